This design comes from an exercise in tuning for small area on the open sky130 flow, not from production work. RTL that was checked went through simulation tests only; none was proved equivalent to the original. The runs stand in the order in which they began. Some may have run side by side, so a run need not build on the results above it, and the first need not be the original design. The series may have gaps, and a smaller design here may also do less where the tests do not look. No functional check of the RTL was part of runs 1 to 6 and 9. Power and IR drop assume default switching activity.

<file path="design/flow/run.sh">
#!/bin/bash
# synth_recipe.tcl (not shown) runs the flow's synth.tcl, then flattens the netlist and writes it again
# the make line also repeats each setting of config.mk as NAME=value (left out here)
make -C /OpenROAD-flow-scripts/flow DESIGN_CONFIG=/design/flow/config.mk WORK_HOME=/design/flow/orfs CLKGATE_MAP_FILE= SYNTH_SCRIPT=/design/flow/synth_recipe.tcl finish
</file>
<file path="design/flow/config.mk">
export PLATFORM = sky130hd
export DESIGN_NAME = Top
export DESIGN_NICKNAME = Top
export VERILOG_FILES = /design/flow/design.v
export SDC_FILE = /design/flow/constraint.sdc
export NUM_CORES = 4
export LEC_CHECK = 0
export CAP_MARGIN = 20
export CORE_MARGIN = 2
export CORE_UTILIZATION = 40
export SLEW_MARGIN = 20
</file>
<file path="design/flow/constraint.sdc">
create_clock -name core_clock -period 4.0 [get_ports {clk}]
set_input_delay 0.8000 -clock core_clock [delete_from_list [all_inputs] [get_ports {clk}]]
set_output_delay 0.8000 -clock core_clock [all_outputs]
set_load 0.01 [all_outputs]
</file>
<file path="design/flow/design.v">
module RREncode(
    input  io_valid_0,
    output io_chosen,
    input  io_ready);
  wire choose;
  assign io_chosen = choose;
  assign choose = io_valid_0 ? 1'h0  : 1'h1 ;
endmodule
module RREncode_1(
    input  io_valid_0,
    output io_chosen,
    input  io_ready);
  wire choose;
  assign io_chosen = choose;
  assign choose = io_valid_0 ? 1'h0  : 1'h1 ;
endmodule
module RREncode_2(
    input  io_valid_0,
    output io_chosen,
    input  io_ready);
  wire choose;
  assign io_chosen = choose;
  assign choose = io_valid_0 ? 1'h0  : 1'h1 ;
endmodule
module incThroughOffload(input clk, input reset,
    output io_in_ready,
    input  io_in_valid,
    input [31:0] io_in_bits,
    input [4:0] io_in_tag,
    input  io_out_ready,
    output io_out_valid,
    output[31:0] io_out_bits,
    output[4:0] io_out_tag,
    input  pcIn0_valid,
    input  pcIn0_bits_request,
    input [15:0] pcIn0_bits_moduleId,
    input [7:0] pcIn0_bits_portId,
    input [15:0] pcIn0_bits_pcValue,
    input [3:0] pcIn0_bits_pcType,
    output io_pcOut_valid,
    output io_pcOut_bits_request,
    output[15:0] io_pcOut_bits_moduleId,
    output[7:0] io_pcOut_bits_portId,
    output[15:0] io_pcOut_bits_pcValue,
    output[3:0] io_pcOut_bits_pcType,
    input  io_off_incrementFactor_req_ready,
    output io_off_incrementFactor_req_valid,
    output[31:0] io_off_incrementFactor_req_bits,
    output[4:0] io_off_incrementFactor_req_tag,
    output io_off_incrementFactor_rep_ready,
    input  io_off_incrementFactor_rep_valid,
    input [31:0] io_off_incrementFactor_rep_bits,
    input [4:0] io_off_incrementFactor_rep_tag);
  reg[0:0] R0;
  wire T1;
  wire T2;
  wire T3;
  wire T4;
  wire T5;
  wire T6;
  wire T7;
  reg[15:0] R8;
  wire T9;
  wire[15:0] T10;
  wire T11;
  reg[0:0] R12;
  wire T13;
  wire T14;
  wire T15;
  reg[3:0] R16;
  wire T17;
  wire[3:0] T18;
  wire T19;
  wire incrementFactorPort_rep_ready;
  wire incrementFactorPort_req_valid;
  wire T20;
  wire T21;
  wire T22;
  wire[7:0] T23;
  wire[7:0] T24;
  wire[7:0] T25;
  wire T26;
  wire T27;
  wire[1:0] T28;
  wire rThreadEncoder_io_chosen;
  wire T29;
  reg[0:0] subStateTh_0;
  wire T30;
  wire T31;
  wire T32;
  wire vThreadEncoder_io_chosen;
  wire T33;
  wire AllOffloadsValid_0;
  wire T34;
  wire T35;
  reg[0:0] incrementFactorPortHadValidRequest_0;
  wire T36;
  wire T37;
  wire T38;
  wire T39;
  wire[4:0] T40;
  wire T41;
  wire T42;
  wire[4:0] T43;
  wire T44;
  reg[0:0] incrementFactor_valid_received_0;
  wire T45;
  wire T46;
  wire T47;
  wire T48;
  wire[4:0] incrementFactorPort_rep_tag;
  wire incrementFactorPort_rep_valid;
  wire T49;
  wire T50;
  wire[4:0] T51;
  wire T52;
  wire T53;
  wire T54;
  wire T55;
  wire T56;
  reg[7:0] State_0;
  wire T57;
  wire T58;
  wire T59;
  wire T60;
  wire[1:0] T61;
  wire T62;
  wire T63;
  wire[7:0] T64;
  wire[7:0] T65;
  wire[7:0] T66;
  wire T67;
  wire T68;
  wire T69;
  wire T70;
  wire T71;
  wire[31:0] T72;
  wire[31:0] T73;
  reg[31:0] counter_0;
  wire T74;
  wire T75;
  wire T76;
  wire T77;
  wire[7:0] T78;
  wire T79;
  wire T80;
  wire T81;
  wire T82;
  wire[7:0] T83;
  wire T84;
  wire[31:0] T85;
  wire[31:0] T86;
  wire[31:0] T87;
  wire T88;
  wire T89;
  wire T90;
  wire T91;
  wire T92;
  wire T93;
  wire T94;
  wire T95;
  wire T96;
  wire T97;
  wire T98;
  wire T99;
  wire T100;
  wire[1:0] T101;
  wire sThreadEncoder_io_chosen;
  wire T102;
  wire T103;
  wire T104;
  wire T105;
  wire T106;
  wire T107;
  wire[7:0] T108;
  wire[7:0] T109;
  wire[7:0] T110;
  wire[7:0] T111;
  wire[7:0] T112;
  wire[7:0] T113;
  wire[7:0] T114;
  wire[7:0] T115;
  reg[7:0] EmitReturnState_0;
  wire[7:0] T116;
  wire[7:0] T117;
  wire[7:0] T118;
  wire T119;
  wire T120;
  wire T121;
  wire T122;
  wire T123;
  wire T124;
  wire T125;
  wire T126;
  wire[4:0] incrementFactorPort_req_tag;
  wire[4:0] T127;
  reg[7:0] R128;
  wire T129;
  wire[7:0] T130;
  wire T131;
  reg[15:0] R132;
  wire T133;
  wire[15:0] T134;
  wire[15:0] T135;
  wire[15:0] T136;
  reg[15:0] R137;
  wire T138;
  wire T139;
  wire T140;
  wire T141;
  wire T142;
  wire T143;
  wire T144;
  wire[3:0] T145;
  wire T146;
  wire[15:0] T147;
  wire[15:0] T148;
  wire[15:0] T149;
  reg[15:0] R150;
  wire T151;
  wire T152;
  wire T153;
  wire T154;
  wire T155;
  wire T156;
  wire T157;
  wire[3:0] T158;
  wire T159;
  wire[15:0] T160;
  wire[15:0] T161;
  wire[15:0] T162;
  wire T163;
  wire[15:0] T164;
  wire[4:0] T165;
  wire[4:0] T166;
  reg[4:0] inputTag_0;
  wire[4:0] T167;
  wire[31:0] T168;
  wire[31:0] T169;
  reg[31:0] outputReg_0;
  wire[31:0] T170;
  wire[31:0] T171;
  wire[31:0] incrementFactorPort_rep_bits;
  wire[31:0] T172;
  wire[31:0] T173;
  reg[31:0] inputReg_0;
  wire[31:0] T174;
  assign io_pcOut_bits_request = R0;
  assign T1 = T3 || T2;
  assign T2 = ! T3;
  assign T3 = T4 && pcIn0_bits_request;
  assign T4 = pcIn0_valid && T5;
  assign T5 = pcIn0_bits_moduleId == 16'h3 ;
  assign T6 = T2 ? pcIn0_bits_request : T7;
  assign T7 = T3 ? 1'h0  : R0;
  assign io_pcOut_bits_moduleId = R8;
  assign T9 = T3 || T2;
  assign T10 = T11 ? pcIn0_bits_moduleId : R8;
  assign T11 = T3 || T2;
  assign io_pcOut_valid = R12;
  assign T13 = T3 || T2;
  assign T14 = T2 ? pcIn0_valid : T15;
  assign T15 = T3 ? 1'h1  : R12;
  assign io_pcOut_bits_pcType = R16;
  assign T17 = T3 || T2;
  assign T18 = T19 ? pcIn0_bits_pcType : R16;
  assign T19 = T3 || T2;
  assign io_off_incrementFactor_rep_ready = incrementFactorPort_rep_ready;
  assign incrementFactorPort_rep_ready = 1'h1 ;
  assign io_off_incrementFactor_req_valid = incrementFactorPort_req_valid;
  assign incrementFactorPort_req_valid = T20;
  assign T20 = T123 && T21;
  assign T21 = T122 && T22;
  assign T22 = T24 == T23;
  assign T23 = {6'h0 , 2'h3 };
  assign T24 = State_0 & T25;
  assign T25 = {4'h8 {T26}};
  assign T26 = T27;
  assign T27 = T28[1'h0 :1'h0 ];
  assign T28 = 1'h1  << rThreadEncoder_io_chosen;
  assign T29 = subStateTh_0 == 1'h0 ;
  assign T30 = T55 ? 1'h1  : T31;
  assign T31 = T32 ? 1'h0  : subStateTh_0;
  assign T32 = 1'h0  == vThreadEncoder_io_chosen;
  assign T33 = T54 && AllOffloadsValid_0;
  assign AllOffloadsValid_0 = T34;
  assign T34 = T44 || T35;
  assign T35 = ! incrementFactorPortHadValidRequest_0;
  assign T36 = T41 && T37;
  assign T37 = incrementFactorPortHadValidRequest_0 || T38;
  assign T38 = T39 && incrementFactorPort_req_valid;
  assign T39 = 5'h0  == T40;
  assign T40 = {4'h0 , rThreadEncoder_io_chosen};
  assign T41 = ! T42;
  assign T42 = T43 == 5'h0 ;
  assign T43 = {4'h0 , vThreadEncoder_io_chosen};
  assign T44 = T52 || incrementFactor_valid_received_0;
  assign T45 = T49 && T46;
  assign T46 = incrementFactor_valid_received_0 || T47;
  assign T47 = incrementFactorPort_rep_valid && T48;
  assign T48 = incrementFactorPort_rep_tag == 5'h0 ;
  assign incrementFactorPort_rep_tag = io_off_incrementFactor_rep_tag;
  assign incrementFactorPort_rep_valid = io_off_incrementFactor_rep_valid;
  assign T49 = ! T50;
  assign T50 = T51 == 5'h0 ;
  assign T51 = {4'h0 , vThreadEncoder_io_chosen};
  assign T52 = incrementFactorPort_rep_valid && T53;
  assign T53 = incrementFactorPort_rep_tag == 5'h0 ;
  assign T54 = subStateTh_0 == 1'h1 ;
  assign T55 = T119 && T56;
  assign T56 = State_0 != 8'hff ;
  assign T57 = T68 || T58;
  assign T58 = T62 && T59;
  assign T59 = T60;
  assign T60 = T61[1'h0 :1'h0 ];
  assign T61 = 1'h1  << vThreadEncoder_io_chosen;
  assign T62 = T67 && T63;
  assign T63 = T65 == T64;
  assign T64 = {6'h0 , 2'h3 };
  assign T65 = State_0 & T66;
  assign T66 = {4'h8 {T59}};
  assign T67 = vThreadEncoder_io_chosen != 1'h1 ;
  assign T68 = T88 || T69;
  assign T69 = T70 && T59;
  assign T70 = T76 && T71;
  assign T71 = T72 == 32'h0 ;
  assign T72 = counter_0 & T73;
  assign T73 = {6'h20 {T59}};
  assign T74 = T80 || T75;
  assign T75 = T76 && T59;
  assign T76 = T79 && T77;
  assign T77 = T65 == T78;
  assign T78 = {6'h0 , 2'h2 };
  assign T79 = vThreadEncoder_io_chosen != 1'h1 ;
  assign T80 = T81 && T59;
  assign T81 = T84 && T82;
  assign T82 = T65 == T83;
  assign T83 = {7'h0 , 1'h1 };
  assign T84 = vThreadEncoder_io_chosen != 1'h1 ;
  assign T85 = T75 ? T87 : T86;
  assign T86 = T80 ? 32'ha  : counter_0;
  assign T87 = T72 - 32'h1 ;
  assign T88 = T89 || T80;
  assign T89 = T98 || T90;
  assign T90 = T91 && T26;
  assign T91 = T95 && io_out_ready;
  assign io_out_valid = T92;
  assign T92 = T94 && T93;
  assign T93 = T24 == 8'hff ;
  assign T94 = rThreadEncoder_io_chosen != 1'h1 ;
  assign T95 = T97 && T96;
  assign T96 = T24 == 8'hff ;
  assign T97 = rThreadEncoder_io_chosen != 1'h1 ;
  assign T98 = T105 && T99;
  assign T99 = T100;
  assign T100 = T101[1'h0 :1'h0 ];
  assign T101 = 1'h1  << sThreadEncoder_io_chosen;
  assign T102 = T104 && T103;
  assign T103 = State_0 == 8'h0 ;
  assign T104 = subStateTh_0 == 1'h0 ;
  assign T105 = T107 && io_in_valid;
  assign io_in_ready = T106;
  assign T106 = sThreadEncoder_io_chosen != 1'h1 ;
  assign T107 = sThreadEncoder_io_chosen != 1'h1 ;
  assign T108 = T58 ? 8'hff  : T109;
  assign T109 = T69 ? T118 : T110;
  assign T110 = T80 ? T117 : T111;
  assign T111 = T90 ? T114 : T112;
  assign T112 = T98 ? T113 : State_0;
  assign T113 = {7'h0 , 1'h1 };
  assign T114 = EmitReturnState_0 & T115;
  assign T115 = {4'h8 {T26}};
  assign T116 = T58 ? 8'h0  : EmitReturnState_0;
  assign T117 = {6'h0 , 2'h2 };
  assign T118 = {6'h0 , 2'h3 };
  assign T119 = T121 && T120;
  assign T120 = State_0 != 8'h0 ;
  assign T121 = 1'h0  == rThreadEncoder_io_chosen;
  assign T122 = rThreadEncoder_io_chosen != 1'h1 ;
  assign T123 = T126 && T124;
  assign T124 = ! T125;
  assign T125 = incrementFactor_valid_received_0 & T26;
  assign T126 = rThreadEncoder_io_chosen != 1'h1 ;
  assign io_off_incrementFactor_req_tag = incrementFactorPort_req_tag;
  assign incrementFactorPort_req_tag = T127;
  assign T127 = {4'h0 , rThreadEncoder_io_chosen};
  assign io_pcOut_bits_portId = R128;
  assign T129 = T3 || T2;
  assign T130 = T131 ? pcIn0_bits_portId : R128;
  assign T131 = T3 || T2;
  assign io_pcOut_bits_pcValue = R132;
  assign T133 = T3 || T2;
  assign T134 = T2 ? pcIn0_bits_pcValue : T135;
  assign T135 = T3 ? T136 : R132;
  assign T136 = T163 ? R150 : R137;
  assign T138 = T143 || T139;
  assign T139 = T142 && T140;
  assign T140 = io_out_valid && T141;
  assign T141 = ! io_out_ready;
  assign T142 = ! T143;
  assign T143 = T146 && T144;
  assign T144 = pcIn0_bits_pcType == T145;
  assign T145 = {2'h0 , 2'h2 };
  assign T146 = pcIn0_valid && pcIn0_bits_request;
  assign T147 = T139 ? T149 : T148;
  assign T148 = T143 ? 16'h0  : R137;
  assign T149 = R137 + 16'h1 ;
  assign T151 = T156 || T152;
  assign T152 = T155 && T153;
  assign T153 = io_in_valid && T154;
  assign T154 = ! io_in_ready;
  assign T155 = ! T156;
  assign T156 = T159 && T157;
  assign T157 = pcIn0_bits_pcType == T158;
  assign T158 = {2'h0 , 2'h2 };
  assign T159 = pcIn0_valid && pcIn0_bits_request;
  assign T160 = T152 ? T162 : T161;
  assign T161 = T156 ? 16'h0  : R150;
  assign T162 = R150 + 16'h1 ;
  assign T163 = T164 == 16'h1 ;
  assign T164 = {8'h0 , pcIn0_bits_portId};
  assign io_out_tag = T165;
  assign T165 = inputTag_0 & T166;
  assign T166 = {3'h5 {T26}};
  assign T167 = T98 ? io_in_tag : inputTag_0;
  assign io_out_bits = T168;
  assign T168 = outputReg_0 & T169;
  assign T169 = {6'h20 {T26}};
  assign T170 = T58 ? T171 : outputReg_0;
  assign T171 = T172 + incrementFactorPort_rep_bits;
  assign incrementFactorPort_rep_bits = io_off_incrementFactor_rep_bits;
  assign T172 = inputReg_0 & T173;
  assign T173 = {6'h20 {T59}};
  assign T174 = T98 ? io_in_bits : inputReg_0;
  RREncode rThreadEncoder(
       .io_valid_0( T29 ),
       .io_chosen( rThreadEncoder_io_chosen ),
       .io_ready(  ));
  RREncode_1 vThreadEncoder(
       .io_valid_0( T33 ),
       .io_chosen( vThreadEncoder_io_chosen ),
       .io_ready(  ));
  RREncode_2 sThreadEncoder(
       .io_valid_0( T102 ),
       .io_chosen( sThreadEncoder_io_chosen ),
       .io_ready(  ));
  always @(posedge clk) begin
    if(reset) begin
      R0 <= 1'h1 ;
    end else if(T1) begin
      R0 <= T6;
    end
    if(reset) begin
      R8 <= 16'h0 ;
    end else if(T9) begin
      R8 <= T10;
    end
    if(reset) begin
      R12 <= 1'h0 ;
    end else if(T13) begin
      R12 <= T14;
    end
    if(reset) begin
      R16 <= 4'h0 ;
    end else if(T17) begin
      R16 <= T18;
    end
    subStateTh_0 <= reset ? 1'h0  : T30;
    incrementFactorPortHadValidRequest_0 <= reset ? 1'h0  : T36;
    incrementFactor_valid_received_0 <= reset ? 1'h0  : T45;
    if(reset) begin
      State_0 <= 8'h0 ;
    end else if(T57) begin
      State_0 <= T108;
    end
    if(T74) begin
      counter_0 <= T85;
    end
    if(reset) begin
      EmitReturnState_0 <= 8'h0 ;
    end else if(T58) begin
      EmitReturnState_0 <= T116;
    end
    if(reset) begin
      R128 <= 8'h0 ;
    end else if(T129) begin
      R128 <= T130;
    end
    if(reset) begin
      R132 <= 16'h0 ;
    end else if(T133) begin
      R132 <= T134;
    end
    if(reset) begin
      R137 <= 16'h0 ;
    end else if(T138) begin
      R137 <= T147;
    end
    if(reset) begin
      R150 <= 16'h0 ;
    end else if(T151) begin
      R150 <= T160;
    end
    if(T98) begin
      inputTag_0 <= T167;
    end
    if(T58) begin
      outputReg_0 <= T170;
    end
    if(T98) begin
      inputReg_0 <= T174;
    end
  end
endmodule
module RREncode_3(
    input  io_valid_0,
    output io_chosen,
    input  io_ready);
  wire choose;
  assign io_chosen = choose;
  assign choose = io_valid_0 ? 1'h0  : 1'h1 ;
endmodule
module RREncode_4(
    input  io_valid_0,
    output io_chosen,
    input  io_ready);
  wire choose;
  assign io_chosen = choose;
  assign choose = io_valid_0 ? 1'h0  : 1'h1 ;
endmodule
module RREncode_5(
    input  io_valid_0,
    output io_chosen,
    input  io_ready);
  wire choose;
  assign io_chosen = choose;
  assign choose = io_valid_0 ? 1'h0  : 1'h1 ;
endmodule
module incThroughOffload_1(input clk, input reset,
    output io_in_ready,
    input  io_in_valid,
    input [31:0] io_in_bits,
    input [4:0] io_in_tag,
    input  io_out_ready,
    output io_out_valid,
    output[31:0] io_out_bits,
    output[4:0] io_out_tag,
    input  io_pcIn_valid,
    input  io_pcIn_bits_request,
    input [15:0] io_pcIn_bits_moduleId,
    input [7:0] io_pcIn_bits_portId,
    input [15:0] io_pcIn_bits_pcValue,
    input [3:0] io_pcIn_bits_pcType,
    output pcOutN_valid,
    output pcOutN_bits_request,
    output[15:0] pcOutN_bits_moduleId,
    output[7:0] pcOutN_bits_portId,
    output[15:0] pcOutN_bits_pcValue,
    output[3:0] pcOutN_bits_pcType,
    input  io_off_incrementFactor_req_ready,
    output io_off_incrementFactor_req_valid,
    output[31:0] io_off_incrementFactor_req_bits,
    output[4:0] io_off_incrementFactor_req_tag,
    output io_off_incrementFactor_rep_ready,
    input  io_off_incrementFactor_rep_valid,
    input [31:0] io_off_incrementFactor_rep_bits,
    input [4:0] io_off_incrementFactor_rep_tag);
  reg[0:0] R0;
  wire T1;
  wire T2;
  wire T3;
  wire T4;
  wire T5;
  wire T6;
  wire T7;
  reg[15:0] R8;
  wire T9;
  wire[15:0] T10;
  wire T11;
  reg[0:0] R12;
  wire T13;
  wire T14;
  wire T15;
  reg[3:0] R16;
  wire T17;
  wire[3:0] T18;
  wire T19;
  wire incrementFactorPort_rep_ready;
  wire incrementFactorPort_req_valid;
  wire T20;
  wire T21;
  wire T22;
  wire[7:0] T23;
  wire[7:0] T24;
  wire[7:0] T25;
  wire T26;
  wire T27;
  wire[1:0] T28;
  wire rThreadEncoder_io_chosen;
  wire T29;
  reg[0:0] subStateTh_0;
  wire T30;
  wire T31;
  wire T32;
  wire vThreadEncoder_io_chosen;
  wire T33;
  wire AllOffloadsValid_0;
  wire T34;
  wire T35;
  reg[0:0] incrementFactorPortHadValidRequest_0;
  wire T36;
  wire T37;
  wire T38;
  wire T39;
  wire[4:0] T40;
  wire T41;
  wire T42;
  wire[4:0] T43;
  wire T44;
  reg[0:0] incrementFactor_valid_received_0;
  wire T45;
  wire T46;
  wire T47;
  wire T48;
  wire[4:0] incrementFactorPort_rep_tag;
  wire T49;
  wire T50;
  wire T51;
  wire T52;
  wire sThreadEncoder_io_chosen;
  wire T53;
  wire T54;
  reg[7:0] State_0;
  wire T55;
  wire T56;
  wire T57;
  wire T58;
  wire[1:0] T59;
  wire T60;
  wire T61;
  wire[7:0] T62;
  wire[7:0] T63;
  wire[7:0] T64;
  wire T65;
  wire T66;
  wire T67;
  wire T68;
  wire T69;
  wire[31:0] T70;
  wire[31:0] T71;
  reg[31:0] counter_0;
  wire T72;
  wire T73;
  wire T74;
  wire T75;
  wire[7:0] T76;
  wire T77;
  wire T78;
  wire T79;
  wire T80;
  wire[7:0] T81;
  wire T82;
  wire[31:0] T83;
  wire[31:0] T84;
  wire[31:0] T85;
  wire T86;
  wire T87;
  wire T88;
  wire T89;
  wire T90;
  wire T91;
  wire T92;
  wire T93;
  wire T94;
  wire T95;
  wire[1:0] T96;
  wire T97;
  wire T98;
  wire[7:0] T99;
  wire[7:0] T100;
  wire[7:0] T101;
  wire[7:0] T102;
  wire[7:0] T103;
  wire[7:0] T104;
  wire[7:0] T105;
  wire[7:0] T106;
  reg[7:0] EmitReturnState_0;
  wire[7:0] T107;
  wire[7:0] T108;
  wire[7:0] T109;
  wire T110;
  wire[4:0] incrementFactorPort_req_tag;
  wire[4:0] T111;
  wire incrementFactorPort_rep_valid;
  wire T112;
  wire T113;
  wire[4:0] T114;
  wire T115;
  wire T116;
  wire T117;
  wire T118;
  wire T119;
  wire T120;
  wire T121;
  wire T122;
  wire T123;
  wire T124;
  wire T125;
  wire T126;
  wire T127;
  reg[7:0] R128;
  wire T129;
  wire[7:0] T130;
  wire T131;
  reg[15:0] R132;
  wire T133;
  wire[15:0] T134;
  wire[15:0] T135;
  wire[15:0] T136;
  reg[15:0] R137;
  wire T138;
  wire T139;
  wire T140;
  wire T141;
  wire T142;
  wire T143;
  wire T144;
  wire[3:0] T145;
  wire T146;
  wire[15:0] T147;
  wire[15:0] T148;
  wire[15:0] T149;
  reg[15:0] R150;
  wire T151;
  wire T152;
  wire T153;
  wire T154;
  wire T155;
  wire T156;
  wire T157;
  wire[3:0] T158;
  wire T159;
  wire[15:0] T160;
  wire[15:0] T161;
  wire[15:0] T162;
  wire T163;
  wire[15:0] T164;
  wire[4:0] T165;
  wire[4:0] T166;
  reg[4:0] inputTag_0;
  wire[4:0] T167;
  wire[31:0] T168;
  wire[31:0] T169;
  reg[31:0] outputReg_0;
  wire[31:0] T170;
  wire[31:0] T171;
  wire[31:0] incrementFactorPort_rep_bits;
  wire[31:0] T172;
  wire[31:0] T173;
  reg[31:0] inputReg_0;
  wire[31:0] T174;
  assign pcOutN_bits_request = R0;
  assign T1 = T3 || T2;
  assign T2 = ! T3;
  assign T3 = T4 && io_pcIn_bits_request;
  assign T4 = io_pcIn_valid && T5;
  assign T5 = io_pcIn_bits_moduleId == 16'h4 ;
  assign T6 = T2 ? io_pcIn_bits_request : T7;
  assign T7 = T3 ? 1'h0  : R0;
  assign pcOutN_bits_moduleId = R8;
  assign T9 = T3 || T2;
  assign T10 = T11 ? io_pcIn_bits_moduleId : R8;
  assign T11 = T3 || T2;
  assign pcOutN_valid = R12;
  assign T13 = T3 || T2;
  assign T14 = T2 ? io_pcIn_valid : T15;
  assign T15 = T3 ? 1'h1  : R12;
  assign pcOutN_bits_pcType = R16;
  assign T17 = T3 || T2;
  assign T18 = T19 ? io_pcIn_bits_pcType : R16;
  assign T19 = T3 || T2;
  assign io_off_incrementFactor_rep_ready = incrementFactorPort_rep_ready;
  assign incrementFactorPort_rep_ready = 1'h1 ;
  assign io_off_incrementFactor_req_valid = incrementFactorPort_req_valid;
  assign incrementFactorPort_req_valid = T20;
  assign T20 = T124 && T21;
  assign T21 = T123 && T22;
  assign T22 = T24 == T23;
  assign T23 = {6'h0 , 2'h3 };
  assign T24 = State_0 & T25;
  assign T25 = {4'h8 {T26}};
  assign T26 = T27;
  assign T27 = T28[1'h0 :1'h0 ];
  assign T28 = 1'h1  << rThreadEncoder_io_chosen;
  assign T29 = subStateTh_0 == 1'h0 ;
  assign T30 = T118 ? 1'h1  : T31;
  assign T31 = T32 ? 1'h0  : subStateTh_0;
  assign T32 = 1'h0  == vThreadEncoder_io_chosen;
  assign T33 = T117 && AllOffloadsValid_0;
  assign AllOffloadsValid_0 = T34;
  assign T34 = T44 || T35;
  assign T35 = ! incrementFactorPortHadValidRequest_0;
  assign T36 = T41 && T37;
  assign T37 = incrementFactorPortHadValidRequest_0 || T38;
  assign T38 = T39 && incrementFactorPort_req_valid;
  assign T39 = 5'h0  == T40;
  assign T40 = {4'h0 , rThreadEncoder_io_chosen};
  assign T41 = ! T42;
  assign T42 = T43 == 5'h0 ;
  assign T43 = {4'h0 , vThreadEncoder_io_chosen};
  assign T44 = T115 || incrementFactor_valid_received_0;
  assign T45 = T112 && T46;
  assign T46 = incrementFactor_valid_received_0 || T47;
  assign T47 = incrementFactorPort_rep_valid && T48;
  assign T48 = incrementFactorPort_rep_tag == 5'h0 ;
  assign incrementFactorPort_rep_tag = io_off_incrementFactor_rep_tag;
  assign io_out_valid = T49;
  assign T49 = T51 && T50;
  assign T50 = T24 == 8'hff ;
  assign T51 = rThreadEncoder_io_chosen != 1'h1 ;
  assign io_in_ready = T52;
  assign T52 = sThreadEncoder_io_chosen != 1'h1 ;
  assign T53 = T110 && T54;
  assign T54 = State_0 == 8'h0 ;
  assign T55 = T66 || T56;
  assign T56 = T60 && T57;
  assign T57 = T58;
  assign T58 = T59[1'h0 :1'h0 ];
  assign T59 = 1'h1  << vThreadEncoder_io_chosen;
  assign T60 = T65 && T61;
  assign T61 = T63 == T62;
  assign T62 = {6'h0 , 2'h3 };
  assign T63 = State_0 & T64;
  assign T64 = {4'h8 {T57}};
  assign T65 = vThreadEncoder_io_chosen != 1'h1 ;
  assign T66 = T86 || T67;
  assign T67 = T68 && T57;
  assign T68 = T74 && T69;
  assign T69 = T70 == 32'h0 ;
  assign T70 = counter_0 & T71;
  assign T71 = {6'h20 {T57}};
  assign T72 = T78 || T73;
  assign T73 = T74 && T57;
  assign T74 = T77 && T75;
  assign T75 = T63 == T76;
  assign T76 = {6'h0 , 2'h2 };
  assign T77 = vThreadEncoder_io_chosen != 1'h1 ;
  assign T78 = T79 && T57;
  assign T79 = T82 && T80;
  assign T80 = T63 == T81;
  assign T81 = {7'h0 , 1'h1 };
  assign T82 = vThreadEncoder_io_chosen != 1'h1 ;
  assign T83 = T73 ? T85 : T84;
  assign T84 = T78 ? 32'ha  : counter_0;
  assign T85 = T70 - 32'h1 ;
  assign T86 = T87 || T78;
  assign T87 = T93 || T88;
  assign T88 = T89 && T26;
  assign T89 = T90 && io_out_ready;
  assign T90 = T92 && T91;
  assign T91 = T24 == 8'hff ;
  assign T92 = rThreadEncoder_io_chosen != 1'h1 ;
  assign T93 = T97 && T94;
  assign T94 = T95;
  assign T95 = T96[1'h0 :1'h0 ];
  assign T96 = 1'h1  << sThreadEncoder_io_chosen;
  assign T97 = T98 && io_in_valid;
  assign T98 = sThreadEncoder_io_chosen != 1'h1 ;
  assign T99 = T56 ? 8'hff  : T100;
  assign T100 = T67 ? T109 : T101;
  assign T101 = T78 ? T108 : T102;
  assign T102 = T88 ? T105 : T103;
  assign T103 = T93 ? T104 : State_0;
  assign T104 = {7'h0 , 1'h1 };
  assign T105 = EmitReturnState_0 & T106;
  assign T106 = {4'h8 {T26}};
  assign T107 = T56 ? 8'h0  : EmitReturnState_0;
  assign T108 = {6'h0 , 2'h2 };
  assign T109 = {6'h0 , 2'h3 };
  assign T110 = subStateTh_0 == 1'h0 ;
  assign io_off_incrementFactor_req_tag = incrementFactorPort_req_tag;
  assign incrementFactorPort_req_tag = T111;
  assign T111 = {4'h0 , rThreadEncoder_io_chosen};
  assign incrementFactorPort_rep_valid = io_off_incrementFactor_rep_valid;
  assign T112 = ! T113;
  assign T113 = T114 == 5'h0 ;
  assign T114 = {4'h0 , vThreadEncoder_io_chosen};
  assign T115 = incrementFactorPort_rep_valid && T116;
  assign T116 = incrementFactorPort_rep_tag == 5'h0 ;
  assign T117 = subStateTh_0 == 1'h1 ;
  assign T118 = T120 && T119;
  assign T119 = State_0 != 8'hff ;
  assign T120 = T122 && T121;
  assign T121 = State_0 != 8'h0 ;
  assign T122 = 1'h0  == rThreadEncoder_io_chosen;
  assign T123 = rThreadEncoder_io_chosen != 1'h1 ;
  assign T124 = T127 && T125;
  assign T125 = ! T126;
  assign T126 = incrementFactor_valid_received_0 & T26;
  assign T127 = rThreadEncoder_io_chosen != 1'h1 ;
  assign pcOutN_bits_portId = R128;
  assign T129 = T3 || T2;
  assign T130 = T131 ? io_pcIn_bits_portId : R128;
  assign T131 = T3 || T2;
  assign pcOutN_bits_pcValue = R132;
  assign T133 = T3 || T2;
  assign T134 = T2 ? io_pcIn_bits_pcValue : T135;
  assign T135 = T3 ? T136 : R132;
  assign T136 = T163 ? R150 : R137;
  assign T138 = T143 || T139;
  assign T139 = T142 && T140;
  assign T140 = io_out_valid && T141;
  assign T141 = ! io_out_ready;
  assign T142 = ! T143;
  assign T143 = T146 && T144;
  assign T144 = io_pcIn_bits_pcType == T145;
  assign T145 = {2'h0 , 2'h2 };
  assign T146 = io_pcIn_valid && io_pcIn_bits_request;
  assign T147 = T139 ? T149 : T148;
  assign T148 = T143 ? 16'h0  : R137;
  assign T149 = R137 + 16'h1 ;
  assign T151 = T156 || T152;
  assign T152 = T155 && T153;
  assign T153 = io_in_valid && T154;
  assign T154 = ! io_in_ready;
  assign T155 = ! T156;
  assign T156 = T159 && T157;
  assign T157 = io_pcIn_bits_pcType == T158;
  assign T158 = {2'h0 , 2'h2 };
  assign T159 = io_pcIn_valid && io_pcIn_bits_request;
  assign T160 = T152 ? T162 : T161;
  assign T161 = T156 ? 16'h0  : R150;
  assign T162 = R150 + 16'h1 ;
  assign T163 = T164 == 16'h1 ;
  assign T164 = {8'h0 , io_pcIn_bits_portId};
  assign io_out_tag = T165;
  assign T165 = inputTag_0 & T166;
  assign T166 = {3'h5 {T26}};
  assign T167 = T93 ? io_in_tag : inputTag_0;
  assign io_out_bits = T168;
  assign T168 = outputReg_0 & T169;
  assign T169 = {6'h20 {T26}};
  assign T170 = T56 ? T171 : outputReg_0;
  assign T171 = T172 + incrementFactorPort_rep_bits;
  assign incrementFactorPort_rep_bits = io_off_incrementFactor_rep_bits;
  assign T172 = inputReg_0 & T173;
  assign T173 = {6'h20 {T57}};
  assign T174 = T93 ? io_in_bits : inputReg_0;
  RREncode_3 rThreadEncoder(
       .io_valid_0( T29 ),
       .io_chosen( rThreadEncoder_io_chosen ),
       .io_ready(  ));
  RREncode_4 vThreadEncoder(
       .io_valid_0( T33 ),
       .io_chosen( vThreadEncoder_io_chosen ),
       .io_ready(  ));
  RREncode_5 sThreadEncoder(
       .io_valid_0( T53 ),
       .io_chosen( sThreadEncoder_io_chosen ),
       .io_ready(  ));
  always @(posedge clk) begin
    if(reset) begin
      R0 <= 1'h1 ;
    end else if(T1) begin
      R0 <= T6;
    end
    if(reset) begin
      R8 <= 16'h0 ;
    end else if(T9) begin
      R8 <= T10;
    end
    if(reset) begin
      R12 <= 1'h0 ;
    end else if(T13) begin
      R12 <= T14;
    end
    if(reset) begin
      R16 <= 4'h0 ;
    end else if(T17) begin
      R16 <= T18;
    end
    subStateTh_0 <= reset ? 1'h0  : T30;
    incrementFactorPortHadValidRequest_0 <= reset ? 1'h0  : T36;
    incrementFactor_valid_received_0 <= reset ? 1'h0  : T45;
    if(reset) begin
      State_0 <= 8'h0 ;
    end else if(T55) begin
      State_0 <= T99;
    end
    if(T72) begin
      counter_0 <= T83;
    end
    if(reset) begin
      EmitReturnState_0 <= 8'h0 ;
    end else if(T56) begin
      EmitReturnState_0 <= T107;
    end
    if(reset) begin
      R128 <= 8'h0 ;
    end else if(T129) begin
      R128 <= T130;
    end
    if(reset) begin
      R132 <= 16'h0 ;
    end else if(T133) begin
      R132 <= T134;
    end
    if(reset) begin
      R137 <= 16'h0 ;
    end else if(T138) begin
      R137 <= T147;
    end
    if(reset) begin
      R150 <= 16'h0 ;
    end else if(T151) begin
      R150 <= T160;
    end
    if(T93) begin
      inputTag_0 <= T167;
    end
    if(T56) begin
      outputReg_0 <= T170;
    end
    if(T93) begin
      inputReg_0 <= T174;
    end
  end
endmodule
module gRRDistributor(input clk, input reset,
    input  io_out_0_ready,
    output io_out_0_valid,
    output[31:0] io_out_0_bits,
    output[4:0] io_out_0_tag,
    input  io_out_1_ready,
    output io_out_1_valid,
    output[31:0] io_out_1_bits,
    output[4:0] io_out_1_tag,
    output io_in_ready,
    input  io_in_valid,
    input [31:0] io_in_bits,
    input [4:0] io_in_tag,
    output io_chosen);
  wire T0;
  wire T1;
  wire T2;
  wire T3;
  wire T4;
  wire T5;
  reg[0:0] last_grant;
  wire T6;
  wire T7;
  wire T8;
  wire T9;
  wire T10;
  wire T11;
  wire T12;
  wire T13;
  wire T14;
  wire T15;
  wire T16;
  wire T17;
  wire T18;
  wire choose;
  wire T19;
  wire T20;
  wire T21;
  wire T22;
  assign io_out_0_valid = T0;
  assign T0 = T1 && io_in_valid;
  assign T1 = T22 || T2;
  assign T2 = ! T3;
  assign T3 = T13 || T4;
  assign T4 = io_out_1_ready && T5;
  assign T5 = 1'h1  > last_grant;
  assign T6 = io_in_valid && io_in_ready;
  assign io_in_ready = T7;
  assign T7 = io_out_0_ready || io_out_1_ready;
  assign io_out_1_valid = T8;
  assign T8 = T9 && io_in_valid;
  assign T9 = T15 || T10;
  assign T10 = ! T11;
  assign T11 = T12 || io_out_0_ready;
  assign T12 = T13 || T4;
  assign T13 = io_out_0_ready && T14;
  assign T14 = 1'h0  > last_grant;
  assign T15 = T17 && T16;
  assign T16 = 1'h1  > last_grant;
  assign T17 = ! T13;
  assign T18 = T6 ? choose : last_grant;
  assign choose = T20 ? 1'h1  : T19;
  assign T19 = io_out_0_ready ? 1'h0  : 1'h1 ;
  assign T20 = io_out_1_ready && T21;
  assign T21 = 1'h1  > last_grant;
  assign T22 = 1'h0  > last_grant;
  assign io_out_1_tag = io_in_tag;
  assign io_out_0_tag = io_in_tag;
  assign io_out_1_bits = io_in_bits;
  assign io_out_0_bits = io_in_bits;
  always @(posedge clk) begin
    if(reset) begin
      last_grant <= 1'h0 ;
    end else if(T6) begin
      last_grant <= T18;
    end
  end
endmodule
module RRDistributorComponent(input clk, input reset,
    input  io_out_0_ready,
    output io_out_0_valid,
    output[31:0] io_out_0_bits,
    output[4:0] io_out_0_tag,
    input  io_out_1_ready,
    output io_out_1_valid,
    output[31:0] io_out_1_bits,
    output[4:0] io_out_1_tag,
    output io_in_ready,
    input  io_in_valid,
    input [31:0] io_in_bits,
    input [4:0] io_in_tag,
    output io_chosen);
  wire rrDist_io_out_0_valid;
  wire rrDist_io_out_1_valid;
  wire[4:0] rrDist_io_out_1_tag;
  wire[4:0] rrDist_io_out_0_tag;
  wire[31:0] rrDist_io_out_1_bits;
  wire[31:0] rrDist_io_out_0_bits;
  wire rrDist_io_in_ready;
  assign io_out_0_valid = rrDist_io_out_0_valid;
  assign io_out_1_valid = rrDist_io_out_1_valid;
  assign io_out_1_tag = rrDist_io_out_1_tag;
  assign io_out_0_tag = rrDist_io_out_0_tag;
  assign io_out_1_bits = rrDist_io_out_1_bits;
  assign io_out_0_bits = rrDist_io_out_0_bits;
  assign io_in_ready = rrDist_io_in_ready;
  gRRDistributor rrDist(.clk(clk), .reset(reset),
       .io_out_0_ready( io_out_0_ready ),
       .io_out_0_valid( rrDist_io_out_0_valid ),
       .io_out_0_bits( rrDist_io_out_0_bits ),
       .io_out_0_tag( rrDist_io_out_0_tag ),
       .io_out_1_ready( io_out_1_ready ),
       .io_out_1_valid( rrDist_io_out_1_valid ),
       .io_out_1_bits( rrDist_io_out_1_bits ),
       .io_out_1_tag( rrDist_io_out_1_tag ),
       .io_in_ready( rrDist_io_in_ready ),
       .io_in_valid( io_in_valid ),
       .io_in_bits( io_in_bits ),
       .io_in_tag( io_in_tag ),
       .io_chosen(  ));
endmodule
module gRRArbiter(input clk, input reset,
    input  io_out_ready,
    output io_out_valid,
    output[31:0] io_out_bits,
    output[4:0] io_out_tag,
    output io_in_0_ready,
    input  io_in_0_valid,
    input [31:0] io_in_0_bits,
    input [4:0] io_in_0_tag,
    output io_in_1_ready,
    input  io_in_1_valid,
    input [31:0] io_in_1_bits,
    input [4:0] io_in_1_tag,
    output io_chosen);
  wire T0;
  wire T1;
  wire T2;
  wire T3;
  wire T4;
  wire T5;
  reg[0:0] last_grant;
  wire T6;
  wire T7;
  wire T8;
  wire choose;
  wire T9;
  wire T10;
  wire T11;
  wire T12;
  wire T13;
  wire T14;
  wire T15;
  wire T16;
  wire T17;
  wire T18;
  wire T19;
  wire T20;
  wire T21;
  wire T22;
  wire[4:0] T23;
  wire[6:0] T24;
  wire[6:0] T25;
  wire[6:0] T26;
  wire T27;
  wire[1:0] T28;
  wire[2:0] T29;
  wire[6:0] tvec_1;
  wire[6:0] T30;
  wire[6:0] T31;
  wire[6:0] T32;
  wire T33;
  wire[6:0] tvec_0;
  wire[6:0] T34;
  wire[31:0] T35;
  wire[31:0] T36;
  wire[31:0] T37;
  wire T38;
  wire[1:0] T39;
  wire[2:0] T40;
  wire[31:0] dvec_1;
  wire[31:0] T41;
  wire[31:0] T42;
  wire T43;
  wire[31:0] dvec_0;
  assign io_in_0_ready = T0;
  assign T0 = T1 && io_out_ready;
  assign T1 = T14 || T2;
  assign T2 = ! T3;
  assign T3 = T12 || T4;
  assign T4 = io_in_1_valid && T5;
  assign T5 = 1'h1  > last_grant;
  assign T6 = io_out_valid && io_out_ready;
  assign io_out_valid = T7;
  assign T7 = io_in_0_valid || io_in_1_valid;
  assign T8 = T6 ? choose : last_grant;
  assign choose = T10 ? 1'h1  : T9;
  assign T9 = io_in_0_valid ? 1'h0  : 1'h1 ;
  assign T10 = io_in_1_valid && T11;
  assign T11 = 1'h1  > last_grant;
  assign T12 = io_in_0_valid && T13;
  assign T13 = 1'h0  > last_grant;
  assign T14 = 1'h0  > last_grant;
  assign io_in_1_ready = T15;
  assign T15 = T16 && io_out_ready;
  assign T16 = T20 || T17;
  assign T17 = ! T18;
  assign T18 = T19 || io_in_0_valid;
  assign T19 = T12 || T4;
  assign T20 = T22 && T21;
  assign T21 = 1'h1  > last_grant;
  assign T22 = ! T12;
  assign io_out_tag = T23;
  assign T23 = T24[3'h4 :1'h0 ];
  assign T24 = T31 | T25;
  assign T25 = tvec_1 & T26;
  assign T26 = {3'h7 {T27}};
  assign T27 = T28[1'h1 ];
  assign T28 = T29[1'h1 :1'h0 ];
  assign T29 = 2'h1  << choose;
  assign tvec_1 = T30;
  assign T30 = {2'h0 , io_in_1_tag};
  assign T31 = tvec_0 & T32;
  assign T32 = {3'h7 {T33}};
  assign T33 = T28[1'h0 ];
  assign tvec_0 = T34;
  assign T34 = {2'h0 , io_in_0_tag};
  assign io_out_bits = T35;
  assign T35 = T41 | T36;
  assign T36 = dvec_1 & T37;
  assign T37 = {6'h20 {T38}};
  assign T38 = T39[1'h1 ];
  assign T39 = T40[1'h1 :1'h0 ];
  assign T40 = 2'h1  << choose;
  assign dvec_1 = io_in_1_bits;
  assign T41 = dvec_0 & T42;
  assign T42 = {6'h20 {T43}};
  assign T43 = T39[1'h0 ];
  assign dvec_0 = io_in_0_bits;
  always @(posedge clk) begin
    if(reset) begin
      last_grant <= 1'h0 ;
    end else if(T6) begin
      last_grant <= T8;
    end
  end
endmodule
module RRAggregatorComponent(input clk, input reset,
    input  io_out_ready,
    output io_out_valid,
    output[31:0] io_out_bits,
    output[4:0] io_out_tag,
    output io_in_0_ready,
    input  io_in_0_valid,
    input [31:0] io_in_0_bits,
    input [4:0] io_in_0_tag,
    output io_in_1_ready,
    input  io_in_1_valid,
    input [31:0] io_in_1_bits,
    input [4:0] io_in_1_tag,
    output io_chosen);
  wire rrArb_io_in_0_ready;
  wire rrArb_io_in_1_ready;
  wire[4:0] rrArb_io_out_tag;
  wire rrArb_io_out_valid;
  wire[31:0] rrArb_io_out_bits;
  assign io_in_0_ready = rrArb_io_in_0_ready;
  assign io_in_1_ready = rrArb_io_in_1_ready;
  assign io_out_tag = rrArb_io_out_tag;
  assign io_out_valid = rrArb_io_out_valid;
  assign io_out_bits = rrArb_io_out_bits;
  gRRArbiter rrArb(.clk(clk), .reset(reset),
       .io_out_ready( io_out_ready ),
       .io_out_valid( rrArb_io_out_valid ),
       .io_out_bits( rrArb_io_out_bits ),
       .io_out_tag( rrArb_io_out_tag ),
       .io_in_0_ready( rrArb_io_in_0_ready ),
       .io_in_0_valid( io_in_0_valid ),
       .io_in_0_bits( io_in_0_bits ),
       .io_in_0_tag( io_in_0_tag ),
       .io_in_1_ready( rrArb_io_in_1_ready ),
       .io_in_1_valid( io_in_1_valid ),
       .io_in_1_bits( io_in_1_bits ),
       .io_in_1_tag( io_in_1_tag ),
       .io_chosen(  ));
endmodule
module gRRArbiter_1(input clk, input reset,
    input  io_out_ready,
    output io_out_valid,
    output[31:0] io_out_bits,
    output[4:0] io_out_tag,
    output io_in_0_ready,
    input  io_in_0_valid,
    input [31:0] io_in_0_bits,
    input [4:0] io_in_0_tag,
    output io_in_1_ready,
    input  io_in_1_valid,
    input [31:0] io_in_1_bits,
    input [4:0] io_in_1_tag,
    output io_chosen);
  wire T0;
  wire[4:0] T1;
  wire[6:0] T2;
  wire[6:0] T3;
  wire[6:0] T4;
  wire T5;
  wire[1:0] T6;
  wire[2:0] T7;
  wire choose;
  wire T8;
  wire T9;
  wire T10;
  reg[0:0] last_grant;
  wire T11;
  wire T12;
  wire[6:0] tvec_1;
  wire[6:0] T13;
  wire[6:0] T14;
  wire[6:0] T15;
  wire T16;
  wire[6:0] tvec_0;
  wire[6:0] T17;
  assign io_out_valid = T0;
  assign T0 = io_in_0_valid || io_in_1_valid;
  assign io_out_tag = T1;
  assign T1 = T2[3'h4 :1'h0 ];
  assign T2 = T14 | T3;
  assign T3 = tvec_1 & T4;
  assign T4 = {3'h7 {T5}};
  assign T5 = T6[1'h1 ];
  assign T6 = T7[1'h1 :1'h0 ];
  assign T7 = 2'h1  << choose;
  assign choose = T9 ? 1'h1  : T8;
  assign T8 = io_in_0_valid ? 1'h0  : 1'h1 ;
  assign T9 = io_in_1_valid && T10;
  assign T10 = 1'h1  > last_grant;
  assign T11 = io_out_valid && io_out_ready;
  assign T12 = T11 ? choose : last_grant;
  assign tvec_1 = T13;
  assign T13 = {2'h0 , io_in_1_tag};
  assign T14 = tvec_0 & T15;
  assign T15 = {3'h7 {T16}};
  assign T16 = T6[1'h0 ];
  assign tvec_0 = T17;
  assign T17 = {2'h0 , io_in_0_tag};
  always @(posedge clk) begin
    if(reset) begin
      last_grant <= 1'h0 ;
    end else if(T11) begin
      last_grant <= T12;
    end
  end
endmodule
module gRRDistributor_1(input clk, input reset,
    input  io_out_0_ready,
    output io_out_0_valid,
    output[31:0] io_out_0_bits,
    output[4:0] io_out_0_tag,
    input  io_out_1_ready,
    output io_out_1_valid,
    output[31:0] io_out_1_bits,
    output[4:0] io_out_1_tag,
    output io_in_ready,
    input  io_in_valid,
    input [31:0] io_in_bits,
    input [4:0] io_in_tag,
    output io_chosen);
  wire T0;
  wire T1;
  wire T2;
  wire T3;
  wire T4;
  wire T5;
  wire T6;
  reg[0:0] last_grant;
  wire T7;
  wire T8;
  wire choose;
  wire T9;
  wire T10;
  wire T11;
  wire T12;
  wire T13;
  wire T14;
  wire T15;
  wire T16;
  wire T17;
  wire T18;
  wire T19;
  wire T20;
  wire T21;
  wire T22;
  assign io_in_ready = T0;
  assign T0 = io_out_0_ready || io_out_1_ready;
  assign io_out_1_tag = io_in_tag;
  assign io_out_0_tag = io_in_tag;
  assign io_out_0_valid = T1;
  assign T1 = T2 && io_in_valid;
  assign T2 = T14 || T3;
  assign T3 = ! T4;
  assign T4 = T12 || T5;
  assign T5 = io_out_1_ready && T6;
  assign T6 = 1'h1  > last_grant;
  assign T7 = io_in_valid && io_in_ready;
  assign T8 = T7 ? choose : last_grant;
  assign choose = T10 ? 1'h1  : T9;
  assign T9 = io_out_0_ready ? 1'h0  : 1'h1 ;
  assign T10 = io_out_1_ready && T11;
  assign T11 = 1'h1  > last_grant;
  assign T12 = io_out_0_ready && T13;
  assign T13 = 1'h0  > last_grant;
  assign T14 = 1'h0  > last_grant;
  assign io_out_1_valid = T15;
  assign T15 = T16 && io_in_valid;
  assign T16 = T20 || T17;
  assign T17 = ! T18;
  assign T18 = T19 || io_out_0_ready;
  assign T19 = T12 || T5;
  assign T20 = T22 && T21;
  assign T21 = 1'h1  > last_grant;
  assign T22 = ! T12;
  assign io_out_1_bits = io_in_bits;
  assign io_out_0_bits = io_in_bits;
  always @(posedge clk) begin
    if(reset) begin
      last_grant <= 1'h0 ;
    end else if(T7) begin
      last_grant <= T8;
    end
  end
endmodule
module gReplicatedComponent(input clk, input reset,
    output io_in_ready,
    input  io_in_valid,
    input [31:0] io_in_bits,
    input [4:0] io_in_tag,
    input  io_out_ready,
    output io_out_valid,
    output[31:0] io_out_bits,
    output[4:0] io_out_tag,
    input  io_pcIn_valid,
    input  io_pcIn_bits_request,
    input [15:0] io_pcIn_bits_moduleId,
    input [7:0] io_pcIn_bits_portId,
    input [15:0] io_pcIn_bits_pcValue,
    input [3:0] io_pcIn_bits_pcType,
    output io_pcOut_valid,
    output io_pcOut_bits_request,
    output[15:0] io_pcOut_bits_moduleId,
    output[7:0] io_pcOut_bits_portId,
    output[15:0] io_pcOut_bits_pcValue,
    output[3:0] io_pcOut_bits_pcType,
    input  mainOff_incrementFactor_req_ready,
    output mainOff_incrementFactor_req_valid,
    output[31:0] mainOff_incrementFactor_req_bits,
    output[4:0] mainOff_incrementFactor_req_tag,
    output mainOff_incrementFactor_rep_ready,
    input  mainOff_incrementFactor_rep_valid,
    input [31:0] mainOff_incrementFactor_rep_bits,
    input [4:0] mainOff_incrementFactor_rep_tag);
  wire incThroughOffload_1_pcOutN_bits_request;
  wire incThroughOffload_io_pcOut_bits_request;
  wire[15:0] incThroughOffload_io_pcOut_bits_moduleId;
  wire incThroughOffload_io_pcOut_valid;
  wire[15:0] incThroughOffload_1_pcOutN_bits_moduleId;
  wire incThroughOffload_1_pcOutN_valid;
  wire[3:0] incThroughOffload_1_pcOutN_bits_pcType;
  wire[3:0] incThroughOffload_io_pcOut_bits_pcType;
  wire gRRDistributor_io_in_ready;
  wire incThroughOffload_1_io_off_incrementFactor_rep_ready;
  wire incThroughOffload_io_off_incrementFactor_rep_ready;
  wire gRRArbiter_io_out_valid;
  wire incThroughOffload_1_io_off_incrementFactor_req_valid;
  wire[4:0] gRRDistributor_io_out_1_tag;
  wire[4:0] gRRArbiter_io_out_tag;
  wire incThroughOffload_io_off_incrementFactor_req_valid;
  wire[4:0] gRRDistributor_io_out_0_tag;
  wire gRRDistributor_io_out_0_valid;
  wire outputArb_io_in_0_ready;
  wire incThroughOffload_1_io_out_valid;
  wire incThroughOffload_io_out_valid;
  wire inputDist_io_out_0_valid;
  wire incThroughOffload_1_io_in_ready;
  wire outputArb_io_in_1_ready;
  wire inputDist_io_out_1_valid;
  wire incThroughOffload_io_in_ready;
  wire[4:0] incThroughOffload_1_io_off_incrementFactor_req_tag;
  wire[4:0] incThroughOffload_io_off_incrementFactor_req_tag;
  wire gRRDistributor_io_out_1_valid;
  wire[7:0] incThroughOffload_1_pcOutN_bits_portId;
  wire[7:0] incThroughOffload_io_pcOut_bits_portId;
  wire[15:0] incThroughOffload_1_pcOutN_bits_pcValue;
  wire[15:0] incThroughOffload_io_pcOut_bits_pcValue;
  wire[4:0] outputArb_io_out_tag;
  wire[4:0] incThroughOffload_1_io_out_tag;
  wire[4:0] inputDist_io_out_1_tag;
  wire[4:0] incThroughOffload_io_out_tag;
  wire[4:0] inputDist_io_out_0_tag;
  wire outputArb_io_out_valid;
  wire[31:0] outputArb_io_out_bits;
  wire[31:0] incThroughOffload_1_io_out_bits;
  wire[31:0] gRRDistributor_io_out_1_bits;
  wire[31:0] inputDist_io_out_1_bits;
  wire[31:0] incThroughOffload_io_out_bits;
  wire[31:0] gRRDistributor_io_out_0_bits;
  wire[31:0] inputDist_io_out_0_bits;
  wire inputDist_io_in_ready;
  assign io_pcOut_bits_request = incThroughOffload_1_pcOutN_bits_request;
  assign io_pcOut_bits_moduleId = incThroughOffload_1_pcOutN_bits_moduleId;
  assign io_pcOut_valid = incThroughOffload_1_pcOutN_valid;
  assign io_pcOut_bits_pcType = incThroughOffload_1_pcOutN_bits_pcType;
  assign mainOff_incrementFactor_rep_ready = gRRDistributor_io_in_ready;
  assign mainOff_incrementFactor_req_valid = gRRArbiter_io_out_valid;
  assign mainOff_incrementFactor_req_tag = gRRArbiter_io_out_tag;
  assign io_pcOut_bits_portId = incThroughOffload_1_pcOutN_bits_portId;
  assign io_pcOut_bits_pcValue = incThroughOffload_1_pcOutN_bits_pcValue;
  assign io_out_tag = outputArb_io_out_tag;
  assign io_out_valid = outputArb_io_out_valid;
  assign io_out_bits = outputArb_io_out_bits;
  assign io_in_ready = inputDist_io_in_ready;
  incThroughOffload incThroughOffload(.clk(clk), .reset(reset),
       .io_in_ready( incThroughOffload_io_in_ready ),
       .io_in_valid( inputDist_io_out_0_valid ),
       .io_in_bits( inputDist_io_out_0_bits ),
       .io_in_tag( inputDist_io_out_0_tag ),
       .io_out_ready( outputArb_io_in_0_ready ),
       .io_out_valid( incThroughOffload_io_out_valid ),
       .io_out_bits( incThroughOffload_io_out_bits ),
       .io_out_tag( incThroughOffload_io_out_tag ),
       .pcIn0_valid( io_pcIn_valid ),
       .pcIn0_bits_request( io_pcIn_bits_request ),
       .pcIn0_bits_moduleId( io_pcIn_bits_moduleId ),
       .pcIn0_bits_portId( io_pcIn_bits_portId ),
       .pcIn0_bits_pcValue( io_pcIn_bits_pcValue ),
       .pcIn0_bits_pcType( io_pcIn_bits_pcType ),
       .io_pcOut_valid( incThroughOffload_io_pcOut_valid ),
       .io_pcOut_bits_request( incThroughOffload_io_pcOut_bits_request ),
       .io_pcOut_bits_moduleId( incThroughOffload_io_pcOut_bits_moduleId ),
       .io_pcOut_bits_portId( incThroughOffload_io_pcOut_bits_portId ),
       .io_pcOut_bits_pcValue( incThroughOffload_io_pcOut_bits_pcValue ),
       .io_pcOut_bits_pcType( incThroughOffload_io_pcOut_bits_pcType ),
       .io_off_incrementFactor_req_ready(  ),
       .io_off_incrementFactor_req_valid( incThroughOffload_io_off_incrementFactor_req_valid ),
       .io_off_incrementFactor_req_bits(  ),
       .io_off_incrementFactor_req_tag( incThroughOffload_io_off_incrementFactor_req_tag ),
       .io_off_incrementFactor_rep_ready( incThroughOffload_io_off_incrementFactor_rep_ready ),
       .io_off_incrementFactor_rep_valid( gRRDistributor_io_out_0_valid ),
       .io_off_incrementFactor_rep_bits( gRRDistributor_io_out_0_bits ),
       .io_off_incrementFactor_rep_tag( gRRDistributor_io_out_0_tag ));
  incThroughOffload_1 incThroughOffload_1(.clk(clk), .reset(reset),
       .io_in_ready( incThroughOffload_1_io_in_ready ),
       .io_in_valid( inputDist_io_out_1_valid ),
       .io_in_bits( inputDist_io_out_1_bits ),
       .io_in_tag( inputDist_io_out_1_tag ),
       .io_out_ready( outputArb_io_in_1_ready ),
       .io_out_valid( incThroughOffload_1_io_out_valid ),
       .io_out_bits( incThroughOffload_1_io_out_bits ),
       .io_out_tag( incThroughOffload_1_io_out_tag ),
       .io_pcIn_valid( incThroughOffload_io_pcOut_valid ),
       .io_pcIn_bits_request( incThroughOffload_io_pcOut_bits_request ),
       .io_pcIn_bits_moduleId( incThroughOffload_io_pcOut_bits_moduleId ),
       .io_pcIn_bits_portId( incThroughOffload_io_pcOut_bits_portId ),
       .io_pcIn_bits_pcValue( incThroughOffload_io_pcOut_bits_pcValue ),
       .io_pcIn_bits_pcType( incThroughOffload_io_pcOut_bits_pcType ),
       .pcOutN_valid( incThroughOffload_1_pcOutN_valid ),
       .pcOutN_bits_request( incThroughOffload_1_pcOutN_bits_request ),
       .pcOutN_bits_moduleId( incThroughOffload_1_pcOutN_bits_moduleId ),
       .pcOutN_bits_portId( incThroughOffload_1_pcOutN_bits_portId ),
       .pcOutN_bits_pcValue( incThroughOffload_1_pcOutN_bits_pcValue ),
       .pcOutN_bits_pcType( incThroughOffload_1_pcOutN_bits_pcType ),
       .io_off_incrementFactor_req_ready(  ),
       .io_off_incrementFactor_req_valid( incThroughOffload_1_io_off_incrementFactor_req_valid ),
       .io_off_incrementFactor_req_bits(  ),
       .io_off_incrementFactor_req_tag( incThroughOffload_1_io_off_incrementFactor_req_tag ),
       .io_off_incrementFactor_rep_ready( incThroughOffload_1_io_off_incrementFactor_rep_ready ),
       .io_off_incrementFactor_rep_valid( gRRDistributor_io_out_1_valid ),
       .io_off_incrementFactor_rep_bits( gRRDistributor_io_out_1_bits ),
       .io_off_incrementFactor_rep_tag( gRRDistributor_io_out_1_tag ));
  RRDistributorComponent inputDist(.clk(clk), .reset(reset),
       .io_out_0_ready( incThroughOffload_io_in_ready ),
       .io_out_0_valid( inputDist_io_out_0_valid ),
       .io_out_0_bits( inputDist_io_out_0_bits ),
       .io_out_0_tag( inputDist_io_out_0_tag ),
       .io_out_1_ready( incThroughOffload_1_io_in_ready ),
       .io_out_1_valid( inputDist_io_out_1_valid ),
       .io_out_1_bits( inputDist_io_out_1_bits ),
       .io_out_1_tag( inputDist_io_out_1_tag ),
       .io_in_ready( inputDist_io_in_ready ),
       .io_in_valid( io_in_valid ),
       .io_in_bits( io_in_bits ),
       .io_in_tag( io_in_tag ),
       .io_chosen(  ));
  RRAggregatorComponent outputArb(.clk(clk), .reset(reset),
       .io_out_ready( io_out_ready ),
       .io_out_valid( outputArb_io_out_valid ),
       .io_out_bits( outputArb_io_out_bits ),
       .io_out_tag( outputArb_io_out_tag ),
       .io_in_0_ready( outputArb_io_in_0_ready ),
       .io_in_0_valid( incThroughOffload_io_out_valid ),
       .io_in_0_bits( incThroughOffload_io_out_bits ),
       .io_in_0_tag( incThroughOffload_io_out_tag ),
       .io_in_1_ready( outputArb_io_in_1_ready ),
       .io_in_1_valid( incThroughOffload_1_io_out_valid ),
       .io_in_1_bits( incThroughOffload_1_io_out_bits ),
       .io_in_1_tag( incThroughOffload_1_io_out_tag ),
       .io_chosen(  ));
  gRRArbiter_1 gRRArbiter(.clk(clk), .reset(reset),
       .io_out_ready( mainOff_incrementFactor_req_ready ),
       .io_out_valid( gRRArbiter_io_out_valid ),
       .io_out_bits(  ),
       .io_out_tag( gRRArbiter_io_out_tag ),
       .io_in_0_ready(  ),
       .io_in_0_valid( incThroughOffload_io_off_incrementFactor_req_valid ),
       .io_in_0_bits(  ),
       .io_in_0_tag( incThroughOffload_io_off_incrementFactor_req_tag ),
       .io_in_1_ready(  ),
       .io_in_1_valid( incThroughOffload_1_io_off_incrementFactor_req_valid ),
       .io_in_1_bits(  ),
       .io_in_1_tag( incThroughOffload_1_io_off_incrementFactor_req_tag ),
       .io_chosen(  ));
  gRRDistributor_1 gRRDistributor(.clk(clk), .reset(reset),
       .io_out_0_ready( incThroughOffload_io_off_incrementFactor_rep_ready ),
       .io_out_0_valid( gRRDistributor_io_out_0_valid ),
       .io_out_0_bits( gRRDistributor_io_out_0_bits ),
       .io_out_0_tag( gRRDistributor_io_out_0_tag ),
       .io_out_1_ready( incThroughOffload_1_io_off_incrementFactor_rep_ready ),
       .io_out_1_valid( gRRDistributor_io_out_1_valid ),
       .io_out_1_bits( gRRDistributor_io_out_1_bits ),
       .io_out_1_tag( gRRDistributor_io_out_1_tag ),
       .io_in_ready( gRRDistributor_io_in_ready ),
       .io_in_valid( mainOff_incrementFactor_rep_valid ),
       .io_in_bits( mainOff_incrementFactor_rep_bits ),
       .io_in_tag( mainOff_incrementFactor_rep_tag ),
       .io_chosen(  ));
endmodule
module RREncode_6(
    input  io_valid_0,
    output io_chosen,
    input  io_ready);
  wire choose;
  assign io_chosen = choose;
  assign choose = io_valid_0 ? 1'h0  : 1'h1 ;
endmodule
module RREncode_7(
    input  io_valid_0,
    output io_chosen,
    input  io_ready);
  wire choose;
  assign io_chosen = choose;
  assign choose = io_valid_0 ? 1'h0  : 1'h1 ;
endmodule
module RREncode_8(
    input  io_valid_0,
    output io_chosen,
    input  io_ready);
  wire choose;
  assign io_chosen = choose;
  assign choose = io_valid_0 ? 1'h0  : 1'h1 ;
endmodule
module sendConst(input clk, input reset,
    output io_in_ready,
    input  io_in_valid,
    input [31:0] io_in_bits,
    input [4:0] io_in_tag,
    input  io_out_ready,
    output io_out_valid,
    output[31:0] io_out_bits,
    output[4:0] io_out_tag,
    input  io_pcIn_valid,
    input  io_pcIn_bits_request,
    input [15:0] io_pcIn_bits_moduleId,
    input [7:0] io_pcIn_bits_portId,
    input [15:0] io_pcIn_bits_pcValue,
    input [3:0] io_pcIn_bits_pcType,
    output io_pcOut_valid,
    output io_pcOut_bits_request,
    output[15:0] io_pcOut_bits_moduleId,
    output[7:0] io_pcOut_bits_portId,
    output[15:0] io_pcOut_bits_pcValue,
    output[3:0] io_pcOut_bits_pcType);
  reg[0:0] R0;
  wire T1;
  wire T2;
  wire T3;
  wire T4;
  wire T5;
  wire T6;
  wire T7;
  reg[3:0] R8;
  wire T9;
  wire[3:0] T10;
  wire T11;
  reg[15:0] R12;
  wire T13;
  wire[15:0] T14;
  wire[15:0] T15;
  wire[15:0] T16;
  reg[15:0] R17;
  wire T18;
  wire T19;
  wire T20;
  wire T21;
  wire T22;
  wire T23;
  wire[7:0] T24;
  wire[7:0] T25;
  wire T26;
  wire T27;
  wire[1:0] T28;
  wire rThreadEncoder_io_chosen;
  wire T29;
  reg[0:0] subStateTh_0;
  wire T30;
  wire T31;
  wire T32;
  wire vThreadEncoder_io_chosen;
  wire T33;
  wire AllOffloadsValid_0;
  wire T34;
  wire T35;
  wire T36;
  reg[7:0] State_0;
  wire T37;
  wire T38;
  wire T39;
  wire T40;
  wire[1:0] T41;
  wire T42;
  wire T43;
  wire[7:0] T44;
  wire[7:0] T45;
  wire[7:0] T46;
  wire T47;
  wire T48;
  wire T49;
  wire T50;
  wire T51;
  wire[7:0] T52;
  wire T53;
  wire T54;
  wire T55;
  wire T56;
  wire T57;
  wire T58;
  wire T59;
  wire T60;
  wire T61;
  wire T62;
  wire[1:0] T63;
  wire sThreadEncoder_io_chosen;
  wire T64;
  wire T65;
  wire T66;
  wire T67;
  wire[4:0] T68;
  wire[4:0] T69;
  reg[4:0] inputTag_0;
  wire[4:0] T70;
  wire T71;
  wire T72;
  wire[7:0] T73;
  wire[7:0] T74;
  wire[7:0] T75;
  wire[7:0] T76;
  wire[7:0] T77;
  wire[7:0] T78;
  wire[7:0] T79;
  reg[7:0] EmitReturnState_0;
  wire[7:0] T80;
  wire[7:0] T81;
  wire T82;
  wire T83;
  wire T84;
  wire T85;
  wire T86;
  wire T87;
  wire T88;
  wire[3:0] T89;
  wire T90;
  wire[15:0] T91;
  wire[15:0] T92;
  wire[15:0] T93;
  reg[15:0] R94;
  wire T95;
  wire T96;
  wire T97;
  wire T98;
  wire T99;
  wire T100;
  wire T101;
  wire[3:0] T102;
  wire T103;
  wire[15:0] T104;
  wire[15:0] T105;
  wire[15:0] T106;
  wire T107;
  wire[15:0] T108;
  reg[7:0] R109;
  wire T110;
  wire[7:0] T111;
  wire T112;
  reg[15:0] R113;
  wire T114;
  wire[15:0] T115;
  wire T116;
  reg[0:0] R117;
  wire T118;
  wire T119;
  wire T120;
  wire[31:0] T121;
  wire[31:0] T122;
  reg[31:0] outputReg_0;
  wire[31:0] T123;
  assign io_pcOut_valid = R0;
  assign T1 = T3 || T2;
  assign T2 = ! T3;
  assign T3 = T4 && io_pcIn_bits_request;
  assign T4 = io_pcIn_valid && T5;
  assign T5 = io_pcIn_bits_moduleId == 16'h5 ;
  assign T6 = T2 ? io_pcIn_valid : T7;
  assign T7 = T3 ? 1'h1  : R0;
  assign io_pcOut_bits_pcType = R8;
  assign T9 = T3 || T2;
  assign T10 = T11 ? io_pcIn_bits_pcType : R8;
  assign T11 = T3 || T2;
  assign io_pcOut_bits_pcValue = R12;
  assign T13 = T3 || T2;
  assign T14 = T2 ? io_pcIn_bits_pcValue : T15;
  assign T15 = T3 ? T16 : R12;
  assign T16 = T107 ? R94 : R17;
  assign T18 = T87 || T19;
  assign T19 = T86 && T20;
  assign T20 = io_out_valid && T21;
  assign T21 = ! io_out_ready;
  assign io_out_valid = T22;
  assign T22 = T85 && T23;
  assign T23 = T24 == 8'hff ;
  assign T24 = State_0 & T25;
  assign T25 = {4'h8 {T26}};
  assign T26 = T27;
  assign T27 = T28[1'h0 :1'h0 ];
  assign T28 = 1'h1  << rThreadEncoder_io_chosen;
  assign T29 = subStateTh_0 == 1'h0 ;
  assign T30 = T35 ? 1'h1  : T31;
  assign T31 = T32 ? 1'h0  : subStateTh_0;
  assign T32 = 1'h0  == vThreadEncoder_io_chosen;
  assign T33 = T34 && AllOffloadsValid_0;
  assign AllOffloadsValid_0 = 1'h1 ;
  assign T34 = subStateTh_0 == 1'h1 ;
  assign T35 = T82 && T36;
  assign T36 = State_0 != 8'hff ;
  assign T37 = T48 || T38;
  assign T38 = T42 && T39;
  assign T39 = T40;
  assign T40 = T41[1'h0 :1'h0 ];
  assign T41 = 1'h1  << vThreadEncoder_io_chosen;
  assign T42 = T47 && T43;
  assign T43 = T45 == T44;
  assign T44 = {6'h0 , 2'h2 };
  assign T45 = State_0 & T46;
  assign T46 = {4'h8 {T39}};
  assign T47 = vThreadEncoder_io_chosen != 1'h1 ;
  assign T48 = T54 || T49;
  assign T49 = T50 && T39;
  assign T50 = T53 && T51;
  assign T51 = T45 == T52;
  assign T52 = {7'h0 , 1'h1 };
  assign T53 = vThreadEncoder_io_chosen != 1'h1 ;
  assign T54 = T60 || T55;
  assign T55 = T56 && T26;
  assign T56 = T57 && io_out_ready;
  assign T57 = T59 && T58;
  assign T58 = T24 == 8'hff ;
  assign T59 = rThreadEncoder_io_chosen != 1'h1 ;
  assign T60 = T67 && T61;
  assign T61 = T62;
  assign T62 = T63[1'h0 :1'h0 ];
  assign T63 = 1'h1  << sThreadEncoder_io_chosen;
  assign T64 = T66 && T65;
  assign T65 = State_0 == 8'h0 ;
  assign T66 = subStateTh_0 == 1'h0 ;
  assign T67 = T72 && io_in_valid;
  assign io_out_tag = T68;
  assign T68 = inputTag_0 & T69;
  assign T69 = {3'h5 {T26}};
  assign T70 = T60 ? io_in_tag : inputTag_0;
  assign io_in_ready = T71;
  assign T71 = sThreadEncoder_io_chosen != 1'h1 ;
  assign T72 = sThreadEncoder_io_chosen != 1'h1 ;
  assign T73 = T38 ? 8'hff  : T74;
  assign T74 = T49 ? T81 : T75;
  assign T75 = T55 ? T78 : T76;
  assign T76 = T60 ? T77 : State_0;
  assign T77 = {7'h0 , 1'h1 };
  assign T78 = EmitReturnState_0 & T79;
  assign T79 = {4'h8 {T26}};
  assign T80 = T38 ? 8'h0  : EmitReturnState_0;
  assign T81 = {6'h0 , 2'h2 };
  assign T82 = T84 && T83;
  assign T83 = State_0 != 8'h0 ;
  assign T84 = 1'h0  == rThreadEncoder_io_chosen;
  assign T85 = rThreadEncoder_io_chosen != 1'h1 ;
  assign T86 = ! T87;
  assign T87 = T90 && T88;
  assign T88 = io_pcIn_bits_pcType == T89;
  assign T89 = {2'h0 , 2'h2 };
  assign T90 = io_pcIn_valid && io_pcIn_bits_request;
  assign T91 = T19 ? T93 : T92;
  assign T92 = T87 ? 16'h0  : R17;
  assign T93 = R17 + 16'h1 ;
  assign T95 = T100 || T96;
  assign T96 = T99 && T97;
  assign T97 = io_in_valid && T98;
  assign T98 = ! io_in_ready;
  assign T99 = ! T100;
  assign T100 = T103 && T101;
  assign T101 = io_pcIn_bits_pcType == T102;
  assign T102 = {2'h0 , 2'h2 };
  assign T103 = io_pcIn_valid && io_pcIn_bits_request;
  assign T104 = T96 ? T106 : T105;
  assign T105 = T100 ? 16'h0  : R94;
  assign T106 = R94 + 16'h1 ;
  assign T107 = T108 == 16'h1 ;
  assign T108 = {8'h0 , io_pcIn_bits_portId};
  assign io_pcOut_bits_portId = R109;
  assign T110 = T3 || T2;
  assign T111 = T112 ? io_pcIn_bits_portId : R109;
  assign T112 = T3 || T2;
  assign io_pcOut_bits_moduleId = R113;
  assign T114 = T3 || T2;
  assign T115 = T116 ? io_pcIn_bits_moduleId : R113;
  assign T116 = T3 || T2;
  assign io_pcOut_bits_request = R117;
  assign T118 = T3 || T2;
  assign T119 = T2 ? io_pcIn_bits_request : T120;
  assign T120 = T3 ? 1'h0  : R117;
  assign io_out_bits = T121;
  assign T121 = outputReg_0 & T122;
  assign T122 = {6'h20 {T26}};
  assign T123 = T49 ? 32'h2  : outputReg_0;
  RREncode_6 rThreadEncoder(
       .io_valid_0( T29 ),
       .io_chosen( rThreadEncoder_io_chosen ),
       .io_ready(  ));
  RREncode_7 vThreadEncoder(
       .io_valid_0( T33 ),
       .io_chosen( vThreadEncoder_io_chosen ),
       .io_ready(  ));
  RREncode_8 sThreadEncoder(
       .io_valid_0( T64 ),
       .io_chosen( sThreadEncoder_io_chosen ),
       .io_ready(  ));
  always @(posedge clk) begin
    if(reset) begin
      R0 <= 1'h0 ;
    end else if(T1) begin
      R0 <= T6;
    end
    if(reset) begin
      R8 <= 4'h0 ;
    end else if(T9) begin
      R8 <= T10;
    end
    if(reset) begin
      R12 <= 16'h0 ;
    end else if(T13) begin
      R12 <= T14;
    end
    if(reset) begin
      R17 <= 16'h0 ;
    end else if(T18) begin
      R17 <= T91;
    end
    subStateTh_0 <= reset ? 1'h0  : T30;
    if(reset) begin
      State_0 <= 8'h0 ;
    end else if(T37) begin
      State_0 <= T73;
    end
    if(T60) begin
      inputTag_0 <= T70;
    end
    if(reset) begin
      EmitReturnState_0 <= 8'h0 ;
    end else if(T38) begin
      EmitReturnState_0 <= T80;
    end
    if(reset) begin
      R94 <= 16'h0 ;
    end else if(T95) begin
      R94 <= T104;
    end
    if(reset) begin
      R109 <= 8'h0 ;
    end else if(T110) begin
      R109 <= T111;
    end
    if(reset) begin
      R113 <= 16'h0 ;
    end else if(T114) begin
      R113 <= T115;
    end
    if(reset) begin
      R117 <= 1'h1 ;
    end else if(T118) begin
      R117 <= T119;
    end
    if(T49) begin
      outputReg_0 <= T123;
    end
  end
endmodule
module gOffloadedComponent(input clk, input reset,
    output io_in_ready,
    input  io_in_valid,
    input [31:0] io_in_bits,
    input [4:0] io_in_tag,
    input  io_out_ready,
    output io_out_valid,
    output[31:0] io_out_bits,
    output[4:0] io_out_tag,
    input  io_pcIn_valid,
    input  io_pcIn_bits_request,
    input [15:0] io_pcIn_bits_moduleId,
    input [7:0] io_pcIn_bits_portId,
    input [15:0] io_pcIn_bits_pcValue,
    input [3:0] io_pcIn_bits_pcType,
    output io_pcOut_valid,
    output io_pcOut_bits_request,
    output[15:0] io_pcOut_bits_moduleId,
    output[7:0] io_pcOut_bits_portId,
    output[15:0] io_pcOut_bits_pcValue,
    output[3:0] io_pcOut_bits_pcType);
  wire offComp_io_pcOut_valid;
  wire mainComp_io_pcOut_bits_request;
  wire[15:0] mainComp_io_pcOut_bits_moduleId;
  wire mainComp_io_pcOut_valid;
  wire[3:0] offComp_io_pcOut_bits_pcType;
  wire[3:0] mainComp_io_pcOut_bits_pcType;
  wire[15:0] offComp_io_pcOut_bits_pcValue;
  wire mainComp_mainOff_incrementFactor_rep_ready;
  wire mainComp_mainOff_incrementFactor_req_valid;
  wire[4:0] offComp_io_out_tag;
  wire[4:0] mainComp_mainOff_incrementFactor_req_tag;
  wire offComp_io_out_valid;
  wire offComp_io_in_ready;
  wire[7:0] mainComp_io_pcOut_bits_portId;
  wire[15:0] mainComp_io_pcOut_bits_pcValue;
  wire[7:0] offComp_io_pcOut_bits_portId;
  wire[15:0] offComp_io_pcOut_bits_moduleId;
  wire offComp_io_pcOut_bits_request;
  wire[4:0] mainComp_io_out_tag;
  wire mainComp_io_out_valid;
  wire[31:0] mainComp_io_out_bits;
  wire[31:0] offComp_io_out_bits;
  wire mainComp_io_in_ready;
  assign io_pcOut_valid = offComp_io_pcOut_valid;
  assign io_pcOut_bits_pcType = offComp_io_pcOut_bits_pcType;
  assign io_pcOut_bits_pcValue = offComp_io_pcOut_bits_pcValue;
  assign io_pcOut_bits_portId = offComp_io_pcOut_bits_portId;
  assign io_pcOut_bits_moduleId = offComp_io_pcOut_bits_moduleId;
  assign io_pcOut_bits_request = offComp_io_pcOut_bits_request;
  assign io_out_tag = mainComp_io_out_tag;
  assign io_out_valid = mainComp_io_out_valid;
  assign io_out_bits = mainComp_io_out_bits;
  assign io_in_ready = mainComp_io_in_ready;
  gReplicatedComponent mainComp(.clk(clk), .reset(reset),
       .io_in_ready( mainComp_io_in_ready ),
       .io_in_valid( io_in_valid ),
       .io_in_bits( io_in_bits ),
       .io_in_tag( io_in_tag ),
       .io_out_ready( io_out_ready ),
       .io_out_valid( mainComp_io_out_valid ),
       .io_out_bits( mainComp_io_out_bits ),
       .io_out_tag( mainComp_io_out_tag ),
       .io_pcIn_valid( io_pcIn_valid ),
       .io_pcIn_bits_request( io_pcIn_bits_request ),
       .io_pcIn_bits_moduleId( io_pcIn_bits_moduleId ),
       .io_pcIn_bits_portId( io_pcIn_bits_portId ),
       .io_pcIn_bits_pcValue( io_pcIn_bits_pcValue ),
       .io_pcIn_bits_pcType( io_pcIn_bits_pcType ),
       .io_pcOut_valid( mainComp_io_pcOut_valid ),
       .io_pcOut_bits_request( mainComp_io_pcOut_bits_request ),
       .io_pcOut_bits_moduleId( mainComp_io_pcOut_bits_moduleId ),
       .io_pcOut_bits_portId( mainComp_io_pcOut_bits_portId ),
       .io_pcOut_bits_pcValue( mainComp_io_pcOut_bits_pcValue ),
       .io_pcOut_bits_pcType( mainComp_io_pcOut_bits_pcType ),
       .mainOff_incrementFactor_req_ready( offComp_io_in_ready ),
       .mainOff_incrementFactor_req_valid( mainComp_mainOff_incrementFactor_req_valid ),
       .mainOff_incrementFactor_req_bits(  ),
       .mainOff_incrementFactor_req_tag( mainComp_mainOff_incrementFactor_req_tag ),
       .mainOff_incrementFactor_rep_ready( mainComp_mainOff_incrementFactor_rep_ready ),
       .mainOff_incrementFactor_rep_valid( offComp_io_out_valid ),
       .mainOff_incrementFactor_rep_bits( offComp_io_out_bits ),
       .mainOff_incrementFactor_rep_tag( offComp_io_out_tag ));
  sendConst offComp(.clk(clk), .reset(reset),
       .io_in_ready( offComp_io_in_ready ),
       .io_in_valid( mainComp_mainOff_incrementFactor_req_valid ),
       .io_in_bits(  ),
       .io_in_tag( mainComp_mainOff_incrementFactor_req_tag ),
       .io_out_ready( mainComp_mainOff_incrementFactor_rep_ready ),
       .io_out_valid( offComp_io_out_valid ),
       .io_out_bits( offComp_io_out_bits ),
       .io_out_tag( offComp_io_out_tag ),
       .io_pcIn_valid( mainComp_io_pcOut_valid ),
       .io_pcIn_bits_request( mainComp_io_pcOut_bits_request ),
       .io_pcIn_bits_moduleId( mainComp_io_pcOut_bits_moduleId ),
       .io_pcIn_bits_portId( mainComp_io_pcOut_bits_portId ),
       .io_pcIn_bits_pcValue( mainComp_io_pcOut_bits_pcValue ),
       .io_pcIn_bits_pcType( mainComp_io_pcOut_bits_pcType ),
       .io_pcOut_valid( offComp_io_pcOut_valid ),
       .io_pcOut_bits_request( offComp_io_pcOut_bits_request ),
       .io_pcOut_bits_moduleId( offComp_io_pcOut_bits_moduleId ),
       .io_pcOut_bits_portId( offComp_io_pcOut_bits_portId ),
       .io_pcOut_bits_pcValue( offComp_io_pcOut_bits_pcValue ),
       .io_pcOut_bits_pcType( offComp_io_pcOut_bits_pcType ));
endmodule
module Top(input clk, input reset,
    output io_in_ready,
    input  io_in_valid,
    input [31:0] io_in_bits,
    input [4:0] io_in_tag,
    input  io_out_ready,
    output io_out_valid,
    output[31:0] io_out_bits,
    output[4:0] io_out_tag,
    input  io_pcIn_valid,
    input  io_pcIn_bits_request,
    input [15:0] io_pcIn_bits_moduleId,
    input [7:0] io_pcIn_bits_portId,
    input [15:0] io_pcIn_bits_pcValue,
    input [3:0] io_pcIn_bits_pcType,
    output io_pcOut_valid,
    output io_pcOut_bits_request,
    output[15:0] io_pcOut_bits_moduleId,
    output[7:0] io_pcOut_bits_portId,
    output[15:0] io_pcOut_bits_pcValue,
    output[3:0] io_pcOut_bits_pcType);
  wire generatedTop_io_pcOut_valid;
  wire[3:0] generatedTop_io_pcOut_bits_pcType;
  wire[15:0] generatedTop_io_pcOut_bits_pcValue;
  wire[7:0] generatedTop_io_pcOut_bits_portId;
  wire[15:0] generatedTop_io_pcOut_bits_moduleId;
  wire generatedTop_io_pcOut_bits_request;
  wire[4:0] generatedTop_io_out_tag;
  wire generatedTop_io_out_valid;
  wire[31:0] generatedTop_io_out_bits;
  wire generatedTop_io_in_ready;
  assign io_pcOut_valid = generatedTop_io_pcOut_valid;
  assign io_pcOut_bits_pcType = generatedTop_io_pcOut_bits_pcType;
  assign io_pcOut_bits_pcValue = generatedTop_io_pcOut_bits_pcValue;
  assign io_pcOut_bits_portId = generatedTop_io_pcOut_bits_portId;
  assign io_pcOut_bits_moduleId = generatedTop_io_pcOut_bits_moduleId;
  assign io_pcOut_bits_request = generatedTop_io_pcOut_bits_request;
  assign io_out_tag = generatedTop_io_out_tag;
  assign io_out_valid = generatedTop_io_out_valid;
  assign io_out_bits = generatedTop_io_out_bits;
  assign io_in_ready = generatedTop_io_in_ready;
  gOffloadedComponent generatedTop(.clk(clk), .reset(reset),
       .io_in_ready( generatedTop_io_in_ready ),
       .io_in_valid( io_in_valid ),
       .io_in_bits( io_in_bits ),
       .io_in_tag( io_in_tag ),
       .io_out_ready( io_out_ready ),
       .io_out_valid( generatedTop_io_out_valid ),
       .io_out_bits( generatedTop_io_out_bits ),
       .io_out_tag( generatedTop_io_out_tag ),
       .io_pcIn_valid( io_pcIn_valid ),
       .io_pcIn_bits_request( io_pcIn_bits_request ),
       .io_pcIn_bits_moduleId( io_pcIn_bits_moduleId ),
       .io_pcIn_bits_portId( io_pcIn_bits_portId ),
       .io_pcIn_bits_pcValue( io_pcIn_bits_pcValue ),
       .io_pcIn_bits_pcType( io_pcIn_bits_pcType ),
       .io_pcOut_valid( generatedTop_io_pcOut_valid ),
       .io_pcOut_bits_request( generatedTop_io_pcOut_bits_request ),
       .io_pcOut_bits_moduleId( generatedTop_io_pcOut_bits_moduleId ),
       .io_pcOut_bits_portId( generatedTop_io_pcOut_bits_portId ),
       .io_pcOut_bits_pcValue( generatedTop_io_pcOut_bits_pcValue ),
       .io_pcOut_bits_pcType( generatedTop_io_pcOut_bits_pcType ));
endmodule
</file>
==> results of run 1 <==
[routing by layer]
layer | wire, µm | vias to the layer above | part of all wire | GRT usage
met4 | 1100 | 0 | 0.024 | 0.0591
met5 | 0 | - | 0 | 0
li1 | - | 6950 | - | -
met2 | 22300 | 320 | 0.48 | 0.308
met1 | 21100 | 6829 | 0.45 | 0.243
met3 | 2070 | 64 | 0.045 | 0.0269
[synth_stat cells (12+ instances only)]
cell,count
sky130_fd_sc_hd__xnor2_1,48
sky130_fd_sc_hd__nor2b_1,98
sky130_fd_sc_hd__and3_1,20
sky130_fd_sc_hd__nor2_1,218
sky130_fd_sc_hd__dfxtp_1,237
sky130_fd_sc_hd__nand4_1,53
sky130_fd_sc_hd__xor2_1,96
sky130_fd_sc_hd__mux2_2,31
sky130_fd_sc_hd__ha_1,13
sky130_fd_sc_hd__o211ai_1,12
sky130_fd_sc_hd__nor4_1,34
sky130_fd_sc_hd__nand3b_1,42
sky130_fd_sc_hd__inv_1,17
sky130_fd_sc_hd__edfxtp_1,203
sky130_fd_sc_hd__nand2_1,195
sky130_fd_sc_hd__a21oi_1,64
sky130_fd_sc_hd__clkbuf_1,77
sky130_fd_sc_hd__o21ai_0,33
sky130_fd_sc_hd__nor3_1,37
sky130_fd_sc_hd__or3_1,36
sky130_fd_sc_hd__and4_1,18
sky130_fd_sc_hd__or4_1,22
sky130_fd_sc_hd__mux2i_1,53
sky130_fd_sc_hd__nand3_1,65
[metrics by stage]
step | hold slack, ns | util | setup slack [ns] | cell area [µm²] | total power, mW
after global placement | 0.442 | 0.456 | 0.864 | 21800 | 7.89
after floorplan | 0.423 | - | 0.0428 | 19400 | 7.01
final | 0.450 | 0.489 | 0.247 | 23400 | 12.2
after detailed placement | 0.440 | 0.456 | 0.796 | 21800 | 7.95
after CTS | 0.453 | 0.489 | 0.249 | 23400 | 12.3
after global routing | 0.472 | 0.489 | 0.104 | 23400 | 12.8
[final timing paths]
kind	slack, ns	endpoint
setup / recovery	0.25	io_out_bits[8]
setup reg to reg	0.77	register
hold reg to reg	0.45	generatedTop.offComp.R12[14]
hold / removal	0.45	generatedTop.offComp.R12[14]
[report_power, final]
group / internal (mW) / leakage [nW] / total [mW] / switching, mW
sequential: 5.28 / 3.77 / 5.67 / 0.386
combinational: 0.893 / 3.50 / 2.20 / 1.31
clock: 2.54 / 0.774 / 4.35 / 1.81
total: 8.71 / 8.04 / 12.2 / 3.51
[logic make-up (layout without fill, tap and decap cells)]
group                    Yosys count  count (layout)  share of synthesized area
adder cells (fa/ha/maj)           13              13                    0.00840
flip-flops                       440             440                      0.560
other                              0               2                          0
multiplexers                      84              84                     0.0454
AND/OR/NAND/NOR                  903             903                      0.246
AO/OA/AOI/OAI                    161             161                     0.0515
XOR/XNOR                         144             144                     0.0652
buffers and inverters            114             306                     0.0234
[sequential cells by signal, summed over array words and instances (netlist names), 16 cells and up, named ones only]
| register | cells |
|---|---|
| generatedTop.offComp.R12 | 16 |
| generatedTop.mainComp.incThroughOffload.outputReg_0 | 32 |
| generatedTop.mainComp.incThroughOffload.inputReg_0 | 32 |
| generatedTop.mainComp.incThroughOffload.R150 | 16 |
| generatedTop.mainComp.incThroughOffload_1.outputReg_0 | 32 |
| generatedTop.mainComp.incThroughOffload_1.counter_0 | 32 |
| generatedTop.offComp.R113 | 16 |
| generatedTop.mainComp.incThroughOffload_1.R150 | 16 |
| generatedTop.mainComp.incThroughOffload_1.inputReg_0 | 32 |
| generatedTop.mainComp.incThroughOffload.R132 | 16 |
| generatedTop.mainComp.incThroughOffload_1.R132 | 16 |
| generatedTop.mainComp.incThroughOffload.R8 | 16 |
| generatedTop.offComp.R94 | 16 |
| generatedTop.mainComp.incThroughOffload_1.R8 | 16 |
| generatedTop.mainComp.incThroughOffload.R137 | 16 |
| generatedTop.mainComp.incThroughOffload.counter_0 | 32 |
| generatedTop.mainComp.incThroughOffload_1.R137 | 16 |
[cell type report]
| class | instances | area [µm²] |
|---|---|---|
| fill | 4364 | 24400 |
| sequential | 440 | 10800 |
| antenna | 2 | 5.00 |
| tap | 615 | 769 |
| clock buffer | 68 | 1420 |
| clock inverter | 20 | 153 |
| multi-input combinational | 1305 | 8190 |
| inverter | 18 | 67.6 |
| timing repair buffer | 200 | 1930 |
[worst register-to-register path: stages, from the launching register on]
cell	delay, ns
sky130_fd_sc_hd__dfxtp_1	0.55
sky130_fd_sc_hd__and4b_1	0.32
sky130_fd_sc_hd__a22oi_2	0.19
sky130_fd_sc_hd__nor2b_1	0.17
sky130_fd_sc_hd__ha_1	0.26
sky130_fd_sc_hd__ha_1	0.26
sky130_fd_sc_hd__and4_1	0.33
sky130_fd_sc_hd__nand3_1	0.29
sky130_fd_sc_hd__or4_1	0.59
sky130_fd_sc_hd__a21oi_1	0.16
==> flow_summary.rst, run 1 <==
.. list-table::
   :header-rows: 1

   * - Metric
     - Value
   * - Result of the run
     - timing/DRC/antenna clean
   * - Critical path class
     - reg -> out
   * - Library cell occupying the most area in the post-synthesis netlist
     - sky130_fd_sc_hd__edfxtp_1
   * - Final GP Congestion
     - 0.812
   * - Top library cells by usage in the layout, fill and taps aside
     - sky130_fd_sc_hd__dfxtp_1 (237), sky130_fd_sc_hd__nor2_1 (217), sky130_fd_sc_hd__edfxtp_1 (203), sky130_fd_sc_hd__nand2_1 (195), sky130_fd_sc_hd__clkdlybuf4s50_1 (170)
   * - Relative max-transition margin
     - 0.358
   * - Wire length of the first global-routing pass
     - 73300 µm
   * - Clock Tree Buf Depth
     - 3
   * - Aggregate routed wire length
     - 46500 µm
   * - Most common cell after layout, fill and taps aside
     - sky130_fd_sc_hd__dfxtp_1
   * - Number of detailed-route iterations in the first pass
     - 5
   * - CTS buffer count
     - 47
   * - Violation count after the first detailed-route iteration
     - 848
   * - Accumulated negative setup slack
     - 0 ns
   * - Buffers plus inverters on the worst setup path
     - 3
   * - Post-CTS setup-driven buffer insertion count
     - 0
   * - Post-CTS Hold Buffers
     - 0
   * - Clock period minus final worst setup slack
     - 3.75 ns
   * - Max-capacitance violation count
     - 0
   * - Buffers on Ports
     - 171
   * - Kind of launch point of the worst setup path
     - register
   * - Area overhead of the layout relative to synthesis
     - 20.7%
   * - Final routed DRC violation total
     - 0
   * - Share of post-route cells with drive strength above 1
     - 0.0834
   * - Synthesized netlist net count
     - 1959
   * - Sum of overflow across all layers after global routing
     - 0
   * - Class of the tightest hold or removal check
     - reg -> reg
   * - H-tree levels
     - 2
   * - Number of clock sinks
     - 440
   * - CTS Root Cell
     - sky130_fd_sc_hd__clkbuf_16
   * - Clock slew seen by the registers of the worst setup and hold paths
     - 0.06 ns
   * - Core Rows
     - 80
   * - Initial antenna violation count
     - 2
   * - Unrepaired setup endpoints after global routing
     - false
   * - Flop and latch count out of synthesis
     - 440
   * - Summed instance area of the synthesized netlist
     - 19400 µm²
   * - Cell type of the slowest stage on the worst timing path
     - sky130_fd_sc_hd__clkdlybuf4s50_1
   * - Cells along the critical path
     - buf_4 -> nand4b_2 -> o21ai_2 -> buf_4 -> nand3b_1 -> nand2_1 -> clkdlybuf4s50_1
   * - Worst Hold Path Cells
     - 2
   * - Count of flip-flops with a built-in enable after synthesis
     - 203
   * - Arrival time of the worst setup path
     - 2.95 ns
   * - Top area cells in the synthesized netlist
     - sky130_fd_sc_hd__edfxtp_1 (31%), sky130_fd_sc_hd__dfxtp_1 (25%), sky130_fd_sc_hd__xor2_1 (4.3%)
   * - Via Count
     - 14163
   * - Initial standard-cell utilization of the core
     - 0.405
   * - Primary FF master, synth
     - sky130_fd_sc_hd__dfxtp_1
   * - Count of pins on the block boundary
     - 172
   * - Hold Violations, Final
     - 0
   * - P per Cell Area
     - 523 nW/µm²
   * - Clk Latency, worst-skew pair
     - 0.58 ns
   * - Yosys top cell area share
     - 0.315
   * - Max Transition Viols Final
     - 0
   * - Count of distinct cell types in the synthesized netlist
     - 71
   * - Number of global-route vias before repair
     - 13510
   * - Crit Reg-Reg Startpoint
     - generatedTop.offComp.State_0[6]
   * - Number of placed instances, taps included
     - 2578
   * - Routed Antenna Nets
     - 0
   * - Average vias per placed instance
     - 5.31
   * - Crit-path leading delay family
     - buffers and inverters
   * - Horizontal die dimension
     - 224 µm
   * - Post-synthesis cell count
     - 1859
   * - Share of the cycle needed by the critical path after routing
     - 0.938
   * - Die height
     - 224 µm
   * - Stage delay of the slowest cell on the critical path
     - 0.53 ns
   * - Floorplan core area
     - 47700 µm²
   * - Dominant cell type by count on the critical path
     - sky130_fd_sc_hd__buf_4
   * - Dpl hpwl
     - 32100 µm
   * - Depth of the worst register-to-register path
     - 9
   * - Clock tree from TritonCTS
     - yes
   * - Maximum number of pins on one net before global-route repair
     - 81
   * - Number of nets in the finished design
     - 2112
   * - CP Depth
     - 7
   * - Die area
     - 50200 µm²
   * - Ys Warns
     - 7
   * - Number of gates resized after CTS
     - 0
   * - Post-synth ARST share
     - 0
   * - Wire length per cell
     - 17.4 µm
   * - Crit end category
     - primary output
   * - Standby leakage power
     - 8.04 nW
   * - Max frequency
     - 0.266 GHz
   * - Clk_skew
     - 0.0274 ns
   * - Worst vdd rail ir drop
     - 0.000304 V
   * - Critical path fanouts, max
     - 47
   * - Synthesized area per cell
     - 10.4 µm²
   * - Required time of the worst setup path
     - 3.20 ns
   * - All-layer global routing usage
     - 0.183
   * - Share of synthesized area occupied by flip-flops and latches
     - 0.560
   * - Final Non-Filler Cells
     - 2668
   * - Slew at the pin closest to its max-slew limit
     - 0.954 ns
   * - Final setup violating endpoints
     - 0
==> inputs of run 2 (changes only) <==
==> design/flow/design.v (replaced) <==
module Top(input clk, input reset,
    output io_in_ready,
    input  io_in_valid,
    input [31:0] io_in_bits,
    input [4:0] io_in_tag,
    input  io_out_ready,
    output io_out_valid,
    output[31:0] io_out_bits,
    output[4:0] io_out_tag,
    input  io_pcIn_valid,
    input  io_pcIn_bits_request,
    input [15:0] io_pcIn_bits_moduleId,
    input [7:0] io_pcIn_bits_portId,
    input [15:0] io_pcIn_bits_pcValue,
    input [3:0] io_pcIn_bits_pcType,
    output io_pcOut_valid,
    output io_pcOut_bits_request,
    output[15:0] io_pcOut_bits_moduleId,
    output[7:0] io_pcOut_bits_portId,
    output[15:0] io_pcOut_bits_pcValue,
    output[3:0] io_pcOut_bits_pcType);
  reg [4:0] st0, st1;
  reg [2:0] ss;
  reg lg_in, lg_out, lg_rep;
  reg recv0, recv1;
  reg [31:0] d0, d1;
  reg [4:0] t0, t1;
  wire r0 = st0 == 5'd0;
  wire r1 = st1 == 5'd0;
  wire f0 = st0 == 5'd29;
  wire f1 = st1 == 5'd29;
  wire g0 = st0 == 5'd30;
  wire g1 = st1 == 5'd30;
  wire v0 = st0 == 5'd31;
  wire v1 = st1 == 5'd31;
  wire iv0 = io_in_valid & ~(r1 & ~lg_in);
  wire iv1 = io_in_valid & (~lg_in | ~r0);
  wire fire0 = iv0 & r0;
  wire fire1 = iv1 & r1;
  assign io_in_ready = r0 | r1;
  wire ch = (v1 & ~lg_out) | ~v0;
  wire ord0 = io_out_ready & ~(v1 & ~lg_out);
  wire ord1 = io_out_ready & (~lg_out | ~v0);
  wire leave0 = v0 & ord0;
  wire leave1 = v1 & ord1;
  assign io_out_valid = v0 | v1;
  assign io_out_bits = ch ? d1 : d0;
  assign io_out_tag = ch ? t1 : t0;
  wire sv = ss == 3'd7;
  wire sr = ss == 3'd0;
  wire req = f0 | f1;
  wire rep0 = sv & lg_rep;
  wire rep1 = sv & ~lg_rep;
  wire [31:0] inc = {io_in_bits[31:1] + 31'd1, io_in_bits[0]};
  always @(posedge clk) begin
    if (reset) begin
      st0 <= 5'd0;
      st1 <= 5'd0;
      ss <= 3'd0;
      lg_in <= 1'b0;
      lg_out <= 1'b0;
      lg_rep <= 1'b0;
    end else begin
      if (r0) begin
        if (fire0) st0 <= 5'd5;
      end else if (!(g0 & ~(rep0 | recv0)) && !(v0 & ~ord0))
        st0 <= st0 + 5'd1;
      if (r1) begin
        if (fire1) st1 <= 5'd5;
      end else if (!(g1 & ~(rep1 | recv1)) && !(v1 & ~ord1))
        st1 <= st1 + 5'd1;
      if (sr) begin
        if (req) ss <= 3'd3;
      end else
        ss <= ss + 3'd1;
      if (io_in_valid & (r0 | r1)) lg_in <= (r1 & ~lg_in) | ~r0;
      if ((v0 | v1) & io_out_ready) lg_out <= ch;
      if (sv) lg_rep <= ~lg_rep;
    end
    recv0 <= f0 & rep0;
    recv1 <= f1 & rep1;
    if (fire0) begin d0 <= inc; t0 <= io_in_tag; end
    if (fire1) begin d1 <= inc; t1 <= io_in_tag; end
  end
  reg [15:0] is0, os0, is1, os1, iss;
  reg pv1, pq1, pv2, pq2, pv3, pq3;
  reg [15:0] pm1, pm2, pm3, pval1, pval2, pval3;
  reg [7:0] pp1, pp2, pp3;
  reg [3:0] pt1, pt2, pt3;
  wire hit1 = io_pcIn_valid & io_pcIn_bits_request & (io_pcIn_bits_moduleId == 16'd3);
  wire clr1 = io_pcIn_valid & io_pcIn_bits_request & (io_pcIn_bits_pcType == 4'd2);
  wire hit2 = pv1 & pq1 & (pm1 == 16'd4);
  wire clr2 = pv1 & pq1 & (pt1 == 4'd2);
  wire hit3 = pv2 & pq2 & (pm2 == 16'd5);
  wire clr3 = pv2 & pq2 & (pt2 == 4'd2);
  always @(posedge clk) begin
    if (reset) begin
      pv1 <= 1'b0;
      pv2 <= 1'b0;
      pv3 <= 1'b0;
    end else begin
      pv1 <= io_pcIn_valid;
      pv2 <= pv1;
      pv3 <= pv2;
    end
    pq1 <= io_pcIn_bits_request & ~hit1;
    pm1 <= io_pcIn_bits_moduleId;
    pp1 <= io_pcIn_bits_portId;
    pt1 <= io_pcIn_bits_pcType;
    pval1 <= hit1 ? ((io_pcIn_bits_portId == 8'd1) ? is0 : os0) : io_pcIn_bits_pcValue;
    pq2 <= pq1 & ~hit2;
    pm2 <= pm1;
    pp2 <= pp1;
    pt2 <= pt1;
    pval2 <= hit2 ? ((pp1 == 8'd1) ? is1 : os1) : pval1;
    pq3 <= pq2 & ~hit3;
    pm3 <= pm2;
    pp3 <= pp2;
    pt3 <= pt2;
    pval3 <= hit3 ? ((pp2 == 8'd1) ? iss : 16'd0) : pval2;
    if (reset | clr1) begin
      is0 <= 16'd0;
      os0 <= 16'd0;
    end else begin
      if (iv0 & ~r0) is0 <= is0 + 16'd1;
      if (v0 & ~ord0) os0 <= os0 + 16'd1;
    end
    if (reset | clr2) begin
      is1 <= 16'd0;
      os1 <= 16'd0;
    end else begin
      if (iv1 & ~r1) is1 <= is1 + 16'd1;
      if (v1 & ~ord1) os1 <= os1 + 16'd1;
    end
    if (reset | clr3)
      iss <= 16'd0;
    else if (req & ~sr)
      iss <= iss + 16'd1;
  end
  assign io_pcOut_valid = pv3;
  assign io_pcOut_bits_request = pq3;
  assign io_pcOut_bits_moduleId = pm3;
  assign io_pcOut_bits_portId = pp3;
  assign io_pcOut_bits_pcValue = pval3;
  assign io_pcOut_bits_pcType = pt3;
endmodule
==> run 2 against run 1 <==
Effect of this change: largest power group unchanged; first-iteration DRC count is 46% lower; sequential share of layout area is 1.4 points lower; still clean; fmax is 1.0% lower; critical endpoint is now io_out_bits[28].
==> flow_summary.rst, run 2 <==
.. list-table::
   :header-rows: 1

   * - Metric
     - Value
   * - Result of the run
     - timing/DRC/antenna clean
   * - Max-capacitance violation count
     - 0
   * - Class of the tightest hold or removal check
     - reg -> reg
   * - Clk_skew
     - 0.0181 ns
   * - Crit end category
     - primary output
   * - Initial antenna violation count
     - 2
   * - Depth of the worst register-to-register path
     - 6
   * - Post-route cell area
     - 15400 µm²
   * - Crit Reg-Reg Startpoint
     - st1[0]
   * - Pre-CTS setup slack
     - 0.568 ns
   * - Wire length of the first global-routing pass
     - 43500 µm
   * - Share of post-route cells with drive strength above 1
     - 0.144
   * - Buffers on Ports
     - 171
   * - Top area cells in the synthesized netlist
     - sky130_fd_sc_hd__dfxtp_1 (39%), sky130_fd_sc_hd__edfxtp_1 (18%), sky130_fd_sc_hd__mux2_2 (9.5%)
   * - Clock Tree Buf Depth
     - 3
   * - Worst setup path startpoint
     - st1[1]
   * - Stage delay of the slowest cell on the critical path
     - 0.48 ns
   * - Dominant cell type by count on the critical path
     - sky130_fd_sc_hd__ha_1
   * - Count of distinct cell types in the synthesized netlist
     - 60
   * - Dpl hpwl
     - 19900 µm
   * - Number of clock sinks
     - 310
   * - CP Depth
     - 8
   * - Ys Warns
     - 1
   * - Crit-path leading delay family
     - buffers and inverters
   * - Initial standard-cell utilization of the core
     - 0.408
   * - Fillers
     - 2618
   * - Final setup violating endpoints
     - 0
   * - Cells along the critical path
     - ha_1 -> and3_1 -> ha_1 -> nand2b_1 -> nand2_1 -> buf_12 -> mux2_2 -> clkdlybuf4s50_1
   * - Clk Latency, worst-skew pair
     - 0.51 ns
   * - Via Count
     - 8541
   * - Core Rows
     - 63
   * - Count of flip-flops with a built-in enable after synthesis
     - 74
   * - Number of nets in the finished design
     - 1344
   * - Average vias per placed instance
     - 5.17
   * - Horizontal die dimension
     - 178 µm
   * - Buffers plus inverters on the worst setup path
     - 2
   * - Die height
     - 178 µm
   * - Worst setup path endpoint
     - io_out_bits[28]
   * - Unrepaired setup endpoints after global routing
     - false
   * - Most congested layer reported by global routing
     - met2
   * - Top library cells by usage in the layout, fill and taps aside
     - sky130_fd_sc_hd__dfxtp_1 (236), sky130_fd_sc_hd__clkdlybuf4s50_1 (171), sky130_fd_sc_hd__mux2_2 (103), sky130_fd_sc_hd__edfxtp_1 (74), sky130_fd_sc_hd__nand2_1 (60)
   * - GRT met3 Usage
     - 0.0343
   * - Share of synthesized area occupied by flip-flops and latches
     - 0.571
   * - Slack of the worst reg-to-reg path
     - 1.37 ns
   * - Worst reg2reg path endpoint
     - is0[13]
   * - Worst vdd rail ir drop
     - 0.000319 V
   * - Max frequency
     - 0.264 GHz
   * - Most common cell after layout, fill and taps aside
     - sky130_fd_sc_hd__dfxtp_1
   * - Wire length per cell
     - 16.8 µm
   * - Standby leakage power
     - 5.47 nW
   * - Floorplan core area
     - 29800 µm²
   * - Sum of overflow across all layers after global routing
     - 0
   * - Synthesized area per cell
     - 11.5 µm²
   * - All-layer global routing usage
     - 0.174
   * - Violation count after the first detailed-route iteration
     - 461
   * - Post-synth ARST share
     - 0
   * - Number of global-route vias before repair
     - 8276
   * - Arrival time of the worst setup path
     - 2.99 ns
   * - Die area
     - 31800 µm²
   * - Post-route setup slack
     - 0.208 ns
   * - Slew at the pin closest to its max-slew limit
     - 1.06 ns
   * - Area overhead of the layout relative to synthesis
     - 27.0%
   * - Final Non-Filler Cells
     - 1652
   * - Final GP Congestion
     - 0.788
   * - Synthesized netlist net count
     - 1163
   * - Accumulated negative setup slack
     - 0 ns
   * - CTS buffer count
     - 36
   * - Post-CTS Hold Buffers
     - 0
   * - Count of pins on the block boundary
     - 172
   * - Summed instance area of the synthesized netlist
     - 12200 µm²
   * - Cell type of the slowest stage on the worst timing path
     - sky130_fd_sc_hd__clkdlybuf4s50_1
   * - Relative max-transition margin
     - 0.292
   * - Post-synthesis cell count
     - 1057
   * - Most repeated cell in the gate-level netlist after synthesis
     - sky130_fd_sc_hd__dfxtp_1
   * - Flop and latch count out of synthesis
     - 310
   * - Met1 track utilization from global routing
     - 0.226
   * - Post-synth top cells
     - sky130_fd_sc_hd__dfxtp_1 (236), sky130_fd_sc_hd__mux2_2 (103), sky130_fd_sc_hd__edfxtp_1 (74)
   * - Clock period minus final worst setup slack
     - 3.79 ns
   * - Share of the cycle needed by the critical path after routing
     - 0.948
   * - CTS Root Cell
     - sky130_fd_sc_hd__clkbuf_16
   * - Kind of launch point of the worst setup path
     - register
   * - Clock slew seen by the registers of the worst setup and hold paths
     - 0.06 ns
   * - Hold Violations, Final
     - 0
   * - Met2 usage in global routing
     - 0.293
   * - Primary FF master, synth
     - sky130_fd_sc_hd__dfxtp_1
   * - Placed standard-cell area
     - 14300 µm²
   * - Routed Antenna Nets
     - 0
   * - Final standard cell utilization of the core
     - 0.518
   * - Library cell occupying the most area in the post-synthesis netlist
     - sky130_fd_sc_hd__dfxtp_1
   * - P per Cell Area
     - 522 nW/µm²
   * - Number of placed instances, taps included
     - 1589
   * - Critical path fanouts, max
     - 37
   * - Critical path class
     - reg -> out
   * - Required time of the worst setup path
     - 3.20 ns
   * - Clock tree from TritonCTS
     - yes
   * - Biggest regs
     - d0 x32, d1 x32
   * - Aggregate routed wire length
     - 27800 µm
   * - H-tree levels
     - 2
   * - Number of detailed-route iterations in the first pass
     - 7
   * - Maximum number of pins on one net before global-route repair
     - 40
   * - Final routed DRC violation total
     - 0
   * - Yosys top cell area share
     - 0.389
   * - Max Transition Viols Final
     - 0
-- run 2: cell types whose count changed in the layout (fill, tap and decap cells not counted), sizes merged, moves of 26 or more --
cell / previous run / this run
nor2: 218 / 41
nand2: 195 / 60
edfxtp: 203 / 74
nor2b: 98 / 10
xor2: 96 / 14
mux2: 31 / 103
nand3b: 42 / 2
mux2i: 53 / 22
nand4: 53 / 24
nor3: 37 / 11
-- run 2: cell type report --
cell class,instances,area [µm²],area share
timing repair buffer,182,1810,0.117
clock inverter,13,131,0.00850
sequential,310,6950,0.450
tap,390,488,0.0316
inverter,41,154,0.00996
antenna,1,2.50,0.000162
clock buffer,48,986,0.0638
multi-input combinational,667,4930,0.319
-- run 2: cell families (layout without fill, tap and decap cells) --
group / Yosys count / in the layout / share of synthesized area
AND/OR/NAND/NOR: 312 / 312 / 0.145
flip-flops: 310 / 310 / 0.571
AO/OA/AOI/OAI: 155 / 155 / 0.0842
multiplexers: 125 / 125 / 0.114
buffers and inverters: 80 / 284 / 0.0263
XOR/XNOR: 56 / 56 / 0.0403
adder cells (fa/ha/maj): 19 / 19 / 0.0196
other: 0 / 1 / 0
-- run 2: worst min path at each step --
stage / from / end / slack, ns / depth (start not counted)
finish: pp2[1] / pp3[1] / 0.34 / 0
floorplan: pm1[9] / pm2[9] / 0.32 / 0
global route: pp2[1] / pp3[1] / 0.35 / 0
CTS: pp2[1] / pp3[1] / 0.34 / 0
detailed placement: pp2[1] / pp3[1] / 0.33 / 0
global placement: pp2[0] / pp3[0] / 0.33 / 0
-- run 2: through the flow --
step | hold slack, ns | total power, mW
finish | 0.341 | 8.06
global route | 0.347 | 8.42
CTS | 0.342 | 8.15
detailed placement | 0.329 | 5.03
global placement | 0.330 | 5.02
floorplan | 0.322 | 4.43
-- run 2: worst register-to-register path: stages (launching register included) --
cell and delay [ns]:
sky130_fd_sc_hd__dfxtp_1 0.35, sky130_fd_sc_hd__inv_1 0.12, sky130_fd_sc_hd__ha_1 0.17, sky130_fd_sc_hd__or4b_1 0.65
sky130_fd_sc_hd__o211ai_1 0.90, sky130_fd_sc_hd__or4_1 0.23, sky130_fd_sc_hd__a21oi_1 0.06
-- run 2: per-layer routing --
layer	wire length, µm	part of all wire	up-vias
met5	0	0	-
met3	1430	0.051	43
met4	593	0.021	0
met2	13200	0.48	192
li1	-	-	4254
met1	12600	0.45	4052
-- run 2: timing repair --
action                     CTS  global route
setup endpoints to repair    2            37
setup buffers                0             0
gates resized for setup      1             3
-- run 2: report_power, final --
group	leakage [nW]	switching, mW	internal [mW]
clock	0.550	1.24	1.86
combinational	2.28	0.651	0.553
sequential	2.64	0.164	3.59
total	5.47	2.05	6.00
==> inputs of run 3 (changes only) <==
--- a/design/flow/config.mk
+++ b/design/flow/config.mk
@@ -9,3 +9,4 @@
 export CORE_MARGIN = 2
 export CORE_UTILIZATION = 40
+export CTS_BUF_LIST = sky130_fd_sc_hd__clkbuf_4
 export SLEW_MARGIN = 20
==> run 3 against run 2 <==
Effect of this change: sequential share of layout area rose by 0.43 points; still clean; largest cell class unchanged; critical endpoint is now io_out_bits[1]; die area stayed put; worst hold slack got worse by 0.0088 ns.
==> flow_summary.rst, run 3 <==
.. list-table::
   :header-rows: 1

   * - Metric
     - Value
   * - Buffers plus inverters on the worst setup path
     - 2
   * - Yosys top cell area share
     - 0.389
   * - Relative max-transition margin
     - 0.301
   * - Power dissipated by switching net loads
     - 2.04 mW
   * - Area of combinational cells with multiple inputs
     - 4940 µm²
   * - H-tree levels
     - 3
   * - Wire length per cell
     - 16.6 µm
   * - Critical path class
     - reg -> out
   * - Post-CTS setup-driven buffer insertion count
     - 0
   * - Number of placed instances, taps included
     - 1589
   * - Synthesized area per cell
     - 11.5 µm²
   * - Floorplan core area
     - 29800 µm²
   * - Clk Latency, worst-skew pair
     - 0.70 ns
   * - Clock share of power
     - 0.342
   * - Final Non-Filler Cells
     - 1717
   * - Post-synth ARST share
     - 0
   * - Number of global-route vias before repair
     - 8654
   * - Stage delay of the slowest cell on the critical path
     - 0.48 ns
   * - Core Rows
     - 63
   * - Sequential cell area in the final layout
     - 6950 µm²
   * - Post-synth top cells
     - sky130_fd_sc_hd__dfxtp_1 (236), sky130_fd_sc_hd__mux2_2 (103), sky130_fd_sc_hd__edfxtp_1 (74)
   * - Crit end category
     - primary output
   * - Dpl hpwl
     - 19900 µm
   * - Result of the run
     - timing/DRC/antenna clean
   * - Clock slew seen by the registers of the worst setup and hold paths
     - 0.07 ns
   * - Cell type of the slowest stage on the worst timing path
     - sky130_fd_sc_hd__clkdlybuf4s50_1
   * - Final setup violating endpoints
     - 0
   * - Share of synthesized area occupied by flip-flops and latches
     - 0.571
   * - Routed met3 length
     - 1530 µm
   * - Dominant cell type by count on the critical path
     - sky130_fd_sc_hd__ha_1
   * - Sum of overflow across all layers after global routing
     - 0
   * - Share of the cycle needed by the critical path after routing
     - 0.946
   * - Max Transition Viols Final
     - 0
   * - Number of nets in the finished design
     - 1390
   * - Slew at the pin closest to its max-slew limit
     - 1.05 ns
   * - Top sig layer
     - met4
   * - Primary FF master, synth
     - sky130_fd_sc_hd__dfxtp_1
   * - Die area
     - 31800 µm²
   * - Area overhead of the layout relative to synthesis
     - 25.9%
   * - Max frequency
     - 0.264 GHz
   * - Wire length on met2
     - 13600 µm
   * - Buffers on Ports
     - 171
   * - Max-capacitance violation count
     - 0
   * - Combinational fraction of design power
     - 0.161
   * - Count of distinct cell types in the synthesized netlist
     - 60
   * - Required time of the worst setup path
     - 3.20 ns
   * - Clk_skew
     - 0.0564 ns
   * - Summed instance area of the synthesized netlist
     - 12200 µm²
   * - Via Count
     - 8836
   * - Cells along the critical path
     - ha_1 -> and3_1 -> ha_1 -> nand2b_2 -> nand2_4 -> clkbuf_16 -> mux2_2 -> clkdlybuf4s50_1
   * - Synthesized netlist net count
     - 1163
   * - Critical path fanouts, max
     - 18
   * - Horizontal die dimension
     - 178 µm
   * - Worst vdd rail ir drop
     - 0.000253 V
   * - Maximum number of pins on one net before global-route repair
     - 40
   * - Count of flip-flops with a built-in enable after synthesis
     - 74
   * - Post-synthesis cell count
     - 1057
   * - Library cell occupying the most area in the post-synthesis netlist
     - sky130_fd_sc_hd__dfxtp_1
   * - Clock Tree Buf Depth
     - 3
   * - Unrepaired setup endpoints after global routing
     - false
   * - Design internal power
     - 5.51 mW
   * - P per Cell Area
     - 493 nW/µm²
   * - Class of the tightest hold or removal check
     - reg -> reg
   * - Crit-path leading delay family
     - buffers and inverters
   * - Violation count after the first detailed-route iteration
     - 413
   * - Initial standard-cell utilization of the core
     - 0.408
   * - Most common cell after layout, fill and taps aside
     - sky130_fd_sc_hd__dfxtp_1
   * - Top library cells by usage in the layout, fill and taps aside
     - sky130_fd_sc_hd__dfxtp_1 (234), sky130_fd_sc_hd__clkdlybuf4s50_1 (171), sky130_fd_sc_hd__clkbuf_4 (108), sky130_fd_sc_hd__mux2_2 (103), sky130_fd_sc_hd__edfxtp_1 (74)
   * - Wire length of the first global-routing pass
     - 44200 µm
   * - Biggest regs
     - d0 x32, d1 x32
   * - Accumulated negative setup slack
     - 0 ns
   * - Fillers
     - 2697
   * - Final GP Congestion
     - 0.788
   * - Flop and latch count out of synthesis
     - 310
   * - Metal1 wirelength
     - 12600 µm
   * - Clock period minus final worst setup slack
     - 3.79 ns
   * - Sequential share of power
     - 0.498
   * - Switching fraction of total power
     - 0.270
   * - Ys Warns
     - 1
   * - Average vias per placed instance
     - 5.15
   * - Die height
     - 178 µm
   * - Arrival time of the worst setup path
     - 2.99 ns
   * - Initial antenna violation count
     - 3
   * - Top area cells in the synthesized netlist
     - sky130_fd_sc_hd__dfxtp_1 (39%), sky130_fd_sc_hd__edfxtp_1 (18%), sky130_fd_sc_hd__mux2_2 (9.5%)
   * - Routed Antenna Nets
     - 0
   * - CTS Root Cell
     - sky130_fd_sc_hd__clkbuf_4
   * - All-layer global routing usage
     - 0.178
   * - Standby leakage power
     - 5.49 nW
   * - Clock tree from TritonCTS
     - yes
   * - Count of pins on the block boundary
     - 172
   * - Kind of launch point of the worst setup path
     - register
   * - Final routed DRC violation total
     - 0
   * - Number of detailed-route iterations in the first pass
     - 4
   * - Number of clock sinks
     - 310
   * - Hold Violations, Final
     - 0
   * - Aggregate routed wire length
     - 28500 µm
   * - Share of post-route cells with drive strength above 1
     - 0.189
   * - Most repeated cell in the gate-level netlist after synthesis
     - sky130_fd_sc_hd__dfxtp_1
   * - CTS buffer count
     - 81
-- run 3: cell types whose count changed in the layout (fill, tap and decap cells not counted), moves of 2 or more --
cell | previous run | this run
sky130_fd_sc_hd__clkbuf_4 | 0 | 108
sky130_fd_sc_hd__clkbuf_1 | 8 | 0
sky130_fd_sc_hd__clkinvlp_4 | 0 | 2
sky130_fd_sc_hd__dfxtp_2 | 0 | 2
sky130_fd_sc_hd__clkinv_2 | 4 | 1
sky130_fd_sc_hd__clkinv_1 | 3 | 9
sky130_fd_sc_hd__dfxtp_1 | 236 | 234
sky130_fd_sc_hd__clkbuf_16 | 36 | 1
sky130_fd_sc_hd__clkbuf_8 | 5 | 1
-- run 3: cell type report --
class / count / area share
timing repair buffer: 183 / 0.120
sequential: 310 / 0.454
multi-input combinational: 667 / 0.322
clock inverter: 16 / 0.00826
antenna: 2 / 0.000327
inverter: 41 / 0.0101
tap: 390 / 0.0319
clock buffer: 108 / 0.0530
-- run 3: power by group through the flow --
| stage | Combinational, mW | Sequential, mW | Clock (mW) |
|---|---|---|---|
| 6_report | 1.21 | 3.76 | 2.58 |
| 5_1_grt | 1.33 | 3.79 | 2.84 |
| 4_1_cts | 1.21 | 3.76 | 2.69 |
| 3_5_place_dp | 1.20 | 3.82 | 0 |
| 3_3_place_gp | 1.19 | 3.83 | 0 |
| 2_1_floorplan | 0.677 | 3.76 | 0 |
-- run 3: path summary, 6_finish.rpt --
check                           startpoint              to  slack, ns  cells past startpoint
worst max-delay path                st1[1]  io_out_bits[1]       0.21                      8
worst min-delay path                pm1[9]          pm2[9]       0.33                      0
worst max register to register      st1[0]          is0[5]       1.39                      6
worst min register to register      pm1[9]          pm2[9]       0.33                      0
-- run 3: cells by family (layout without fill, tap and decap cells) --
logic type | Yosys count | count (layout) | synth area share
DFF | 310 | 310 | 0.571
AOI/OAI and AO/OA | 155 | 155 | 0.0842
buffers and inverters | 80 | 348 | 0.0263
xor gates and xnor gates | 56 | 56 | 0.0403
muxes | 125 | 125 | 0.114
and+or+nand+nor | 312 | 312 | 0.145
adders and majority gates | 19 | 19 | 0.0196
other | 0 | 2 | 0
-- run 3: per-stage QoR --
stage	util	total power, mW	hold slack (ns)	worst slack (ns)	cell area, µm²
after floorplan	-	4.43	0.322	0.715	12200
after global placement	0.480	5.02	0.330	0.663	14300
after detailed placement	0.480	5.03	0.329	0.568	14300
after CTS	0.512	7.66	0.320	0.0476	15200
after global routing	0.514	7.96	0.325	0.0524	15300
final	0.514	7.55	0.333	0.214	15300
-- run 3: timing repair --
item | CTS | global route
gates cloned | 0 | 1
gates resized for setup | 4 | 4
hold buffers | 0 | 0
endpoints found under the hold margin | 0 | 0
endpoints found under the setup margin | 37 | 37
-- run 3: routing by layer --
metal / up-vias / track usage
li1: 4381 / -
met1: 4179 / 0.222
met2: 222 / 0.295
met3: 54 / 0.0437
met4: 0 / 0.0718
met5: - / 0
==> inputs of run 4 (changes only) <==
--- a/design/flow/config.mk
+++ b/design/flow/config.mk
@@ -6,7 +6,7 @@
 export NUM_CORES = 4
 export LEC_CHECK = 0
+export ABC_AREA = 1
 export CAP_MARGIN = 20
 export CORE_MARGIN = 2
 export CORE_UTILIZATION = 40
-export CTS_BUF_LIST = sky130_fd_sc_hd__clkbuf_4
 export SLEW_MARGIN = 20
==> run 4 against run 3 <==
Effect of this change: critical endpoint is now io_out_bits[3]; still clean; sequential share of layout area shrank 2.3 points; global-route usage grew 1.5 points; setup slack gained 0.093 ns; highest routed layer is now met5; cell count grew 28%.
==> flow_summary.rst, run 4 <==
.. list-table::
   :header-rows: 1

   * - Metric
     - Value
   * - Required time of the worst setup path
     - 3.20 ns
   * - Horizontal die dimension
     - 183 µm
   * - Aggregate routed wire length
     - 32200 µm
   * - Via Count
     - 10680
   * - Arrival time of the worst setup path
     - 2.89 ns
   * - Depth of the worst register-to-register path
     - 13
   * - Average vias per placed instance
     - 4.85
   * - Most common cell after layout, fill and taps aside
     - sky130_fd_sc_hd__nand2_1
   * - Max Transition Viols Final
     - 0
   * - Number of global-route vias before repair
     - 10189
   * - Worst Hold Path Cells
     - 0
   * - Core Rows
     - 65
   * - Library cell occupying the most area in the post-synthesis netlist
     - sky130_fd_sc_hd__dfxtp_1
   * - Number of detailed-route iterations in the first pass
     - 5
   * - Final Non-Filler Cells
     - 2202
   * - Number of placed instances, taps included
     - 2139
   * - Share of the cycle needed by the critical path after routing
     - 0.923
   * - CTS Root Cell
     - sky130_fd_sc_hd__clkbuf_16
   * - Area overhead of the layout relative to synthesis
     - 25.4%
   * - Synthesized area per cell
     - 8.07 µm²
   * - Relative max-transition margin
     - 0.463
   * - Final GP Congestion
     - 0.878
   * - Class of the tightest hold or removal check
     - reg -> reg
   * - Critical path fanouts, max
     - 33
   * - Clk Latency, worst-skew pair
     - 0.51 ns
   * - Buffers on Ports
     - 171
   * - Max frequency
     - 0.271 GHz
   * - Top library cells by usage in the layout, fill and taps aside
     - sky130_fd_sc_hd__nand2_1 (536), sky130_fd_sc_hd__dfxtp_1 (236), sky130_fd_sc_hd__nor2_1 (188), sky130_fd_sc_hd__clkdlybuf4s50_1 (171), sky130_fd_sc_hd__inv_1 (125)
   * - Clock slew seen by the registers of the worst setup and hold paths
     - 0.06 ns
   * - Initial standard-cell utilization of the core
     - 0.407
   * - Standby leakage power
     - 6.35 nW
   * - Share of post-route cells with drive strength above 1
     - 0.0583
   * - Count of distinct cell types in the synthesized netlist
     - 41
   * - Post-synth top cells
     - sky130_fd_sc_hd__nand2_1 (536), sky130_fd_sc_hd__dfxtp_1 (236), sky130_fd_sc_hd__nor2_1 (188)
   * - Number of gates resized after CTS
     - 0
   * - Area of combinational cells with multiple inputs
     - 5230 µm²
   * - Final routed DRC violation total
     - 0
   * - Crit end category
     - primary output
   * - Max-capacitance violation count
     - 0
   * - Fillers
     - 3014
   * - Die area
     - 33600 µm²
   * - Antenna Diode Count
     - 0
   * - Clk_skew
     - 0.0163 ns
   * - Number of nets in the finished design
     - 1881
   * - Die height
     - 183 µm
   * - Count of flip-flops with a built-in enable after synthesis
     - 74
   * - Critical path class
     - reg -> out
   * - Accumulated negative setup slack
     - 0 ns
   * - Clock period minus final worst setup slack
     - 3.69 ns
   * - CTS buffer count
     - 35
   * - Post-synthesis cell count
     - 1591
   * - Unrepaired setup endpoints after global routing
     - false
   * - Post-CTS Hold Buffers
     - 0
   * - Most repeated cell in the gate-level netlist after synthesis
     - sky130_fd_sc_hd__nand2_1
   * - Flop and latch count out of synthesis
     - 310
   * - Clock Tree Buf Depth
     - 3
   * - Worst vdd rail ir drop
     - 0.000290 V
   * - P per Cell Area
     - 504 nW/µm²
   * - Primary FF master, synth
     - sky130_fd_sc_hd__dfxtp_1
   * - Maximum number of pins on one net before global-route repair
     - 38
   * - Yosys top cell area share
     - 0.368
   * - Routed Antenna Nets
     - 0
   * - Slew at the pin closest to its max-slew limit
     - 0.800 ns
   * - Violation count after the first detailed-route iteration
     - 680
   * - Wire length of the first global-routing pass
     - 52000 µm
   * - Number of clock sinks
     - 310
   * - Post-synth ARST share
     - 0
   * - Initial antenna violation count
     - 1
   * - H-tree levels
     - 2
   * - Share of synthesized area occupied by flip-flops and latches
     - 0.541
   * - All-layer global routing usage
     - 0.193
   * - Wire length per cell
     - 14.6 µm
   * - Sum of overflow across all layers after global routing
     - 0
   * - Ys Warns
     - 1
   * - Dpl hpwl
     - 24200 µm
   * - Hold Violations, Final
     - 0
   * - Top area cells in the synthesized netlist
     - sky130_fd_sc_hd__dfxtp_1 (37%), sky130_fd_sc_hd__edfxtp_1 (17%), sky130_fd_sc_hd__nand2_1 (16%)
   * - Summed instance area of the synthesized netlist
     - 12800 µm²
   * - Clock tree from TritonCTS
     - yes
   * - Biggest regs
     - d0 x32, d1 x32
   * - Sequential cell area in the final layout
     - 6950 µm²
   * - Post-CTS setup-driven buffer insertion count
     - 0
   * - Floorplan core area
     - 31600 µm²
   * - Count of pins on the block boundary
     - 172
   * - Final setup violating endpoints
     - 0
   * - Result of the run
     - timing/DRC/antenna clean
   * - Synthesized netlist net count
     - 1697
   * - Kind of launch point of the worst setup path
     - register
==> run 4: cell count changes after synthesis, sizes merged, moves of 22 or more <==
cell,delta
nand3,+48
mux2,-103
xnor2,-27
nand2,+478
inv,+90
mux2i,-22
o21ai,+46
nor2,+161
or4,-22
==> run 4: final timing paths <==
path                            slack (ns)        endpoint    start
worst max register to register        1.67          os0[9]   st1[0]
worst min register to register        0.35         pm3[10]  pm2[10]
worst min-delay path                  0.35         pm3[10]  pm2[10]
worst max-delay path                  0.31  io_out_bits[3]   st0[0]
==> run 4: cell type report <==
cell class	count	area share
Clock buffer	45	0.0586
Clock inverter	17	0.0112
Inverter	131	0.0307
Multi-Input combinational cell	1115	0.325
Sequential cell	310	0.431
Tap cell	402	0.0312
Timing Repair Buffer	182	0.112
==> run 4: through the flow <==
step                hold WS (ns)  worst slack [ns]  area (µm²)  total power, mW  utilization
finish                     0.349             0.307       16100             8.12        0.510
global route               0.349            0.0789       16100             8.51        0.510
CTS                        0.348             0.178       16100             8.21        0.510
detailed placement         0.336             0.746       15000             5.05        0.474
global placement           0.334             0.832       15000             5.06        0.474
floorplan                  0.322              1.50       12800             4.47            -
==> run 4: where the power goes <==
group | switching (mW) | internal, mW | total, mW | leakage (nW)
sequential | 0.180 | 3.60 | 3.79 | 2.64
combinational | 0.709 | 0.498 | 1.21 | 3.16
clock | 1.26 | 1.87 | 3.13 | 0.557
total | 2.15 | 5.98 | 8.12 | 6.35
==> run 4: kinds of logic (layout without fill, tap and decap cells) <==
group	after synthesis	after routing	synth area share
AND/OR/NAND/NOR	920	920	0.306
flip-flops	310	310	0.541
buffers and inverters	166	375	0.0528
AO/OA/AOI/OAI	140	140	0.0574
XOR/XNOR	36	36	0.0246
adder cells (fa/ha/maj)	19	19	0.0185
==> run 4: worst max-delay path: stages (launching register included) <==
cell                              delay, ns
sky130_fd_sc_hd__dfxtp_1               0.40
sky130_fd_sc_hd__ha_1                  0.20
sky130_fd_sc_hd__inv_1                 0.04
sky130_fd_sc_hd__nor2_1                0.10
sky130_fd_sc_hd__ha_1                  0.23
sky130_fd_sc_hd__inv_1                 0.11
sky130_fd_sc_hd__a21oi_4               0.26
sky130_fd_sc_hd__buf_6                 0.30
sky130_fd_sc_hd__nand2_1               0.10
sky130_fd_sc_hd__nand2_1               0.08
sky130_fd_sc_hd__clkdlybuf4s50_1       0.53
==> run 4: routing by layer <==
layer / part of all wire / up-vias / GRT usage
met5: 0.00053 / - / 0
met4: 0.027 / 2 / 0.0637
met2: 0.46 / 285 / 0.321
li1: - / 5507 / -
met1: 0.45 / 4830 / 0.250
met3: 0.066 / 56 / 0.0411
==> inputs of run 5 (changes only) <==
--- a/design/flow/config.mk
+++ b/design/flow/config.mk
@@ -6,7 +6,8 @@
 export NUM_CORES = 4
 export LEC_CHECK = 0
-export ABC_AREA = 1
 export CAP_MARGIN = 20
 export CORE_MARGIN = 2
-export CORE_UTILIZATION = 40
+export CORE_UTILIZATION = 60
+export CTS_CLUSTER_DIAMETER = 100
+export CTS_CLUSTER_SIZE = 30
 export SLEW_MARGIN = 20
==> run 5 against run 4 <==
Effect of this change: cell area decreased by 9.5%; clock power down 47%; sequential cell count unchanged; synthesized cell count down 34%; worst hold slack better by 0.0052 ns; sequential share of layout area rose by 4.5 points; largest cell class unchanged.
==> flow_summary.rst, run 5 <==
.. list-table::
   :header-rows: 1

   * - Metric
     - Value
   * - Result of the run
     - timing/DRC/antenna clean
   * - Routed Antenna Nets
     - 0
   * - P per Cell Area
     - 453 nW/µm²
   * - Ys Warns
     - 1
   * - Clock share of power
     - 0.252
   * - Core Rows
     - 52
   * - Floorplan core area
     - 20000 µm²
   * - Design internal power
     - 4.85 mW
   * - Arrival time of the worst setup path
     - 3.02 ns
   * - Average vias per placed instance
     - 5.73
   * - Class of the tightest hold or removal check
     - reg -> reg
   * - Unrepaired setup endpoints after global routing
     - false
   * - Switching fraction of total power
     - 0.265
   * - Worst vdd rail ir drop
     - 0.000357 V
   * - Slack of the worst reg-to-reg path
     - 1.36 ns
   * - Critical path fanouts, max
     - 37
   * - Post-synthesis cell count
     - 1057
   * - Post-CTS Hold Buffers
     - 0
   * - Clock Tree Buf Depth
     - 3
   * - Aggregate routed wire length
     - 25800 µm
   * - Depth of the worst register-to-register path
     - 6
   * - Slew at the pin closest to its max-slew limit
     - 1.06 ns
   * - Synthesized area per cell
     - 11.5 µm²
   * - Post-route cell area
     - 14600 µm²
   * - H-tree levels
     - 1
   * - Sum of overflow across all layers after global routing
     - 0
   * - Largest family of logic cells by synthesized area
     - simple AND/OR/NAND/NOR gates
   * - Maximum number of pins on one net before global-route repair
     - 40
   * - Share of synthesized area occupied by flip-flops and latches
     - 0.571
   * - Library cell occupying the most area in the post-synthesis netlist
     - sky130_fd_sc_hd__dfxtp_1
   * - Horizontal die dimension
     - 146 µm
   * - Post-Synth XOR/XNOR Area
     - 0.0403
   * - Via Count
     - 8539
   * - Number of clock sinks
     - 310
   * - Max Transition Viols Final
     - 0
   * - Count of pins on the block boundary
     - 172
   * - Post-Synth Adder-Cell Area
     - 0.0196
   * - Combinational fraction of design power
     - 0.180
   * - Number of nets in the finished design
     - 1321
   * - Dpl hpwl
     - 18600 µm
   * - Hold Violations, Final
     - 0
   * - Accumulated negative setup slack
     - 0 ns
   * - CTS Root Cell
     - sky130_fd_sc_hd__clkbuf_16
   * - Share of post-route cells with drive strength above 1
     - 0.119
   * - Buffers on Ports
     - 171
   * - Worst reg2reg path endpoint
     - is0[10]
   * - Final GP Congestion
     - 0.821
   * - Relative max-transition margin
     - 0.288
   * - Summed instance area of the synthesized netlist
     - 12200 µm²
   * - Power dissipated by switching net loads
     - 1.75 mW
   * - Clock slew seen by the registers of the worst setup and hold paths
     - 0.12 ns
   * - Worst Hold Path Cells
     - 0
   * - Initial standard-cell utilization of the core
     - 0.607
   * - Critical path class
     - reg -> out
   * - Flop and latch count out of synthesis
     - 310
   * - Hold slack
     - 0.354 ns
   * - Top library cells by usage in the layout, fill and taps aside
     - sky130_fd_sc_hd__dfxtp_1 (236), sky130_fd_sc_hd__clkdlybuf4s50_1 (171), sky130_fd_sc_hd__mux2_2 (103), sky130_fd_sc_hd__edfxtp_1 (74), sky130_fd_sc_hd__nand2_1 (60)
   * - Kind of launch point of the worst setup path
     - register
   * - Clock tree from TritonCTS
     - yes
   * - Final setup violating endpoints
     - 0
   * - Primary FF master, synth
     - sky130_fd_sc_hd__dfxtp_1
   * - Die area
     - 21400 µm²
   * - Placed standard-cell area
     - 14100 µm²
   * - Clk Latency, worst-skew pair
     - 0.50 ns
   * - Count of flip-flops with a built-in enable after synthesis
     - 74
   * - Yosys top cell area share
     - 0.389
   * - Most common cell after layout, fill and taps aside
     - sky130_fd_sc_hd__dfxtp_1
   * - Post-synth ARST share
     - 0
   * - Final routed DRC violation total
     - 0
   * - Biggest regs
     - d0 x32, d1 x32
   * - Sequential share of power
     - 0.568
   * - Number of global-route vias before repair
     - 8030
   * - All-layer global routing usage
     - 0.235
   * - Number of gates resized after CTS
     - 0
   * - Clk_skew
     - 0.0287 ns
   * - Antenna Diode Count
     - 0
   * - Fraction of the mapped netlist area in compound gates
     - 0.0842
   * - Wire length per cell
     - 17.3 µm
   * - Worst hold endpoint
     - pp2[0]
   * - Post-CTS setup-driven buffer insertion count
     - 0
   * - Critical hold path startpoint
     - pp1[0]
   * - Max frequency
     - 0.262 GHz
   * - Crit end category
     - primary output
   * - Required time of the worst setup path
     - 3.20 ns
   * - Most repeated cell in the gate-level netlist after synthesis
     - sky130_fd_sc_hd__dfxtp_1
   * - Share of the cycle needed by the critical path after routing
     - 0.954
   * - Top area cells in the synthesized netlist
     - sky130_fd_sc_hd__dfxtp_1 (39%), sky130_fd_sc_hd__edfxtp_1 (18%), sky130_fd_sc_hd__mux2_2 (9.5%)
   * - Clock period minus final worst setup slack
     - 3.82 ns
   * - Number of detailed-route iterations in the first pass
     - 5
   * - Initial antenna violation count
     - 0
   * - Synthesized netlist net count
     - 1163
   * - Proportion of synthesized area in mux cells
     - 0.114
   * - Violation count after the first detailed-route iteration
     - 444
   * - Post-synth top cells
     - sky130_fd_sc_hd__dfxtp_1 (236), sky130_fd_sc_hd__mux2_2 (103), sky130_fd_sc_hd__edfxtp_1 (74)
   * - Fillers
     - 1478
   * - Die height
     - 146 µm
   * - Area overhead of the layout relative to synthesis
     - 19.9%
   * - Simple-Gate Fraction of Synth Area
     - 0.145
   * - Wire length of the first global-routing pass
     - 41100 µm
   * - CTS buffer count
     - 14
   * - Crit Reg-Reg Startpoint
     - st1[0]
   * - Max-capacitance violation count
     - 0
   * - Standby leakage power
     - 5.12 nW
   * - Count of distinct cell types in the synthesized netlist
     - 60
[run 5: critical path: stages, from the launching register on]
cell and delay (ns):
sky130_fd_sc_hd__dfxtp_1 0.42, sky130_fd_sc_hd__ha_1 0.22, sky130_fd_sc_hd__and3_1 0.17, sky130_fd_sc_hd__ha_1 0.18
sky130_fd_sc_hd__nand2b_1 0.22, sky130_fd_sc_hd__nand2_1 0.19, sky130_fd_sc_hd__buf_12 0.22, sky130_fd_sc_hd__mux2_2 0.37
sky130_fd_sc_hd__clkdlybuf4s50_1 0.49
[run 5: kinds of logic (layout without fill, tap and decap cells)]
family,after synthesis,after routing
xor gates and xnor gates,56,56
adders and majority gates,19,19
muxes,125,125
and+or+nand+nor,312,312
buffers and inverters,80,243
DFF,310,310
AOI/OAI and AO/OA,155,155
[run 5: area by class of cell]
type                       instances  area (µm²)  area share
timing repair buffer             181        1810       0.124
multi-input combinational        667        4920       0.337
inverter                          41         154      0.0106
clock inverter                     1        20.0     0.00137
sequential                       310        6950       0.477
clock buffer                      20         394      0.0270
tap                              270         338      0.0232
[run 5: layer usage]
layer	wire (µm)	vias up	global-route usage	part of all wire
met5	0	-	0	0
met4	631	0	0.0675	0.024
met3	1370	37	0.0359	0.053
met2	12500	212	0.396	0.48
met1	11300	4090	0.319	0.44
li1	-	4200	-	-
[run 5: worst max-delay path by stage]
| stage | startpoint | endpoint | depth (start not counted) |
|---|---|---|---|
| 6_report | st1[1] | io_out_tag[4] | 8 |
| 5_1_grt | st1[1] | io_out_bits[3] | 8 |
| 4_1_cts | st1[1] | io_out_bits[31] | 8 |
| 3_5_place_dp | io_in_bits[3] | d1[26] | 5 |
| 3_3_place_gp | st1[0] | io_out_bits[28] | 8 |
| 2_1_floorplan | st1[0] | st1[1] | 7 |
[run 5: power groups by stage]
stage | clock (mW) | sequential (mW) | combinational [mW]
global route | 1.80 | 3.79 | 1.29
floorplan | 0 | 3.76 | 0.677
CTS | 1.69 | 3.75 | 1.20
detailed placement | 0 | 3.82 | 1.19
finish | 1.66 | 3.75 | 1.19
global placement | 0 | 3.82 | 1.17
[run 5: per-stage QoR]
step	total power, mW	util	setup slack, ns	instances
2_1_floorplan	4.43	-	0.715	1057
3_3_place_gp	4.98	0.706	0.826	1468
3_5_place_dp	5.01	0.706	0.744	1468
4_1_cts	6.64	0.727	0.183	1489
5_1_grt	6.88	0.727	0.0366	1490
6_report	6.60	0.727	0.183	1490
==> inputs of run 6 (changes only) <==
--- a/design/flow/design.v
+++ b/design/flow/design.v
@@ -94,4 +94,23 @@
   wire hit3 = pv2 & pq2 & (pm2 == 16'd5);
   wire clr3 = pv2 & pq2 & (pt2 == 4'd2);
+  wire [15:0] c_is0, c_os0, c_is1, c_os1, c_iss;
+  assign c_is0[0] = iv0 & ~r0;
+  assign c_os0[0] = v0 & ~ord0;
+  assign c_is1[0] = iv1 & ~r1;
+  assign c_os1[0] = v1 & ~ord1;
+  assign c_iss[0] = req & ~sr;
+  genvar k;
+  generate
+    for (k = 1; k < 16; k = k + 1) begin : carry
+      assign c_is0[k] = c_is0[k-1] & is0[k-1];
+      assign c_os0[k] = c_os0[k-1] & os0[k-1];
+      assign c_is1[k] = c_is1[k-1] & is1[k-1];
+      assign c_os1[k] = c_os1[k-1] & os1[k-1];
+      assign c_iss[k] = c_iss[k-1] & iss[k-1];
+    end
+  endgenerate
+  wire port1_0 = io_pcIn_bits_portId == 8'd1;
+  wire port1_1 = pp1 == 8'd1;
+  wire port1_2 = pp2 == 8'd1;
   always @(posedge clk) begin
     if (reset) begin
@@ -108,33 +127,20 @@
     pp1 <= io_pcIn_bits_portId;
     pt1 <= io_pcIn_bits_pcType;
-    pval1 <= hit1 ? ((io_pcIn_bits_portId == 8'd1) ? is0 : os0) : io_pcIn_bits_pcValue;
+    pval1 <= ({16{hit1 & port1_0}} & is0) | ({16{hit1 & ~port1_0}} & os0) | ({16{~hit1}} & io_pcIn_bits_pcValue);
     pq2 <= pq1 & ~hit2;
     pm2 <= pm1;
     pp2 <= pp1;
     pt2 <= pt1;
-    pval2 <= hit2 ? ((pp1 == 8'd1) ? is1 : os1) : pval1;
+    pval2 <= ({16{hit2 & port1_1}} & is1) | ({16{hit2 & ~port1_1}} & os1) | ({16{~hit2}} & pval1);
     pq3 <= pq2 & ~hit3;
     pm3 <= pm2;
     pp3 <= pp2;
     pt3 <= pt2;
-    pval3 <= hit3 ? ((pp2 == 8'd1) ? iss : 16'd0) : pval2;
-    if (reset | clr1) begin
-      is0 <= 16'd0;
-      os0 <= 16'd0;
-    end else begin
-      if (iv0 & ~r0) is0 <= is0 + 16'd1;
-      if (v0 & ~ord0) os0 <= os0 + 16'd1;
-    end
-    if (reset | clr2) begin
-      is1 <= 16'd0;
-      os1 <= 16'd0;
-    end else begin
-      if (iv1 & ~r1) is1 <= is1 + 16'd1;
-      if (v1 & ~ord1) os1 <= os1 + 16'd1;
-    end
-    if (reset | clr3)
-      iss <= 16'd0;
-    else if (req & ~sr)
-      iss <= iss + 16'd1;
+    pval3 <= ({16{hit3 & port1_2}} & iss) | ({16{~hit3}} & pval2);
+    is0 <= (is0 ^ c_is0) & {16{~(reset | clr1)}};
+    os0 <= (os0 ^ c_os0) & {16{~(reset | clr1)}};
+    is1 <= (is1 ^ c_is1) & {16{~(reset | clr2)}};
+    os1 <= (os1 ^ c_os1) & {16{~(reset | clr2)}};
+    iss <= (iss ^ c_iss) & {16{~(reset | clr3)}};
   end
   assign io_pcOut_valid = pv3;
--- a/design/flow/config.mk
+++ b/design/flow/config.mk
@@ -8,6 +8,4 @@
 export CAP_MARGIN = 20
 export CORE_MARGIN = 2
-export CORE_UTILIZATION = 60
-export CTS_CLUSTER_DIAMETER = 100
-export CTS_CLUSTER_SIZE = 30
+export CORE_UTILIZATION = 40
 export SLEW_MARGIN = 20
==> run 6 against run 5 <==
Effect of this change: worst hold slack got worse by 0.0087 ns; fmax decreased by 3.6%; first-iteration DRC count is 19% lower; wire length shrank 9.5%; sequential cell count unchanged; utilization fell by 17 points; critical endpoint is now is0[15]; largest power group unchanged; highest routed layer unchanged.
==> flow_summary.rst, run 6 <==
.. list-table::
   :header-rows: 1

   * - Metric
     - Value
   * - Yosys top cell area share
     - 0.414
   * - Library cell occupying the most area in the post-synthesis netlist
     - sky130_fd_sc_hd__dfxtp_1
   * - Result of the run
     - timing/DRC/antenna clean
   * - Post-synth top cells
     - sky130_fd_sc_hd__dfxtp_1 (236), sky130_fd_sc_hd__mux2_2 (103), sky130_fd_sc_hd__ha_1 (89)
   * - Biggest regs
     - d0 x32, d1 x32
   * - CTS Root Cell
     - sky130_fd_sc_hd__clkbuf_16
   * - Slew at the pin closest to its max-slew limit
     - 0.778 ns
   * - Aggregate routed wire length
     - 23400 µm
   * - Number of clock sinks
     - 310
   * - Crit end category
     - register
   * - Sequential share of power
     - 0.455
   * - Kind of launch point of the worst setup path
     - register
   * - Count of distinct cell types in the synthesized netlist
     - 51
   * - Post-route cell area
     - 15600 µm²
   * - Number of global-route vias before repair
     - 6838
   * - Share of synthesized area occupied by flip-flops and latches
     - 0.609
   * - Routed Antenna Nets
     - 0
   * - Placed standard-cell area
     - 13900 µm²
   * - Unrepaired setup endpoints after global routing
     - true
   * - Power dissipated by switching net loads
     - 1.97 mW
   * - Area overhead of the layout relative to synthesis
     - 37.0%
   * - Clock slew seen by the registers of the worst setup and hold paths
     - 0.07 ns
   * - All-layer global routing usage
     - 0.153
   * - Switching fraction of total power
     - 0.240
   * - Post-synth ARST share
     - 0
   * - Final setup violating endpoints
     - 0
   * - Clock period minus final worst setup slack
     - 3.96 ns
   * - Dpl hpwl
     - 16400 µm
   * - CTS buffer count
     - 31
   * - Ys Warns
     - 1
   * - Cell type of the slowest stage on the worst timing path
     - sky130_fd_sc_hd__or4b_4
   * - Average vias per placed instance
     - 4.70
   * - Final GP Congestion
     - 0.777
   * - Hold Violations, Final
     - 0
   * - Share of post-route cells with drive strength above 1
     - 0.288
   * - Cells along the critical path
     - inv_4 -> ha_4 -> or4b_4 -> o21ai_2 -> nor2_1 -> ha_2 -> ha_4 -> ha_4 -> ha_4 -> ha_4 -> ha_4 -> ha_4 -> ha_4 -> ha_4 -> ha_4 -> ha_4 -> ha_4 -> ha_4 -> ha_4 -> ha_4 -> xor2_1 -> and2_1
   * - Clock Tree Buf Depth
     - 3
   * - Wire length of the first global-routing pass
     - 36600 µm
   * - Accumulated negative setup slack
     - 0 ns
   * - Fillers
     - 2343
   * - Sum of overflow across all layers after global routing
     - 0
   * - Synthesized netlist net count
     - 1012
   * - Class of the tightest hold or removal check
     - reg -> reg
   * - Clk_skew
     - 0.00983 ns
   * - Clock share of power
     - 0.391
   * - Critical path class
     - reg -> reg
   * - Flop and latch count out of synthesis
     - 310
   * - Horizontal die dimension
     - 173 µm
   * - Floorplan core area
     - 27900 µm²
   * - Initial antenna violation count
     - 1
   * - P per Cell Area
     - 526 nW/µm²
   * - Max-capacitance violation count
     - 0
   * - Violation count after the first detailed-route iteration
     - 358
   * - Via Count
     - 6884
   * - Initial standard-cell utilization of the core
     - 0.408
   * - Max frequency
     - 0.253 GHz
   * - H-tree levels
     - 1
   * - Summed instance area of the synthesized netlist
     - 11400 µm²
   * - Final standard cell utilization of the core
     - 0.559
   * - Post-CTS Hold Buffers
     - 0
   * - Most common cell after layout, fill and taps aside
     - sky130_fd_sc_hd__dfxtp_1
   * - Count of flip-flops with a built-in enable after synthesis
     - 74
   * - Synthesized area per cell
     - 13.6 µm²
   * - Number of nets in the finished design
     - 1237
   * - Relative max-transition margin
     - 0.480
   * - Design internal power
     - 6.25 mW
   * - Wire length per cell
     - 15.9 µm
   * - Standby leakage power
     - 6.10 nW
   * - Stage delay of the slowest cell on the critical path
     - 0.47 ns
   * - Pre-CTS setup slack
     - -0.591 ns
   * - Max Transition Viols Final
     - 0
   * - Final routed DRC violation total
     - 0
   * - Core Rows
     - 61
   * - Clk Latency, worst-skew pair
     - 0.55 ns
   * - Post-route setup slack
     - 0.0405 ns
   * - Top area cells in the synthesized netlist
     - sky130_fd_sc_hd__dfxtp_1 (41%), sky130_fd_sc_hd__edfxtp_1 (19%), sky130_fd_sc_hd__mux2_2 (10%)
   * - Die area
     - 29900 µm²
   * - Crit-path leading delay family
     - adder cells
   * - Arrival time of the worst setup path
     - 4.41 ns
   * - Required time of the worst setup path
     - 4.45 ns
   * - Worst vdd rail ir drop
     - 0.000391 V
   * - Share of the cycle needed by the critical path after routing
     - 0.990
   * - Post-synthesis cell count
     - 836
   * - Clock tree from TritonCTS
     - yes
   * - Buffers plus inverters on the worst setup path
     - 1
   * - Die height
     - 173 µm
   * - Number of detailed-route iterations in the first pass
     - 4
   * - Dominant cell type by count on the critical path
     - sky130_fd_sc_hd__ha_4
   * - Critical path fanouts, max
     - 4
   * - Primary FF master, synth
     - sky130_fd_sc_hd__dfxtp_1
   * - Maximum number of pins on one net before global-route repair
     - 41
   * - Combinational fraction of design power
     - 0.154
   * - Most repeated cell in the gate-level netlist after synthesis
     - sky130_fd_sc_hd__dfxtp_1
   * - Count of pins on the block boundary
     - 172
   * - Buffers on Ports
     - 171
   * - Top library cells by usage in the layout, fill and taps aside
     - sky130_fd_sc_hd__dfxtp_1 (231), sky130_fd_sc_hd__clkdlybuf4s50_1 (171), sky130_fd_sc_hd__mux2_2 (103), sky130_fd_sc_hd__and2_1 (81), sky130_fd_sc_hd__edfxtp_1 (74)
==> run 6: cell types whose count changed in the layout (fill, tap and decap cells not counted), sizes merged, moves of 19 or more <==
cell / delta
and2: +76
ha: +70
a21oi: -47
nand2: -39
buf: +31
nand3: -30
nor2: -28
inv: -23
or4: -22
mux2i: -21
or3: -21
o31ai: -19
xnor2: -19
==> run 6: final cells by class <==
cell class | count | area, µm² | share of cell area
Antenna cell | 1 | 2.50 | 0.000160
Clock buffer | 39 | 931 | 0.0596
Clock inverter | 19 | 251 | 0.0161
Inverter | 14 | 65.1 | 0.00417
Multi-Input combinational cell | 493 | 4920 | 0.315
Sequential cell | 310 | 6960 | 0.446
Tap cell | 378 | 473 | 0.0303
Timing Repair Buffer | 211 | 2010 | 0.129
==> run 6: worst register-to-register path, cell delays in order (launching register included) <==
cell and delay (ns):
sky130_fd_sc_hd__dfxtp_4 0.37, sky130_fd_sc_hd__inv_4 0.06, sky130_fd_sc_hd__ha_4 0.12, sky130_fd_sc_hd__or4b_4 0.47, sky130_fd_sc_hd__o21ai_2 0.15, sky130_fd_sc_hd__nor2_1 0.05, sky130_fd_sc_hd__ha_2 0.19, sky130_fd_sc_hd__ha_4 0.16
sky130_fd_sc_hd__ha_4 0.15, sky130_fd_sc_hd__ha_4 0.15, sky130_fd_sc_hd__ha_4 0.15, sky130_fd_sc_hd__ha_4 0.15, sky130_fd_sc_hd__ha_4 0.15, sky130_fd_sc_hd__ha_4 0.15, sky130_fd_sc_hd__ha_4 0.15, sky130_fd_sc_hd__ha_4 0.15
sky130_fd_sc_hd__ha_4 0.15, sky130_fd_sc_hd__ha_4 0.16, sky130_fd_sc_hd__ha_4 0.15, sky130_fd_sc_hd__ha_4 0.16, sky130_fd_sc_hd__ha_4 0.15, sky130_fd_sc_hd__xor2_1 0.15, sky130_fd_sc_hd__and2_1 0.15
==> run 6: per-stage QoR <==
step / cells / power (mW) / hold WS, ns
final: 1465 / 8.22 / 0.345
after global routing: 1465 / 8.58 / 0.352
after CTS: 1461 / 8.28 / 0.344
after detailed placement: 1403 / 5.02 / 0.330
after global placement: 1403 / 5.01 / 0.329
after floorplan: 836 / 4.36 / 0.322
==> run 6: power by group through the flow <==
stage | logic [mW] | registers [mW] | clock network, mW
floorplan | 0.576 | 3.78 | 0
global placement | 1.23 | 3.78 | 0
detailed placement | 1.23 | 3.79 | 0
CTS | 1.25 | 3.73 | 3.30
global route | 1.38 | 3.78 | 3.42
finish | 1.26 | 3.74 | 3.22
==> run 6: path summary, 6_finish.rpt <==
check          from       to  slack (ns)  depth (start not counted)
max          st1[0]  is0[15]        0.04                         22
min          pm2[0]   pm3[0]        0.35                          0
max reg2reg  st1[0]  is0[15]        0.04                         22
min reg2reg  pm2[0]   pm3[0]        0.35                          0
==> run 6: timing repair <==
action | in CTS | in global routing
pin swaps | 8 | 11
setup buffers | 0 | 3
gates resized for setup | 47 | 46
endpoints found under the setup margin | 10 | 9
==> run 6: logic make-up after synthesis <==
| logic type | share of synthesized area |
|---|---|
| AOI/OAI and AO/OA | 0.0338 |
| xor gates and xnor gates | 0.0261 |
| adders and majority gates | 0.0977 |
| buffers and inverters | 0.0115 |
| and+or+nand+nor | 0.119 |
| DFF | 0.609 |
| muxes | 0.103 |
==> run 6: layer usage <==
metal | vias up | wire (µm) | GRT usage
li1 | 3464 | - | -
met1 | 3242 | 11500 | 0.214
met2 | 140 | 10500 | 0.241
met3 | 38 | 872 | 0.0255
met4 | 0 | 557 | 0.0516
met5 | - | 0 | 0
==> inputs of run 7 (changes only) <==
--- a/design/flow/design.v
+++ b/design/flow/design.v
@@ -94,20 +94,25 @@
   wire hit3 = pv2 & pq2 & (pm2 == 16'd5);
   wire clr3 = pv2 & pq2 & (pt2 == 4'd2);
-  wire [15:0] c_is0, c_os0, c_is1, c_os1, c_iss;
-  assign c_is0[0] = iv0 & ~r0;
-  assign c_os0[0] = v0 & ~ord0;
-  assign c_is1[0] = iv1 & ~r1;
-  assign c_os1[0] = v1 & ~ord1;
-  assign c_iss[0] = req & ~sr;
+  wire [15:0] p_is0, p_os0, p_is1, p_os1, p_iss;
+  assign p_is0[0] = 1'b1;
+  assign p_os0[0] = 1'b1;
+  assign p_is1[0] = 1'b1;
+  assign p_os1[0] = 1'b1;
+  assign p_iss[0] = 1'b1;
   genvar k;
   generate
     for (k = 1; k < 16; k = k + 1) begin : carry
-      assign c_is0[k] = c_is0[k-1] & is0[k-1];
-      assign c_os0[k] = c_os0[k-1] & os0[k-1];
-      assign c_is1[k] = c_is1[k-1] & is1[k-1];
-      assign c_os1[k] = c_os1[k-1] & os1[k-1];
-      assign c_iss[k] = c_iss[k-1] & iss[k-1];
+      assign p_is0[k] = p_is0[k-1] & is0[k-1];
+      assign p_os0[k] = p_os0[k-1] & os0[k-1];
+      assign p_is1[k] = p_is1[k-1] & is1[k-1];
+      assign p_os1[k] = p_os1[k-1] & os1[k-1];
+      assign p_iss[k] = p_iss[k-1] & iss[k-1];
     end
   endgenerate
+  wire [15:0] c_is0 = p_is0 & {16{iv0 & ~r0}};
+  wire [15:0] c_os0 = p_os0 & {16{v0 & ~ord0}};
+  wire [15:0] c_is1 = p_is1 & {16{iv1 & ~r1}};
+  wire [15:0] c_os1 = p_os1 & {16{v1 & ~ord1}};
+  wire [15:0] c_iss = p_iss & {16{req & ~sr}};
   wire port1_0 = io_pcIn_bits_portId == 8'd1;
   wire port1_1 = pp1 == 8'd1;
==> run 7 against run 6 <==
Effect of this change: die area grew 4.9%; combinational power shrank about 10%; cell area shrank 3.1%; area after synthesis grew 5.0%; still clean on timing, DRC and antenna; count of clock-buffer cells in the layout grew 8; utilization shrank 4.7 points; power shrank 6.7%; worst hold slack lost 0.00073 ns; global-route usage grew 2.4 points; largest cell class unchanged; clock skew grew 0.00074 ns; register-to-register slack gained 1.0 ns; cell count grew 11%; critical endpoint is now io_out_bits[23].
==> flow_summary.rst, run 7 <==
.. list-table::
   :header-rows: 1

   * - Metric
     - Value
   * - Result of the run
     - timing/DRC/antenna clean
   * - Clock Tree Buf Depth
     - 3
   * - Share of the cycle needed by the critical path after routing
     - 0.932
   * - Final GP Congestion
     - 0.823
   * - Biggest regs
     - d0 x32, d1 x32
   * - Clock share of power
     - 0.363
   * - Critical path fanouts, max
     - 37
   * - Top library cells by usage in the layout, fill and taps aside
     - sky130_fd_sc_hd__dfxtp_1 (236), sky130_fd_sc_hd__clkdlybuf4s50_1 (171), sky130_fd_sc_hd__mux2_2 (102), sky130_fd_sc_hd__edfxtp_1 (74), sky130_fd_sc_hd__a21oi_1 (61)
   * - Post-synth ARST share
     - 0
   * - Routed Antenna Nets
     - 0
   * - H-tree levels
     - 1
   * - Clk_skew
     - 0.0106 ns
   * - Accumulated negative setup slack
     - 0 ns
   * - Post-synthesis cell count
     - 1028
   * - Violation count after the first detailed-route iteration
     - 482
   * - Max frequency
     - 0.268 GHz
   * - Summed instance area of the synthesized netlist
     - 12000 µm²
   * - Synthesized netlist net count
     - 1134
   * - Final routed DRC violation total
     - 0
   * - P per Cell Area
     - 507 nW/µm²
   * - Worst setup path startpoint
     - st1[1]
   * - Clock slew seen by the registers of the worst setup and hold paths
     - 0.06 ns
   * - Flop and latch count out of synthesis
     - 310
   * - Sum of overflow across all layers after global routing
     - 0
   * - Primary FF master, synth
     - sky130_fd_sc_hd__dfxtp_1
   * - Maximum number of pins on one net before global-route repair
     - 38
   * - Initial standard-cell utilization of the core
     - 0.405
   * - Clk Latency, worst-skew pair
     - 0.55 ns
   * - Die area
     - 31300 µm²
   * - Horizontal die dimension
     - 177 µm
   * - Final setup violating endpoints
     - 0
   * - Count of flip-flops with a built-in enable after synthesis
     - 74
   * - Max-capacitance violation count
     - 0
   * - CTS Root Cell
     - sky130_fd_sc_hd__clkbuf_16
   * - Library cell occupying the most area in the post-synthesis netlist
     - sky130_fd_sc_hd__dfxtp_1
   * - Design internal power
     - 5.77 mW
   * - Wire length per cell
     - 17.4 µm
   * - Area of combinational cells with multiple inputs
     - 4760 µm²
   * - Most repeated cell in the gate-level netlist after synthesis
     - sky130_fd_sc_hd__dfxtp_1
   * - Clock period minus final worst setup slack
     - 3.73 ns
   * - Unrepaired setup endpoints after global routing
     - false
   * - Power dissipated by switching net loads
     - 1.91 mW
   * - Number of gates resized after CTS
     - 0
   * - Pre-CTS setup slack
     - 0.608 ns
   * - Number of clock sinks
     - 310
   * - Crit Reg-Reg Startpoint
     - st0[0]
   * - Average vias per placed instance
     - 5.17
   * - Combinational fraction of design power
     - 0.147
   * - Core Rows
     - 63
   * - Required time of the worst setup path
     - 3.20 ns
   * - Class of the tightest hold or removal check
     - reg -> reg
   * - Clock tree from TritonCTS
     - yes
   * - Number of global-route vias before repair
     - 7939
   * - Dpl hpwl
     - 20900 µm
   * - Count of pins on the block boundary
     - 172
   * - Number of nets in the finished design
     - 1313
   * - Arrival time of the worst setup path
     - 2.93 ns
   * - Fillers
     - 2644
   * - Sequential share of power
     - 0.490
   * - Count of distinct cell types in the synthesized netlist
     - 58
   * - Slew at the pin closest to its max-slew limit
     - 1.00 ns
   * - Share of synthesized area occupied by flip-flops and latches
     - 0.581
   * - Area overhead of the layout relative to synthesis
     - 26.4%
   * - All-layer global routing usage
     - 0.177
   * - Synthesized area per cell
     - 11.6 µm²
   * - Initial antenna violation count
     - 2
   * - Post-CTS setup-driven buffer insertion count
     - 0
   * - Kind of launch point of the worst setup path
     - register
   * - Critical hold path startpoint
     - pt1[2]
   * - Share of post-route cells with drive strength above 1
     - 0.141
   * - Worst vdd rail ir drop
     - 0.000316 V
   * - Max Transition Viols Final
     - 0
   * - Relative max-transition margin
     - 0.324
   * - Die height
     - 177 µm
   * - Ys Warns
     - 1
   * - Post-route setup slack
     - 0.272 ns
   * - Wire length of the first global-routing pass
     - 43800 µm
   * - Most common cell after layout, fill and taps aside
     - sky130_fd_sc_hd__dfxtp_1
   * - Crit end category
     - primary output
   * - Power, Total
     - 7.67 mW
   * - Floorplan core area
     - 29600 µm²
   * - Switching fraction of total power
     - 0.248
   * - Aggregate routed wire length
     - 28200 µm
   * - Critical path class
     - reg -> out
   * - Hold Violations, Final
     - 0
   * - Post-CTS Hold Buffers
     - 0
   * - Via Count
     - 8397
   * - Buffers on Ports
     - 171
   * - Top area cells in the synthesized netlist
     - sky130_fd_sc_hd__dfxtp_1 (39%), sky130_fd_sc_hd__edfxtp_1 (19%), sky130_fd_sc_hd__mux2_2 (9.6%)
   * - Yosys top cell area share
     - 0.395
   * - Standby leakage power
     - 5.41 nW
   * - Number of detailed-route iterations in the first pass
     - 5
   * - Post-synth top cells
     - sky130_fd_sc_hd__dfxtp_1 (236), sky130_fd_sc_hd__mux2_2 (102), sky130_fd_sc_hd__edfxtp_1 (74)
   * - Sequential cell area in the final layout
     - 6950 µm²
   * - CTS buffer count
     - 31
-- run 7: power by group through the flow --
stage | registers (mW) | clock network, mW | logic [mW]
final | 3.76 | 2.78 | 1.13
after CTS | 3.77 | 2.85 | 1.13
after detailed placement | 3.83 | 0 | 1.13
after global placement | 3.84 | 0 | 1.11
after floorplan | 3.79 | 0 | 0.588
after global routing | 3.79 | 2.99 | 1.23
-- run 7: cell families after synthesis --
family,Yosys count,share of synthesized area
and+or+nand+nor,306,0.148
DFF,310,0.581
AOI/OAI and AO/OA,167,0.0913
adders and majority gates,19,0.0199
muxes,111,0.104
buffers and inverters,71,0.0243
xor gates and xnor gates,44,0.0322
-- run 7: final timing paths --
check                     to  slack [ns]  cells past startpoint
max          io_out_bits[23]        0.27                      8
min                   pt2[2]        0.34                      0
max reg2reg          os1[15]        1.09                      7
min reg2reg           pt2[2]        0.34                      0
-- run 7: per-layer routing --
metal / up-vias / track usage / share of wire
li1: 4191 / - / -
met1: 3980 / 0.238 / 0.46
met2: 197 / 0.300 / 0.48
met3: 29 / 0.0292 / 0.053
met4: 0 / 0.0375 / 0.015
met5: - / 0 / 0
-- run 7: worst max-delay path: stages (launching register included) --
cell                              delay, ns
sky130_fd_sc_hd__dfxtp_1               0.39
sky130_fd_sc_hd__ha_1                  0.22
sky130_fd_sc_hd__and3_1                0.17
sky130_fd_sc_hd__ha_2                  0.24
sky130_fd_sc_hd__nand2b_1              0.13
sky130_fd_sc_hd__nand2_1               0.13
sky130_fd_sc_hd__buf_12                0.22
sky130_fd_sc_hd__mux2_2                0.37
sky130_fd_sc_hd__clkdlybuf4s50_1       0.48
-- run 7: area by class of cell --
class | count | area share
inverters | 38 | 0.00943
diodes | 2 | 0.000331
flip-flops and latches | 310 | 0.459
clock inverters | 10 | 0.00571
multi-input cells | 647 | 0.315
well taps | 390 | 0.0323
repair buffers | 179 | 0.119
clock buffers | 47 | 0.0595
-- run 7: through the flow --
step	hold WS (ns)	util	area, µm²	instances
2_1_floorplan	0.322	-	12000	1028
3_3_place_gp	0.329	0.477	14100	1563
3_5_place_dp	0.334	0.477	14100	1564
4_1_cts	0.346	0.511	15100	1621
5_1_grt	0.351	0.512	15100	1622
6_report	0.344	0.512	15100	1623
==> inputs of run 8 (changes only) <==
==> design/flow/flow/run.sh (new file) <==
#!/bin/bash
set -euo pipefail
export BUFFER_PORTS_ARGS="-buffer_cell sky130_fd_sc_hd__buf_1"
bash standard.sh > standard.log 2>&1
==> design/flow/standard.sh (new file) <==
#!/bin/bash
# synth_recipe.tcl (not shown) runs the flow's synth.tcl, then flattens the netlist and writes it again
# the make line also repeats each setting of config.mk as NAME=value (left out here)
make -C /OpenROAD-flow-scripts/flow DESIGN_CONFIG=/design/flow/config.mk WORK_HOME=/design/flow/orfs CLKGATE_MAP_FILE= SYNTH_SCRIPT=/design/flow/synth_recipe.tcl "${@:-finish}"
--- a/design/flow/config.mk
+++ b/design/flow/config.mk
@@ -8,4 +8,6 @@
 export CAP_MARGIN = 20
 export CORE_MARGIN = 2
-export CORE_UTILIZATION = 40
+export CORE_UTILIZATION = 60
+export CTS_CLUSTER_DIAMETER = 100
+export CTS_CLUSTER_SIZE = 30
 export SLEW_MARGIN = 20
removed: design/flow/run.sh
==> run 8 against run 7 <==
Effect of this change: die area decreased by 33%; utilization increased by 17 points; wire length decreased by 13%; still clean on timing, DRC and antenna; critical path type unchanged; cell count decreased by 10%; register-to-register slack improved by 0.02 ns; setup slack improved by 0.17 ns; critical path depth unchanged; first-iteration DRC count decreased by 7.3%; cell area decreased by 12%; fmax increased by 4.8%; area after synthesis unchanged.
==> flow_summary.rst, run 8 <==
.. list-table::
   :header-rows: 1

   * - Metric
     - Value
   * - Fillers
     - 1541
   * - Violation count after the first detailed-route iteration
     - 447
   * - Critical path class
     - reg -> out
   * - Clock Tree Buf Depth
     - 3
   * - Clk Latency, worst-skew pair
     - 0.50 ns
   * - Core Rows
     - 51
   * - Max Transition Viols Final
     - 0
   * - Number of nets in the finished design
     - 1298
   * - Wire length per cell
     - 16.8 µm
   * - Cell type of the slowest stage on the worst timing path
     - sky130_fd_sc_hd__dfxtp_1
   * - Dominant cell type by count on the critical path
     - sky130_fd_sc_hd__ha_1
   * - CTS Root Cell
     - sky130_fd_sc_hd__clkbuf_16
   * - Final routed DRC violation total
     - 0
   * - Unrepaired setup endpoints after global routing
     - false
   * - Share of post-route cells with drive strength above 1
     - 0.118
   * - Post-route setup slack
     - 0.442 ns
   * - Wire length of the first global-routing pass
     - 39500 µm
   * - Buffers on Ports
     - 171
   * - Kind of launch point of the worst setup path
     - register
   * - Post-synth ARST share
     - 0
   * - Number of detailed-route iterations in the first pass
     - 5
   * - Worst vdd rail ir drop
     - 0.000375 V
   * - Proportion of synthesized area in mux cells
     - 0.104
   * - Sequential cell area in the final layout
     - 6950 µm²
   * - CTS buffer count
     - 14
   * - Clock tree from TritonCTS
     - yes
   * - Design internal power
     - 4.64 mW
   * - Yosys top cell area share
     - 0.395
   * - Post-CTS setup-driven buffer insertion count
     - 0
   * - Fraction of the mapped netlist area in compound gates
     - 0.0913
   * - Post-Synth XOR/XNOR Area
     - 0.0322
   * - Hold Violations, Final
     - 0
   * - Slew at the pin closest to its max-slew limit
     - 0.928 ns
   * - Class of the tightest hold or removal check
     - reg -> reg
   * - Pre-CTS setup slack
     - 0.998 ns
   * - Dpl hpwl
     - 17800 µm
   * - Area overhead of the layout relative to synthesis
     - 11.1%
   * - Stage delay of the slowest cell on the critical path
     - 0.41 ns
   * - Synthesized netlist net count
     - 1134
   * - Power dissipated by switching net loads
     - 1.64 mW
   * - Clk_skew
     - 0.0291 ns
   * - Top library cells by usage in the layout, fill and taps aside
     - sky130_fd_sc_hd__dfxtp_1 (236), sky130_fd_sc_hd__buf_1 (171), sky130_fd_sc_hd__mux2_2 (102), sky130_fd_sc_hd__edfxtp_1 (74), sky130_fd_sc_hd__a21oi_1 (61)
   * - Post-Synth Adder-Cell Area
     - 0.0199
   * - Sum of overflow across all layers after global routing
     - 0
   * - Most repeated cell in the gate-level netlist after synthesis
     - sky130_fd_sc_hd__dfxtp_1
   * - Post-synth top cells
     - sky130_fd_sc_hd__dfxtp_1 (236), sky130_fd_sc_hd__mux2_2 (102), sky130_fd_sc_hd__edfxtp_1 (74)
   * - Top area cells in the synthesized netlist
     - sky130_fd_sc_hd__dfxtp_1 (39%), sky130_fd_sc_hd__edfxtp_1 (19%), sky130_fd_sc_hd__mux2_2 (9.6%)
   * - Buffers plus inverters on the worst setup path
     - 2
   * - Average vias per placed instance
     - 5.61
   * - Initial standard-cell utilization of the core
     - 0.613
   * - Share of synthesized area occupied by flip-flops and latches
     - 0.581
   * - Routed Antenna Nets
     - 0
   * - Largest family of logic cells by synthesized area
     - simple AND/OR/NAND/NOR gates
   * - Standby leakage power
     - 4.65 nW
   * - Relative max-transition margin
     - 0.380
   * - Switching fraction of total power
     - 0.261
   * - Count of distinct cell types in the synthesized netlist
     - 58
   * - Via Count
     - 8195
   * - Aggregate routed wire length
     - 24500 µm
   * - Flop and latch count out of synthesis
     - 310
   * - Clock share of power
     - 0.261
   * - Crit-path leading delay family
     - buffers and inverters
   * - Crit end category
     - primary output
   * - Synthesized area per cell
     - 11.6 µm²
   * - Antenna Diode Count
     - 0
   * - Count of pins on the block boundary
     - 172
   * - Power, Total
     - 6.28 mW
   * - Final Non-Filler Cells
     - 1461
   * - Max-capacitance violation count
     - 0
   * - Required time of the worst setup path
     - 3.20 ns
   * - Primary FF master, synth
     - sky130_fd_sc_hd__dfxtp_1
   * - Combinational fraction of design power
     - 0.142
   * - Ys Warns
     - 1
   * - Result of the run
     - timing/DRC/antenna clean
   * - Area of combinational cells with multiple inputs
     - 4750 µm²
   * - Sequential share of power
     - 0.597
   * - Post-CTS Hold Buffers
     - 0
   * - Arrival time of the worst setup path
     - 2.76 ns
   * - Number of placed instances, taps included
     - 1441
   * - Simple-Gate Fraction of Synth Area
     - 0.148
   * - Die height
     - 145 µm
   * - Critical path fanouts, max
     - 37
   * - Library cell occupying the most area in the post-synthesis netlist
     - sky130_fd_sc_hd__dfxtp_1
   * - Number of clock sinks
     - 310
   * - Cells along the critical path
     - ha_1 -> and3_1 -> ha_1 -> nand2b_1 -> nand2_1 -> buf_4 -> mux2_2 -> buf_1
   * - Share of the cycle needed by the critical path after routing
     - 0.889
   * - Clock slew seen by the registers of the worst setup and hold paths
     - 0.11 ns
   * - Summed instance area of the synthesized netlist
     - 12000 µm²
   * - All-layer global routing usage
     - 0.227
   * - Number of gates resized after CTS
     - 0
   * - Maximum number of pins on one net before global-route repair
     - 40
   * - Most common cell after layout, fill and taps aside
     - sky130_fd_sc_hd__dfxtp_1
   * - Accumulated negative setup slack
     - 0 ns
   * - Number of global-route vias before repair
     - 7864
   * - Floorplan core area
     - 19500 µm²
   * - Max frequency
     - 0.281 GHz
   * - Count of flip-flops with a built-in enable after synthesis
     - 74
   * - P per Cell Area
     - 472 nW/µm²
   * - Die area
     - 21100 µm²
   * - Post-synthesis cell count
     - 1028
   * - Final setup violating endpoints
     - 0
   * - Biggest regs
     - d0 x32, d1 x32
   * - Clock period minus final worst setup slack
     - 3.56 ns
   * - Final GP Congestion
     - 0.833
   * - Initial antenna violation count
     - 1
   * - Horizontal die dimension
     - 145 µm
   * - H-tree levels
     - 1
run 8: cell counts after synthesis:
No cell type changed its count.
run 8: layer usage:
layer  wire length [µm]  GRT usage  up-vias
met5                 11          0        -
met4                502     0.0515        2
met3               1050     0.0355       30
met2              11900      0.393      164
met1              11100      0.302     3860
li1                   -          -     4139
run 8: through the flow:
step / instance area (µm²) / util / hold slack (ns)
after global routing: 13300 / 0.681 / 0.351
after floorplan: 12000 / - / 0.322
after CTS: 13300 / 0.681 / 0.342
final: 13300 / 0.681 / 0.340
after detailed placement: 12900 / 0.660 / 0.331
after global placement: 12900 / 0.660 / 0.328
run 8: logic make-up after synthesis:
logic type	after synthesis
fa+ha+maj	19
mux	111
compound gates	167
buf+inv	71
flops	310
simple gates	306
xor+xnor	44
run 8: power groups by stage:
stage                     Combinational [mW]  Sequential, mW  Clock, mW
after global routing                   0.996            3.79       1.79
after floorplan                        0.588            3.79          0
after CTS                              0.903            3.75       1.69
final                                  0.892            3.75       1.64
after global placement                 0.881            3.82          0
after detailed placement               0.897            3.83          0
run 8: area by class of cell:
type | instances | area share
clock buffer | 19 | 0.0294
clock inverter | 1 | 0.00151
inverter | 38 | 0.0107
multi-input combinational | 647 | 0.357
sequential | 310 | 0.522
tap | 265 | 0.0249
timing repair buffer | 181 | 0.0539
run 8: worst paths after layout:
check | from | endpoint | slack, ns | cells after the start
max reg2reg | st0[1] | os1[14] | 1.11 | 7
min reg2reg | pt1[1] | pt2[1] | 0.34 | 0
min | pt1[1] | pt2[1] | 0.34 | 0
max | st1[1] | io_out_tag[1] | 0.44 | 8
==> inputs of run 9 (changes only) <==
--- a/design/flow/design.v
+++ b/design/flow/design.v
@@ -52,5 +52,13 @@
   wire rep0 = sv & lg_rep;
   wire rep1 = sv & ~lg_rep;
-  wire [31:0] inc = {io_in_bits[31:1] + 31'd1, io_in_bits[0]};
+  wire [31:0] icy;
+  assign icy[1:0] = 2'b11;
+  genvar j;
+  generate
+    for (j = 2; j < 32; j = j + 1) begin : incc
+      assign icy[j] = icy[j-1] & io_in_bits[j-1];
+    end
+  endgenerate
+  wire [31:0] inc = {io_in_bits[31:1] ^ icy[31:1], io_in_bits[0]};
   always @(posedge clk) begin
     if (reset) begin
==> run 9 against run 8 <==
Effect of this change: now fails the layout checks on negative setup slack; synthesized cell count fell by 7.2%; largest cell class unchanged; highest routed layer is now met4; via count decreased by 4.4%; sequential share of layout area shrank 0.47 points; power shrank 0.38%; worst hold slack better by 0.0044 ns; cell count decreased by 5.2%.
==> flow_summary.rst, run 9 <==
.. list-table::
   :header-rows: 1

   * - Metric
     - Value
   * - Worst Hold Path Cells
     - 0
   * - All-layer global routing usage
     - 0.224
   * - Max-capacitance violation count
     - 0
   * - Wire length per cell
     - 16.9 µm
   * - Combinational fraction of design power
     - 0.140
   * - Biggest regs
     - d0 x32, d1 x32
   * - Clock tree from TritonCTS
     - yes
   * - Die area
     - 20600 µm²
   * - Via Count
     - 7838
   * - Result of the run
     - finished with violations
   * - Crit Reg-Reg Startpoint
     - st0[0]
   * - Dominant cell type by count on the critical path
     - sky130_fd_sc_hd__ha_4
   * - Final routed DRC violation total
     - 0
   * - Number of global-route vias before repair
     - 7397
   * - Count of pins on the block boundary
     - 172
   * - Stage delay of the slowest cell on the critical path
     - 0.17 ns
   * - Switching fraction of total power
     - 0.258
   * - Unrepaired setup endpoints after global routing
     - true
   * - Initial antenna violation count
     - 0
   * - Kind of launch point of the worst setup path
     - input port
   * - Yosys top cell area share
     - 0.404
   * - Share of synthesized area occupied by flip-flops and latches
     - 0.594
   * - Most repeated cell in the gate-level netlist after synthesis
     - sky130_fd_sc_hd__dfxtp_1
   * - Violation count after the first detailed-route iteration
     - 386
   * - Number of clock sinks
     - 310
   * - Antenna Diode Count
     - 0
   * - Slew at the pin closest to its max-slew limit
     - 1.04 ns
   * - Top library cells by usage in the layout, fill and taps aside
     - sky130_fd_sc_hd__dfxtp_1 (236), sky130_fd_sc_hd__buf_1 (169), sky130_fd_sc_hd__mux2_2 (102), sky130_fd_sc_hd__edfxtp_1 (74), sky130_fd_sc_hd__a21oi_1 (67)
   * - Library cell occupying the most area in the post-synthesis netlist
     - sky130_fd_sc_hd__dfxtp_1
   * - Crit end category
     - register
   * - Count of distinct cell types in the synthesized netlist
     - 54
   * - Power, Total
     - 6.26 mW
   * - Failed Checks
     - negative setup slack
   * - Critical path class
     - in -> reg
   * - Number of detailed-route iterations in the first pass
     - 5
   * - Placed standard-cell area
     - 13000 µm²
   * - Count of flip-flops with a built-in enable after synthesis
     - 74
   * - Cell type of the slowest stage on the worst timing path
     - sky130_fd_sc_hd__xor2_2
   * - P per Cell Area
     - 466 nW/µm²
   * - Most common cell after layout, fill and taps aside
     - sky130_fd_sc_hd__dfxtp_1
   * - Required time of the worst setup path
     - 4.24 ns
   * - Clock period minus final worst setup slack
     - 5.30 ns
   * - Share of post-route cells with drive strength above 1
     - 0.156
   * - Dpl hpwl
     - 16600 µm
   * - Synthesized netlist net count
     - 1088
   * - Die height
     - 144 µm
   * - Aggregate routed wire length
     - 23300 µm
   * - Class of the tightest hold or removal check
     - reg -> reg
   * - Clk_skew
     - 0.0277 ns
   * - Slack of the worst reg-to-reg path
     - 1.38 ns
   * - Clock Tree Buf Depth
     - 3
   * - Post-route setup slack
     - -1.30 ns
   * - Max frequency
     - 0.189 GHz
   * - Flop and latch count out of synthesis
     - 310
   * - Final setup violating endpoints
     - 18
   * - Post-synthesis cell count
     - 954
   * - Post-synth top cells
     - sky130_fd_sc_hd__dfxtp_1 (236), sky130_fd_sc_hd__mux2_2 (102), sky130_fd_sc_hd__edfxtp_1 (74)
   * - CTS buffer count
     - 14
   * - Max Transition Viols Final
     - 0
   * - Core Rows
     - 51
   * - Average vias per placed instance
     - 5.66
   * - Horizontal die dimension
     - 144 µm
   * - Synthesized area per cell
     - 12.3 µm²
   * - Hold Violations, Final
     - 0
   * - Summed instance area of the synthesized netlist
     - 11700 µm²
   * - Routed Antenna Nets
     - 0
   * - Critical hold path startpoint
     - pm2[2]
   * - Arrival time of the worst setup path
     - 5.55 ns
   * - Worst hold endpoint
     - pm3[2]
   * - Post-route cell area
     - 13400 µm²
   * - Final GP Congestion
     - 0.772
   * - Number of nets in the finished design
     - 1249
   * - Sum of overflow across all layers after global routing
     - 0
   * - Ys Warns
     - 1
   * - Share of the cycle needed by the critical path after routing
     - 1.33
   * - Power dissipated by switching net loads
     - 1.61 mW
   * - Primary FF master, synth
     - sky130_fd_sc_hd__dfxtp_1
   * - Sequential share of power
     - 0.597
   * - Number of placed instances, taps included
     - 1363
   * - Depth of the worst register-to-register path
     - 7
   * - Area overhead of the layout relative to synthesis
     - 14.7%
   * - Final Non-Filler Cells
     - 1385
   * - Clock share of power
     - 0.263
   * - Buffers on Ports
     - 171
   * - Hold slack
     - 0.345 ns
   * - Post-CTS setup-driven buffer insertion count
     - 0
   * - CTS Root Cell
     - sky130_fd_sc_hd__clkbuf_16
   * - Relative max-transition margin
     - 0.307
   * - Accumulated negative setup slack
     - -12.66 ns
   * - Wire length of the first global-routing pass
     - 36900 µm
   * - Worst vdd rail ir drop
     - 0.000404 V
   * - Critical path fanouts, max
     - 2
   * - Worst reg2reg path endpoint
     - os1[15]
   * - Clock slew seen by the registers of the worst setup and hold paths
     - 0.11 ns
   * - Floorplan core area
     - 19300 µm²
   * - Design internal power
     - 4.65 mW
   * - Initial standard-cell utilization of the core
     - 0.607
   * - H-tree levels
     - 1
   * - Top area cells in the synthesized netlist
     - sky130_fd_sc_hd__dfxtp_1 (40%), sky130_fd_sc_hd__edfxtp_1 (19%), sky130_fd_sc_hd__mux2_2 (9.8%)
   * - Clk Latency, worst-skew pair
     - 0.49 ns
   * - Standby leakage power
     - 4.62 nW
   * - Maximum number of pins on one net before global-route repair
     - 41
   * - Post-synth ARST share
     - 0
==> run 9: cell count changes after synthesis, moves of 9 or more <==
cell,delta
sky130_fd_sc_hd__nor4_1,-9
sky130_fd_sc_hd__xor2_1,-9
sky130_fd_sc_hd__nor3_1,-16
sky130_fd_sc_hd__xnor2_1,-17
sky130_fd_sc_hd__inv_1,-11
sky130_fd_sc_hd__ha_1,+28
sky130_fd_sc_hd__nand3_1,-9
sky130_fd_sc_hd__nand2_1,-20
==> run 9: final cells by class <==
type | count | area, µm²
Clock inverter | 1 | 20.0
Sequential cell | 310 | 6950
Inverter | 27 | 101
Fill cell | 1524 | 5850
Tap cell | 265 | 332
Clock buffer | 20 | 394
Multi-Input combinational cell | 583 | 4900
Timing Repair Buffer | 179 | 721
==> run 9: worst max-delay path by stage <==
stage / from / end / slack [ns]
5_1_grt: io_in_bits[1] / d1[31] / -1.36
3_3_place_gp: io_in_bits[1] / d0[31] / -1.79
2_1_floorplan: io_in_bits[1] / d0[31] / -1.56
6_report: io_in_bits[1] / d1[31] / -1.30
3_5_place_dp: io_in_bits[1] / d0[31] / -1.88
4_1_cts: io_in_bits[2] / d1[31] / -1.31
==> run 9: per-stage QoR <==
| stage | utilization | setup slack (ns) |
|---|---|---|
| 5_1_grt | 0.696 | -1.36 |
| 2_1_floorplan | - | -1.56 |
| 6_report | 0.696 | -1.30 |
| 3_3_place_gp | 0.673 | -1.79 |
| 4_1_cts | 0.696 | -1.31 |
| 3_5_place_dp | 0.673 | -1.88 |
==> run 9: cells by family after synthesis <==
logic type,Yosys count,share of synthesized area
xor gates and xnor gates,18,0.0135
DFF,310,0.594
muxes,106,0.102
buffers and inverters,61,0.0212
AOI/OAI and AO/OA,175,0.0967
adders and majority gates,47,0.0503
and+or+nand+nor,237,0.123
==> run 9: what timing repair did <==
| action | CTS | global route |
|---|---|---|
| pin swaps | 2 | 0 |
| hold buffers | 0 | 0 |
| cloned | 0 | 0 |
| endpoints found under the setup margin | 18 | 18 |
| gates resized for setup | 5 | 1 |
==> run 9: per-layer routing <==
layer,routed length (µm),share of wire,GRT usage
met5,0,0,0
met4,406,0.017,0.0547
met3,1040,0.045,0.0317
met2,11500,0.49,0.389
met1,10400,0.44,0.297
==> run 9: power groups by stage <==
stage / combinational, mW / sequential [mW] / clock [mW]
after floorplan: 0.564 / 3.78 / 0
after global placement: 0.869 / 3.79 / 0
after detailed placement: 0.884 / 3.81 / 0
after CTS: 0.891 / 3.74 / 1.68
after global routing: 0.977 / 3.78 / 1.79
final: 0.878 / 3.74 / 1.64
==> run 9: worst max-delay path, delay by kind of cell <==
kind       cells  cell delay (ns)
xor+xnor       1             0.17
fa+ha+maj     29             4.43
buf+inv        1             0.10
==> inputs of run 10 (changes only) <==
--- a/design/flow/design.v
+++ b/design/flow/design.v
@@ -52,13 +52,5 @@
   wire rep0 = sv & lg_rep;
   wire rep1 = sv & ~lg_rep;
-  wire [31:0] icy;
-  assign icy[1:0] = 2'b11;
-  genvar j;
-  generate
-    for (j = 2; j < 32; j = j + 1) begin : incc
-      assign icy[j] = icy[j-1] & io_in_bits[j-1];
-    end
-  endgenerate
-  wire [31:0] inc = {io_in_bits[31:1] ^ icy[31:1], io_in_bits[0]};
+  wire [31:0] inc = {io_in_bits[31:1] + 31'd1, io_in_bits[0]};
   always @(posedge clk) begin
     if (reset) begin
--- a/design/flow/config.mk
+++ b/design/flow/config.mk
@@ -9,5 +9,6 @@
 export CORE_MARGIN = 2
 export CORE_UTILIZATION = 60
-export CTS_CLUSTER_DIAMETER = 100
-export CTS_CLUSTER_SIZE = 30
+export CTS_BUF_LIST = sky130_fd_sc_hd__clkbuf_8
+export CTS_CLUSTER_DIAMETER = 60
+export CTS_CLUSTER_SIZE = 15
 export SLEW_MARGIN = 20
==> run 10 against run 9 <==
Effect of this change: the run now finishes clean; count of clock-buffer cells in the layout grew 6; synthesized cell count grew 7.8%; critical path type is now reg -> out; sequential power is essentially flat; critical path depth shrank 23; via count grew 5.3%; clock skew shrank 0.0029 ns; sequential cell count is the same; setup slack gained 1.7 ns; die area grew 2.2%; combinational power grew 1%; worst hold slack is essentially flat; critical endpoint is now io_out_tag[1].
==> flow_summary.rst, run 10 <==
.. list-table::
   :header-rows: 1

   * - Metric
     - Value
   * - Slack of the worst reg-to-reg path
     - 1.11 ns
   * - Number of global-route vias before repair
     - 8021
   * - Hold Violations, Final
     - 0
   * - Share of the cycle needed by the critical path after routing
     - 0.901
   * - Final GP Congestion
     - 0.833
   * - Max frequency
     - 0.277 GHz
   * - Buffers on Ports
     - 171
   * - Wire length per cell
     - 16.6 µm
   * - Post-synth ARST share
     - 0
   * - Routed Antenna Nets
     - 0
   * - Average vias per placed instance
     - 5.58
   * - Cell type of the slowest stage on the worst timing path
     - sky130_fd_sc_hd__buf_4
   * - Dpl hpwl
     - 17800 µm
   * - Die height
     - 145 µm
   * - Slew at the pin closest to its max-slew limit
     - 0.954 ns
   * - Clock tree from TritonCTS
     - yes
   * - Number of detailed-route iterations in the first pass
     - 4
   * - Worst reg2reg path endpoint
     - os1[14]
   * - Required time of the worst setup path
     - 3.20 ns
   * - Unrepaired setup endpoints after global routing
     - false
   * - Depth of the worst register-to-register path
     - 7
   * - Ys Warns
     - 1
   * - Initial standard-cell utilization of the core
     - 0.613
   * - Crit Reg-Reg Startpoint
     - st0[1]
   * - Post-CTS Hold Buffers
     - 0
   * - Crit end category
     - primary output
   * - Clock slew seen by the registers of the worst setup and hold paths
     - 0.10 ns
   * - Count of flip-flops with a built-in enable after synthesis
     - 74
   * - Hold slack
     - 0.345 ns
   * - Final setup violating endpoints
     - 0
   * - Top library cells by usage in the layout, fill and taps aside
     - sky130_fd_sc_hd__dfxtp_1 (236), sky130_fd_sc_hd__buf_1 (171), sky130_fd_sc_hd__mux2_2 (102), sky130_fd_sc_hd__edfxtp_1 (74), sky130_fd_sc_hd__a21oi_1 (61)
   * - Power, Total
     - 6.21 mW
   * - H-tree levels
     - 1
   * - Arrival time of the worst setup path
     - 2.80 ns
   * - Critical path fanouts, max
     - 37
   * - Accumulated negative setup slack
     - 0 ns
   * - Worst Hold Path Cells
     - 0
   * - Pre-CTS setup slack
     - 0.998 ns
   * - Clock period minus final worst setup slack
     - 3.60 ns
   * - Share of post-route cells with drive strength above 1
     - 0.129
   * - Standby leakage power
     - 4.68 nW
   * - Horizontal die dimension
     - 145 µm
   * - Number of gates resized after CTS
     - 0
   * - Max Transition Viols Final
     - 0
   * - Primary FF master, synth
     - sky130_fd_sc_hd__dfxtp_1
   * - Clk Latency, worst-skew pair
     - 0.56 ns
   * - Stage delay of the slowest cell on the critical path
     - 0.41 ns
   * - Share of synthesized area occupied by flip-flops and latches
     - 0.581
   * - Aggregate routed wire length
     - 24500 µm
   * - Die area
     - 21100 µm²
   * - Post-route setup slack
     - 0.395 ns
   * - Critical path class
     - reg -> out
   * - Relative max-transition margin
     - 0.363
   * - Most repeated cell in the gate-level netlist after synthesis
     - sky130_fd_sc_hd__dfxtp_1
   * - Class of the tightest hold or removal check
     - reg -> reg
   * - Via Count
     - 8251
   * - Clock Tree Buf Depth
     - 3
   * - Dominant cell type by count on the critical path
     - sky130_fd_sc_hd__ha_1
   * - Synthesized area per cell
     - 11.6 µm²
   * - Critical hold path startpoint
     - pp1[0]
   * - Post-synth top cells
     - sky130_fd_sc_hd__dfxtp_1 (236), sky130_fd_sc_hd__mux2_2 (102), sky130_fd_sc_hd__edfxtp_1 (74)
   * - Count of distinct cell types in the synthesized netlist
     - 58
   * - Post-CTS setup-driven buffer insertion count
     - 0
   * - Worst vdd rail ir drop
     - 0.000252 V
   * - Library cell occupying the most area in the post-synthesis netlist
     - sky130_fd_sc_hd__dfxtp_1
   * - Yosys top cell area share
     - 0.395
   * - Violation count after the first detailed-route iteration
     - 386
   * - CTS Root Cell
     - sky130_fd_sc_hd__clkbuf_8
   * - Floorplan core area
     - 19500 µm²
   * - Top area cells in the synthesized netlist
     - sky130_fd_sc_hd__dfxtp_1 (39%), sky130_fd_sc_hd__edfxtp_1 (19%), sky130_fd_sc_hd__mux2_2 (9.6%)
   * - CTS buffer count
     - 25
   * - Wire length of the first global-routing pass
     - 40000 µm
   * - Worst hold endpoint
     - pp2[0]
   * - Number of nets in the finished design
     - 1309
   * - Kind of launch point of the worst setup path
     - register
   * - Number of clock sinks
     - 310
   * - Sum of overflow across all layers after global routing
     - 0
   * - Synthesized netlist net count
     - 1134
   * - Core Rows
     - 51
   * - Biggest regs
     - d0 x32, d1 x32
   * - Area overhead of the layout relative to synthesis
     - 11.2%
   * - Most common cell after layout, fill and taps aside
     - sky130_fd_sc_hd__dfxtp_1
   * - Max-capacitance violation count
     - 0
   * - Cells along the critical path
     - ha_1 -> and3_1 -> ha_1 -> nand2b_1 -> nand2_1 -> buf_4 -> mux2_2 -> buf_1
   * - P per Cell Area
     - 467 nW/µm²
   * - Flop and latch count out of synthesis
     - 310
   * - Post-synthesis cell count
     - 1028
   * - Antenna Diode Count
     - 0
   * - Final routed DRC violation total
     - 0
   * - All-layer global routing usage
     - 0.230
   * - Count of pins on the block boundary
     - 172
   * - Initial antenna violation count
     - 1
   * - Summed instance area of the synthesized netlist
     - 12000 µm²
   * - Result of the run
     - timing/DRC/antenna clean
   * - Maximum number of pins on one net before global-route repair
     - 40
   * - Clk_skew
     - 0.0249 ns
[run 10: cell count changes after synthesis, moves of 9 or more]
cell | before | now
sky130_fd_sc_hd__nor3_1 | 2 | 18
sky130_fd_sc_hd__ha_1 | 47 | 19
sky130_fd_sc_hd__xnor2_1 | 13 | 30
sky130_fd_sc_hd__nand3_1 | 26 | 35
sky130_fd_sc_hd__nor4_1 | 14 | 23
sky130_fd_sc_hd__inv_1 | 27 | 38
sky130_fd_sc_hd__nand2_1 | 34 | 54
sky130_fd_sc_hd__xor2_1 | 5 | 14
[run 10: worst max-delay path: cells and delay by family, from the launching register on]
family / cells / cell delay, ns
buffers and inverters: 2 / 0.54
adders and majority gates: 2 / 0.46
and+or+nand+nor: 3 / 0.41
DFF: 1 / 0.40
muxes: 1 / 0.40
[run 10: metal layers]
metal  vias up  track usage  wire length (µm)
li1       4169            -                 -
met1      3859        0.301             10800
met2       183        0.397             11900
met3        38       0.0415              1260
met4         2       0.0539               488
met5         -            0                11
[run 10: power by group]
part           switching [mW]  internal, mW  leakage, nW
clock network           0.965         0.603        0.229
logic                   0.554         0.337         1.80
registers               0.151          3.60         2.64
[run 10: metrics by stage]
stage / std cells / area [µm²] / utilization
after floorplan: 1028 / 12000 / -
after global placement: 1441 / 12900 / 0.660
after detailed placement: 1441 / 12900 / 0.660
after CTS: 1479 / 13300 / 0.682
after global routing: 1479 / 13300 / 0.682
final: 1479 / 13300 / 0.682
[run 10: logic make-up (layout without fill, tap and decap cells)]
kind of cell,count (synthesis),in the layout,share of synthesized area
buffers and inverters,71,257,0.0243
adders and majority gates,19,19,0.0199
and+or+nand+nor,306,306,0.148
DFF,310,310,0.581
muxes,111,111,0.104
xor gates and xnor gates,44,44,0.0322
AOI/OAI and AO/OA,167,167,0.0913
[run 10: layout make-up]
cell class | count | area, µm²
Clock buffer | 26 | 358
Clock inverter | 12 | 61.3
Fill cell | 1548 | 6220
Inverter | 38 | 143
Multi-Input combinational cell | 647 | 4750
Sequential cell | 310 | 6950
Tap cell | 265 | 332
Timing Repair Buffer | 181 | 717
[run 10: worst max-delay path by stage]
stage	start	endpoint	slack (ns)	cells after the start
after floorplan	st1[0]	st1[1]	0.75	6
after global placement	st1[1]	io_out_tag[4]	1.10	8
after detailed placement	st1[1]	io_out_tag[1]	1.0	8
after CTS	st1[1]	io_out_tag[1]	0.34	8
after global routing	st1[1]	io_out_bits[21]	0.21	8
final	st1[0]	io_out_tag[1]	0.40	8

## re-timing with driven ports
How much do the figures lean on ideal ports? The routed layouts below were timed once more, with nothing changed but the port constraints. Step 1: set_driving_cell puts a clkbuf_16 on clk and a buf_2 on each other input, an assumption about the parent block. Step 2 adds t to the input delays and takes it off the output delays; t is the mean of the earliest and latest rising clock arrival at the registers after step 1. Input paths then give back, and output paths get back, about the clock's delay inside the block. Slacks: ideal ports / drivers / drivers and shift; pairs: ideal ports / drivers.
run	shift t [ns]	setup WS [ns]	worst setup path after step 2	latest minus earliest clock arrival (ns)	worst data-port slew with drivers (ns)
run 1	0.625	0.247 / 0.192 / 0.766	register to register	0.028 / 0.027	0.09
run 2	0.552	0.208 / 0.159 / 0.711	register to output	0.022 / 0.022	0.09
run 3	0.713	0.214 / 0.172 / 0.744	input to register	0.056 / 0.056	0.10
run 4	0.555	0.307 / 0.257 / 0.812	register to output	0.019 / 0.019	0.09
run 5	0.530	0.183 / 0.136 / 0.666	register to output	0.029 / 0.029	0.06
run 6	0.595	0.041 / 0.041 / -0.413	input to register	0.013 / 0.013	0.08
run 7	0.599	0.272 / 0.222 / 0.702	input to register	0.011 / 0.011	0.10
run 8	0.532	0.442 / 0.396 / 0.928	register to output	0.029 / 0.029	0.07
run 9	0.530	-1.302 / -1.290 / -1.821	input to register	0.029 / 0.029	0.06
run 10	0.597	0.395 / 0.351 / 0.948	register to output	0.025 / 0.025	0.07
With both steps, setup timing fails in run 6, where it was met with ideal ports. For run 9, which loses most, drivers alone change the setup slack by +0.012 ns; drivers and shift together by -0.519 ns.
